From an optimization exercise on the open Yosys and OpenROAD flow, aimed at small area; shortcuts taken in it are not production practice.
At most, simulation tests tie the RTL to the original design; equivalence was not proved.
The runs stand in the order in which they began. Some may have run side by side, so a run need not build on the results above it, and the first need not be the original design.
Some runs may be left out. An edit can pass the tests and still lose a function that they never use.
The RTL of runs 2 to 8 was laid out without a check of its function.

### flow/config.mk
export PLATFORM = sky130hd
export DESIGN_NAME = top
export DESIGN_NICKNAME = top
export VERILOG_FILES = /design/flow/design.v
export SDC_FILE = /design/flow/constraint.sdc
export NUM_CORES = 4
export LEC_CHECK = 0
export CAP_MARGIN = 20
export CORE_MARGIN = 2
export CORE_UTILIZATION = 40
export SLEW_MARGIN = 20
### flow/design.v
`timescale 1ns / 1ps
module m_sequence_generator (
    input wire clk_2m,       
    input wire clk_10k,      
    input wire rst_n,       
    output reg m_seq_out    
);
reg [7:0] lfsr;
wire feedback = lfsr[7] ^ lfsr[3] ^ lfsr[2] ^ lfsr[1];
reg sync0, sync1;
always @(posedge clk_2m or negedge rst_n) begin
    if (!rst_n) begin
        sync0 <= 1'b0;
        sync1 <= 1'b0;
    end else begin
        sync0 <= clk_10k;
        sync1 <= sync0;
    end
end
wire step = sync0 & ~sync1;
always @(posedge clk_2m or negedge rst_n) begin
    if (!rst_n) begin
        lfsr <= 8'b10101010;  
        m_seq_out <= 1'b0;
    end else if (step) begin
        lfsr <= {lfsr[6:0], feedback};
        m_seq_out <= lfsr[7]; 
    end
end
endmodule
`timescale 1ns / 1ps
module dpll_clock_recovery (
    input wire clk_2m,         
    input wire rst_n,          
	input wire clk_in,           
    input wire m_seq_in,       
    output reg recovered_clk,  
    output reg locked          
);
parameter clk_2m_FREQ = 2000000;
parameter GATE_TIME    = 1;
localparam integer GATE_CNT = clk_2m_FREQ * GATE_TIME;
reg [31:0] gate_cnt;
reg        gate_en;
reg        gate_done;
always @(posedge clk_2m or negedge rst_n) begin
    if (!rst_n) begin
        gate_cnt  <= 0;
        gate_en   <= 1'b0;
        gate_done <= 1'b0;
    end else begin
        if (gate_cnt < GATE_CNT - 1) begin
            gate_cnt  <= gate_cnt + 1;
            gate_en   <= 1'b1;
            gate_done <= 1'b0;
        end else begin
            gate_cnt  <= 0;
            gate_en   <= 1'b0;
            gate_done <= 1'b1;
        end
    end
end
reg sync0, sync1;
wire pulse_edge;
always @(posedge clk_2m or negedge rst_n) begin
    if (!rst_n) begin
        sync0 <= 1'b0;
        sync1 <= 1'b0;
    end else begin
        sync0 <= clk_in;
        sync1 <= sync0;
    end
end
assign pulse_edge = sync0 & ~sync1;
reg [31:0] pulse_cnt;
reg [31:0] freq_value;
always @(posedge clk_2m or negedge rst_n) begin
    if (!rst_n) begin
        pulse_cnt  <= 32'd0;
        freq_value <= 32'd0;
    end else begin
        if (gate_en) begin
            if (pulse_edge)
                pulse_cnt <= pulse_cnt + 1;
        end
        if (gate_done) begin
            freq_value <= pulse_cnt;     
            pulse_cnt  <= 32'd0;
        end
    end
end
parameter KP = 8'h10;    
parameter KI = 8'h05;    
reg [31:0] INIT_INC;
always @(posedge clk_2m or negedge rst_n) begin 
    if (!rst_n) 
        INIT_INC <= 32'd0; 
    else begin 
        INIT_INC <= freq_value * 32'd2147;   
    end 
end
reg [2:0] m_seq_delay;   
always @(posedge clk_2m) m_seq_delay <= {m_seq_delay[1:0], m_seq_in};
wire edge_detected = (m_seq_delay[1] ^ m_seq_delay[0]) & ~(m_seq_delay[2] ^ m_seq_delay[1]);
reg signed [15:0] phase_error;   
reg signed [31:0] int_error;     
reg [31:0] dco_phase;            
reg [31:0] dco_increment;        
reg [7:0] lock_counter;          
reg signed [15:0] phase_now;     
reg signed [15:0] phase_diff;    
always @(posedge clk_2m or negedge rst_n) begin
    if (!rst_n) begin
        phase_error   <= 16'd0;
        int_error     <= 32'd0;
        dco_phase     <= 32'd0;
        dco_increment <= 32'd0;   
        recovered_clk <= 1'b0;
        locked        <= 1'b0;
        lock_counter  <= 8'd0;
        phase_now     <= 16'd0;
        phase_diff    <= 16'd0;
    end else begin
        if (edge_detected) begin
            phase_now <= dco_phase[31:16];
            phase_diff <= phase_now;
            if (phase_now > 16'sd32767)
                phase_diff <= phase_now - 16'sd65536;
            else if (phase_now < -16'sd32768)
                phase_diff <= phase_now + 16'sd65536;
            phase_error <= phase_diff;
            int_error <= int_error + (phase_error >>> 2);
            if (int_error > 32'sh000FFFFF)
                int_error <= 32'sh000FFFFF;
            else if (int_error < -32'sh000FFFFF)
                int_error <= -32'sh000FFFFF;
            dco_increment <= INIT_INC +
                             ((KP * phase_error) >>> 4) +
                             ((KI * int_error) >>> 8);
            if ((phase_error < 16'sd50) && (phase_error > -16'sd50)) begin
                if (lock_counter != 8'hFF)
                    lock_counter <= lock_counter + 1'b1;
            end else begin
                if (lock_counter != 8'h00)
                    lock_counter <= lock_counter - 1'b1;
            end
        end
        dco_phase     <= dco_phase + dco_increment;
        recovered_clk <= dco_phase[31];          
        locked        <= (lock_counter > 8'd32); 
    end
end
endmodule
`timescale 1ns / 1ps
module display (
    input  wire        sys_clk,        
    input  wire        sys_clk_out,    
    input  wire        rst_n,          
	 output wire	  dot,               
    output reg  [3:0]  DCBA,           
    output reg  [5:0]  w_out         
);
parameter SYS_CLK_FREQ = 2000000;  
parameter GATE_TIME    = 1;         
localparam integer GATE_CNT = SYS_CLK_FREQ * GATE_TIME;  
reg [31:0] gate_cnt;     
reg        gate_en;      
reg        gate_done;    
always @(posedge sys_clk or negedge rst_n) begin
    if (!rst_n) begin
        gate_cnt  <= 0;
        gate_en   <= 1'b0;
        gate_done <= 1'b0;
    end else begin
        if (gate_cnt < GATE_CNT - 1) begin
            gate_cnt  <= gate_cnt + 1;
            gate_en   <= 1'b1;
            gate_done <= 1'b0;
        end else begin
            gate_cnt  <= 0;
            gate_en   <= 1'b0;
            gate_done <= 1'b1;  
        end
    end
end
reg sync0, sync1;   
wire pulse_edge;     
always @(posedge sys_clk or negedge rst_n) begin
    if (!rst_n) begin
        sync0 <= 1'b0;
        sync1 <= 1'b0;
    end else begin
        sync0 <= sys_clk_out;   
        sync1 <= sync0;
    end
end
assign pulse_edge = sync0 & ~sync1;  
reg [31:0] pulse_cnt;    
reg [31:0] freq_value;   
always @(posedge sys_clk or negedge rst_n) begin
    if (!rst_n) begin
        pulse_cnt  <= 32'd0;
        freq_value <= 32'd0;
    end else begin
        if (gate_en) begin
            if (pulse_edge)
                pulse_cnt <= pulse_cnt + 1;
        end
        if (gate_done) begin
            freq_value <= pulse_cnt;  
            pulse_cnt  <= 32'd0;      
        end
    end
end
reg [3:0] bcd0, bcd1, bcd2, bcd3, bcd4, bcd5;
reg [31:0] value;    
integer i;   
always @(*) begin
    bcd0 = 4'd0; bcd1 = 4'd0; bcd2 = 4'd0;
    bcd3 = 4'd0; bcd4 = 4'd0; bcd5 = 4'd0;
    value = freq_value;
    for (i = 31; i >= 0; i = i - 1) begin
        if (bcd0 >= 4'd5) bcd0 = bcd0 + 4'd3;
        if (bcd1 >= 4'd5) bcd1 = bcd1 + 4'd3;
        if (bcd2 >= 4'd5) bcd2 = bcd2 + 4'd3;
        if (bcd3 >= 4'd5) bcd3 = bcd3 + 4'd3;
        if (bcd4 >= 4'd5) bcd4 = bcd4 + 4'd3;
        if (bcd5 >= 4'd5) bcd5 = bcd5 + 4'd3;
        {bcd5, bcd4, bcd3, bcd2, bcd1, bcd0} =
            {bcd5, bcd4, bcd3, bcd2, bcd1, bcd0} << 1;
        bcd0[0] = value[i];
    end
end
reg [2:0]  scan_sel;
reg [15:0] scan_cnt;
always @(posedge sys_clk or negedge rst_n) begin
    if (!rst_n) begin
        scan_cnt <= 16'd0;
        scan_sel <= 3'd0;
    end else begin
        if (scan_cnt >= 2000) begin
            scan_cnt <= 16'd0;
            scan_sel <= scan_sel + 1;
        end else begin
            scan_cnt <= scan_cnt + 1;
        end
    end
end
assign dot = 1'b1;
always @(*) begin
    case (scan_sel)
        3'd0: begin w_out = 6'b111110; DCBA = bcd5; end
        3'd1: begin w_out = 6'b111101; DCBA = bcd4; end
        3'd2: begin w_out = 6'b111011; DCBA = bcd3; end
        3'd3: begin w_out = 6'b110111; DCBA = bcd2; end
        3'd4: begin w_out = 6'b101111; DCBA = bcd1; end
        3'd5: begin w_out = 6'b011111; DCBA = bcd0; end
        default: begin w_out = 6'b111111; DCBA = 4'd0; end
    endcase
end
endmodule
`timescale 1ns / 1ps
module top (
    input wire clk_2m,        
    input wire clk_10k,       
    input wire rst_n,         
    output wire m_seq_out,     
    output wire sys_clk_out,  
    output wire locked,        
    output wire [3:0] DCBA,  
    output wire [5:0] w_out,     
	 output wire dot     
);
m_sequence_generator m_seq_gen (
    .clk_2m(clk_2m),
    .clk_10k(clk_10k),
    .rst_n(rst_n),
    .m_seq_out(m_seq_out)
);
dpll_clock_recovery dpll_clock_recovery (
   .clk_2m(clk_2m),
   .rst_n(rst_n),
    .clk_in(clk_10k),
   .m_seq_in(m_seq_out),
   .recovered_clk(sys_clk_out),
   .locked(locked)
);
display display (
		.sys_clk(clk_2m),
		.sys_clk_out(clk_10k),
		.rst_n(rst_n),
		.dot(dot),
		.DCBA(DCBA),
		.w_out(w_out)
);
endmodule
### flow/constraint.sdc
create_clock -name core_clock -period 40.0 [get_ports {clk_2m}]
set_input_delay 8.0000 -clock core_clock [delete_from_list [all_inputs] [get_ports {clk_2m}]]
set_output_delay 8.0000 -clock core_clock [all_outputs]
set_load 0.01 [all_outputs]
### flow/run.sh
#!/bin/bash
# synth_recipe.tcl (not shown) runs the flow's synth.tcl, then flattens the netlist and writes it again
# the make line also repeats each setting of config.mk as NAME=value (left out here)
make -C /OpenROAD-flow-scripts/flow DESIGN_CONFIG=/design/flow/config.mk WORK_HOME=/design/flow/orfs CLKGATE_MAP_FILE= SYNTH_SCRIPT=/design/flow/synth_recipe.tcl finish
==> run notes, run 1 <==
run status=finished clean; Reg2Reg Depth=between 40 and 50; Rel. slew slack=0.264; CTS Buf Count=50; NumNets Final=5867; CTS tree=done; Tmin final=~38 ns; DP Wirelength=between 70000 and 80000 um; Final ANT Viol Nets=0; Hold Path Stages=0; # diodes=0; vias in the first global route=~36000; total grt overflow=0; Hold-fix buffers, CTS=0; Critical Path AT=between 20 and 30 ns; Starting Density=0.403; vias=about 38000; CP required=between 30 and 40 ns; Port Buf Inserts=15; Post-synth EDFFs=0; r2r startpoint=dpll_clock_recovery.int_error[2]; period utilization=0.938; row count=122; # setup viols final=0; # H-tree levels=2; Hold Path Class=flop to flop; Die Y=around 340 um; WL final=~98000 um; Yosys reg bits=just over 400; largest net degree at the start of global routing=slightly above 100; Crit Path Category=flop to output port; initial antenna violation count=0; Die Area=around 0.11 mm^2; max-cap violation count=0; slowest CP cell=or4_4; sequential area share after synthesis=0.233; largest stage delay on the critical path=~0.56 ns; clock latency (worst-skew pair)=around 0.62 ns; Placed Instance Area=~0.046 mm^2; worst-path maximum fanout=9; Floorplan Core Area=about 0.11 mm^2; die width=between 300 and 400 um; Max Fclk=approximately 27 MHz; Final Instance Area=roughly 0.048 mm^2; synthesized area per cell=roughly 8 um^2; Max clock buf depth=3; Mapped Cells=5418; Layout area overhead=8.35%; pre-CTS WS=around 2.0 ns; Worst path most repeated cell=ha_1; Slew @ Worst Pin=about 1.1 ns; drt pass-1 iters=8; Crit. End Element=output port; clock sinks=~420; clk root buf=clkbuf_16; final RePlAce weighted congestion=roughly 0.84; commonest non-fill, non-tap cell in the layout=nand2_1; clock slew at reported path FFs=roughly 0.060 ns; fin util=0.437; min setup slack post-route=2.47 ns; Vias per Instance=around 5.6; Netlist cell types=approximately 150; Synth Cell Area=roughly 0.045 mm^2; global-route wire length before repair=around 170000 um; final hold vios=0; R2R Path End=dpll_clock_recovery.dco_increment[31]; boundary pin count=17; final setup TNS=0 ns; share of cells above drive strength 1=0.0914; synth warn=5; most frequent cells in the layout=nand2_1, nor2_1, inv_1; Startpoint Class=flop; DR DRC count=0; reg-to-reg setup timing slack=between 30 and 40 ns; hold_sp=dpll_clock_recovery.sync0; hold endpoint=dpll_clock_recovery.sync1; skew final=around 0.036 ns; wire per inst=~14 um; GRT Util Overall=0.171; FFs w/ async S/R, synth=0.993; Slew Limit Fails=0; DRT iter0 DRCs=roughly 2400; Primary FF master, synth=dfrtp_1
-- repair_timing --
action | 4_1_cts | 5_1_grt
endpoints found under the hold margin | 0 | 0
resized for setup | 0 | 26
endpoints found under the setup margin | 0 | 3
buffers inserted | 0 | 6
-- metrics by stage --
step	instances	hold WS (ns)
final	6904	0.363
after global routing	6904	0.387
after CTS	6897	0.366
after detailed placement	6805	0.353
after global placement	6805	0.355
after floorplan	5444	0.347
-- worst max-delay path: cells and delay by family, from the launching register on --
family                   cells  cell delay (ns)
AO/OA/AOI/OAI               45             9.47
AND/OR/NAND/NOR             35             6.64
buffers and inverters       16             1.81
flip-flops                   1             0.49
XOR/XNOR                    16             4.15
adder cells (fa/ha/maj)     29             6.29
-- synthesized netlist by cell type, types with 30 or more instances --
cell	n	area, um^2
and3_1	58	363
o211ai_1	58	435
xnor2_1	179	1570
inv_2	30	113
a31oi_1	40	250
inv_1	445	1670
nand2_1	485	1820
fa_1	89	1780
or3_1	42	263
nor2b_1	37	231
and2_1	66	413
mux2_2	68	766
nand3_1	173	866
nand2b_1	42	263
o21ai_0	276	1380
ha_1	399	4990
nor2_1	467	1750
o21ai_1	64	320
a211oi_1	59	443
nor4_1	39	244
a21oi_1	349	1750
clkbuf_1	129	484
o21a_1	80	601
mux2i_1	75	751
xor2_1	118	1030
nand4_1	36	225
o21bai_1	56	420
dfrtp_1	408	10200
a21o_1	60	450
o31ai_1	42	315
nor3_1	154	771
-- routing by layer --
layer | track usage | wire length [um]
met1 | 0.239 | 49100
met2 | 0.284 | 45200
met3 | 0.0186 | 2560
met4 | 0.0313 | 1310
met5 | 0 | 0
-- kinds of logic (layout without fill, tap and decap cells) --
logic type,count (synthesis),after routing,synth area share
AOI/OAI and AO/OA,1641,1641,0.266
other,2,28,0.000168
adders and majority gates,490,490,0.152
and+or+nand+nor,1730,1730,0.185
DFF,415,415,0.233
buffers and inverters,660,632,0.0572
muxes,167,167,0.0417
xor gates and xnor gates,313,313,0.0652
-- area by class of cell --
| class | instances | area, um^2 |
|---|---|---|
| sequential | 415 | 10400 |
| clock inverter | 29 | 442 |
| clock buffer | 63 | 1400 |
| fill | 10977 | 62400 |
| inverter | 486 | 1830 |
| tap | 1488 | 1860 |
| multi-input combinational | 4369 | 32000 |
| timing repair buffer | 54 | 448 |
-- worst max path at each step --
stage                      startpoint      end
2_1_floorplan  display.freq_value[29]  DCBA[1]
3_3_place_gp   display.freq_value[29]  DCBA[1]
3_5_place_dp   display.freq_value[29]  DCBA[1]
4_1_cts        display.freq_value[29]  DCBA[1]
5_1_grt        display.freq_value[29]  DCBA[1]
6_report       display.freq_value[29]  DCBA[1]
-- sequential cells by signal, summed over array words and instances, names as in the netlist, 32 cells and up --
name and count:
display.freq_value 32, display.gate_cnt 32, display.pulse_cnt 32, dpll_clock_recovery.INIT_INC 32, dpll_clock_recovery.dco_increment 32, dpll_clock_recovery.dco_phase 32
dpll_clock_recovery.freq_value 32, dpll_clock_recovery.gate_cnt 32, dpll_clock_recovery.int_error 32, dpll_clock_recovery.pulse_cnt 32
Power of run 1 is not shown: the default activity estimate is doubtful for this run.
==> run 2: changes to the inputs <==
==> flow/design.v (replaced) <==
module m_sequence_generator (
    input  wire clk_2m,
    input  wire rst_n,
    input  wire step,
    output reg  m_seq_out
);
reg [7:0] lfsr;
wire feedback = lfsr[7] ^ lfsr[3] ^ lfsr[2] ^ lfsr[1];
always @(posedge clk_2m or negedge rst_n) begin
    if (!rst_n) begin
        lfsr      <= 8'b10101010;
        m_seq_out <= 1'b0;
    end else if (step) begin
        lfsr      <= {lfsr[6:0], feedback};
        m_seq_out <= lfsr[7];
    end
end
endmodule
module dpll_clock_recovery (
    input  wire clk_2m,
    input  wire rst_n,
    input  wire pulse_edge,      
    input  wire gate_done,       
    input  wire m_seq_in,
    output reg  recovered_clk,
    output reg  locked
);
reg [30:0] acc;
reg [30:0] INIT_INC;
reg        gate_done_d;
wire [30:0] acc_next = (gate_done_d ? 31'd0 : acc) + (pulse_edge ? 31'd2147 : 31'd0);
always @(posedge clk_2m or negedge rst_n) begin
    if (!rst_n) begin
        acc         <= 31'd0;
        INIT_INC    <= 31'd0;
        gate_done_d <= 1'b0;
    end else begin
        gate_done_d <= gate_done;
        if (!gate_done)
            acc <= acc_next;
        if (gate_done_d)
            INIT_INC <= acc;
    end
end
reg [1:0] m_seq_delay;
always @(posedge clk_2m) m_seq_delay <= {m_seq_delay[0], m_seq_in};
wire edge_detected = m_seq_delay[1] ^ m_seq_delay[0];
reg [15:0] phase_now, phase_diff, phase_error;
reg signed [21:0] int_error;      
reg [31:0] dco_phase;
reg [31:0] dco_increment;
reg [7:0]  lock_counter;
wire signed [15:0] pe_s = phase_error;
wire signed [21:0] int_sum = int_error + (pe_s >>> 2);
wire int_hi = int_error > 22'sd1048575;
wire int_lo = int_error < -22'sd1048575;
wire signed [23:0] int5 = int_error * 24'sd5;
wire [23:0] i_term = {{8{int5[23]}}, int5[23:8]};
wire [31:0] inc_next = {1'b0, INIT_INC} + {16'b0, phase_error} + {8'b0, i_term};
wire pe_small = (pe_s < 16'sd50) && (pe_s > -16'sd50);
always @(posedge clk_2m or negedge rst_n) begin
    if (!rst_n) begin
        phase_now     <= 16'd0;
        phase_diff    <= 16'd0;
        phase_error   <= 16'd0;
        int_error     <= 22'sd0;
        dco_phase     <= 32'd0;
        dco_increment <= 32'd0;
        lock_counter  <= 8'd0;
        recovered_clk <= 1'b0;
        locked        <= 1'b0;
    end else begin
        if (edge_detected) begin
            phase_now   <= dco_phase[31:16];
            phase_diff  <= phase_now;
            phase_error <= phase_diff;
            if (int_hi)
                int_error <= 22'sd1048575;
            else if (int_lo)
                int_error <= -22'sd1048575;
            else
                int_error <= int_sum;
            dco_increment <= inc_next;
            if (pe_small) begin
                if (lock_counter != 8'hFF)
                    lock_counter <= lock_counter + 1'b1;
            end else begin
                if (lock_counter != 8'h00)
                    lock_counter <= lock_counter - 1'b1;
            end
        end
        dco_phase     <= dco_phase + dco_increment;
        recovered_clk <= dco_phase[31];
        locked        <= (lock_counter > 8'd32);
    end
end
endmodule
module display (
    input  wire       sys_clk,
    input  wire       rst_n,
    input  wire       pulse_edge,
    input  wire       gate_done,
    output wire       dot,
    output reg  [3:0] DCBA,
    output reg  [5:0] w_out
);
reg [23:0] pulse_bcd;    
reg [23:0] freq_bcd;     
reg [23:0] bcd_inc;
reg        carry;
integer k;
always @(*) begin
    carry = 1'b1;
    for (k = 0; k < 6; k = k + 1) begin
        if (carry && pulse_bcd[4*k +: 4] == 4'd9) begin
            bcd_inc[4*k +: 4] = 4'd0;
        end else begin
            bcd_inc[4*k +: 4] = pulse_bcd[4*k +: 4] + {3'b0, carry};
            carry = 1'b0;
        end
    end
end
always @(posedge sys_clk or negedge rst_n) begin
    if (!rst_n) begin
        pulse_bcd <= 24'd0;
        freq_bcd  <= 24'd0;
    end else begin
        if (gate_done) begin
            freq_bcd  <= pulse_bcd;
            pulse_bcd <= 24'd0;
        end else if (pulse_edge) begin
            pulse_bcd <= bcd_inc;
        end
    end
end
localparam [10:0] SCAN_FIRST = 11'h066;
localparam [10:0] SCAN_LAST  = 11'h533;
reg [10:0] scan_cnt;
reg [2:0]  scan_sel;
wire       scan_hit = (scan_cnt == SCAN_LAST);
always @(posedge sys_clk or negedge rst_n) begin
    if (!rst_n) begin
        scan_cnt <= SCAN_FIRST;
        scan_sel <= 3'd0;
    end else begin
        scan_cnt <= {scan_cnt[9:0], scan_cnt[10] ^ scan_cnt[8]} ^ {1'b0, scan_hit, 9'b0};
        if (scan_hit)
            scan_sel <= scan_sel + 1'b1;
    end
end
assign dot = 1'b1;
always @(*) begin
    case (scan_sel)
        3'd0: begin w_out = 6'b111110; DCBA = freq_bcd[23:20]; end
        3'd1: begin w_out = 6'b111101; DCBA = freq_bcd[19:16]; end
        3'd2: begin w_out = 6'b111011; DCBA = freq_bcd[15:12]; end
        3'd3: begin w_out = 6'b110111; DCBA = freq_bcd[11:8];  end
        3'd4: begin w_out = 6'b101111; DCBA = freq_bcd[7:4];   end
        3'd5: begin w_out = 6'b011111; DCBA = freq_bcd[3:0];   end
        default: begin w_out = 6'b111111; DCBA = 4'd0; end
    endcase
end
endmodule
module top (
    input  wire       clk_2m,
    input  wire       clk_10k,
    input  wire       rst_n,
    output wire       m_seq_out,
    output wire       sys_clk_out,
    output wire       locked,
    output wire [3:0] DCBA,
    output wire [5:0] w_out,
    output wire       dot
);
reg sync0, sync1;
always @(posedge clk_2m or negedge rst_n) begin
    if (!rst_n) begin
        sync0 <= 1'b0;
        sync1 <= 1'b0;
    end else begin
        sync0 <= clk_10k;
        sync1 <= sync0;
    end
end
wire rise = sync0 & ~sync1;
localparam [20:0] GATE_FIRST = 21'h0bf6b1;
localparam [20:0] GATE_LAST  = 21'h11fb58;
reg [20:0] gate_cnt;
reg        gate_done;
wire       gate_hit = (gate_cnt == GATE_LAST);
always @(posedge clk_2m or negedge rst_n) begin
    if (!rst_n) begin
        gate_cnt  <= GATE_FIRST;
        gate_done <= 1'b0;
    end else begin
        gate_cnt  <= {gate_cnt[19:0], gate_cnt[20] ^ gate_cnt[18]} ^ {1'b0, gate_hit, 19'b0};
        gate_done <= gate_hit;
    end
end
m_sequence_generator m_seq_gen (
    .clk_2m(clk_2m),
    .rst_n(rst_n),
    .step(rise),
    .m_seq_out(m_seq_out)
);
dpll_clock_recovery dpll_clock_recovery (
    .clk_2m(clk_2m),
    .rst_n(rst_n),
    .pulse_edge(rise),
    .gate_done(gate_done),
    .m_seq_in(m_seq_out),
    .recovered_clk(sys_clk_out),
    .locked(locked)
);
display display (
    .sys_clk(clk_2m),
    .rst_n(rst_n),
    .pulse_edge(rise),
    .gate_done(gate_done),
    .dot(dot),
    .DCBA(DCBA),
    .w_out(w_out)
);
endmodule
==> run 2 against run 1 <==
Against the previous run:
- still clean on timing, DRC and antenna
- design area down 59%
- first-iteration DRC count fell by 68%
- synthesized area shrank 60%
- routed wire length decreased by 61%
- critical path type unchanged
==> run notes, run 2 <==
run status=finished clean; Synth area leader=dfrtp_1; DP Wirelength=26500 um (-64%); postcts setup bufs=0 (unchanged); Die Area=0.0458 mm^2 (-60%); Die Y=214 um (-37%); Slew Limit Fails=0 (unchanged); slowest CP cell=dfrtp_1; WL final=38300 um (-61%); row count=76 (-38%); worst-path maximum fanout=16 (+7); cells along the critical path=inv_1 -> ha_1 -> or4_1 -> clkdlybuf4s50_1; largest stage delay on the critical path=0.71 ns (+0.15 ns); vias in the first global route=12984 (-64%); die width=214 um (-37%); DRT iter0 DRCs=764 (-68%); sequential area share after synthesis=0.432 (+0.199); synthesized area per cell=9.57 um^2 (+16%); unrepaired setup endpoints after global routing=no; Crit Path Category=flop to output port; hold_sp=gate_cnt[13]; Synth top area share=0.399 (+0.170); Slew @ Worst Pin=0.964 ns (-0.137 ns); CP required=32.00 ns (about the same); boundary pin count=17 (unchanged); Port Buf Inserts=15 (unchanged); Tmin final=10.84 ns (-26.69 ns); Vias per Instance=5.27 (-5.3%); Layout area overhead=11.1%; Synth Cell Area=0.0176 mm^2 (-60%); share of cells above drive strength 1=0.0885 (-0.00291); most frequent cells in the layout=nand2_1, dfrtp_1, ha_1; drt pass-1 iters=5 (-3); final RePlAce weighted congestion=0.839 (about the same); most common cell in the synthesized netlist=nand2_1; FFs w/ async S/R, synth=0.993 (about the same); Critical Path AT=2.84 ns (-26.69 ns); R2R Path End=dpll_clock_recovery.dco_increment[30]; Hold-fix buffers, CTS=0 (unchanged); global-route wire length before repair=65200 um (-62%); Max Fclk=92.3 MHz (+250%); Max clock buf depth=3 (unchanged); # H-tree levels=2 (unchanged); Synth top cells by count=nand2_1, dfrtp_1, ha_1; NumNets Final=2032 (-65%); Hold Path Stages=0 (unchanged); synth warn=4 (-1); initial antenna violation count=0 (unchanged); Mapped Cells=1843 (-66%); CTS Buf Count=37 (-26%); Starting Density=0.408 (+0.00494); Crit. End Element=output port; Post-synth EDFFs=0 (unchanged); clock latency (worst-skew pair)=0.55 ns (-0.07 ns); largest net degree at the start of global routing=90 (-13%); # setup viols final=0 (unchanged); final hold vios=0 (unchanged); post-cts resize count=0 (unchanged); Rel. slew slack=0.358 (+0.0941); biggest regs=dpll_clock_recovery.dco_increment: 32 flops, dpll_clock_recovery.dco_phase: 32 flops; max-cap violation count=0 (unchanged); Floorplan Core Area=0.0433 mm^2 (-61%); DR DRC count=0 (unchanged); commonest non-fill, non-tap cell in the layout=nand2_1; GRT Util Overall=0.171 (+0.000178); Netlist cell types=81 (-46%); Yosys reg bits=304 (-27%); Reg2Reg Depth=21 (-57%); # diodes=0 (unchanged); reg-to-reg setup timing slack=33.92 ns (+2.94 ns); r2r startpoint=dpll_clock_recovery.int_error[7]; hold endpoint=gate_cnt[14]; CTS tree=done; total grt overflow=0 (unchanged); final setup TNS=0 ns (unchanged); skew final=0.0197 ns (-0.0160 ns); clk root buf=clkbuf_16; clock slew at reported path FFs=0.06 ns (about the same); Startpoint Class=flop; clock sinks=304 (-27%); vias=12966 (-66%); Final ANT Viol Nets=0 (unchanged); dominant cells by area after synthesis=dfrtp_1, ha_1, nand2_1; period utilization=0.271 (-0.667); Hold Path Class=flop to flop; wire per inst=15.5 um (+9.3%); Primary FF master, synth=dfrtp_1
## run 2: logic make-up after synthesis
family                     after synthesis  synth area share
xor gates and xnor gates               114            0.0566
and+or+nand+nor                        613             0.158
DFF                                    304             0.432
AOI/OAI and AO/OA                      413             0.143
adders and majority gates              177             0.134
buffers and inverters                  154            0.0331
muxes                                   67            0.0421
other                                    1          0.000213
## run 2: metal layers
layer	up-vias	track usage	share of wire
met4	0	0.0559	0.023
met3	47	0.0281	0.035
met2	162	0.279	0.46
li1	6461	-	-
met5	-	0	0
met1	6296	0.232	0.48
## run 2: layout make-up
type	instances	area [um^2]
clock inverter	11	121
clock buffer	52	1040
timing repair buffer	28	253
tap	585	732
inverter	96	360
multi-input combinational	1385	9460
fill	4123	23700
sequential	304	7630
## run 2: worst max path at each step
stage,startpoint,to,slack (ns)
detailed placement,display.scan_sel[2],w_out[2],29.68
global placement,display.scan_sel[2],w_out[2],29.76
finish,display.scan_sel[2],w_out[2],29.16
global route,display.scan_sel[2],DCBA[1],28.93
floorplan,display.scan_sel[2],w_out[2],30.31
CTS,display.scan_sel[2],w_out[2],29.07
## run 2: metrics by stage
step / utilization / setup slack, ns / cell area [um^2] / cells / hold WS (ns)
finish: 0.453 / 29.16 / 19600 / 2461 / 0.359
global route: 0.453 / 28.93 / 19600 / 2461 / 0.363
CTS: 0.453 / 29.07 / 19600 / 2461 / 0.363
detailed placement: 0.426 / 29.68 / 18400 / 2398 / 0.358
global placement: 0.426 / 29.76 / 18400 / 2398 / 0.355
floorplan: - / 30.31 / 17600 / 1843 / 0.347
## run 2: worst max-delay path: cells and delay by family (launching register included)
family                   cells  cell delay (ns)
flip-flops                   1             0.71
buffers and inverters        2             0.70
AND/OR/NAND/NOR              1             0.55
adder cells (fa/ha/maj)      1             0.33
Power of run 2 is not shown: the default activity estimate is doubtful for this run.
==> run 3: changes to the inputs <==
--- a/flow/design.v
+++ b/flow/design.v
@@ -25,73 +25,115 @@
     output reg  recovered_clk,
     output reg  locked
 );
+parameter KP = 8'h10;    
+parameter KI = 8'h05;    
 reg [30:0] acc;
 reg [30:0] INIT_INC;
 reg        gate_done_d;
-wire [30:0] acc_next = (gate_done_d ? 31'd0 : acc) + (pulse_edge ? 31'd2147 : 31'd0);
+wire       cnt = pulse_edge & ~gate_done;
+wire [30:0] acc_next;
+rca #(31) acc_add (
+    .a(acc & {31{~gate_done_d}}),
+    .b({19'd0, cnt, 4'd0, cnt, cnt, 3'd0, cnt, cnt}),    
+    .ci(1'b0),
+    .s(acc_next)
+);
 always @(posedge clk_2m or negedge rst_n) begin
     if (!rst_n) begin
         acc         <= 31'd0;
-        INIT_INC    <= 31'd0;
         gate_done_d <= 1'b0;
     end else begin
         gate_done_d <= gate_done;
-        if (!gate_done)
-            acc <= acc_next;
-        if (gate_done_d)
-            INIT_INC <= acc;
-    end
+        acc         <= acc_next;
+    end
+end
+wire load_all = ~rst_n;
+always @(posedge clk_2m) begin
+    if (gate_done_d | load_all)
+        INIT_INC <= acc;
 end
 reg [1:0] m_seq_delay;
 always @(posedge clk_2m) m_seq_delay <= {m_seq_delay[0], m_seq_in};
 wire edge_detected = m_seq_delay[1] ^ m_seq_delay[0];
 reg [15:0] phase_now, phase_diff, phase_error;
-reg signed [21:0] int_error;      
+reg [21:0] int_error;      
 reg [31:0] dco_phase;
 reg [31:0] dco_increment;
 reg [7:0]  lock_counter;
-wire signed [15:0] pe_s = phase_error;
-wire signed [21:0] int_sum = int_error + (pe_s >>> 2);
-wire int_hi = int_error > 22'sd1048575;
-wire int_lo = int_error < -22'sd1048575;
-wire signed [23:0] int5 = int_error * 24'sd5;
+wire [21:0] int_sum;
+rca #(22) int_add (
+    .a(int_error),
+    .b({{8{phase_error[15]}}, phase_error[15:2]}),
+    .ci(1'b0),
+    .s(int_sum)
+);
+wire int_hi = ~int_error[21] & int_error[20];
+wire int_lo = int_error[21] & (~int_error[20] | ~|int_error[19:0]);
+wire [21:0] int_next = int_hi ? 22'h0FFFFF :
+                       int_lo ? 22'h300001 : int_sum;
+wire [23:0] int_sx = {{2{int_error[21]}}, int_error};
+wire [23:0] int5;
+rca #(24) int5_add (
+    .a(int_sx),
+    .b({int_sx[21:0], 2'b00}),
+    .ci(1'b0),
+    .s(int5)
+);
 wire [23:0] i_term = {{8{int5[23]}}, int5[23:8]};
-wire [31:0] inc_next = {1'b0, INIT_INC} + {16'b0, phase_error} + {8'b0, i_term};
-wire pe_small = (pe_s < 16'sd50) && (pe_s > -16'sd50);
-always @(posedge clk_2m or negedge rst_n) begin
-    if (!rst_n) begin
-        phase_now     <= 16'd0;
-        phase_diff    <= 16'd0;
-        phase_error   <= 16'd0;
-        int_error     <= 22'sd0;
+wire [24:0] pi_sum;
+rca #(25) pi_add (
+    .a({1'b0, i_term}),
+    .b({9'd0, phase_error}),
+    .ci(1'b0),
+    .s(pi_sum)
+);
+wire [31:0] inc_next;
+rca #(32) inc_add (
+    .a({1'b0, INIT_INC}),
+    .b({7'd0, pi_sum}),
+    .ci(1'b0),
+    .s(inc_next)
+);
+wire pe_small = phase_error[15] ? (phase_error > 16'hFFCE) : (phase_error < 16'd50);
+wire lc_sat = pe_small ? (&lock_counter) : ~|lock_counter;
+wire [7:0] lc_next;
+rca #(8) lc_add (
+    .a(lock_counter),
+    .b({{7{~pe_small}}, 1'b1}),
+    .ci(1'b0),
+    .s(lc_next)
+);
+wire [31:0] phase_next;
+rca #(32) nco_add (
+    .a(dco_phase),
+    .b(dco_increment),
+    .ci(1'b0),
+    .s(phase_next)
+);
+always @(posedge clk_2m or negedge rst_n) begin
+    if (!rst_n) begin
+        int_error     <= 22'd0;
         dco_phase     <= 32'd0;
-        dco_increment <= 32'd0;
         lock_counter  <= 8'd0;
         recovered_clk <= 1'b0;
         locked        <= 1'b0;
     end else begin
         if (edge_detected) begin
-            phase_now   <= dco_phase[31:16];
-            phase_diff  <= phase_now;
-            phase_error <= phase_diff;
-            if (int_hi)
-                int_error <= 22'sd1048575;
-            else if (int_lo)
-                int_error <= -22'sd1048575;
-            else
-                int_error <= int_sum;
-            dco_increment <= inc_next;
-            if (pe_small) begin
-                if (lock_counter != 8'hFF)
-                    lock_counter <= lock_counter + 1'b1;
-            end else begin
-                if (lock_counter != 8'h00)
-                    lock_counter <= lock_counter - 1'b1;
-            end
+            int_error <= int_next;
+            if (!lc_sat)
+                lock_counter <= lc_next;
         end
-        dco_phase     <= dco_phase + dco_increment;
+        dco_phase     <= phase_next;
         recovered_clk <= dco_phase[31];
         locked        <= (lock_counter > 8'd32);
+    end
+end
+always @(posedge clk_2m) begin
+    if (edge_detected | load_all) begin
+        phase_now     <= dco_phase[31:16];
+        phase_diff    <= phase_now;
+        phase_error   <= phase_diff;
+        dco_increment <= inc_next;
     end
 end
 endmodule
@@ -222,3 +264,21 @@
     .w_out(w_out)
 );
 endmodule
+module rca #(
+    parameter W = 8
+) (
+    input  wire [W-1:0] a,
+    input  wire [W-1:0] b,
+    input  wire         ci,
+    output wire [W-1:0] s
+);
+wire [W:0] c;
+assign c[0] = ci;
+genvar i;
+generate
+    for (i = 0; i < W; i = i + 1) begin : bit_
+        assign s[i]   = a[i] ^ b[i] ^ c[i];
+        assign c[i+1] = (a[i] & b[i]) | (c[i] & (a[i] ^ b[i]));
+    end
+endgenerate
+endmodule
==> run 3 against run 2 <==
Against the previous run:
- clock-buffer cell count down 10
- worst hold slack improved by 0.0048 ns
- synthesized cell count is 47% lower
- global-route usage decreased by 3.4 points
- critical endpoint is now dpll_clock_recovery.dco_increment[30]
- highest routed layer unchanged
==> run notes, run 3 <==
Vias per Instance=4.79 (-9.1%); Hold-fix buffers, CTS=0 (unchanged); # setup viols final=0 (unchanged); period utilization=0.333 (+0.0618); Startpoint Class=flop; post-cts resize count=0 (unchanged); run status=finished clean; vias in the first global route=7701 (-41%); vias=7138 (-45%); most frequent cells in the layout=dfrtp_1, inv_1, fa_1; DRT iter0 DRCs=431 (-44%); clock latency (worst-skew pair)=0.50 ns (-0.05 ns); final RePlAce weighted congestion=0.762 (-9.2%); Slew @ Worst Pin=1.02 ns (+0.0588 ns); Crit Path Category=flop to flop; die width=191 um (-11%); R2R Path End=dpll_clock_recovery.dco_increment[30]; CTS tree=done; drt pass-1 iters=5 (unchanged); DP Wirelength=15500 um (-41%); Synth area leader=dfrtp_1; r2r startpoint=dpll_clock_recovery.int_error[3]; FFs w/ async S/R, synth=0.628 (-0.365); total grt overflow=0 (unchanged); # diodes=0 (unchanged); max-cap violation count=0 (unchanged); Final ANT Viol Nets=0 (unchanged); Post-synth EDFFs=111 (+111); Max Fclk=75.1 MHz (-19%); Synth top cells by count=dfrtp_1, inv_1, fa_1; hold_sp=gate_cnt[2]; Crit. End Element=flop; CTS Buf Count=35 (-5.4%); wire per inst=15.3 um (-1.9%); clock sinks=304 (unchanged); Rel. slew slack=0.318 (-0.0392); initial antenna violation count=0 (unchanged); Mapped Cells=974 (-47%); synthesized area per cell=14.4 um^2 (+51%); Die Y=191 um (-11%); sequential area share after synthesis=0.582 (+0.150); global-route wire length before repair=39700 um (-39%); DR DRC count=0 (unchanged); largest net degree at the start of global routing=81 (-10%); worst-path maximum fanout=4 (-12); postcts setup bufs=0 (unchanged); # H-tree levels=2 (unchanged); hold endpoint=gate_cnt[3]; biggest regs=dpll_clock_recovery.dco_increment: 32 flops, dpll_clock_recovery.dco_phase: 32 flops; final setup TNS=0 ns (unchanged); NumNets Final=1189 (-41%); Reg2Reg Depth=42 (+100%); skew final=0.0147 ns (-0.00502 ns); Starting Density=0.407 (-0.00130); Synth Cell Area=0.0140 mm^2 (-20%); GRT Util Overall=0.137 (-0.0339); largest stage delay on the critical path=0.50 ns (-0.21 ns); Hold Path Stages=0 (unchanged); boundary pin count=17 (unchanged); Floorplan Core Area=0.0345 mm^2 (-20%); commonest non-fill, non-tap cell in the layout=dfrtp_1; clock slew at reported path FFs=0.06 ns (about the same); CP required=40.25 ns (+8.25 ns); clk root buf=clkbuf_16; Synth top area share=0.303 (-0.0956); reg-to-reg setup timing slack=26.69 ns (-7.23 ns); row count=68 (-11%); Primary FF master, synth=dfrtp_1; Yosys reg bits=304 (unchanged); unrepaired setup endpoints after global routing=no; final hold vios=0 (unchanged); Port Buf Inserts=15 (unchanged); Worst path most repeated cell=fa_1; Max clock buf depth=3 (unchanged); synth warn=4 (unchanged); slowest CP cell=fa_1; dominant cells by area after synthesis=dfrtp_1, edfxtp_1, fa_1; Slew Limit Fails=0 (unchanged); share of cells above drive strength 1=0.121 (+0.0322); Die Area=0.0366 mm^2 (-20%); Netlist cell types=56 (-31%); WL final=22700 um (-41%); Hold Path Class=flop to flop; most common cell in the synthesized netlist=dfrtp_1; Layout area overhead=13.7%; Tmin final=13.31 ns (+2.47 ns); Critical Path AT=13.56 ns (+10.72 ns)
run 3: cell count changes in the layout (fill, tap and decap cells not counted), moves of 37 or more:
| cell | delta |
|---|---|
| xor2_1 | -48 |
| ha_1 | -95 |
| nand2_1 | -253 |
| xnor2_1 | -50 |
| a21o_1 | -37 |
| nor2_1 | -91 |
| a21oi_1 | -108 |
| fa_1 | +93 |
| o21ai_0 | -101 |
| dfrtp_1 | -109 |
| edfxtp_1 | +111 |
| inv_1 | +49 |
run 3: worst max path at each step:
stage	startpoint	slack, ns	to	cells after the start
detailed placement	dpll_clock_recovery.int_error[3]	26.55	dpll_clock_recovery.dco_increment[30]	42
CTS	dpll_clock_recovery.int_error[3]	26.56	dpll_clock_recovery.dco_increment[30]	42
global placement	dpll_clock_recovery.int_error[3]	26.85	dpll_clock_recovery.dco_increment[30]	42
floorplan	dpll_clock_recovery.int_error[3]	27.18	dpll_clock_recovery.dco_increment[30]	42
global route	dpll_clock_recovery.int_error[3]	26.13	dpll_clock_recovery.dco_increment[30]	42
finish	dpll_clock_recovery.int_error[3]	26.69	dpll_clock_recovery.dco_increment[30]	42
run 3: routing by layer:
layer	up-vias	wire length (um)	global-route usage
li1	3345	-	-
met1	3653	10600	0.191
met2	106	10800	0.218
met5	-	0	0
met4	0	499	0.0456
met3	34	841	0.0233
run 3: layout make-up:
cell class	count	area, um^2
Fill cell	3086	18600
Tap cell	455	569
Clock inverter	20	264
Sequential cell	304	8180
Inverter	144	541
Timing Repair Buffer	24	221
Multi-Input combinational cell	502	5250
Clock buffer	42	942
run 3: metrics by stage:
step	cells	setup slack [ns]	hold slack, ns	instance area [um^2]	util
6_report	1491	26.69	0.363	16000	0.462
5_1_grt	1491	26.13	0.371	16000	0.462
4_1_cts	1491	26.56	0.365	16000	0.462
3_5_place_dp	1429	26.55	0.357	14800	0.427
3_3_place_gp	1429	26.85	0.354	14800	0.427
2_1_floorplan	974	27.18	0.347	14000	-
run 3: critical path: cells and delay by family (launching register included):
family	cells	cell delay, ns
AO/OA/AOI/OAI	4	0.38
adder cells (fa/ha/maj)	34	12.01
buffers and inverters	3	0.17
AND/OR/NAND/NOR	1	0.11
flip-flops	1	0.42
run 3: logic make-up after synthesis:
group,synth area share
DFF,0.582
adders and majority gates,0.217
and+or+nand+nor,0.0631
buffers and inverters,0.0452
AOI/OAI and AO/OA,0.0535
muxes,0.0293
xor gates and xnor gates,0.00936
other,0.000267
Power of run 3 is not shown: the default activity estimate is doubtful for this run.
==> run 4: changes to the inputs <==
--- a/flow/config.mk
+++ b/flow/config.mk
@@ -8,4 +8,6 @@
 export CAP_MARGIN = 20
 export CORE_MARGIN = 2
 export CORE_UTILIZATION = 40
+export CTS_BUF_LIST = sky130_fd_sc_hd__clkbuf_4
+export CTS_CLUSTER_SIZE = 20
 export SLEW_MARGIN = 20
==> run 4 against run 3 <==
Against the previous run:
- clock skew is 0.043 ns higher
- critical endpoint unchanged
- worst hold slack worse by 0.0080 ns
- register-to-register slack better by 0.02 ns
- die area is the same
- highest routed layer unchanged
- fmax rose by 0.12%
- design area shrank 0.54%
- sequential share of layout area up 0.28 points
- synthesized cell count did not move
- utilization down 0.25 points
==> run notes, run 4 <==
run status=finished clean; total grt overflow=0 (unchanged); Layout Cells excl Fill=1583 (+6.2%); R2R Path End=dpll_clock_recovery.dco_increment[30]; Synth top cells by count=dfrtp_1, inv_1, fa_1; r2r startpoint=dpll_clock_recovery.int_error[3]; NumNets Final=1237 (+4.0%); Max clock buf depth=3 (unchanged); # H-tree levels=3 (+1); final RePlAce weighted congestion=0.762 (unchanged); Die Y=191 um (unchanged); WL final=23100 um (+1.7%); # setup viols final=0 (unchanged); Synth Cell Area=0.0140 mm^2 (unchanged); Hold-fix buffers, CTS=0 (unchanged); post-cts resize count=0 (unchanged); CTS tree=done; dominant cells by area after synthesis=dfrtp_1, edfxtp_1, fa_1; clock sinks=304 (unchanged); final hold vios=0 (unchanged); hold endpoint=display.scan_cnt[10]; Mapped Cells=974 (unchanged); GRT Util Overall=0.141 (+0.00439); fin util=0.460 (-0.00250); Tmin final=13.29 ns (-0.0159 ns); most common cell in the synthesized netlist=dfrtp_1; hold_sp=display.scan_cnt[9]; Synth area leader=dfrtp_1; synthesized area per cell=14.4 um^2 (unchanged); Critical Path AT=13.73 ns (+0.17 ns); commonest non-fill, non-tap cell in the layout=dfrtp_1; Hold Path Stages=0 (unchanged); slowest CP cell=fa_1; FFs w/ async S/R, synth=0.628 (unchanged); CP Buf/Inv Count=3 (unchanged); wire per inst=14.6 um (-4.2%); max-cap violation count=0 (unchanged); clk root buf=clkbuf_4; reg-to-reg setup timing slack=26.71 ns (+0.02 ns); Die Area=0.0366 mm^2 (unchanged); most frequent cells in the layout=dfrtp_1, inv_1, clkbuf_4; CTS Buf Count=83 (+140%); cell depth of the worst setup path=42 (unchanged); Reg2Reg Depth=42 (unchanged); drt pass-1 iters=4 (-1); DP Wirelength=15500 um (unchanged); pre-CTS WS=26.55 ns (unchanged); Crit. End Element=flop; Floorplan Core Area=0.0345 mm^2 (unchanged); sequential area share after synthesis=0.582 (unchanged); Hold Path Class=flop to flop; boundary pin count=17 (unchanged); final setup TNS=0 ns (unchanged); largest net degree at the start of global routing=81 (unchanged); initial antenna violation count=1 (+1); Slew @ Worst Pin=1.06 ns (+0.0345 ns); Starting Density=0.407 (unchanged); unrepaired setup endpoints after global routing=no; period utilization=0.332 (-0.000398); Max Fclk=75.2 MHz (+0.12%); Top delay family on crit path=adder cells; Crit Path Category=flop to flop; largest stage delay on the critical path=0.50 ns (about the same); postcts setup bufs=0 (unchanged); global-route wire length before repair=40800 um (+2.7%); DR DRC count=0 (unchanged); DRT iter0 DRCs=349 (-19%); worst-path maximum fanout=4 (unchanged); Post-synth EDFFs=111 (unchanged); synth warn=4 (unchanged); Netlist cell types=56 (unchanged); Worst path most repeated cell=fa_1; Vias per Instance=4.72 (-1.5%); Startpoint Class=flop; Primary FF master, synth=dfrtp_1; vias=7464 (+4.6%); row count=68 (unchanged); biggest regs=dpll_clock_recovery.dco_increment: 32 flops, dpll_clock_recovery.dco_phase: 32 flops; vias in the first global route=8152 (+5.9%); Port Buf Inserts=15 (unchanged); skew final=0.0577 ns (+0.0430 ns); CP required=40.44 ns (+0.19 ns); min setup slack post-route=26.71 ns (+0.0159 ns); clock slew at reported path FFs=0.06 ns (about the same); Final ANT Viol Nets=0 (unchanged); die width=191 um (unchanged); clock latency (worst-skew pair)=0.69 ns (+0.19 ns); share of cells above drive strength 1=0.192 (+0.0710); cell total after placement=1429 (unchanged); Rel. slew slack=0.295 (-0.0230); Slew Limit Fails=0 (unchanged); Layout area overhead=13.1%; Synth top area share=0.303 (unchanged); fillers=3170 (+2.7%); Yosys reg bits=304 (unchanged)
[run 4: how the worst max path moves through the flow]
stage / from / end / slack, ns
6_report: dpll_clock_recovery.int_error[3] / dpll_clock_recovery.dco_increment[30] / 26.71
4_1_cts: dpll_clock_recovery.int_error[3] / dpll_clock_recovery.dco_increment[30] / 26.60
2_1_floorplan: dpll_clock_recovery.int_error[3] / dpll_clock_recovery.dco_increment[30] / 27.18
3_5_place_dp: dpll_clock_recovery.int_error[3] / dpll_clock_recovery.dco_increment[30] / 26.55
5_1_grt: dpll_clock_recovery.int_error[3] / dpll_clock_recovery.dco_increment[30] / 26.17
3_3_place_gp: dpll_clock_recovery.int_error[3] / dpll_clock_recovery.dco_increment[30] / 26.85
[run 4: per-layer routing]
layer	up-vias	GRT usage	share of wire
li1	3502	-	-
met1	3761	0.188	0.45
met2	145	0.220	0.48
met3	56	0.0323	0.045
met4	0	0.0666	0.027
met5	-	0	0
[run 4: metrics by stage]
stage	hold WS, ns	cell area [um^2]
CTS	0.360	15900
detailed placement	0.357	14800
finish	0.355	15900
global route	0.339	15900
floorplan	0.347	14000
global placement	0.354	14800
[run 4: cell type report]
cell class	count	area (um^2)	area share
well taps	455	569	0.0359
flip-flops and latches	304	8180	0.515
multi-input cells	502	5250	0.330
clock inverters	13	66.3	0.00418
repair buffers	24	221	0.0139
clock buffers	140	1050	0.0662
inverters	144	541	0.0340
diodes	1	2.50	0.000158
[run 4: cells by family (layout without fill, tap and decap cells)]
group	count (synthesis)	in the layout	synth area share
other	1	2	0.000267
AOI/OAI and AO/OA	108	108	0.0535
muxes	35	35	0.0293
DFF	304	304	0.582
xor gates and xnor gates	15	15	0.00936
adders and majority gates	175	175	0.217
buffers and inverters	168	321	0.0452
and+or+nand+nor	168	168	0.0631
Power of run 4 is not shown: the default activity estimate is doubtful for this run.
==> run 5: changes to the inputs <==
--- a/flow/config.mk
+++ b/flow/config.mk
@@ -8,6 +8,7 @@
 export CAP_MARGIN = 20
 export CORE_MARGIN = 2
 export CORE_UTILIZATION = 40
-export CTS_BUF_LIST = sky130_fd_sc_hd__clkbuf_4
+export CTS_BUF_LIST = sky130_fd_sc_hd__clkbuf_8
+export CTS_CLUSTER_DIAMETER = 50
 export CTS_CLUSTER_SIZE = 20
 export SLEW_MARGIN = 20
==> run 5 against run 4 <==
Against the previous run:
- synthesized cell count unchanged
- fmax increased by 0.16%
- first-iteration DRC count increased by 15%
- via count decreased by 4.7%
- register-to-register slack improved by 0.02 ns
- sequential share of layout area increased by 1.1 points
- synthesized area unchanged
- final cell count decreased by 5.9%
- utilization decreased by 1.0 points
- worst hold slack improved by 0.013 ns
- critical path type unchanged
- critical endpoint unchanged
==> run notes, run 5 <==
wire per inst=15.1 um (+3.3%); skew final=0.0497 ns (-0.00796 ns); clock sinks=304 (unchanged); Crit. End Element=flop; Top delay family on crit path=adder cells; Max clock buf depth=3 (unchanged); Synth top area share=0.303 (unchanged); routed wl met2=10700 um (-3.0%); Slew Limit Fails=0 (unchanged); final setup TNS=0 ns (unchanged); Starting Density=0.407 (unchanged); fillers=3124 (-1.5%); R2R Path End=dpll_clock_recovery.dco_increment[30]; drt pass-1 iters=5 (+1); min setup slack post-route=26.73 ns (+0.0209 ns); pre-CTS WS=26.55 ns (unchanged); Hold Path Class=flop to flop; largest stage delay on the critical path=0.50 ns (about the same); CP required=40.29 ns (-0.15 ns); Synth area leader=dfrtp_1; period utilization=0.332 (-0.000523); clock slew at reported path FFs=0.09 ns (+0.03 ns); NumNets Final=1188 (-4.0%); metal3 WL=752 um (-27%); Reg2Reg Depth=42 (unchanged); Max Fclk=75.3 MHz (+0.16%); clk root buf=clkbuf_8; Die Area=0.0366 mm^2 (unchanged); Slew @ Worst Pin=1.03 ns (-0.0304 ns); slowest CP cell=fa_1; CP Buf/Inv Count=3 (unchanged); boundary pin count=17 (unchanged); synthesized area per cell=14.4 um^2 (unchanged); FFs w/ async S/R, synth=0.628 (unchanged); postcts setup bufs=0 (unchanged); Layout area overhead=10.6%; Primary FF master, synth=dfrtp_1; most frequent cells in the layout=dfrtp_1, inv_1, fa_1; synth warn=4 (unchanged); hold_sp=gate_cnt[15]; r2r startpoint=dpll_clock_recovery.int_error[3]; CTS Buf Count=34 (-59%); Metal-1 WL=10500 um (+0.53%); Startpoint Class=flop; Crit Path Category=flop to flop; post-cts resize count=0 (unchanged); worst-path maximum fanout=4 (unchanged); DR DRC count=0 (unchanged); Worst path most repeated cell=fa_1; Yosys reg bits=304 (unchanged); DRT iter0 DRCs=401 (+15%); GRT Util Overall=0.136 (-0.00571); clock latency (worst-skew pair)=0.54 ns (-0.15 ns); most common cell in the synthesized netlist=dfrtp_1; Port Buf Inserts=15 (unchanged); global-route wire length before repair=39400 um (-3.5%); Synth Cell Area=0.0140 mm^2 (unchanged); Vias per Instance=4.77 (+1.2%); Synth top cells by count=dfrtp_1, inv_1, fa_1; vias in the first global route=7648 (-6.2%); largest net degree at the start of global routing=81 (unchanged); CTS tree=done; initial antenna violation count=0 (-1); cell depth of the worst setup path=42 (unchanged); Die Y=191 um (unchanged); final RePlAce weighted congestion=0.762 (unchanged); max-cap violation count=0 (unchanged); dominant cells by area after synthesis=dfrtp_1, edfxtp_1, fa_1; die width=191 um (unchanged); share of cells above drive strength 1=0.123 (-0.0690); reg-to-reg setup timing slack=26.73 ns (+0.02 ns); top layer in use=met4; CP Capture Point=dpll_clock_recovery.dco_increment[30]; Mapped Cells=974 (unchanged); row count=68 (unchanged); Critical Path AT=13.56 ns (-0.17 ns); total grt overflow=0 (unchanged); Netlist cell types=56 (unchanged); commonest non-fill, non-tap cell in the layout=dfrtp_1; vias=7111 (-4.7%); # H-tree levels=2 (-1); run status=finished clean; sequential area share after synthesis=0.582 (unchanged); # diodes=0 (-1); Hold-fix buffers, CTS=0 (unchanged); DP Wirelength=15500 um (unchanged); unrepaired setup endpoints after global routing=no; biggest regs=dpll_clock_recovery.dco_increment: 32 flops, dpll_clock_recovery.dco_phase: 32 flops; final hold vios=0 (unchanged); WL final=22500 um (-2.7%); Final ANT Viol Nets=0 (unchanged); # setup viols final=0 (unchanged); Critical Path Source=dpll_clock_recovery.int_error[3]; Rel. slew slack=0.316 (+0.0203); Post-synth EDFFs=111 (unchanged); Floorplan Core Area=0.0345 mm^2 (unchanged); Tmin final=13.27 ns (-0.0209 ns)
[run 5: cell counts after synthesis]
Identical to the previous run, type by type.
[run 5: how the worst min path moves through the flow]
stage	to	depth (start not counted)
5_1_grt	gate_cnt[16]	0
6_report	gate_cnt[16]	0
3_3_place_gp	gate_cnt[17]	0
3_5_place_dp	display.scan_cnt[6]	0
2_1_floorplan	gate_cnt[3]	0
4_1_cts	gate_cnt[16]	0
[run 5: cell families after synthesis]
kind of cell	after synthesis	share of synthesized area
adder cells (fa/ha/maj)	175	0.217
multiplexers	35	0.0293
AND/OR/NAND/NOR	168	0.0631
XOR/XNOR	15	0.00936
buffers and inverters	168	0.0452
other	1	0.000267
flip-flops	304	0.582
AO/OA/AOI/OAI	108	0.0535
[run 5: layout make-up]
type                    count  area [um^2]  area share
flip-flops and latches    304         8180       0.527
repair buffers             24          221      0.0143
clock buffers              37          509      0.0328
inverters                 144          541      0.0348
multi-input cells         502         5250       0.338
well taps                 455          569      0.0367
clock inverters            24          264      0.0170
[run 5: worst register-to-register path, delay by kind of cell, from the launching register on]
family / cells / cell delay (ns)
adder cells (fa/ha/maj): 34 / 12.01
flip-flops: 1 / 0.41
AO/OA/AOI/OAI: 4 / 0.38
buffers and inverters: 3 / 0.16
AND/OR/NAND/NOR: 1 / 0.11
[run 5: through the flow]
stage / cell area (um^2) / cells / hold slack, ns / util
2_1_floorplan: 14000 / 974 / 0.347 / -
3_3_place_gp: 14800 / 1429 / 0.354 / 0.427
3_5_place_dp: 14800 / 1429 / 0.357 / 0.427
4_1_cts: 15500 / 1490 / 0.369 / 0.450
5_1_grt: 15500 / 1490 / 0.375 / 0.450
6_report: 15500 / 1490 / 0.368 / 0.450
[run 5: per-layer routing]
| metal | track usage | up-vias |
|---|---|---|
| met5 | 0 | - |
| met2 | 0.214 | 94 |
| met3 | 0.0222 | 44 |
| li1 | - | 3332 |
| met1 | 0.190 | 3641 |
| met4 | 0.0482 | 0 |
Power of run 5 is not shown: the default activity estimate is doubtful for this run.
==> run 6: changes to the inputs <==
--- a/flow/config.mk
+++ b/flow/config.mk
@@ -8,7 +8,7 @@
 export CAP_MARGIN = 20
 export CORE_MARGIN = 2
 export CORE_UTILIZATION = 40
-export CTS_BUF_LIST = sky130_fd_sc_hd__clkbuf_8
-export CTS_CLUSTER_DIAMETER = 50
-export CTS_CLUSTER_SIZE = 20
+export CTS_BUF_LIST = sky130_fd_sc_hd__clkbuf_16
+export CTS_CLUSTER_DIAMETER = 60
+export CTS_CLUSTER_SIZE = 30
 export SLEW_MARGIN = 20
==> run 6 against run 5 <==
Against the previous run:
- clock-buffer cell count decreased by 10
- critical path type unchanged
- worst hold slack got worse by 0.0010 ns
- via count decreased by 0.59%
- clock skew decreased by 0.031 ns
- highest routed layer unchanged
- fmax decreased by 0.20%
==> run notes, run 6 <==
run status=finished clean; # H-tree levels=1 (-1); Synth Cell Area=0.0140 mm^2 (unchanged); # setup viols final=0 (unchanged); share of cells above drive strength 1=0.116 (-0.00627); largest net degree at the start of global routing=81 (unchanged); Hold Path Class=flop to flop; CTS Buf Count=26 (-24%); most common cell in the synthesized netlist=dfrtp_1; worst-path maximum fanout=4 (unchanged); Synth top cells by count=dfrtp_1, inv_1, fa_1; Port Buf Inserts=15 (unchanged); drt pass-1 iters=5 (unchanged); clock latency (worst-skew pair)=0.54 ns (about the same); Worst path most repeated cell=fa_1; sequential area share after synthesis=0.582 (unchanged); wire per inst=15.2 um (+0.79%); Vias per Instance=4.79 (+0.28%); Slew Limit Fails=0 (unchanged); dominant cells by area after synthesis=dfrtp_1, edfxtp_1, fa_1; synthesized area per cell=14.4 um^2 (unchanged); die width=191 um (unchanged); DP Wirelength=15500 um (unchanged); Mapped Cells=974 (unchanged); synth warn=4 (unchanged); Slew @ Worst Pin=1.02 ns (-0.00162 ns); Crit. End Element=flop; Post-synth EDFFs=111 (unchanged); Synth top area share=0.303 (unchanged); Max Fclk=75.2 MHz (-0.20%); final setup TNS=0 ns (unchanged); total grt overflow=0 (unchanged); Rel. slew slack=0.317 (+0.00108); vias=7069 (-0.59%); row count=68 (unchanged); Die Y=191 um (unchanged); Floorplan Core Area=0.0345 mm^2 (unchanged); WL final=22500 um (about the same); commonest non-fill, non-tap cell in the layout=dfrtp_1; skew final=0.0183 ns (-0.0314 ns); max-cap violation count=0 (unchanged); initial antenna violation count=0 (unchanged); Layout area overhead=12.2%; final hold vios=0 (unchanged); CP Buf/Inv Count=3 (unchanged); Hold-fix buffers, CTS=0 (unchanged); period utilization=0.332 (+0.000655); Crit Path Category=flop to flop; Synth area leader=dfrtp_1; Primary FF master, synth=dfrtp_1; FFs w/ async S/R, synth=0.628 (unchanged); DRT iter0 DRCs=359 (-10%); Die Area=0.0366 mm^2 (unchanged); DR DRC count=0 (unchanged); clk root buf=clkbuf_16; pre-CTS WS=26.55 ns (unchanged); min setup slack post-route=26.70 ns (-0.0262 ns); vias in the first global route=7539 (-1.4%); clock sinks=304 (unchanged); slowest CP cell=fa_1; Final ANT Viol Nets=0 (unchanged); global-route wire length before repair=39300 um (-0.33%); Tmin final=13.30 ns (+0.0262 ns); boundary pin count=17 (unchanged); CP required=40.30 ns (about the same); unrepaired setup endpoints after global routing=no; Yosys reg bits=304 (unchanged); NumNets Final=1180 (-0.67%); final RePlAce weighted congestion=0.762 (unchanged); Startpoint Class=flop; Netlist cell types=56 (unchanged); largest stage delay on the critical path=0.50 ns (about the same); Top delay family on crit path=adder cells; most frequent cells in the layout=dfrtp_1, inv_1, fa_1; # diodes=0 (unchanged); CTS tree=done; clock slew at reported path FFs=0.08 ns (about the same); post-cts resize count=0 (unchanged); Starting Density=0.407 (unchanged); hold slack=0.367 ns (-0.00104 ns); Critical Path AT=13.60 ns (+0.04 ns); Max clock buf depth=3 (unchanged); GRT Util Overall=0.134 (-0.00163); biggest regs=dpll_clock_recovery.dco_increment: 32 flops, dpll_clock_recovery.dco_phase: 32 flops; postcts setup bufs=0 (unchanged)
run 6: cell types whose count changed in the layout (fill, tap and decap cells not counted), moves of 4 or more:
cell       change
clkbuf_8      -37
clkbuf_16     +27
clkinv_2       -6
inv_12         +5
clkinv_8       +4
inv_1          -4
run 6: worst paths after layout:
kind,start,end,slack [ns],depth (start not counted)
setup / recovery,dpll_clock_recovery.int_error[3],dpll_clock_recovery.dco_increment[30],26.70,42
setup reg to reg,dpll_clock_recovery.int_error[3],dpll_clock_recovery.dco_increment[30],26.70,42
max in group asynchronous,rst_n,dpll_clock_recovery.acc[1],31.17,2
min in group asynchronous,rst_n,dpll_clock_recovery.dco_phase[29],7.43,1
hold / removal,display.scan_cnt[5],display.scan_cnt[6],0.37,0
hold reg to reg,display.scan_cnt[5],display.scan_cnt[6],0.37,0
run 6: layout make-up:
| cell class | count | area (um^2) |
|---|---|---|
| Fill cell | 3092 | 18800 |
| Sequential cell | 304 | 8180 |
| Multi-Input combinational cell | 502 | 5250 |
| Clock buffer | 27 | 676 |
| Tap cell | 455 | 569 |
| Inverter | 144 | 541 |
| Clock inverter | 21 | 317 |
| Timing Repair Buffer | 24 | 221 |
run 6: per-stage QoR:
stage / std cells / instance area, um^2 / util
finish: 1477 / 15700 / 0.456
global route: 1477 / 15700 / 0.456
CTS: 1477 / 15700 / 0.456
detailed placement: 1429 / 14800 / 0.427
global placement: 1429 / 14800 / 0.427
floorplan: 974 / 14000 / -
run 6: metal layers:
layer	share of wire	GRT usage	vias to the layer above	wire [um]
met4	0.022	0.0346	0	499
li1	-	-	3317	-
met2	0.48	0.216	104	10700
met1	0.46	0.191	3612	10400
met3	0.038	0.0196	36	855
met5	0	0	-	0
run 6: cells by family (layout without fill, tap and decap cells):
| kind of cell | after synthesis | in the layout | share of synthesized area |
|---|---|---|---|
| other | 1 | 1 | 0.000267 |
| AND/OR/NAND/NOR | 168 | 168 | 0.0631 |
| adder cells (fa/ha/maj) | 175 | 175 | 0.217 |
| flip-flops | 304 | 304 | 0.582 |
| XOR/XNOR | 15 | 15 | 0.00936 |
| multiplexers | 35 | 35 | 0.0293 |
| buffers and inverters | 168 | 216 | 0.0452 |
| AO/OA/AOI/OAI | 108 | 108 | 0.0535 |
Power of run 6 is not shown: the default activity estimate is doubtful for this run.
==> run 7: changes to the inputs <==
--- a/flow/design.v
+++ b/flow/design.v
@@ -31,25 +31,24 @@
 reg [30:0] INIT_INC;
 reg        gate_done_d;
 wire       cnt = pulse_edge & ~gate_done;
+wire load_all = ~rst_n;
+wire acc_clr  = gate_done_d | load_all;
 wire [30:0] acc_next;
 rca #(31) acc_add (
-    .a(acc & {31{~gate_done_d}}),
+    .a(acc & {31{~acc_clr}}),
     .b({19'd0, cnt, 4'd0, cnt, cnt, 3'd0, cnt, cnt}),    
     .ci(1'b0),
     .s(acc_next)
 );
 always @(posedge clk_2m or negedge rst_n) begin
-    if (!rst_n) begin
-        acc         <= 31'd0;
+    if (!rst_n)
         gate_done_d <= 1'b0;
-    end else begin
+    else
         gate_done_d <= gate_done;
-        acc         <= acc_next;
-    end
-end
-wire load_all = ~rst_n;
+end
 always @(posedge clk_2m) begin
-    if (gate_done_d | load_all)
+    acc <= acc_next;
+    if (acc_clr)
         INIT_INC <= acc;
 end
 reg [1:0] m_seq_delay;
@@ -148,32 +147,30 @@
 );
 reg [23:0] pulse_bcd;    
 reg [23:0] freq_bcd;     
-reg [23:0] bcd_inc;
-reg        carry;
-integer k;
-always @(*) begin
-    carry = 1'b1;
-    for (k = 0; k < 6; k = k + 1) begin
-        if (carry && pulse_bcd[4*k +: 4] == 4'd9) begin
-            bcd_inc[4*k +: 4] = 4'd0;
-        end else begin
-            bcd_inc[4*k +: 4] = pulse_bcd[4*k +: 4] + {3'b0, carry};
-            carry = 1'b0;
-        end
-    end
-end
+wire        clr = gate_done | ~rst_n;
+wire [6:0]  carry;
+wire [23:0] bcd_next;
+assign carry[0] = pulse_edge;
+genvar k;
+generate
+    for (k = 0; k < 6; k = k + 1) begin : digit
+        wire [3:0] d = pulse_bcd[4*k +: 4];
+        wire [3:0] n;
+        assign n[0] = ~d[0];
+        assign n[1] = ~d[3] & (d[1] ^ d[0]);
+        assign n[2] = d[2] ^ (d[1] & d[0]);
+        assign n[3] = (d[2] & d[1] & d[0]) | (d[3] & ~d[0]);
+        assign carry[k+1] = carry[k] & d[3] & d[0];
+        assign bcd_next[4*k +: 4] = clr ? 4'd0 : carry[k] ? n : d;
+    end
+endgenerate
+always @(posedge sys_clk)
+    pulse_bcd <= bcd_next;
 always @(posedge sys_clk or negedge rst_n) begin
-    if (!rst_n) begin
-        pulse_bcd <= 24'd0;
-        freq_bcd  <= 24'd0;
-    end else begin
-        if (gate_done) begin
-            freq_bcd  <= pulse_bcd;
-            pulse_bcd <= 24'd0;
-        end else if (pulse_edge) begin
-            pulse_bcd <= bcd_inc;
-        end
-    end
+    if (!rst_n)
+        freq_bcd <= 24'd0;
+    else if (gate_done)
+        freq_bcd <= pulse_bcd;
 end
 localparam [10:0] SCAN_FIRST = 11'h066;
 localparam [10:0] SCAN_LAST  = 11'h533;
--- a/flow/config.mk
+++ b/flow/config.mk
@@ -8,7 +8,7 @@
 export CAP_MARGIN = 20
 export CORE_MARGIN = 2
 export CORE_UTILIZATION = 40
-export CTS_BUF_LIST = sky130_fd_sc_hd__clkbuf_16
-export CTS_CLUSTER_DIAMETER = 60
-export CTS_CLUSTER_SIZE = 30
+export CTS_BUF_LIST = sky130_fd_sc_hd__clkbuf_8
+export CTS_CLUSTER_DIAMETER = 50
+export CTS_CLUSTER_SIZE = 20
 export SLEW_MARGIN = 20
==> run 7 against run 6 <==
Against the previous run:
- global-route usage shrank 0.43 points
- design area decreased by 3.8%
- worst hold slack barely moved
- critical path type is now primary input to flop
- highest routed layer unchanged
- via count is 3.4% lower
- synthesized cell count decreased by 0.62%
==> run notes, run 7 <==
# diodes=0 (unchanged); pre-CTS WS=25.12 ns (-1.42 ns); dominant cells by area after synthesis=edfxtp_1, dfrtp_1, fa_1; fillers=3018 (-2.4%); Primary FF master, synth=dfrtp_1; wire per inst=14.3 um (-6.2%); Synth top area share=0.244 (-0.0589); Critical Path AT=14.72 ns (+1.12 ns); clock latency (worst-skew pair)=0.54 ns (about the same); Max Fclk=70.0 MHz (-6.9%); slowest CP cell=fa_1; Netlist cell types=52 (-7.1%); synth warn=4 (unchanged); sequential area share after synthesis=0.579 (-0.00367); Storage cell area=0.00790 mm^2 (-3.4%); Synth top cells by count=inv_1, dfrtp_1, fa_1; CP required=40.44 ns (+0.14 ns); Mapped Cells=968 (-0.62%); Crit Path Category=primary input to flop; Vias per Instance=4.63 (-3.2%); XOR/XNOR Fraction of Synth Area=0.0154 (+0.00604); period utilization=0.357 (+0.0247); Slew Limit Fails=0 (unchanged); Startpoint Class=primary input; DP Wirelength=14700 um (-5.7%); most frequent cells in the layout=inv_1, dfrtp_1, fa_1; final RePlAce weighted congestion=0.758 (-0.46%); # setup viols final=0 (unchanged); DR DRC count=0 (unchanged); WL final=21000 um (-6.3%); Yosys reg bits=304 (unchanged); row count=67 (-1.5%); Adder-Cell Fraction of Synth Area=0.218 (+0.000643); most common cell in the synthesized netlist=inv_1; CTS Buf Count=35 (+35%); Starting Density=0.406 (about the same); GRT Util Overall=0.130 (-0.00431); Die Y=189 um (-1.4%); min setup slack post-route=25.72 ns (-0.986 ns); postcts setup bufs=0 (unchanged); post-cts resize count=0 (unchanged); CTS tree=done; NumNets Final=1172 (-0.68%); final setup TNS=0 ns (unchanged); global-route wire length before repair=37400 um (-4.6%); run status=finished clean; Final ANT Viol Nets=0 (unchanged); Tmin final=14.28 ns (+0.986 ns); vias=6828 (-3.4%); Die Area=0.0356 mm^2 (-2.7%); # H-tree levels=2 (+1); Placed Instance Area=0.0143 mm^2 (-2.9%); Simple-Gate Fraction of Synth Area=0.0678 (+0.00472); Top delay family on crit path=adder cells; Layout area overhead=10.9%; share of cells above drive strength 1=0.127 (+0.0103); Floorplan Core Area=0.0336 mm^2 (-2.7%); worst-path maximum fanout=32 (+28); max-cap violation count=0 (unchanged); synthesized area per cell=14.1 um^2 (-2.2%); largest stage delay on the critical path=0.36 ns (-0.14 ns); Synth area leader=edfxtp_1; Synth Cell Area=0.0137 mm^2 (-2.8%); Max clock buf depth=3 (unchanged); DRT iter0 DRCs=371 (+3.3%); Synth Area in Compound Gates=0.0435 (-0.00994); commonest non-fill, non-tap cell in the layout=inv_1; clk root buf=clkbuf_8; Post-synth EDFFs=111 (unchanged); CP Buf/Inv Count=8 (+5); initial antenna violation count=0 (unchanged); Slew @ Worst Pin=1.02 ns (-0.00212 ns); mux cell area share after synthesis=0.0301 (+0.000830); die width=189 um (-1.4%); Rel. slew slack=0.317 (about the same); Crit. End Element=flop; hold slack=0.367 ns (+0.000168 ns); largest family of logic cells by synthesized area=adder cells; vias in the first global route=7335 (-2.7%); unrepaired setup endpoints after global routing=no; clock sinks=304 (unchanged); multi-input logic area=0.00513 mm^2 (-2.2%); total grt overflow=0 (unchanged); Worst path most repeated cell=ha_1; Final Instance Area=0.0152 mm^2 (-3.8%); Port Buf Inserts=15 (unchanged); Hold Path Class=flop to flop; FFs w/ async S/R, synth=0.447 (-0.181); Hold-fix buffers, CTS=0 (unchanged); final hold vios=0 (unchanged); largest net degree at the start of global routing=81 (unchanged); drt pass-1 iters=4 (-1); biggest regs=dpll_clock_recovery.dco_increment: 32 flops, dpll_clock_recovery.dco_phase: 32 flops; clock slew at reported path FFs=0.11 ns (+0.03 ns); skew final=0.0291 ns (+0.0108 ns); boundary pin count=17 (unchanged)
[run 7: kinds of logic (layout without fill, tap and decap cells)]
logic type	after synthesis	in the layout
buffers and inverters	168	226
muxes	35	35
xor gates and xnor gates	24	24
DFF	304	304
other	1	1
adders and majority gates	169	169
and+or+nand+nor	179	179
AOI/OAI and AO/OA	88	88
[run 7: cell type report]
class / instances / share of cell area
Clock inverter: 24 / 0.0191
Sequential cell: 304 / 0.522
Multi-Input combinational cell: 496 / 0.339
Clock buffer: 39 / 0.0354
Inverter: 142 / 0.0352
Timing Repair Buffer: 21 / 0.0130
Tap cell: 448 / 0.0370
[run 7: routing by layer]
layer / vias up / track usage / wire, um / part of all wire
met5: - / 0 / 0 / 0
met4: 0 / 0.0364 / 395 / 0.019
met3: 31 / 0.0242 / 682 / 0.032
met2: 62 / 0.209 / 10100 / 0.48
met1: 3473 / 0.181 / 9860 / 0.47
li1: 3262 / - / - / -
[run 7: worst register-to-register path: cells and delay by family (launching register included)]
family          cells  cell delay [ns]
buf+inv             3             0.19
simple gates        1             0.11
fa+ha+maj          34            12.05
flops               1             0.43
compound gates      4             0.39
[run 7: path summary, 6_finish.rpt]
| check | from | endpoint | slack [ns] | cells past startpoint |
|---|---|---|---|---|
| worst min-delay path | gate_cnt[4] | gate_cnt[5] | 0.37 | 0 |
| min in group asynchronous | rst_n | gate_cnt[1] | 7.32 | 1 |
| worst max-delay path | rst_n | dpll_clock_recovery.acc[30] | 25.72 | 41 |
| worst min register to register | gate_cnt[4] | gate_cnt[5] | 0.37 | 0 |
| max in group asynchronous | rst_n | dpll_clock_recovery.int_error[19] | 31.52 | 2 |
| worst max register to register | dpll_clock_recovery.int_error[3] | dpll_clock_recovery.dco_increment[30] | 26.58 | 42 |
[run 7: through the flow]
step	instances	util
floorplan	968	-
global placement	1411	0.426
detailed placement	1411	0.426
CTS	1474	0.451
global route	1474	0.451
finish	1474	0.451
Power of run 7 is not shown: the default activity estimate is doubtful for this run.
==> run 8: changes to the inputs <==
==> flow/flow/run.sh (new file) <==
#!/bin/bash
# Standard layout, with clock tree synthesis run without dummy loads.
set -euo pipefail
export CTS_ARGS="-sink_clustering_enable -repair_clock_nets -dont_use_dummy_load -buf_list sky130_fd_sc_hd__clkbuf_8 -sink_clustering_size 20 -sink_clustering_max_diameter 50"
bash standard.sh > standard.log 2>&1
==> flow/standard.sh (new file) <==
#!/bin/bash
# synth_recipe.tcl (not shown) runs the flow's synth.tcl, then flattens the netlist and writes it again
# the make line also repeats each setting of config.mk as NAME=value (left out here)
make -C /OpenROAD-flow-scripts/flow DESIGN_CONFIG=/design/flow/config.mk WORK_HOME=/design/flow/orfs CLKGATE_MAP_FILE= SYNTH_SCRIPT=/design/flow/synth_recipe.tcl "${@:-finish}"
--- a/flow/config.mk
+++ b/flow/config.mk
@@ -8,7 +8,4 @@
 export CAP_MARGIN = 20
 export CORE_MARGIN = 2
 export CORE_UTILIZATION = 40
-export CTS_BUF_LIST = sky130_fd_sc_hd__clkbuf_8
-export CTS_CLUSTER_DIAMETER = 50
-export CTS_CLUSTER_SIZE = 20
 export SLEW_MARGIN = 20
removed: flow/run.sh
==> run 8 against run 7 <==
Against the previous run:
- utilization decreased by 1.0 points
- worst hold slack got worse by 0.024 ns
- clock-buffer cell count decreased by 4
- critical path depth did not move
- sequential cell count is the same
- final cell count shrank 1.9%
- design area is 2.3% lower
- register-to-register slack about the same
- via count decreased by 0.86%
- first-iteration DRC count is 19% lower
- routed wire length is 1.2% lower
- largest cell class unchanged
==> run notes, run 8 <==
sequential area share after synthesis=0.579 (unchanged); skew final=0.0662 ns (+0.0370 ns); clock sinks=304 (unchanged); row count=67 (unchanged); clock latency (worst-skew pair)=0.54 ns (about the same); Layout Cells excl Fill=1446 (-1.9%); CTS Buf Count=35 (unchanged); run status=finished clean; Yosys reg bits=304 (unchanged); Hold-fix buffers, CTS=0 (unchanged); XOR/XNOR Fraction of Synth Area=0.0154 (unchanged); clk root buf=clkbuf_8; Crit Path Category=primary input to flop; Netlist cell types=52 (unchanged); boundary pin count=17 (unchanged); met3 GRT Util=0.0246 (+0.000373); WL final=20800 um (-1.2%); share of cells above drive strength 1=0.104 (-0.0225); CP Buf/Inv Count=8 (unchanged); cell total after placement=1411 (unchanged); wire per inst=14.4 um (+0.67%); dominant cells by area after synthesis=edfxtp_1, dfrtp_1, fa_1; Hold Path Class=flop to flop; # setup viols final=0 (unchanged); drt pass-1 iters=4 (unchanged); fillers=3039 (+0.70%); Primary FF master, synth=dfrtp_1; CTS tree=done; Synth Cell Area=0.0137 mm^2 (unchanged); Mapped Cells=968 (unchanged); Layout area overhead=8.43%; Tmin final=14.27 ns (-0.0177 ns); mux cell area share after synthesis=0.0301 (unchanged); Max Fclk=70.1 MHz (+0.12%); FFs w/ async S/R, synth=0.447 (unchanged); Max clock buf depth=3 (unchanged); GRT Util Overall=0.129 (-0.000907); min setup slack post-route=25.73 ns (+0.0177 ns); Die Y=189 um (unchanged); Synth area leader=edfxtp_1; Synth Area in Compound Gates=0.0435 (unchanged); # diodes=0 (unchanged); Slew @ Worst Pin=1.02 ns (+0.0000848 ns); Final ANT Viol Nets=0 (unchanged); DRT iter0 DRCs=300 (-19%); vias=6769 (-0.86%); synth warn=4 (unchanged); postcts setup bufs=0 (unchanged); Slew Limit Fails=0 (unchanged); Critical Path AT=14.71 ns (about the same); initial antenna violation count=0 (unchanged); # H-tree levels=2 (unchanged); die width=189 um (unchanged); slowest CP cell=fa_1; Post-synth EDFFs=111 (unchanged); Adder-Cell Fraction of Synth Area=0.218 (unchanged); busiest grt layer=met2; Vias per Instance=4.68 (+1.1%); DP Wirelength=14700 um (unchanged); vias in the first global route=7237 (-1.3%); Rel. slew slack=0.318 (+0.00135); synthesized area per cell=14.1 um^2 (unchanged); worst-path maximum fanout=32 (unchanged); DR DRC count=0 (unchanged); largest family of logic cells by synthesized area=adder cells; grt met2 use=0.207 (-0.00212); final setup TNS=0 ns (unchanged); Die Area=0.0356 mm^2 (unchanged); final hold vios=0 (unchanged); met1 Resource Use GR=0.179 (-0.00141); Floorplan Core Area=0.0336 mm^2 (unchanged); pre-CTS WS=25.12 ns (unchanged); Simple-Gate Fraction of Synth Area=0.0678 (unchanged); fin util=0.440 (-0.0102); commonest non-fill, non-tap cell in the layout=inv_1; most common cell in the synthesized netlist=inv_1; Top delay family on crit path=adder cells; total grt overflow=0 (unchanged); Synth top cells by count=inv_1, dfrtp_1, fa_1; Startpoint Class=primary input; final RePlAce weighted congestion=0.758 (unchanged); largest net degree at the start of global routing=81 (unchanged); unrepaired setup endpoints after global routing=no; largest stage delay on the critical path=0.36 ns (about the same); period utilization=0.357 (-0.000443); Worst path most repeated cell=ha_1; Port Buf Inserts=15 (unchanged); most frequent cells in the layout=inv_1, dfrtp_1, fa_1; Synth top area share=0.244 (unchanged); max-cap violation count=0 (unchanged); CP required=40.44 ns (about the same); biggest regs=dpll_clock_recovery.dco_increment: 32 flops, dpll_clock_recovery.dco_phase: 32 flops; clock slew at reported path FFs=0.10 ns (about the same); post-cts resize count=0 (unchanged); Starting Density=0.406 (unchanged); global-route wire length before repair=37100 um (-1.0%); Crit. End Element=flop; NumNets Final=1172 (unchanged)
==> run 8: through the flow <==
step,hold slack [ns],area [um^2]
floorplan,0.347,13700
global placement,0.352,14300
detailed placement,0.354,14300
CTS,0.342,14800
global route,0.343,14800
finish,0.343,14800
==> run 8: logic make-up after synthesis <==
group           count (synthesis)
buf+inv                       168
simple gates                  179
other cells                     1
mux                            35
xor+xnor                       24
compound gates                 88
flops                         304
fa+ha+maj                     169
==> run 8: cell type report <==
class | instances | area [um^2] | share of cell area
clock buffers | 35 | 482 | 0.0325
inverters | 142 | 533 | 0.0360
multi-input cells | 496 | 5130 | 0.347
flip-flops and latches | 304 | 7900 | 0.534
well taps | 448 | 561 | 0.0379
repair buffers | 21 | 196 | 0.0133
==> run 8: final timing paths <==
check	endpoint	slack, ns	start	cells past startpoint
max in group asynchronous	dpll_clock_recovery.int_error[21]	31.50	rst_n	2
min in group asynchronous	m_seq_gen.lfsr[0]	7.33	rst_n	1
worst max register to register	dpll_clock_recovery.dco_increment[30]	26.59	dpll_clock_recovery.int_error[3]	42
worst max-delay path	dpll_clock_recovery.acc[30]	25.73	rst_n	41
worst min-delay path	dpll_clock_recovery.INIT_INC[15]	0.34	dpll_clock_recovery.acc[15]	0
worst min register to register	dpll_clock_recovery.INIT_INC[15]	0.34	dpll_clock_recovery.acc[15]	0
==> run 8: metal layers <==
| layer | routed length, um | vias to the layer above |
|---|---|---|
| met3 | 663 | 27 |
| met2 | 9990 | 68 |
| li1 | - | 3232 |
| met1 | 9740 | 3442 |
| met4 | 383 | 0 |
| met5 | 0 | - |
Power of run 8 is not shown: the default activity estimate is doubtful for this run.
==> run 9: changes to the inputs <==
--- a/flow/design.v
+++ b/flow/design.v
@@ -129,7 +129,7 @@
 end
 always @(posedge clk_2m) begin
     if (edge_detected | load_all) begin
-        phase_now     <= dco_phase[31:16];
+        phase_now     <= dco_phase[31:16] & {16{rst_n}};
         phase_diff    <= phase_now;
         phase_error   <= phase_diff;
         dco_increment <= inc_next;
@@ -274,8 +274,9 @@
 genvar i;
 generate
     for (i = 0; i < W; i = i + 1) begin : bit_
-        assign s[i]   = a[i] ^ b[i] ^ c[i];
-        assign c[i+1] = (a[i] & b[i]) | (c[i] & (a[i] ^ b[i]));
+        wire nc = ~c[i];
+        assign s[i]   = ~(a[i] ^ b[i] ^ nc);
+        assign c[i+1] = ~((~a[i] & ~b[i]) | (nc & ~(a[i] & b[i])));
     end
 endgenerate
 endmodule
==> run 9 against run 8 <==
Against the previous run:
- final cell count is 5.9% lower
- design area down 2.2%
- still clean
- global-route usage down 0.33 points
- sequential share of layout area rose by 1.2 points
- clock-buffer cell count fell by 4
- worst setup slack got worse by 0.20 ns
==> run notes, run 9 <==
Layout area overhead=8.14%; FFs w/ async S/R, synth=0.447 (unchanged); largest net degree at the start of global routing=82 (+1.2%); clk root buf=clkbuf_8; most frequent cells in the layout=dfrtp_1, fa_1, edfxtp_1; DP Wirelength=14100 um (-4.1%); initial antenna violation count=0 (unchanged); run status=finished clean; CTS tree=done; final setup TNS=0 ns (unchanged); # diodes=0 (unchanged); most common cell in the synthesized netlist=dfrtp_1; Critical Path AT=14.94 ns (+0.23 ns); Vias per Instance=4.80 (+2.5%); WL final=20400 um (-1.9%); CP required=40.47 ns (+0.03 ns); Worst path most repeated cell=ha_1; commonest non-fill, non-tap cell in the layout=dfrtp_1; post-cts resize count=0 (unchanged); boundary pin count=17 (unchanged); Final ANT Viol Nets=0 (unchanged); Netlist cell types=48 (-7.7%); Die Y=187 um (-0.97%); Yosys reg bits=304 (unchanged); row count=66 (-1.5%); DR DRC count=0 (unchanged); Floorplan Core Area=0.0328 mm^2 (-2.5%); Synth top cells by count=dfrtp_1, fa_1, edfxtp_1; die width=187 um (-0.97%); dominant cells by area after synthesis=edfxtp_1, dfrtp_1, fa_1; Rel. slew slack=0.301 (-0.0170); sequential area share after synthesis=0.590 (+0.0117); Mapped Cells=895 (-7.5%); Synth area leader=edfxtp_1; total grt overflow=0 (unchanged); Die Area=0.0349 mm^2 (-1.9%); Slew @ Worst Pin=1.05 ns (+0.0255 ns); final hold vios=0 (unchanged); Max Fclk=69.1 MHz (-1.4%); period utilization=0.362 (+0.00495); Synth top area share=0.249 (+0.00493); DRT iter0 DRCs=357 (+19%); Starting Density=0.408 (+0.00207); clock slew at reported path FFs=0.11 ns (about the same); postcts setup bufs=0 (unchanged); largest stage delay on the critical path=0.20 ns (-0.16 ns); # H-tree levels=1 (-1); Top delay family on crit path=adder cells; CP Buf/Inv Count=8 (unchanged); Port Buf Inserts=15 (unchanged); worst-path maximum fanout=37 (+16%); Hold Path Class=flop to flop; clock sinks=304 (unchanged); Max clock buf depth=3 (unchanged); unrepaired setup endpoints after global routing=no; biggest regs=dpll_clock_recovery.dco_increment: 32 flops, dpll_clock_recovery.dco_phase: 32 flops; CTS Buf Count=31 (-11%); NumNets Final=1088 (-7.2%); Synth Cell Area=0.0134 mm^2 (-2.0%); vias in the first global route=6943 (-4.1%); final RePlAce weighted congestion=0.786 (+3.7%); slowest CP cell=buf_4; vias=6528 (-3.6%); Tmin final=14.46 ns (+0.198 ns); skew final=0.109 ns (+0.0429 ns); synthesized area per cell=15.0 um^2 (+6.0%); Crit. End Element=flop; Slew Limit Fails=0 (unchanged); max-cap violation count=0 (unchanged); Hold-fix buffers, CTS=0 (unchanged); GRT Util Overall=0.125 (-0.00327); # setup viols final=0 (unchanged); Post-synth EDFFs=111 (unchanged); Primary FF master, synth=dfrtp_1; Crit Path Category=primary input to flop; clock latency (worst-skew pair)=0.62 ns (+0.08 ns); drt pass-1 iters=5 (+1); wire per inst=15.0 um (+4.2%); synth warn=4 (unchanged); global-route wire length before repair=35900 um (-3.2%); share of cells above drive strength 1=0.111 (+0.00678); Startpoint Class=primary input
## run 9: cell types whose count changed in the layout (fill, tap and decap cells not counted), sizes merged, moves of 3 or more
cell / change
a221oi: +4
ha: -5
nand3: -4
o21ai: +4
nand4: +3
nor2: -5
and2: +17
inv: -84
clkbuf: -4
a31o: -3
## run 9: cells by family (layout without fill, tap and decap cells)
family          after synthesis  after routing  share of synthesized area
other cells                   1              1                   0.000280
buf+inv                      87            111                     0.0249
compound gates               88             88                     0.0441
mux                          35             35                     0.0301
simple gates                191            191                     0.0766
flops                       304            304                      0.590
fa+ha+maj                   164            164                      0.217
xor+xnor                     25             25                     0.0164
## run 9: stage by stage
stage                     instances  setup WS, ns  area, um^2   util  hold slack, ns
after detailed placement       1330         24.88       14000  0.429           0.358
after CTS                      1361         25.51       14500  0.442           0.335
after floorplan                 895         25.58       13400      -           0.347
final                          1361         25.54       14500  0.442           0.334
after global routing           1361         25.12       14500  0.442           0.331
after global placement         1330         24.95       14000  0.429           0.355
## run 9: worst reg2reg max path, delay by kind of cell, from the launching register on
family / cells / cell delay (ns)
compound gates: 4 / 0.65
fa+ha+maj: 33 / 11.89
buf+inv: 2 / 0.21
flops: 1 / 0.40
## run 9: metal layers
metal  part of all wire  up-vias  track usage
met2               0.49       65        0.210
met3              0.029       38       0.0193
met4              0.027        0       0.0372
met5                  0        -            0
li1                   -     3087            -
met1               0.45     3338        0.170
## run 9: final cells by class
type                            count  area (um^2)
Clock buffer                       31          427
Fill cell                        2899        18300
Inverter                           58          218
Multi-Input combinational cell    504         5170
Sequential cell                   304         7900
Tap cell                          442          553
Timing Repair Buffer               22          204
## run 9: worst paths after layout
path | cells after the start | startpoint | slack [ns] | end
worst min-delay path | 0 | display.scan_cnt[5] | 0.33 | display.scan_cnt[6]
worst max register to register | 39 | dpll_clock_recovery.int_error[3] | 26.56 | dpll_clock_recovery.dco_increment[30]
worst min register to register | 0 | display.scan_cnt[5] | 0.33 | display.scan_cnt[6]
max in group asynchronous | 2 | rst_n | 31.40 | display.freq_bcd[11]
worst max-delay path | 41 | rst_n | 25.54 | dpll_clock_recovery.acc[30]
min in group asynchronous | 1 | rst_n | 7.26 | gate_cnt[11]
Power of run 9 is not shown: the default activity estimate is doubtful for this run.
==> run 10: changes to the inputs <==
==> flow/flow/run.sh (replaced) <==
#!/bin/bash
# Standard layout, with clock tree synthesis run without dummy loads and the
# port buffers built from the smallest buffer.
set -euo pipefail
export CTS_ARGS="-sink_clustering_enable -repair_clock_nets -dont_use_dummy_load -buf_list sky130_fd_sc_hd__clkbuf_8 -sink_clustering_size 20 -sink_clustering_max_diameter 50"
export BUFFER_PORTS_ARGS="-buffer_cell sky130_fd_sc_hd__buf_1"
bash standard.sh > standard.log 2>&1
--- a/flow/config.mk
+++ b/flow/config.mk
@@ -7,5 +7,5 @@
 export LEC_CHECK = 0
 export CAP_MARGIN = 20
 export CORE_MARGIN = 2
-export CORE_UTILIZATION = 40
+export CORE_UTILIZATION = 65
 export SLEW_MARGIN = 20
==> run 10 against run 9 <==
Against the previous run:
- die area decreased by 38%
- first-iteration DRC count decreased by 11%
- worst setup slack got worse by 0.37 ns
- critical endpoint unchanged
- synthesized area unchanged
- global-route usage increased by 8.6 points
- worst hold slack improved by 0.014 ns
- synthesized cell count unchanged
==> run notes, run 10 <==
cell total after placement=1158 (-13%); global-route wire length before repair=36800 um (+2.7%); post-cts resize count=0 (unchanged); Slew @ Worst Pin=1.03 ns (-0.0233 ns); Top delay family on crit path=adder cells; CTS tree=done; Netlist cell types=48 (unchanged); Mapped Cells=895 (unchanged); largest stage delay on the critical path=0.39 ns (+0.19 ns); total grt overflow=0 (unchanged); Post-synth EDFFs=111 (unchanged); Rel. slew slack=0.317 (+0.0155); most frequent cells in the layout=fa_1, dfrtp_1, edfxtp_1; wire per inst=17.6 um (+17%); most common cell in the synthesized netlist=dfrtp_1; Max clock buf depth=3 (unchanged); Starting Density=0.662 (+0.253); fin util=0.700 (+0.259); CP Buf/Inv Count=8 (unchanged); Startpoint Class=primary input; WL final=20900 um (+2.4%); vias=6696 (+2.6%); final hold vios=0 (unchanged); Port Buf Inserts=15 (unchanged); vias in the first global route=7364 (+6.1%); drt pass-1 iters=7 (+2); worst-path maximum fanout=45 (+22%); clock slew at reported path FFs=0.08 ns (-0.03 ns); Yosys reg bits=304 (unchanged); boundary pin count=17 (unchanged); Tmin final=14.83 ns (+0.368 ns); Synth area leader=edfxtp_1; Synth top cells by count=dfrtp_1, fa_1, edfxtp_1; die width=148 um (-21%); initial antenna violation count=0 (unchanged); Max Fclk=67.4 MHz (-2.5%); biggest regs=dpll_clock_recovery.dco_increment: 32 flops, dpll_clock_recovery.dco_phase: 32 flops; row count=52 (-21%); Die Y=148 um (-21%); NumNets Final=1087 (-0.092%); Synth Cell Area=0.0134 mm^2 (unchanged); Layout Cells excl Fill=1188 (-13%); # H-tree levels=1 (unchanged); Final ANT Viol Nets=0 (unchanged); DRT iter0 DRCs=316 (-11%); Worst path most repeated cell=ha_1; Die Area=0.0218 mm^2 (-38%); sequential area share after synthesis=0.590 (unchanged); period utilization=0.371 (+0.00921); dominant cells by area after synthesis=edfxtp_1, dfrtp_1, fa_1; max-cap violation count=0 (unchanged); DP Wirelength=15000 um (+7.0%); # diodes=0 (unchanged); Floorplan Core Area=0.0202 mm^2 (-38%); clock sinks=304 (unchanged); DR DRC count=0 (unchanged); final RePlAce weighted congestion=0.822 (+4.6%); Critical Path Source=rst_n; CP required=40.47 ns (about the same); CTS Buf Count=30 (-3.2%); Primary FF master, synth=dfrtp_1; final setup TNS=0 ns (unchanged); share of cells above drive strength 1=0.109 (-0.00206); synth warn=4 (unchanged); Layout area overhead=5.86%; slowest CP cell=clkbuf_4; Crit. End Element=flop; largest net degree at the start of global routing=81 (-1.2%); r2r startpoint=dpll_clock_recovery.int_error[3]; unrepaired setup endpoints after global routing=no; FFs w/ async S/R, synth=0.447 (unchanged); Hold-fix buffers, CTS=0 (unchanged); # setup viols final=0 (unchanged); GRT Util Overall=0.211 (+0.0857); clock latency (worst-skew pair)=0.61 ns (about the same); hold_sp=gate_cnt[15]; skew final=0.105 ns (-0.00361 ns); Crit Path Category=primary input to flop; synthesized area per cell=15.0 um^2 (unchanged); Synth top area share=0.249 (unchanged); run status=finished clean; hold slack=0.348 ns (+0.0140 ns); Critical Path AT=15.30 ns (+0.36 ns); Hold Path Class=flop to flop; clk root buf=clkbuf_8; postcts setup bufs=0 (unchanged); Vias per Instance=5.64 (+18%); Slew Limit Fails=0 (unchanged)
==> run 10: cell counts after synthesis <==
No cell type changed its count.
==> run 10: logic make-up (layout without fill, tap and decap cells) <==
logic type,after synthesis,after routing,share of synthesized area
flip-flops,304,304,0.590
other,1,1,0.000280
AND/OR/NAND/NOR,191,191,0.0766
AO/OA/AOI/OAI,88,88,0.0441
buffers and inverters,87,110,0.0249
multiplexers,35,35,0.0301
XOR/XNOR,25,25,0.0164
adder cells (fa/ha/maj),164,164,0.217
==> run 10: final cells by class <==
class,count,area [um^2]
inverters,58,218
flip-flops and latches,304,7910
fillers,1377,6060
repair buffers,22,133
clock buffers,30,413
multi-input cells,504,5160
well taps,270,338
==> run 10: per-layer routing <==
layer,GRT usage,vias up,share of wire
li1,-,3083,-
met1,0.299,3446,0.44
met2,0.348,131,0.50
met3,0.0340,36,0.040
met4,0.0577,0,0.022
met5,0,-,0
==> run 10: path summary, 6_finish.rpt <==
path                                                         end  slack (ns)  cells after the start
setup / recovery                     dpll_clock_recovery.acc[30]       25.17                     41
hold / removal                                      gate_cnt[16]        0.35                      0
setup reg to reg           dpll_clock_recovery.dco_increment[30]       26.56                     39
hold reg to reg                                     gate_cnt[16]        0.35                      0
max in group asynchronous                              gate_done       31.17                      2
min in group asynchronous      dpll_clock_recovery.dco_phase[15]        7.47                      1
==> run 10: through the flow <==
step           setup slack, ns  instance area (um^2)
2_1_floorplan            25.58                 13400
3_3_place_gp             24.67                 13700
3_5_place_dp             24.50                 13800
4_1_cts                  25.12                 14200
5_1_grt                  24.74                 14200
6_report                 25.17                 14200
Power of run 10 is not shown: the default activity estimate is doubtful for this run.
==> run 11: changes to the inputs <==
==> flow/flow/run.sh (replaced) <==
#!/bin/bash
# Standard layout, with clock tree synthesis run without dummy loads and the
# port buffers built from the smallest buffer.
set -euo pipefail
export CTS_ARGS="-sink_clustering_enable -repair_clock_nets -dont_use_dummy_load -buf_list sky130_fd_sc_hd__clkbuf_16 -sink_clustering_size 40 -sink_clustering_max_diameter 60"
export BUFFER_PORTS_ARGS="-buffer_cell sky130_fd_sc_hd__buf_1"
bash standard.sh > standard.log 2>&1
==> run 11 against run 10 <==
Against the previous run:
- still clean on timing, DRC and antenna
- design area grew 0.79%
- utilization up 0.56 points
- worst hold slack better by 0.020 ns
- synthesized area did not move
- worst setup slack got worse by 0.063 ns
- first-iteration DRC count fell by 1.6%
- sequential share of layout area shrank 0.44 points
- highest routed layer unchanged
==> run notes, run 11 <==
run status=finished clean; Floorplan Core Area=0.0202 mm^2 (unchanged); most common cell in the synthesized netlist=dfrtp_1; Starting Density=0.662 (unchanged); unrepaired setup endpoints after global routing=no; GRT Util Overall=0.212 (+0.000358); wire per inst=17.8 um (+1.5%); vias in the first global route=7330 (-0.46%); vias=6670 (-0.39%); NumNets Final=1078 (-0.83%); Synth area leader=edfxtp_1; drt pass-1 iters=4 (-3); Max clock buf depth=3 (unchanged); Synth top area share=0.249 (unchanged); DRT iter0 DRCs=311 (-1.6%); Post-synth EDFFs=111 (unchanged); global-route wire length before repair=37000 um (+0.50%); CTS Buf Count=21 (-30%); max-cap violation count=0 (unchanged); Worst path most repeated cell=ha_1; final hold vios=0 (unchanged); most frequent cells in the layout=fa_1, dfrtp_1, edfxtp_1; Tmin final=14.90 ns (+0.0626 ns); Top delay family on crit path=adder cells; dominant cells by area after synthesis=edfxtp_1, dfrtp_1, fa_1; Die Y=148 um (unchanged); largest stage delay on the critical path=0.39 ns (about the same); postcts setup bufs=0 (unchanged); fillers=1356 (-1.5%); Slew @ Worst Pin=1.04 ns (+0.0159 ns); Hold Path Class=flop to flop; Vias per Instance=5.66 (+0.37%); synth warn=4 (unchanged); Mapped Cells=895 (unchanged); slowest CP cell=clkbuf_4; final RePlAce weighted congestion=0.822 (unchanged); Crit Path Category=primary input to flop; Startpoint Class=primary input; synthesized area per cell=15.0 um^2 (unchanged); row count=52 (unchanged); Critical Path AT=15.31 ns (about the same); Primary FF master, synth=dfrtp_1; Layout area overhead=6.70%; Rel. slew slack=0.306 (-0.0106); CTS tree=done; largest net degree at the start of global routing=81 (unchanged); DR DRC count=0 (unchanged); Synth top cells by count=dfrtp_1, fa_1, edfxtp_1; # H-tree levels=1 (unchanged); share of cells above drive strength 1=0.100 (-0.00882); boundary pin count=17 (unchanged); total grt overflow=0 (unchanged); period utilization=0.372 (+0.00157); metal3 WL=611 um (-26%); # setup viols final=0 (unchanged); sequential area share after synthesis=0.590 (unchanged); CP Buf/Inv Count=8 (unchanged); Netlist cell types=48 (unchanged); final setup TNS=0 ns (unchanged); Hold-fix buffers, CTS=0 (unchanged); Yosys reg bits=304 (unchanged); routed wl met2=10600 um (+1.1%); Synth Cell Area=0.0134 mm^2 (unchanged); # diodes=0 (unchanged); worst-path maximum fanout=45 (unchanged); clk root buf=clkbuf_16; Final ANT Viol Nets=0 (unchanged); initial antenna violation count=0 (unchanged); DP Wirelength=15000 um (unchanged); die width=148 um (unchanged); Slew Limit Fails=0 (unchanged); skew final=0.0395 ns (-0.0660 ns); biggest regs=dpll_clock_recovery.dco_increment: 32 flops, dpll_clock_recovery.dco_phase: 32 flops; FFs w/ async S/R, synth=0.447 (unchanged); clock slew at reported path FFs=0.09 ns (about the same); Max Fclk=67.1 MHz (-0.42%); CP required=40.42 ns (-0.05 ns); clock latency (worst-skew pair)=0.52 ns (-0.09 ns); Metal-1 WL=9310 um (+2.5%); WL final=21000 um (+0.75%); clock sinks=304 (unchanged); Port Buf Inserts=15 (unchanged); Die Area=0.0218 mm^2 (unchanged); Crit. End Element=flop; top layer in use=met4; post-cts resize count=0 (unchanged)
[run 11: cell counts after synthesis]
Identical to the previous run, type by type.
[run 11: final timing paths]
| check | from | slack, ns | end | cells after the start |
|---|---|---|---|---|
| worst max-delay path | rst_n | 25.10 | dpll_clock_recovery.acc[30] | 41 |
| worst min-delay path | gate_cnt[13] | 0.37 | gate_cnt[14] | 0 |
| worst max register to register | dpll_clock_recovery.int_error[3] | 26.54 | dpll_clock_recovery.dco_increment[30] | 39 |
| worst min register to register | gate_cnt[13] | 0.37 | gate_cnt[14] | 0 |
| max in group asynchronous | rst_n | 31.14 | gate_done | 2 |
| min in group asynchronous | rst_n | 7.52 | dpll_clock_recovery.dco_phase[6] | 1 |
[run 11: per-layer routing]
layer | vias up | track usage
met5 | - | 0
met1 | 3442 | 0.304
met2 | 115 | 0.352
met3 | 41 | 0.0278
li1 | 3072 | -
met4 | 0 | 0.0505
[run 11: layout make-up]
| type | count | area (um^2) | area share |
|---|---|---|---|
| Clock buffer | 21 | 526 | 0.0368 |
| Sequential cell | 304 | 7910 | 0.553 |
| Timing Repair Buffer | 22 | 133 | 0.00929 |
| Multi-Input combinational cell | 504 | 5160 | 0.362 |
| Tap cell | 270 | 338 | 0.0237 |
| Inverter | 58 | 218 | 0.0152 |
[run 11: logic make-up (layout without fill, tap and decap cells)]
group,Yosys count,count (layout),share of synthesized area
buf+inv,87,101,0.0249
fa+ha+maj,164,164,0.217
xor+xnor,25,25,0.0164
other cells,1,1,0.000280
compound gates,88,88,0.0441
mux,35,35,0.0301
simple gates,191,191,0.0766
flops,304,304,0.590
[run 11: stage by stage]
stage | setup WS (ns) | hold slack, ns | util | instance area (um^2) | cells
floorplan | 25.58 | 0.347 | - | 13400 | 895
global placement | 24.67 | 0.350 | 0.678 | 13700 | 1157
detailed placement | 24.50 | 0.357 | 0.680 | 13800 | 1158
CTS | 25.03 | 0.369 | 0.706 | 14300 | 1179
global route | 24.66 | 0.371 | 0.706 | 14300 | 1179
finish | 25.10 | 0.368 | 0.706 | 14300 | 1179
Power of run 11 is not shown: the default activity estimate is doubtful for this run.
==> run 12: changes to the inputs <==
==> flow/flow/run.sh (replaced) <==
#!/bin/bash
# Standard layout, with clock tree synthesis run without dummy loads and the
# port buffers built from the smallest buffer.
set -euo pipefail
export CTS_ARGS="-sink_clustering_enable -repair_clock_nets -dont_use_dummy_load -buf_list sky130_fd_sc_hd__clkbuf_8 -sink_clustering_size 30 -sink_clustering_max_diameter 45"
export BUFFER_PORTS_ARGS="-buffer_cell sky130_fd_sc_hd__buf_1"
bash standard.sh > standard.log 2>&1
==> run 12 against run 11 <==
Against the previous run:
- sequential share of layout area is 0.063 points higher
- critical path type unchanged
- utilization shrank 0.080 points
- first-iteration DRC count grew 12%
==> run notes, run 12 <==
# H-tree levels=2 (+1); Yosys reg bits=304 (unchanged); DR DRC count=0 (unchanged); CTS tree=done; initial antenna violation count=0 (unchanged); Crit. End Element=flop; share of cells above drive strength 1=0.116 (+0.0156); Placed Instance Area=0.0138 mm^2 (unchanged); Reg2Reg Depth=39 (unchanged); wire per inst=17.6 um (-1.2%); Vias per Instance=5.58 (-1.3%); row count=52 (unchanged); r2r startpoint=dpll_clock_recovery.int_error[3]; Critical Path AT=15.30 ns (about the same); DP Wirelength=15000 um (unchanged); Synth area leader=edfxtp_1; synth warn=4 (unchanged); global-route wire length before repair=37200 um (+0.56%); drt pass-1 iters=5 (+1); GRT Util Overall=0.215 (+0.00333); worst-path maximum fanout=45 (unchanged); Critical Path Source=rst_n; synthesized area per cell=15.0 um^2 (unchanged); Worst path most repeated cell=ha_1; CP required=40.42 ns (about the same); slowest CP cell=clkbuf_4; total grt overflow=0 (unchanged); most common cell in the synthesized netlist=dfrtp_1; clk root buf=clkbuf_8; hold_sp=display.scan_cnt[2]; Crit Path Category=primary input to flop; final hold vios=0 (unchanged); CTS Buf Count=37 (+76%); die width=148 um (unchanged); Slew Limit Fails=0 (unchanged); Hold Path Class=flop to flop; WL final=21100 um (+0.19%); largest stage delay on the critical path=0.39 ns (about the same); vias in the first global route=7413 (+1.1%); Synth Cell Area=0.0134 mm^2 (unchanged); Layout area overhead=6.58%; skew final=0.0857 ns (+0.0462 ns); boundary pin count=17 (unchanged); clock slew at reported path FFs=0.11 ns (+0.02 ns); vias=6674 (+0.060%); Die Area=0.0218 mm^2 (unchanged); Rel. slew slack=0.308 (+0.00224); # diodes=0 (unchanged); DRT iter0 DRCs=349 (+12%); Netlist cell types=48 (unchanged); unrepaired setup endpoints after global routing=no; met1 Resource Use GR=0.303 (-0.00146); most frequent cells in the layout=fa_1, dfrtp_1, edfxtp_1; biggest regs=dpll_clock_recovery.dco_increment: 32 flops, dpll_clock_recovery.dco_phase: 32 flops; final RePlAce weighted congestion=0.822 (unchanged); Post-synth EDFFs=111 (unchanged); largest net degree at the start of global routing=81 (unchanged); busiest grt layer=met2; postcts setup bufs=0 (unchanged); Starting Density=0.662 (unchanged); Hold Path Stages=0 (unchanged); run status=finished clean; Final Instance Area=0.0143 mm^2 (-0.11%); Primary FF master, synth=dfrtp_1; final setup TNS=0 ns (unchanged); Synth top cells by count=dfrtp_1, fa_1, edfxtp_1; Hold-fix buffers, CTS=0 (unchanged); Floorplan Core Area=0.0202 mm^2 (unchanged); Final ANT Viol Nets=0 (unchanged); dominant cells by area after synthesis=edfxtp_1, dfrtp_1, fa_1; Mapped Cells=895 (unchanged); period utilization=0.372 (-0.000565); post-cts resize count=0 (unchanged); grt met2 use=0.349 (-0.00302); FFs w/ async S/R, synth=0.447 (unchanged); clock latency (worst-skew pair)=0.56 ns (+0.04 ns); Synth top area share=0.249 (unchanged); clock sinks=304 (unchanged); Max clock buf depth=3 (unchanged); max-cap violation count=0 (unchanged); sequential area share after synthesis=0.590 (unchanged); met3 GRT Util=0.0383 (+0.0105); Port Buf Inserts=15 (unchanged); Die Y=148 um (unchanged); Startpoint Class=primary input; # setup viols final=0 (unchanged); NumNets Final=1094 (+1.5%); Tmin final=14.87 ns (-0.0226 ns); Max Fclk=67.2 MHz (+0.15%); Slew @ Worst Pin=1.04 ns (-0.00335 ns)
==> run 12: cell counts after synthesis <==
No cell type changed its count.
==> run 12: path summary, 6_finish.rpt <==
check                      slack [ns]                                    end
max in group asynchronous       31.16                              gate_done
hold / removal                   0.35                    display.scan_cnt[3]
hold reg to reg                  0.35                    display.scan_cnt[3]
setup / recovery                25.13            dpll_clock_recovery.acc[30]
setup reg to reg                26.55  dpll_clock_recovery.dco_increment[30]
min in group asynchronous        7.52      dpll_clock_recovery.dco_phase[15]
==> run 12: cells by family (layout without fill, tap and decap cells) <==
group / after synthesis / in the layout / synth area share
muxes: 35 / 35 / 0.0301
other: 1 / 1 / 0.000280
adders and majority gates: 164 / 164 / 0.217
AOI/OAI and AO/OA: 88 / 88 / 0.0441
buffers and inverters: 87 / 117 / 0.0249
DFF: 304 / 304 / 0.590
xor gates and xnor gates: 25 / 25 / 0.0164
and+or+nand+nor: 191 / 191 / 0.0766
==> run 12: worst max-delay path: cells and delay by family <==
kind | cells | cell delay (ns)
adder cells (fa/ha/maj) | 30 | 5.75
buffers and inverters | 8 | 0.93
AND/OR/NAND/NOR | 2 | 0.46
XOR/XNOR | 1 | 0.12
==> run 12: cell type report <==
type                       instances  area (um^2)
timing repair buffer              22          133
tap                              270          338
fill                            1368         5970
inverter                          58          218
multi-input combinational        504         5160
clock buffer                      37          509
sequential                       304         7910
==> run 12: stage by stage <==
stage	cells	utilization	worst slack, ns	hold WS, ns
floorplan	895	-	25.58	0.347
global placement	1157	0.678	24.67	0.350
detailed placement	1158	0.680	24.50	0.357
CTS	1195	0.705	25.05	0.348
global route	1195	0.705	24.69	0.355
finish	1195	0.705	25.13	0.352
==> run 12: routing by layer <==
layer	part of all wire	wire [um]
met4	0.027	569
met2	0.50	10500
met5	0	0
met1	0.44	9260
met3	0.036	754
Power of run 12 is not shown: the default activity estimate is doubtful for this run.
==> run 13: changes to the inputs <==
==> flow/flow/run.sh (replaced) <==
#!/bin/bash
# Standard layout, with clock tree synthesis run without dummy loads and the
# port buffers built from the smallest buffer.
set -euo pipefail
export CTS_ARGS="-sink_clustering_enable -repair_clock_nets -dont_use_dummy_load -buf_list sky130_fd_sc_hd__clkbuf_8 -sink_clustering_size 20 -sink_clustering_max_diameter 50"
export BUFFER_PORTS_ARGS="-buffer_cell sky130_fd_sc_hd__buf_1"
bash standard.sh > standard.log 2>&1
--- a/flow/config.mk
+++ b/flow/config.mk
@@ -7,5 +7,5 @@
 export LEC_CHECK = 0
 export CAP_MARGIN = 20
 export CORE_MARGIN = 2
-export CORE_UTILIZATION = 65
+export CORE_UTILIZATION = 80
 export SLEW_MARGIN = 20
==> run 13 against run 12 <==
Against the previous run:
- worst setup slack got worse by 0.24 ns
- sequential cell count unchanged
- non-clock buffer count increased by 2
- design area decreased by 1.4%
- utilization increased by 15 points
- global-route usage increased by 6.7 points
- critical path depth increased by 1
- critical path type unchanged
==> run notes, run 13 <==
share of cells above drive strength 1=0.106 (-0.00966); clock latency (worst-skew pair)=0.58 ns (+0.02 ns); total grt overflow=0 (unchanged); Mapped Cells=895 (unchanged); Hold-fix buffers, CTS=0 (unchanged); row count=47 (-9.6%); Crit Path Category=primary input to flop; Critical Path AT=15.56 ns (+0.26 ns); max-cap violation count=0 (unchanged); Max clock buf depth=3 (unchanged); initial antenna violation count=0 (unchanged); Rel. slew slack=0.318 (+0.00981); die width=133 um (-9.6%); GRT Util Overall=0.282 (+0.0670); DRT iter0 DRCs=487 (+40%); Slew Limit Fails=0 (unchanged); Worst path most repeated cell=ha_1; Final ANT Viol Nets=0 (unchanged); Max Fclk=66.2 MHz (-1.6%); Die Y=133 um (-9.6%); biggest regs=dpll_clock_recovery.dco_increment: 32 flops, dpll_clock_recovery.dco_phase: 32 flops; CP required=40.45 ns (+0.03 ns); Synth top cells by count=dfrtp_1, fa_1, edfxtp_1; worst-path maximum fanout=57 (+27%); Synth top area share=0.249 (unchanged); # H-tree levels=1 (-1); unrepaired setup endpoints after global routing=no; largest net degree at the start of global routing=81 (unchanged); final setup TNS=0 ns (unchanged); Post-synth EDFFs=111 (unchanged); CTS Buf Count=25 (-32%); global-route wire length before repair=39100 um (+5.1%); Die Area=0.0178 mm^2 (-18%); Primary FF master, synth=dfrtp_1; wire per inst=20.3 um (+15%); boundary pin count=17 (unchanged); hold_sp=gate_cnt[12]; synth warn=4 (unchanged); final RePlAce weighted congestion=0.935 (+14%); clk root buf=clkbuf_8; drt pass-1 iters=5 (unchanged); Hold Path Stages=0 (unchanged); dominant cells by area after synthesis=edfxtp_1, dfrtp_1, fa_1; Layout area overhead=5.14%; NumNets Final=1084 (-0.91%); vias in the first global route=7737 (+4.4%); clock sinks=304 (unchanged); # diodes=0 (unchanged); period utilization=0.378 (+0.00597); synthesized area per cell=15.0 um^2 (unchanged); Crit. End Element=flop; Tmin final=15.11 ns (+0.239 ns); Netlist cell types=48 (unchanged); reg-to-reg setup timing slack=26.17 ns (-0.38 ns); Synth area leader=edfxtp_1; Floorplan Core Area=0.0165 mm^2 (-19%); FFs w/ async S/R, synth=0.447 (unchanged); DR DRC count=0 (unchanged); DP Wirelength=16400 um (+9.3%); run status=finished clean; post-cts resize count=0 (unchanged); vias=6869 (+2.9%); r2r startpoint=dpll_clock_recovery.int_error[3]; Reg2Reg Depth=39 (unchanged); hold endpoint=gate_cnt[13]; final hold vios=0 (unchanged); largest stage delay on the critical path=0.33 ns (-0.06 ns); Synth Cell Area=0.0134 mm^2 (unchanged); clock slew at reported path FFs=0.09 ns (-0.02 ns); skew final=0.0957 ns (+0.00999 ns); # setup viols final=0 (unchanged); most common cell in the synthesized netlist=dfrtp_1; Yosys reg bits=304 (unchanged); CTS tree=done; sequential area share after synthesis=0.590 (unchanged); WL final=23100 um (+9.5%); slowest CP cell=buf_4; Vias per Instance=6.05 (+8.4%); R2R Path End=dpll_clock_recovery.dco_increment[30]; most frequent cells in the layout=fa_1, dfrtp_1, edfxtp_1; postcts setup bufs=0 (unchanged); Startpoint Class=primary input; Starting Density=0.813 (+0.151); Slew @ Worst Pin=1.02 ns (-0.0147 ns); Port Buf Inserts=15 (unchanged); Hold Path Class=flop to flop
==> run 13: cell count changes in the layout (fill, tap and decap cells not counted), sizes merged <==
cell	before	now
clkbuf	38	26
buf	21	23
==> run 13: critical path: cells and delay by family <==
kind          cells  cell delay (ns)
simple gates      2             0.43
fa+ha+maj        30             5.93
buf+inv           9             1.03
xor+xnor          1             0.12
==> run 13: worst max path at each step <==
stage                     start                          end  slack, ns  cells after the start
final                     rst_n  dpll_clock_recovery.acc[30]      24.89                     42
after global routing      rst_n  dpll_clock_recovery.acc[30]      24.36                     42
after CTS                 rst_n  dpll_clock_recovery.acc[30]      24.88                     42
after detailed placement  rst_n  dpll_clock_recovery.acc[30]      24.31                     42
after global placement    rst_n  dpll_clock_recovery.acc[30]      24.70                     42
after floorplan           rst_n  dpll_clock_recovery.acc[30]      25.58                     40
==> run 13: cell families after synthesis <==
logic type      Yosys count  synth area share
flops                   304             0.590
simple gates            191            0.0766
fa+ha+maj               164             0.217
compound gates           88            0.0441
buf+inv                  87            0.0249
mux                      35            0.0301
xor+xnor                 25            0.0164
other cells               1          0.000280
==> run 13: layout make-up <==
| cell class | count | area, um^2 |
|---|---|---|
| well taps | 220 | 275 |
| repair buffers | 24 | 168 |
| clock buffers | 25 | 344 |
| multi-input cells | 504 | 5160 |
| fillers | 765 | 2390 |
| flip-flops and latches | 304 | 7910 |
| inverters | 58 | 218 |
==> run 13: routing by layer <==
layer	vias to the layer above	GRT usage	routed length, um
li1	3070	-	-
met2	181	0.492	12300
met3	51	0.0320	893
met1	3567	0.385	9250
met5	-	0	0
met4	0	0.0827	623
==> run 13: through the flow <==
| step | util | hold WS (ns) | setup slack, ns | instances | instance area [um^2] |
|---|---|---|---|---|---|
| 6_report | 0.855 | 0.370 | 24.89 | 1135 | 14100 |
| 5_1_grt | 0.855 | 0.370 | 24.36 | 1135 | 14100 |
| 2_1_floorplan | - | 0.347 | 25.58 | 895 | 13400 |
| 3_5_place_dp | 0.832 | 0.358 | 24.31 | 1109 | 13700 |
| 4_1_cts | 0.853 | 0.369 | 24.88 | 1134 | 14000 |
| 3_3_place_gp | 0.830 | 0.351 | 24.70 | 1108 | 13700 |
Power of run 13 is not shown: the default activity estimate is doubtful for this run.
==> run 14: changes to the inputs <==
==> flow/flow/run.sh (replaced) <==
#!/bin/bash
# Standard layout, with clock tree synthesis run without dummy loads and the
# port buffers built from the smallest buffer.
set -euo pipefail
export CTS_ARGS="-sink_clustering_enable -repair_clock_nets -dont_use_dummy_load -buf_list {sky130_fd_sc_hd__clkbuf_4 sky130_fd_sc_hd__clkbuf_8} -sink_clustering_size 16 -sink_clustering_max_diameter 40"
export BUFFER_PORTS_ARGS="-buffer_cell sky130_fd_sc_hd__buf_1"
bash standard.sh > standard.log 2>&1
--- a/flow/config.mk
+++ b/flow/config.mk
@@ -7,5 +7,5 @@
 export LEC_CHECK = 0
 export CAP_MARGIN = 20
 export CORE_MARGIN = 2
-export CORE_UTILIZATION = 80
+export CORE_UTILIZATION = 65
 export SLEW_MARGIN = 20
==> run 14 against run 13 <==
Against the previous run:
- still clean
- die area grew 22%
- clock skew shrank 0.020 ns
- via count down 2.4%
- design area increased by 1.6%
- synthesized cell count unchanged
- sequential share of layout area down 0.87 points
- fmax grew 1.4%
- critical path depth decreased by 1
- non-clock buffer count is 2 lower
- utilization decreased by 15 points
- first-iteration DRC count down 28%
- synthesized area unchanged
- highest routed layer unchanged
==> run notes, run 14 <==
synth warn=4 (unchanged); Worst path most repeated cell=ha_1; WL final=21100 um (-8.4%); NumNets Final=1096 (+1.1%); final setup TNS=0 ns (unchanged); Synth top cells by count=dfrtp_1, fa_1, edfxtp_1; clock slew at reported path FFs=0.09 ns (about the same); Slew @ Worst Pin=1.03 ns (+0.00870 ns); Post-synth EDFFs=111 (unchanged); vias in the first global route=7492 (-3.2%); Max Fclk=67.1 MHz (+1.4%); Hold Path Class=flop to flop; Port Buf Inserts=15 (unchanged); clock latency (worst-skew pair)=0.55 ns (-0.03 ns); Primary FF master, synth=dfrtp_1; total grt overflow=0 (unchanged); sequential area share after synthesis=0.590 (unchanged); hold slack=0.346 ns (-0.0240 ns); Synth top area share=0.249 (unchanged); Storage cell area=0.00791 mm^2 (unchanged); drt pass-1 iters=4 (-1); Vias per Instance=5.60 (-7.4%); Slew Limit Fails=0 (unchanged); DRT iter0 DRCs=351 (-28%); # diodes=0 (unchanged); CTS Buf Count=39 (+56%); GRT Util Overall=0.216 (-0.0660); Max clock buf depth=3 (unchanged); biggest regs=dpll_clock_recovery.dco_increment: 32 flops, dpll_clock_recovery.dco_phase: 32 flops; synthesized area per cell=15.0 um^2 (unchanged); worst-path maximum fanout=45 (-21%); Metal-1 WL=9150 um (-1.2%); initial antenna violation count=0 (unchanged); unrepaired setup endpoints after global routing=no; most common cell in the synthesized netlist=dfrtp_1; vias=6707 (-2.4%); Hold-fix buffers, CTS=0 (unchanged); Mapped Cells=895 (unchanged); Crit. End Element=flop; Die Area=0.0218 mm^2 (+22%); post-cts resize count=0 (unchanged); Layout area overhead=6.79%; Die Y=148 um (+11%); row count=52 (+11%); skew final=0.0758 ns (-0.0198 ns); CTS tree=done; Final ANT Viol Nets=0 (unchanged); run status=finished clean; CP required=40.42 ns (-0.03 ns); clock sinks=304 (unchanged); multi-input logic area=0.00516 mm^2 (unchanged); routed wl met2=10600 um (-14%); metal3 WL=790 um (-12%); Critical Path AT=15.33 ns (-0.23 ns); Synth area leader=edfxtp_1; global-route wire length before repair=37300 um (-4.6%); DP Wirelength=15000 um (-8.5%); die width=148 um (+11%); Tmin final=14.91 ns (-0.205 ns); wire per inst=17.6 um (-13%); Startpoint Class=primary input; most frequent cells in the layout=fa_1, dfrtp_1, edfxtp_1; fillers=1372 (+79%); Netlist cell types=48 (unchanged); Starting Density=0.662 (-0.151); Crit Path Category=primary input to flop; Yosys reg bits=304 (unchanged); DR DRC count=0 (unchanged); largest stage delay on the critical path=0.39 ns (+0.06 ns); # setup viols final=0 (unchanged); # H-tree levels=2 (+1); slowest CP cell=clkbuf_4; max-cap violation count=0 (unchanged); FFs w/ async S/R, synth=0.447 (unchanged); Rel. slew slack=0.312 (-0.00580); boundary pin count=17 (unchanged); largest net degree at the start of global routing=81 (unchanged); final RePlAce weighted congestion=0.822 (-12%); final hold vios=0 (unchanged); dominant cells by area after synthesis=edfxtp_1, dfrtp_1, fa_1; top layer in use=met4; share of cells above drive strength 1=0.118 (+0.0116); Floorplan Core Area=0.0202 mm^2 (+23%); postcts setup bufs=0 (unchanged); period utilization=0.373 (-0.00512); clk root buf=clkbuf_8; Synth Cell Area=0.0134 mm^2 (unchanged)
==> run 14: cell counts after synthesis <==
No cell type changed its count.
==> run 14: per-layer routing <==
metal  GRT usage  vias up
li1            -     3097
met1       0.302     3431
met2       0.349      137
met3      0.0389       42
met4      0.0750        0
met5           0        -
==> run 14: worst paths after layout <==
| check | slack [ns] | to | cells past startpoint | from |
|---|---|---|---|---|
| setup / recovery | 25.09 | dpll_clock_recovery.acc[30] | 41 | rst_n |
| hold / removal | 0.35 | gate_cnt[14] | 0 | gate_cnt[13] |
| setup reg to reg | 26.52 | dpll_clock_recovery.dco_increment[30] | 39 | dpll_clock_recovery.int_error[3] |
| hold reg to reg | 0.35 | gate_cnt[14] | 0 | gate_cnt[13] |
| max in group asynchronous | 31.16 | dpll_clock_recovery.lock_counter[1] | 2 | rst_n |
| min in group asynchronous | 7.54 | dpll_clock_recovery.dco_phase[12] | 1 | rst_n |
==> run 14: worst max-delay path: cells and delay by family <==
kind	cells	cell delay, ns
buf+inv	8	0.93
simple gates	2	0.46
xor+xnor	1	0.12
fa+ha+maj	30	5.78
==> run 14: cell type report <==
| cell class | count | share of cell area |
|---|---|---|
| clock buffer | 39 | 0.0376 |
| inverter | 58 | 0.0152 |
| multi-input combinational | 504 | 0.361 |
| sequential | 304 | 0.553 |
| tap | 270 | 0.0236 |
| timing repair buffer | 22 | 0.00928 |
==> run 14: kinds of logic after synthesis <==
family | synth area share
adders and majority gates | 0.217
AOI/OAI and AO/OA | 0.0441
muxes | 0.0301
xor gates and xnor gates | 0.0164
buffers and inverters | 0.0249
other | 0.000280
DFF | 0.590
and+or+nand+nor | 0.0766
==> run 14: through the flow <==
step	setup WS [ns]	instances	utilization	cell area, um^2
floorplan	25.58	895	-	13400
detailed placement	24.50	1158	0.680	13800
global route	24.67	1197	0.706	14300
global placement	24.67	1157	0.678	13700
CTS	25.03	1197	0.706	14300
finish	25.09	1197	0.706	14300
Power of run 14 is not shown: the default activity estimate is doubtful for this run.
==> run 15: changes to the inputs <==
--- a/flow/design.v
+++ b/flow/design.v
@@ -142,7 +142,7 @@
     input  wire       pulse_edge,
     input  wire       gate_done,
     output wire       dot,
-    output reg  [3:0] DCBA,
+    output wire [3:0] DCBA,
     output reg  [5:0] w_out
 );
 reg [23:0] pulse_bcd;    
@@ -166,12 +166,9 @@
 endgenerate
 always @(posedge sys_clk)
     pulse_bcd <= bcd_next;
-always @(posedge sys_clk or negedge rst_n) begin
-    if (!rst_n)
-        freq_bcd <= 24'd0;
-    else if (gate_done)
+always @(posedge sys_clk)
+    if (clr)
         freq_bcd <= pulse_bcd;
-end
 localparam [10:0] SCAN_FIRST = 11'h066;
 localparam [10:0] SCAN_LAST  = 11'h533;
 reg [10:0] scan_cnt;
@@ -188,17 +185,19 @@
     end
 end
 assign dot = 1'b1;
+reg [3:0] shown;
 always @(*) begin
     case (scan_sel)
-        3'd0: begin w_out = 6'b111110; DCBA = freq_bcd[23:20]; end
-        3'd1: begin w_out = 6'b111101; DCBA = freq_bcd[19:16]; end
-        3'd2: begin w_out = 6'b111011; DCBA = freq_bcd[15:12]; end
-        3'd3: begin w_out = 6'b110111; DCBA = freq_bcd[11:8];  end
-        3'd4: begin w_out = 6'b101111; DCBA = freq_bcd[7:4];   end
-        3'd5: begin w_out = 6'b011111; DCBA = freq_bcd[3:0];   end
-        default: begin w_out = 6'b111111; DCBA = 4'd0; end
+        3'd0: begin w_out = 6'b111110; shown = freq_bcd[23:20]; end
+        3'd1: begin w_out = 6'b111101; shown = freq_bcd[19:16]; end
+        3'd2: begin w_out = 6'b111011; shown = freq_bcd[15:12]; end
+        3'd3: begin w_out = 6'b110111; shown = freq_bcd[11:8];  end
+        3'd4: begin w_out = 6'b101111; shown = freq_bcd[7:4];   end
+        3'd5: begin w_out = 6'b011111; shown = freq_bcd[3:0];   end
+        default: begin w_out = 6'b111111; shown = 4'd0; end
     endcase
 end
+assign DCBA = shown & {4{rst_n}};
 endmodule
 module top (
     input  wire       clk_2m,
==> flow/flow/run.sh (replaced) <==
#!/bin/bash
# Standard layout, with clock tree synthesis run without dummy loads and the
# port buffers built from the smallest buffer.
set -euo pipefail
export CTS_ARGS="-sink_clustering_enable -repair_clock_nets -dont_use_dummy_load -buf_list sky130_fd_sc_hd__clkbuf_8 -sink_clustering_size 20 -sink_clustering_max_diameter 50"
export BUFFER_PORTS_ARGS="-buffer_cell sky130_fd_sc_hd__buf_1"
bash standard.sh > standard.log 2>&1
--- a/flow/config.mk
+++ b/flow/config.mk
@@ -7,5 +7,5 @@
 export LEC_CHECK = 0
 export CAP_MARGIN = 20
 export CORE_MARGIN = 2
-export CORE_UTILIZATION = 65
+export CORE_UTILIZATION = 80
 export SLEW_MARGIN = 20
==> run 15 against run 14 <==
Against the previous run:
- routed wire length increased by 2.9%
- utilization increased by 15 points
- sequential share of layout area increased by 2.1 points
- fmax decreased by 12%
- clock-buffer cell count decreased by 10
- worst setup slack got worse by 2.1 ns
- worst hold slack got worse by 0.024 ns
- die area decreased by 19%
- register-to-register slack got worse by 0.40 ns
- critical path type is now primary input to output port
- largest cell class unchanged
==> run notes, run 15 <==
clock sinks=304 (unchanged); Starting Density=0.811 (+0.150); CTS Buf Count=29 (-26%); R2R Path End=dpll_clock_recovery.dco_increment[30]; most frequent cells in the layout=edfxtp_1, fa_1, dfrtp_1; largest stage delay on the critical path=0.53 ns (+0.14 ns); final RePlAce weighted congestion=0.855 (+3.9%); Startpoint Class=primary input; skew final=0.0588 ns (-0.0170 ns); WL final=21700 um (+2.9%); max-cap violation count=0 (unchanged); clk root buf=clkbuf_8; Hold Path Class=flop to flop; wire per inst=19.4 um (+10%); Die Area=0.0177 mm^2 (-19%); commonest non-fill, non-tap cell in the layout=edfxtp_1; Critical Path AT=9.02 ns (-6.31 ns); hold endpoint=gate_cnt[5]; FFs w/ async S/R, synth=0.368 (-0.0789); Hold-fix buffers, CTS=0 (unchanged); Floorplan Core Area=0.0164 mm^2 (-19%); die width=133 um (-9.8%); Storage cell area=0.00802 mm^2 (+1.5%); CP required=32.00 ns (-8.42 ns); synthesized area per cell=15.2 um^2 (+1.7%); hold_sp=gate_cnt[4]; # diodes=0 (unchanged); row count=47 (-9.6%); Slew @ Worst Pin=1.03 ns (+0.00320 ns); Tmin final=17.02 ns (+2.11 ns); initial antenna violation count=0 (unchanged); r2r startpoint=dpll_clock_recovery.int_error[4]; # H-tree levels=1 (-1); final hold vios=0 (unchanged); reg-to-reg setup timing slack=26.12 ns (-0.40 ns); global-route wire length before repair=37100 um (-0.65%); post-cts resize count=0 (unchanged); fillers=723 (-47%); DP Wirelength=15600 um (+3.9%); Primary FF master, synth=edfxtp_1; Mapped Cells=875 (-2.2%); share of cells above drive strength 1=0.0868 (-0.0308); cells along the critical path=clkbuf_4 -> a21boi_0 -> buf_1; biggest regs=dpll_clock_recovery.dco_increment: 32 flops, dpll_clock_recovery.dco_phase: 32 flops; Final ANT Viol Nets=0 (unchanged); unrepaired setup endpoints after global routing=no; DRT iter0 DRCs=470 (+34%); Port Buf Inserts=15 (unchanged); Max Fclk=58.7 MHz (-12%); dominant cells by area after synthesis=edfxtp_1, fa_1, dfrtp_1; multi-input logic area=0.00496 mm^2 (-4.0%); Synth Cell Area=0.0133 mm^2 (-0.57%); most common cell in the synthesized netlist=edfxtp_1; drt pass-1 iters=5 (+1); NumNets Final=1068 (-2.6%); Hold Path Stages=0 (unchanged); Synth top area share=0.305 (+0.0556); total grt overflow=0 (unchanged); synth warn=4 (unchanged); Crit Path Category=primary input to output port; Synth area leader=edfxtp_1; GRT Util Overall=0.270 (+0.0537); slowest CP cell=clkbuf_4; Post-synth EDFFs=135 (+22%); Vias per Instance=5.95 (+6.3%); period utilization=0.426 (+0.0529); run status=finished clean; Die Y=133 um (-9.8%); Reg2Reg Depth=39 (unchanged); Synth top cells by count=edfxtp_1, fa_1, dfrtp_1; worst-path maximum fanout=45 (unchanged); Rel. slew slack=0.310 (-0.00213); # setup viols final=0 (unchanged); vias in the first global route=7418 (-0.99%); Yosys reg bits=304 (unchanged); Layout area overhead=5.05%; Netlist cell types=59 (+23%); boundary pin count=17 (unchanged); final setup TNS=0 ns (unchanged); vias=6662 (-0.67%); DR DRC count=0 (unchanged); postcts setup bufs=0 (unchanged); Max clock buf depth=3 (unchanged); sequential area share after synthesis=0.603 (+0.0124); clock latency (worst-skew pair)=0.58 ns (+0.03 ns); CTS tree=done; Crit. End Element=output port; largest net degree at the start of global routing=81 (unchanged); clock slew at reported path FFs=0.11 ns (+0.02 ns); Slew Limit Fails=0 (unchanged)
## run 15: per-layer routing
metal | part of all wire | routed length, um | global-route usage
met4 | 0.027 | 580 | 0.0824
met3 | 0.039 | 851 | 0.0448
met2 | 0.54 | 11800 | 0.476
met5 | 0 | 0 | 0
met1 | 0.39 | 8540 | 0.351
## run 15: cell type report
type                    instances  area share
repair buffers                 21     0.00779
well taps                     220      0.0197
flip-flops and latches        304       0.574
multi-input cells             487       0.354
inverters                      58      0.0156
clock buffers                  29      0.0285
## run 15: per-stage QoR
| step | cells | utilization | cell area [um^2] | hold slack (ns) | worst slack (ns) |
|---|---|---|---|---|---|
| after detailed placement | 1089 | 0.827 | 13600 | 0.354 | 22.93 |
| final | 1119 | 0.852 | 14000 | 0.322 | 22.98 |
| after floorplan | 875 | - | 13300 | 0.347 | 23.59 |
| after global placement | 1089 | 0.827 | 13600 | 0.351 | 22.96 |
| after CTS | 1118 | 0.851 | 14000 | 0.324 | 22.93 |
| after global routing | 1119 | 0.852 | 14000 | 0.323 | 22.86 |
## run 15: cells by family (layout without fill, tap and decap cells)
| family | after synthesis | after routing | synth area share |
|---|---|---|---|
| flops | 304 | 304 | 0.603 |
| simple gates | 200 | 200 | 0.0798 |
| fa+ha+maj | 165 | 165 | 0.219 |
| buf+inv | 84 | 108 | 0.0260 |
| compound gates | 82 | 82 | 0.0431 |
| xor+xnor | 26 | 26 | 0.0171 |
| mux | 13 | 13 | 0.0116 |
| other cells | 1 | 1 | 0.000282 |
## run 15: how the worst max path moves through the flow
| stage | from | to | slack, ns |
|---|---|---|---|
| 2_1_floorplan | rst_n | DCBA[0] | 23.59 |
| 3_3_place_gp | rst_n | DCBA[1] | 22.96 |
| 3_5_place_dp | rst_n | DCBA[1] | 22.93 |
| 4_1_cts | rst_n | DCBA[1] | 22.93 |
| 5_1_grt | rst_n | DCBA[1] | 22.86 |
| 6_report | rst_n | DCBA[1] | 22.98 |
## run 15: critical path, delay by kind of cell
kind                   cells  cell delay (ns)
AO/OA/AOI/OAI              1             0.27
buffers and inverters      2             0.70
Power of run 15 is not shown: the default activity estimate is doubtful for this run.
==> run 16: changes to the inputs <==
==> flow/flow/run.sh (replaced) <==
#!/bin/bash
# Standard layout, with clock tree synthesis run without dummy loads and the
# port buffers built from the smallest buffer.
set -euo pipefail
export CTS_ARGS="-sink_clustering_enable -repair_clock_nets -dont_use_dummy_load -buf_list sky130_fd_sc_hd__clkbuf_8 -sink_clustering_size 24 -sink_clustering_max_diameter 40 -sink_buffer_max_cap_derate 0.5"
export BUFFER_PORTS_ARGS="-buffer_cell sky130_fd_sc_hd__buf_1"
bash standard.sh > standard.log 2>&1
==> run 16 against run 15 <==
Against the previous run:
- still clean on timing, DRC and antenna
- final cell count grew 0.63%
- non-clock buffer count is the same
- worst setup slack lost 0.011 ns
- routed wire length grew 2.8%
- clock-buffer cell count grew 7
- synthesized cell count is the same
- sequential cell count is the same
- register-to-register slack lost 0.04 ns
==> run notes, run 16 <==
run status=finished clean; pre-CTS WS=22.93 ns (unchanged); Die Y=133 um (unchanged); cells along the critical path=clkbuf_4 -> a21boi_0 -> buf_1; Startpoint Class=primary input; Tmin final=17.03 ns (+0.0106 ns); Netlist cell types=59 (unchanged); DP Wirelength=15600 um (unchanged); CTS tree=done; post-cts resize count=0 (unchanged); postcts setup bufs=0 (unchanged); commonest non-fill, non-tap cell in the layout=edfxtp_1; Floorplan Core Area=0.0164 mm^2 (unchanged); drt pass-1 iters=7 (+2); Critical Path AT=9.03 ns (about the same); WL final=22400 um (+2.8%); Synth Area in Compound Gates=0.0431 (unchanged); DR DRC count=0 (unchanged); Adder-Cell Fraction of Synth Area=0.219 (unchanged); worst-path maximum fanout=45 (unchanged); boundary pin count=17 (unchanged); hold_sp=display.scan_cnt[1]; Placed Instance Area=0.0136 mm^2 (unchanged); Crit. End Element=output port; Yosys reg bits=304 (unchanged); clk root buf=clkbuf_8; Synth top area share=0.305 (unchanged); Post-synth EDFFs=135 (unchanged); Mapped Cells=875 (unchanged); max-cap violation count=0 (unchanged); NumNets Final=1075 (+0.66%); clock sinks=304 (unchanged); R2R Path End=dpll_clock_recovery.dco_increment[30]; Layout area overhead=5.77%; hold endpoint=display.scan_cnt[2]; Primary FF master, synth=edfxtp_1; FFs w/ async S/R, synth=0.368 (unchanged); mux cell area share after synthesis=0.0116 (unchanged); multi-input logic area=0.00496 mm^2 (unchanged); largest family of logic cells by synthesized area=adder cells; Slew Limit Fails=0 (unchanged); CTS Buf Count=36 (+24%); Synth area leader=edfxtp_1; Slew @ Worst Pin=1.05 ns (+0.0144 ns); total grt overflow=0 (unchanged); initial antenna violation count=0 (unchanged); Top delay family on crit path=buffers and inverters; Die Area=0.0177 mm^2 (unchanged); synth warn=4 (unchanged); Max Fclk=58.7 MHz (about the same); r2r startpoint=dpll_clock_recovery.int_error[4]; Final Instance Area=0.0141 mm^2 (+0.69%); wire per inst=19.9 um (+2.2%); largest stage delay on the critical path=0.53 ns (about the same); Starting Density=0.811 (unchanged); Crit Path Category=primary input to output port; final hold vios=0 (unchanged); GRT Util Overall=0.278 (+0.00835); vias in the first global route=7571 (+2.1%); CP Buf/Inv Count=2 (unchanged); Final ANT Viol Nets=0 (unchanged); biggest regs=dpll_clock_recovery.dco_increment: 32 flops, dpll_clock_recovery.dco_phase: 32 flops; largest net degree at the start of global routing=81 (unchanged); global-route wire length before repair=37800 um (+2.1%); sequential area share after synthesis=0.603 (unchanged); skew final=0.0611 ns (+0.00226 ns); XOR/XNOR Fraction of Synth Area=0.0171 (unchanged); slowest CP cell=clkbuf_4; Max clock buf depth=3 (unchanged); dominant cells by area after synthesis=edfxtp_1, fa_1, dfrtp_1; period utilization=0.426 (about the same); die width=133 um (unchanged); most frequent cells in the layout=edfxtp_1, fa_1, dfrtp_1; share of cells above drive strength 1=0.0938 (+0.00706); final RePlAce weighted congestion=0.855 (unchanged); clock slew at reported path FFs=0.08 ns (-0.03 ns); Vias per Instance=5.98 (+0.41%); # diodes=0 (unchanged); most common cell in the synthesized netlist=edfxtp_1; vias=6731 (+1.0%); Port Buf Inserts=15 (unchanged); synthesized area per cell=15.2 um^2 (unchanged); # setup viols final=0 (unchanged); Synth top cells by count=edfxtp_1, fa_1, dfrtp_1; Hold Path Class=flop to flop; final setup TNS=0 ns (unchanged); DRT iter0 DRCs=531 (+13%); CP required=32.00 ns (about the same); # H-tree levels=2 (+1); clock latency (worst-skew pair)=0.55 ns (-0.03 ns); Storage cell area=0.00802 mm^2 (unchanged); Hold-fix buffers, CTS=0 (unchanged); fillers=705 (-2.5%); min setup slack post-route=22.97 ns (-0.0106 ns); unrepaired setup endpoints after global routing=no; Layout Cells excl Fill=1126 (+0.63%); Simple-Gate Fraction of Synth Area=0.0798 (unchanged); cell total after placement=1089 (unchanged); Synth Cell Area=0.0133 mm^2 (unchanged); Reg2Reg Depth=39 (unchanged); Hold Path Stages=0 (unchanged); row count=47 (unchanged); reg-to-reg setup timing slack=26.08 ns (-0.04 ns); Rel. slew slack=0.301 (-0.00957)
==> run 16: routing by layer <==
metal / wire length [um] / vias to the layer above / track usage
met5: 0 / - / 0
met4: 586 / 0 / 0.0962
met3: 872 / 53 / 0.0406
met2: 12100 / 177 / 0.494
met1: 8760 / 3475 / 0.357
li1: - / 3026 / -
==> run 16: cell type report <==
cell class / instances / area share
sequential: 304 / 0.570
multi-input combinational: 487 / 0.352
clock buffer: 36 / 0.0352
tap: 220 / 0.0196
inverter: 58 / 0.0155
timing repair buffer: 21 / 0.00773
==> run 16: cells by family after synthesis <==
kind of cell    count (synthesis)
flops                         304
simple gates                  200
fa+ha+maj                     165
buf+inv                        84
compound gates                 82
xor+xnor                       26
mux                            13
other cells                     1
==> run 16: worst max-delay path by stage <==
stage	start	endpoint	slack (ns)	cells past startpoint
finish	rst_n	DCBA[1]	22.97	3
CTS	rst_n	DCBA[1]	22.92	3
global route	rst_n	DCBA[1]	22.86	3
global placement	rst_n	DCBA[1]	22.96	3
detailed placement	rst_n	DCBA[1]	22.93	3
floorplan	rst_n	DCBA[0]	23.59	2
==> run 16: through the flow <==
step                      hold WS (ns)   util
after floorplan                  0.347      -
after global placement           0.351  0.827
after detailed placement         0.354  0.827
after CTS                        0.343  0.857
after global routing             0.338  0.858
final                            0.338  0.858
Power of run 16 is not shown: the default activity estimate is doubtful for this run.
==> run 17: changes to the inputs <==
==> flow/flow/run.sh (replaced) <==
#!/bin/bash
# Standard layout, with clock tree synthesis run without dummy loads and the
# port buffers built from the smallest buffer.
set -euo pipefail
export CTS_ARGS="-sink_clustering_enable -repair_clock_nets -dont_use_dummy_load -buf_list sky130_fd_sc_hd__clkbuf_8 -sink_clustering_size 24 -sink_clustering_max_diameter 45 -sink_buffer_max_cap_derate 0.8"
export BUFFER_PORTS_ARGS="-buffer_cell sky130_fd_sc_hd__buf_1"
bash standard.sh > standard.log 2>&1
==> run 17 against run 16 <==
Against the previous run:
- worst hold slack improved by 0.019 ns
- first-iteration DRC count fell by 2.8%
- critical endpoint unchanged
- still clean
- sequential cell count unchanged
==> run notes, run 17 <==
r2r startpoint=dpll_clock_recovery.int_error[4]; vias in the first global route=7514 (-0.75%); Critical Path AT=9.03 ns (about the same); R2R Path End=dpll_clock_recovery.dco_increment[30]; Floorplan Core Area=0.0164 mm^2 (unchanged); fillers=716 (+1.6%); clk root buf=clkbuf_8; hold endpoint=gate_cnt[15]; Mapped Cells=875 (unchanged); clock sinks=304 (unchanged); CTS tree=done; Final ANT Viol Nets=0 (unchanged); Reg2Reg Depth=39 (unchanged); dominant cells by area after synthesis=edfxtp_1, fa_1, dfrtp_1; min setup slack post-route=22.97 ns (-0.00140 ns); pre-CTS WS=22.93 ns (unchanged); worst-path maximum fanout=45 (unchanged); skew final=0.0408 ns (-0.0203 ns); Die Y=133 um (unchanged); postcts setup bufs=0 (unchanged); # H-tree levels=1 (-1); hold_sp=gate_cnt[14]; Tmin final=17.03 ns (+0.00140 ns); initial antenna violation count=0 (unchanged); CTS Buf Count=31 (-14%); cell total after placement=1089 (unchanged); Port Buf Inserts=15 (unchanged); most common cell in the synthesized netlist=edfxtp_1; synth warn=4 (unchanged); Layout area overhead=5.25%; Yosys reg bits=304 (unchanged); final setup TNS=0 ns (unchanged); Die Area=0.0177 mm^2 (unchanged); top layer in use=met4; routed wl met2=12000 um (-1.1%); Netlist cell types=59 (unchanged); Synth Cell Area=0.0133 mm^2 (unchanged); fin util=0.854 (-0.00419); FFs w/ async S/R, synth=0.368 (unchanged); Hold Path Class=flop to flop; slowest CP cell=clkbuf_4; Post-synth EDFFs=135 (unchanged); total grt overflow=0 (unchanged); largest net degree at the start of global routing=81 (unchanged); run status=finished clean; global-route wire length before repair=37300 um (-1.5%); NumNets Final=1070 (-0.47%); DR DRC count=0 (unchanged); row count=47 (unchanged); most frequent cells in the layout=edfxtp_1, fa_1, dfrtp_1; final RePlAce weighted congestion=0.855 (unchanged); commonest non-fill, non-tap cell in the layout=edfxtp_1; final hold vios=0 (unchanged); metal3 WL=889 um (+1.9%); Synth area leader=edfxtp_1; Metal-1 WL=8440 um (-3.7%); Starting Density=0.811 (unchanged); post-cts resize count=0 (unchanged); Vias per Instance=5.98 (about the same); Max Fclk=58.7 MHz (about the same); Hold Path Stages=0 (unchanged); drt pass-1 iters=5 (-2); clock latency (worst-skew pair)=0.58 ns (+0.03 ns); cells along the critical path=clkbuf_4 -> a21boi_0 -> buf_1; Max clock buf depth=3 (unchanged); biggest regs=dpll_clock_recovery.dco_increment: 32 flops, dpll_clock_recovery.dco_phase: 32 flops; Startpoint Class=primary input; synthesized area per cell=15.2 um^2 (unchanged); period utilization=0.426 (about the same); wire per inst=19.6 um (-1.4%); largest stage delay on the critical path=0.54 ns (about the same); Synth top cells by count=edfxtp_1, fa_1, dfrtp_1; Crit Path Category=primary input to output port; boundary pin count=17 (unchanged); Primary FF master, synth=edfxtp_1; clock slew at reported path FFs=0.09 ns (about the same); GRT Util Overall=0.271 (-0.00677); Slew Limit Fails=0 (unchanged); # diodes=0 (unchanged); DP Wirelength=15600 um (unchanged); Hold-fix buffers, CTS=0 (unchanged); DRT iter0 DRCs=516 (-2.8%); Rel. slew slack=0.308 (+0.00757); sequential area share after synthesis=0.603 (unchanged); Crit. End Element=output port; vias=6698 (-0.49%); unrepaired setup endpoints after global routing=no; Synth top area share=0.305 (unchanged); max-cap violation count=0 (unchanged); # setup viols final=0 (unchanged); die width=133 um (unchanged); Layout Cells excl Fill=1121 (-0.44%); share of cells above drive strength 1=0.0888 (-0.00503); CP required=32.00 ns (about the same); reg-to-reg setup timing slack=26.08 ns (about the same); Slew @ Worst Pin=1.04 ns (-0.0114 ns); WL final=21900 um (-1.9%)
run 17: cell counts after synthesis:
No cell type changed its count.
run 17: worst max-delay path by stage:
stage                          to  start  cells past startpoint  slack (ns)
final                     DCBA[1]  rst_n                      3       22.97
after global routing      DCBA[1]  rst_n                      3       22.86
after CTS                 DCBA[1]  rst_n                      3       22.92
after detailed placement  DCBA[1]  rst_n                      3       22.93
after global placement    DCBA[1]  rst_n                      3       22.96
after floorplan           DCBA[0]  rst_n                      2       23.59
run 17: logic make-up after synthesis:
logic type,after synthesis,share of synthesized area
DFF,304,0.603
and+or+nand+nor,200,0.0798
other,1,0.000282
adders and majority gates,165,0.219
AOI/OAI and AO/OA,82,0.0431
muxes,13,0.0116
buffers and inverters,84,0.0260
xor gates and xnor gates,26,0.0171
run 17: cell type report:
| class | count | area (um^2) | share of cell area |
|---|---|---|---|
| flip-flops and latches | 304 | 8020 | 0.573 |
| clock buffers | 31 | 427 | 0.0305 |
| repair buffers | 21 | 109 | 0.00777 |
| multi-input cells | 487 | 4960 | 0.354 |
| well taps | 220 | 275 | 0.0196 |
| inverters | 58 | 218 | 0.0155 |
run 17: routing by layer:
layer  vias up  GRT usage
met5         -          0
met4         0     0.0824
met3        53     0.0395
met2       174      0.485
met1      3459      0.351
li1       3012          -
run 17: worst max-delay path: cells and delay by family:
family          cells  cell delay, ns
compound gates      1            0.27
buf+inv             2            0.71
run 17: stage by stage:
stage	instance area (um^2)	hold WS [ns]
after floorplan	13300	0.347
after global placement	13600	0.351
after detailed placement	13600	0.354
after CTS	14000	0.356
after global routing	14000	0.368
final	14000	0.357
Power of run 17 is not shown: the default activity estimate is doubtful for this run.
==> run 18: changes to the inputs <==
==> flow/flow/run.sh (replaced) <==
#!/bin/bash
# Standard layout, with clock tree synthesis run without dummy loads and the
# port buffers built from the smallest buffer.
set -euo pipefail
export CTS_ARGS="-sink_clustering_enable -repair_clock_nets -dont_use_dummy_load -buf_list sky130_fd_sc_hd__clkbuf_8 -sink_clustering_size 16 -sink_clustering_max_diameter 40"
export BUFFER_PORTS_ARGS="-buffer_cell sky130_fd_sc_hd__buf_1"
bash standard.sh > standard.log 2>&1
--- a/flow/config.mk
+++ b/flow/config.mk
@@ -7,5 +7,5 @@
 export LEC_CHECK = 0
 export CAP_MARGIN = 20
 export CORE_MARGIN = 2
-export CORE_UTILIZATION = 80
+export CORE_UTILIZATION = 86
 export SLEW_MARGIN = 20
==> run 18 against run 17 <==
Against the previous run:
- via count rose by 7.4%
- worst hold slack improved by 0.010 ns
- worst setup slack worse by 0.27 ns
- fmax decreased by 1.5%
- utilization up 7.2 points
- non-clock buffer count unchanged
- largest cell class unchanged
==> run notes, run 18 <==
run status=finished clean; Vias per Instance=6.58 (+10%); clock sinks=304 (unchanged); wire per inst=24.1 um (+23%); vias in the first global route=7863 (+4.6%); final hold vios=0 (unchanged); DP Wirelength=16800 um (+7.6%); cells along the critical path=clkbuf_4 -> buf_4 -> o21a_1 -> buf_1; reg-to-reg setup timing slack=25.81 ns (-0.27 ns); Hold Path Class=flop to flop; Synth area leader=edfxtp_1; Mapped Cells=875 (unchanged); slowest CP cell=buf_4; Hold-fix buffers, CTS=0 (unchanged); # diodes=0 (unchanged); Die Y=128 um (-3.4%); most frequent cells in the layout=edfxtp_1, fa_1, dfrtp_1; Top delay family on crit path=buffers and inverters; CP Capture Point=DCBA[3]; Layout area overhead=5.34% (about the same); CTS Buf Count=35 (+13%); clock slew at reported path FFs=0.06 ns (-0.03 ns); Netlist cell types=59 (unchanged); cell depth of the worst setup path=4 (+1); die width=128 um (-3.4%); Floorplan Core Area=0.0151 mm^2 (-7.7%); Critical Path Source=rst_n; Crit. End Element=output port; max-cap violation count=0 (unchanged); multi-input logic area=0.00496 mm^2 (unchanged); Die Area=0.0165 mm^2 (-6.8%); boundary pin count=17 (unchanged); worst-path maximum fanout=44 (-2.2%); Crit Path Category=primary input to output port; postcts setup bufs=0 (unchanged); # H-tree levels=2 (+1); vias=7194 (+7.4%); synthesized area per cell=15.2 um^2 (unchanged); Port Buf Inserts=15 (unchanged); post-cts resize count=0 (unchanged); Tmin final=17.30 ns (+0.267 ns); Rel. slew slack=0.295 (-0.0128); row count=45 (-4.3%); Critical Path AT=9.30 ns (+0.27 ns); final setup TNS=0 ns (unchanged); skew final=0.0693 ns (+0.0285 ns); FFs w/ async S/R, synth=0.368 (unchanged); CTS tree=done; DRT iter0 DRCs=789 (+53%); R2R Path End=dpll_clock_recovery.dco_increment[30]; Synth top cells by count=edfxtp_1, fa_1, dfrtp_1; largest net degree at the start of global routing=81 (unchanged); GRT Util Overall=0.347 (+0.0760); Synth Cell Area=0.0133 mm^2 (unchanged); Max clock buf depth=3 (unchanged); share of cells above drive strength 1=0.0928 (+0.00403); Final ANT Viol Nets=0 (unchanged); CP required=32.00 ns (about the same); drt pass-1 iters=5 (unchanged); fillers=456 (-36%); unrepaired setup endpoints after global routing=no; r2r startpoint=dpll_clock_recovery.int_error[4]; sequential area share after synthesis=0.603 (unchanged); Synth top area share=0.305 (unchanged); commonest non-fill, non-tap cell in the layout=edfxtp_1; Starting Density=0.879 (+0.0675); WL final=26300 um (+20%); Primary FF master, synth=edfxtp_1; # setup viols final=0 (unchanged); dominant cells by area after synthesis=edfxtp_1, fa_1, dfrtp_1; Slew @ Worst Pin=1.06 ns (+0.0192 ns); largest stage delay on the critical path=0.52 ns (-0.02 ns); biggest regs=dpll_clock_recovery.dco_increment: 32 flops, dpll_clock_recovery.dco_phase: 32 flops; NumNets Final=1074 (+0.37%); Slew Limit Fails=0 (unchanged); Yosys reg bits=304 (unchanged); clock latency (worst-skew pair)=0.55 ns (-0.03 ns); Storage cell area=0.00802 mm^2 (unchanged); Startpoint Class=primary input; initial antenna violation count=0 (unchanged); period utilization=0.433 (+0.00668); Post-synth EDFFs=135 (unchanged); final RePlAce weighted congestion=0.858 (+0.42%); CP Buf/Inv Count=3 (+1); total grt overflow=0 (unchanged); Max Fclk=57.8 MHz (-1.5%); most common cell in the synthesized netlist=edfxtp_1; global-route wire length before repair=42100 um (+13%); clk root buf=clkbuf_8; Reg2Reg Depth=39 (unchanged); synth warn=4 (unchanged); DR DRC count=0 (unchanged)
[run 18: changes by cell type in the layout (fill, tap and decap cells not counted)]
cell and change:
clkbuf_8 +4, buf_4 +1, buf_6 -1
[run 18: kinds of logic (layout without fill, tap and decap cells)]
group | Yosys count | count (layout) | synth area share
AOI/OAI and AO/OA | 82 | 82 | 0.0431
xor gates and xnor gates | 26 | 26 | 0.0171
adders and majority gates | 165 | 165 | 0.219
buffers and inverters | 84 | 114 | 0.0260
DFF | 304 | 304 | 0.603
muxes | 13 | 13 | 0.0116
other | 1 | 1 | 0.000282
and+or+nand+nor | 200 | 200 | 0.0798
[run 18: per-layer routing]
metal	global-route usage	routed length, um	up-vias
li1	-	-	3014
met1	0.445	9430	3692
met2	0.596	14000	374
met3	0.0595	1690	114
met4	0.159	1180	0
met5	0	0	-
[run 18: layout make-up]
class / instances / area share
Clock buffer: 35 / 0.0344
Inverter: 58 / 0.0155
Multi-Input combinational cell: 487 / 0.354
Sequential cell: 304 / 0.572
Tap cell: 188 / 0.0168
Timing Repair Buffer: 21 / 0.00750
[run 18: per-stage QoR]
step | instances | setup WS, ns | hold WS (ns) | utilization | cell area (um^2)
after detailed placement | 1057 | 22.70 | 0.354 | 0.893 | 13500
after CTS | 1092 | 22.68 | 0.366 | 0.925 | 14000
final | 1093 | 22.70 | 0.367 | 0.926 | 14000
after global routing | 1093 | 22.54 | 0.373 | 0.926 | 14000
after floorplan | 875 | 23.59 | 0.347 | - | 13300
after global placement | 1057 | 22.77 | 0.351 | 0.893 | 13500
[run 18: worst min path at each step]
stage | start | end | slack (ns) | depth (start not counted)
finish | gate_cnt[9] | gate_cnt[10] | 0.37 | 0
global route | display.scan_cnt[1] | display.scan_cnt[2] | 0.37 | 0
CTS | gate_cnt[9] | gate_cnt[10] | 0.37 | 0
detailed placement | gate_cnt[6] | gate_cnt[7] | 0.35 | 0
global placement | gate_cnt[6] | gate_cnt[7] | 0.35 | 0
floorplan | display.scan_cnt[3] | display.scan_cnt[4] | 0.35 | 0
[run 18: worst register-to-register path: cells and delay by family (launching register included)]
kind	cells	cell delay (ns)
compound gates	3	0.39
fa+ha+maj	34	12.69
buf+inv	1	0.07
flops	1	0.42
simple gates	1	0.44
Power of run 18 is not shown: the default activity estimate is doubtful for this run.

-- port drivers added, routing unchanged --
No port has a modelled driver above. Below, the same layouts with a new extraction and two added sets of constraints.
Step 1 assumes that a clkbuf_16 drives the clock port and a buf_2 every other input.
Step 2 also shifts input and output timing later by t, the mid clock arrival at the registers, as if the neighbouring blocks saw the same clock.
Three values: ideal ports, drivers, drivers and shift; two values: the first two.
| run | shift t [ns] | setup WS [ns] | hold slack, ns | worst setup path after step 2 | worst slew at a driven data input, ns |
|---|---|---|---|---|---|
| run 1 | 0.665 | 2.470 / 2.406 / 3.072 | 0.363 / 0.363 / 0.363 | register to output | 0.06 |
| run 2 | 0.598 | 29.162 / 29.108 / 29.706 | 0.359 / 0.359 / 0.359 | register to output | 0.05 |
| run 3 | 0.542 | 26.691 / 26.691 / 26.691 | 0.363 / 0.363 / 0.363 | register to register | 0.04 |
| run 4 | 0.706 | 26.707 / 26.707 / 26.707 | 0.355 / 0.355 / 0.355 | register to register | 0.04 |
| run 5 | 0.565 | 26.728 / 26.728 / 26.728 | 0.368 / 0.368 / 0.368 | register to register | 0.04 |
| run 6 | 0.585 | 26.702 / 26.702 / 26.702 | 0.367 / 0.367 / 0.367 | register to register | 0.04 |
| run 7 | 0.571 | 25.715 / 25.729 / 25.158 | 0.367 / 0.367 / 0.367 | input to register | 0.04 |
| run 8 | 0.555 | 25.733 / 25.747 / 25.192 | 0.343 / 0.343 / 0.343 | input to register | 0.04 |
| run 9 | 0.607 | 25.535 / 25.531 / 24.924 | 0.334 / 0.334 / 0.334 | input to register | 0.06 |
| run 10 | 0.592 | 25.167 / 25.174 / 24.582 | 0.348 / 0.348 / 0.348 | input to register | 0.04 |
| run 11 | 0.546 | 25.105 / 25.117 / 24.571 | 0.368 / 0.368 / 0.368 | input to register | 0.04 |
| run 12 | 0.558 | 25.127 / 25.135 / 24.577 | 0.352 / 0.352 / 0.352 | input to register | 0.04 |
| run 13 | 0.575 | 24.888 / 24.906 / 24.331 | 0.370 / 0.370 / 0.370 | input to register | 0.03 |
| run 14 | 0.556 | 25.093 / 25.102 / 24.546 | 0.346 / 0.346 / 0.346 | input to register | 0.04 |
| run 15 | 0.595 | 22.979 / 22.951 / 22.951 | 0.322 / 0.322 / 0.322 | input to output | 0.03 |
| run 16 | 0.556 | 22.968 / 22.940 / 22.940 | 0.338 / 0.338 / 0.338 | input to output | 0.03 |
| run 17 | 0.601 | 22.966 / 22.939 / 22.939 | 0.357 / 0.357 / 0.357 | input to output | 0.03 |
| run 18 | 0.556 | 22.699 / 22.672 / 22.672 | 0.367 / 0.367 / 0.367 | input to output | 0.03 |
After both steps setup and hold are still met in every run listed. The setup slack of run 9, which loses most, moves by -0.004 ns with the drivers and by -0.611 ns with both steps.
